This design comes from an exercise in tuning for small area on the open sky130 flow, not from production work. RTL that was checked went through simulation tests only; none was proved equivalent to the original. Order is by start time. A run may have started before the one above it ended, and the first run may already hold edits. Some runs may be left out. An edit can pass the tests and still lose a function that they never use. Function not checked in run 2: the RTL went through the layout flow alone. Power and IR drop assume default switching activity.

`flow/run.sh`:
```
#!/bin/bash
# synth_recipe.tcl (not shown) runs the flow's synth.tcl, then flattens the netlist and writes it again
# the make line also repeats each setting of config.mk as NAME=value (left out here)
make -C /OpenROAD-flow-scripts/flow DESIGN_CONFIG=/design/flow/config.mk WORK_HOME=/design/flow/orfs CLKGATE_MAP_FILE= SYNTH_SCRIPT=/design/flow/synth_recipe.tcl finish
```
`flow/config.mk`:
```
export PLATFORM = sky130hd
export DESIGN_NAME = tv80s
export DESIGN_NICKNAME = tv80s
export VERILOG_FILES = /design/flow/design.v
export SDC_FILE = /design/flow/constraint.sdc
export NUM_CORES = 4
export LEC_CHECK = 0
export CAP_MARGIN = 20
export CORE_MARGIN = 2
export CORE_UTILIZATION = 40
export SLEW_MARGIN = 20
```
`flow/constraint.sdc`:
```
create_clock -name core_clock -period 11.0 [get_ports {clk}]
set_input_delay 2.2000 -clock core_clock [delete_from_list [all_inputs] [get_ports {clk}]]
set_output_delay 2.2000 -clock core_clock [all_outputs]
set_load 0.01 [all_outputs]
```
`flow/design.v`:
```
module tv80_reg ( 
  DOBH, DOAL, DOCL, DOBL, DOCH, DOAH, 
  AddrC, AddrA, AddrB, DIH, DIL, clk, CEN, WEH, WEL
  );
    input  [2:0] AddrC;
    output [7:0] DOBH;
    input  [2:0] AddrA;
    input  [2:0] AddrB;
    input  [7:0] DIH;
    output [7:0] DOAL;
    output [7:0] DOCL;
    input  [7:0] DIL;
    output [7:0] DOBL;
    output [7:0] DOCH;
    output [7:0] DOAH;
    input  clk, CEN, WEH, WEL;
  reg [7:0] RegsH [0:7];
  reg [7:0] RegsL [0:7];
  always @(posedge clk)
    begin
      if (CEN)
        begin
          if (WEH) RegsH[AddrA] <= DIH;
          if (WEL) RegsL[AddrA] <= DIL;
        end
    end
  assign DOAH = RegsH[AddrA];
  assign DOAL = RegsL[AddrA];
  assign DOBH = RegsH[AddrB];
  assign DOBL = RegsL[AddrB];
  assign DOCH = RegsH[AddrC];
  assign DOCL = RegsL[AddrC];
  wire [7:0] B = RegsH[0];
  wire [7:0] BP = RegsH[4];
  wire [7:0] C = RegsL[0];
  wire [7:0] CP = RegsL[4];
  wire [7:0] D = RegsH[1];
  wire [7:0] DP = RegsH[5];
  wire [7:0] E = RegsL[1];
  wire [7:0] EP = RegsL[5];
  wire [7:0] H = RegsH[2];
  wire [7:0] HP = RegsH[6];
  wire [7:0] L = RegsL[2];
  wire [7:0] LP = RegsL[6];
  wire [15:0] IX = { RegsH[3], RegsL[3] };
  wire [15:0] IY = { RegsH[7], RegsL[7] };
endmodule
module tv80_alu ( 
  Q, F_Out, 
  Arith16, Z16, ALU_Op, IR, ISet, BusA, BusB, F_In
  );
  parameter		Mode   = 0;
  parameter		Flag_C = 0;
  parameter		Flag_N = 1;
  parameter		Flag_P = 2;
  parameter		Flag_X = 3;
  parameter		Flag_H = 4;
  parameter		Flag_Y = 5;
  parameter		Flag_Z = 6;
  parameter		Flag_S = 7;
  input 		Arith16;
  input 		Z16;
  input [3:0]           ALU_Op ;
  input [5:0]           IR;
  input [1:0]           ISet;
  input [7:0]           BusA;
  input [7:0]           BusB;
  input [7:0]           F_In;
  output [7:0]          Q;
  output [7:0]          F_Out;
  reg [7:0]             Q;
  reg [7:0]             F_Out;
  function [4:0] AddSub4;
    input [3:0] A;
    input [3:0] B;
    input Sub;
    input Carry_In;
    begin
      AddSub4 = { 1'b0, A } + { 1'b0, (Sub)?~B:B } + {4'h0,Carry_In};
    end
  endfunction  
  function [3:0] AddSub3;
    input [2:0] A;
    input [2:0] B;
    input Sub;
    input Carry_In;
    begin
      AddSub3 = { 1'b0, A } + { 1'b0, (Sub)?~B:B } + {3'h0,Carry_In};
    end
  endfunction  
  function [1:0] AddSub1;
    input A;
    input B;
    input Sub;
    input Carry_In;
    begin
      AddSub1 = { 1'b0, A } + { 1'b0, (Sub)?~B:B } + {1'h0,Carry_In};
    end
  endfunction  
  reg UseCarry;
  reg Carry7_v;
  reg OverFlow_v;
  reg HalfCarry_v;
  reg Carry_v;
  reg [7:0] Q_v;
  reg [7:0] BitMask;
  always @( ALU_Op or BusA or BusB or F_In or IR)
    begin
      case (IR[5:3])
        3'b000 : BitMask = 8'b00000001;
        3'b001 : BitMask = 8'b00000010;
        3'b010 : BitMask = 8'b00000100; 
        3'b011 : BitMask = 8'b00001000; 
        3'b100 : BitMask = 8'b00010000; 
        3'b101 : BitMask = 8'b00100000; 
        3'b110 : BitMask = 8'b01000000; 
        default: BitMask = 8'b10000000; 
      endcase  
      UseCarry = ~ ALU_Op[2] && ALU_Op[0];
      { HalfCarry_v, Q_v[3:0] } = AddSub4(BusA[3:0], BusB[3:0], ALU_Op[1], ALU_Op[1] ^ (UseCarry && F_In[Flag_C]) );
      { Carry7_v, Q_v[6:4]  } = AddSub3(BusA[6:4], BusB[6:4], ALU_Op[1], HalfCarry_v);
      { Carry_v, Q_v[7] } = AddSub1(BusA[7], BusB[7], ALU_Op[1], Carry7_v);
      OverFlow_v = Carry_v ^ Carry7_v;
    end  
  reg [7:0] Q_t;
  reg [8:0] DAA_Q;
  always @ ( ALU_Op or Arith16 or BitMask or BusA or BusB
	    or Carry_v or F_In or HalfCarry_v or IR or ISet
	    or OverFlow_v or Q_v or Z16)
    begin
      Q_t = 8'hxx;
      DAA_Q = {9{1'bx}};
      F_Out = F_In;
      case (ALU_Op)
	4'b0000, 4'b0001,  4'b0010, 4'b0011, 4'b0100, 4'b0101, 4'b0110, 4'b0111 :
          begin
	    F_Out[Flag_N] = 1'b0;
	    F_Out[Flag_C] = 1'b0;
	    case (ALU_Op[2:0])
	      3'b000, 3'b001 :  
                begin
		  Q_t = Q_v;
		  F_Out[Flag_C] = Carry_v;
		  F_Out[Flag_H] = HalfCarry_v;
		  F_Out[Flag_P] = OverFlow_v;
                end
	      3'b010, 3'b011, 3'b111 :  
                begin
		  Q_t = Q_v;
		  F_Out[Flag_N] = 1'b1;
		  F_Out[Flag_C] = ~ Carry_v;
		  F_Out[Flag_H] = ~ HalfCarry_v;
		  F_Out[Flag_P] = OverFlow_v;
                end
	      3'b100 :  
                begin
		  Q_t[7:0] = BusA & BusB;
		  F_Out[Flag_H] = 1'b1;
                end
	      3'b101 :  
                begin
		  Q_t[7:0] = BusA ^ BusB;
		  F_Out[Flag_H] = 1'b0;
                end
	      default :  
                begin
		  Q_t[7:0] = BusA | BusB;
		  F_Out[Flag_H] = 1'b0;
                end
	    endcase  
	    if (ALU_Op[2:0] == 3'b111 ) 
              begin  
		F_Out[Flag_X] = BusB[3];
		F_Out[Flag_Y] = BusB[5];
	      end 
            else 
              begin
		F_Out[Flag_X] = Q_t[3];
		F_Out[Flag_Y] = Q_t[5];
	      end
	    if (Q_t[7:0] == 8'b00000000 ) 
              begin
		F_Out[Flag_Z] = 1'b1;
		if (Z16 == 1'b1 ) 
                  begin
		    F_Out[Flag_Z] = F_In[Flag_Z];	 
		  end
	      end 
            else 
              begin
		F_Out[Flag_Z] = 1'b0;
	      end  
	    F_Out[Flag_S] = Q_t[7];
	    case (ALU_Op[2:0])
	      3'b000, 3'b001, 3'b010, 3'b011, 3'b111 :  
                ;
	      default :
	        F_Out[Flag_P] = ~(^Q_t);                    
	    endcase  
	    if (Arith16 == 1'b1 ) 
              begin
		F_Out[Flag_S] = F_In[Flag_S];
		F_Out[Flag_Z] = F_In[Flag_Z];
		F_Out[Flag_P] = F_In[Flag_P];
	      end
          end  
	4'b1100 :
          begin
	    F_Out[Flag_H] = F_In[Flag_H];
	    F_Out[Flag_C] = F_In[Flag_C];
	    DAA_Q[7:0] = BusA;
	    DAA_Q[8] = 1'b0;
	    if (F_In[Flag_N] == 1'b0 ) 
              begin
		if (DAA_Q[3:0] > 9 || F_In[Flag_H] == 1'b1 ) 
                  begin
		    if ((DAA_Q[3:0] > 9) ) 
                      begin
			F_Out[Flag_H] = 1'b1;
		      end 
                    else 
                      begin
			F_Out[Flag_H] = 1'b0;
		      end
		    DAA_Q = DAA_Q + 6;
		  end  
		if (DAA_Q[8:4] > 9 || F_In[Flag_C] == 1'b1 ) 
                  begin
		    DAA_Q = DAA_Q + 96;  
		  end
	      end 
            else 
              begin
		if (DAA_Q[3:0] > 9 || F_In[Flag_H] == 1'b1 ) 
                  begin
		    if (DAA_Q[3:0] > 5 ) 
                      begin
			F_Out[Flag_H] = 1'b0;
		      end
		    DAA_Q[7:0] = DAA_Q[7:0] - 6;
		  end
		if (BusA > 153 || F_In[Flag_C] == 1'b1 ) 
                  begin
		    DAA_Q = DAA_Q - 352;  
		  end
	      end  
	    F_Out[Flag_X] = DAA_Q[3];
	    F_Out[Flag_Y] = DAA_Q[5];
	    F_Out[Flag_C] = F_In[Flag_C] || DAA_Q[8];
	    Q_t = DAA_Q[7:0];
	    if (DAA_Q[7:0] == 8'b00000000 ) 
              begin
		F_Out[Flag_Z] = 1'b1;
	      end 
            else 
              begin
		F_Out[Flag_Z] = 1'b0;
	      end
	    F_Out[Flag_S] = DAA_Q[7];
	    F_Out[Flag_P] = ~ (^DAA_Q);
          end  
	4'b1101, 4'b1110 :
          begin
	    Q_t[7:4] = BusA[7:4];
	    if (ALU_Op[0] == 1'b1 ) 
              begin
		Q_t[3:0] = BusB[7:4];
	      end 
            else 
              begin
		Q_t[3:0] = BusB[3:0];
	      end
	    F_Out[Flag_H] = 1'b0;
	    F_Out[Flag_N] = 1'b0;
	    F_Out[Flag_X] = Q_t[3];
	    F_Out[Flag_Y] = Q_t[5];
	    if (Q_t[7:0] == 8'b00000000 ) 
              begin
		F_Out[Flag_Z] = 1'b1;
	      end 
            else 
              begin
		F_Out[Flag_Z] = 1'b0;
	      end
	    F_Out[Flag_S] = Q_t[7];
            F_Out[Flag_P] = ~(^Q_t);
          end  
	4'b1001 :
          begin
	    Q_t[7:0] = BusB & BitMask;
	    F_Out[Flag_S] = Q_t[7];
	    if (Q_t[7:0] == 8'b00000000 ) 
              begin
		F_Out[Flag_Z] = 1'b1;
		F_Out[Flag_P] = 1'b1;
	      end 
            else 
              begin
		F_Out[Flag_Z] = 1'b0;
		F_Out[Flag_P] = 1'b0;
	      end
	    F_Out[Flag_H] = 1'b1;
	    F_Out[Flag_N] = 1'b0;
	    F_Out[Flag_X] = 1'b0;
	    F_Out[Flag_Y] = 1'b0;
	    if (IR[2:0] != 3'b110 ) 
              begin
		F_Out[Flag_X] = BusB[3];
		F_Out[Flag_Y] = BusB[5];
	      end
          end  
	4'b1010 :
	  Q_t[7:0] = BusB | BitMask;
	4'b1011 :
	  Q_t[7:0] = BusB & ~ BitMask;
	4'b1000 :
          begin
	    case (IR[5:3])
	      3'b000 :  
                begin
		  Q_t[7:1] = BusA[6:0];
		  Q_t[0] = BusA[7];
		  F_Out[Flag_C] = BusA[7];
                end
	      3'b010 :  
                begin
		  Q_t[7:1] = BusA[6:0];
		  Q_t[0] = F_In[Flag_C];
		  F_Out[Flag_C] = BusA[7];
                end
	      3'b001 :  
                begin
		  Q_t[6:0] = BusA[7:1];
		  Q_t[7] = BusA[0];
		  F_Out[Flag_C] = BusA[0];
                end
	      3'b011 :  
                begin                        
		  Q_t[6:0] = BusA[7:1];
		  Q_t[7] = F_In[Flag_C];
		  F_Out[Flag_C] = BusA[0];
                end
	      3'b100 :  
                begin
		  Q_t[7:1] = BusA[6:0];
		  Q_t[0] = 1'b0;
		  F_Out[Flag_C] = BusA[7];
                end
	      3'b110 :  
                begin
		  if (Mode == 3 ) 
                    begin
		      Q_t[7:4] = BusA[3:0];
		      Q_t[3:0] = BusA[7:4];
		      F_Out[Flag_C] = 1'b0;                            
		    end 
                  else 
                    begin
		      Q_t[7:1] = BusA[6:0];
		      Q_t[0] = 1'b1;
		      F_Out[Flag_C] = BusA[7];
		    end  
                end  
	      3'b101 :  
                begin
		  Q_t[6:0] = BusA[7:1];
		  Q_t[7] = BusA[7];
		  F_Out[Flag_C] = BusA[0];
                end
	      default :  
                begin
		  Q_t[6:0] = BusA[7:1];
		  Q_t[7] = 1'b0;
		  F_Out[Flag_C] = BusA[0];
                end
	    endcase  
	    F_Out[Flag_H] = 1'b0;
	    F_Out[Flag_N] = 1'b0;
	    F_Out[Flag_X] = Q_t[3];
	    F_Out[Flag_Y] = Q_t[5];
	    F_Out[Flag_S] = Q_t[7];
	    if (Q_t[7:0] == 8'b00000000 ) 
              begin
		F_Out[Flag_Z] = 1'b1;
	      end 
            else 
              begin
		F_Out[Flag_Z] = 1'b0;
	      end
            F_Out[Flag_P] = ~(^Q_t);
	    if (ISet == 2'b00 ) 
              begin
		F_Out[Flag_P] = F_In[Flag_P];
		F_Out[Flag_S] = F_In[Flag_S];
		F_Out[Flag_Z] = F_In[Flag_Z];
	      end
          end  
	default :
	  ;
      endcase  
      Q = Q_t;
    end  
endmodule  
module tv80_mcode 
  ( 
  MCycles, TStates, Prefix, Inc_PC, Inc_WZ, IncDec_16, Read_To_Reg, 
  Read_To_Acc, Set_BusA_To, Set_BusB_To, ALU_Op, Save_ALU, PreserveC, 
  Arith16, Set_Addr_To, IORQ, Jump, JumpE, JumpXY, Call, RstP, LDZ, 
  LDW, LDSPHL, Special_LD, ExchangeDH, ExchangeRp, ExchangeAF, 
  ExchangeRS, I_DJNZ, I_CPL, I_CCF, I_SCF, I_RETN, I_BT, I_BC, I_BTR, 
  I_RLD, I_RRD, I_INRC, SetDI, SetEI, IMode, Halt, NoRead, Write, 
  IR, ISet, MCycle, F, NMICycle, IntCycle
  );
  parameter             Mode   = 0;
  parameter             Flag_C = 0;
  parameter             Flag_N = 1;
  parameter             Flag_P = 2;
  parameter             Flag_X = 3;
  parameter             Flag_H = 4;
  parameter             Flag_Y = 5;
  parameter             Flag_Z = 6;
  parameter             Flag_S = 7;
  input [7:0]           IR;
  input [1:0]           ISet                    ;
  input [6:0]           MCycle                  ;
  input [7:0]           F                       ;
  input                 NMICycle                ;
  input                 IntCycle                ;
  output [2:0]          MCycles                 ;
  output [2:0]          TStates                 ;
  output [1:0]          Prefix                  ;  
  output                Inc_PC                  ;
  output                Inc_WZ                  ;
  output [3:0]          IncDec_16               ;  
  output                Read_To_Reg             ;
  output                Read_To_Acc             ;
  output [3:0]          Set_BusA_To     ;  
  output [3:0]          Set_BusB_To     ;  
  output [3:0]          ALU_Op                  ;
  output                Save_ALU                ;
  output                PreserveC               ;
  output                Arith16                 ;
  output [2:0]          Set_Addr_To             ;  
  output                IORQ                    ;
  output                Jump                    ;
  output                JumpE                   ;
  output                JumpXY                  ;
  output                Call                    ;
  output                RstP                    ;
  output                LDZ                     ;
  output                LDW                     ;
  output                LDSPHL                  ;
  output [2:0]          Special_LD              ;  
  output                ExchangeDH              ;
  output                ExchangeRp              ;
  output                ExchangeAF              ;
  output                ExchangeRS              ;
  output                I_DJNZ                  ;
  output                I_CPL                   ;
  output                I_CCF                   ;
  output                I_SCF                   ;
  output                I_RETN                  ;
  output                I_BT                    ;
  output                I_BC                    ;
  output                I_BTR                   ;
  output                I_RLD                   ;
  output                I_RRD                   ;
  output                I_INRC                  ;
  output                SetDI                   ;
  output                SetEI                   ;
  output [1:0]          IMode                   ;
  output                Halt                    ;
  output                NoRead                  ;
  output                Write   ;                
  reg [2:0]             MCycles                 ;
  reg [2:0]             TStates                 ;
  reg [1:0]             Prefix                  ;  
  reg                   Inc_PC                  ;
  reg                   Inc_WZ                  ;
  reg [3:0]             IncDec_16               ;  
  reg                   Read_To_Reg             ;
  reg                   Read_To_Acc             ;
  reg [3:0]             Set_BusA_To     ;  
  reg [3:0]             Set_BusB_To     ;  
  reg [3:0]             ALU_Op                  ;
  reg                   Save_ALU                ;
  reg                   PreserveC               ;
  reg                   Arith16                 ;
  reg [2:0]             Set_Addr_To             ;  
  reg                   IORQ                    ;
  reg                   Jump                    ;
  reg                   JumpE                   ;
  reg                   JumpXY                  ;
  reg                   Call                    ;
  reg                   RstP                    ;
  reg                   LDZ                     ;
  reg                   LDW                     ;
  reg                   LDSPHL                  ;
  reg [2:0]             Special_LD              ;  
  reg                   ExchangeDH              ;
  reg                   ExchangeRp              ;
  reg                   ExchangeAF              ;
  reg                   ExchangeRS              ;
  reg                   I_DJNZ                  ;
  reg                   I_CPL                   ;
  reg                   I_CCF                   ;
  reg                   I_SCF                   ;
  reg                   I_RETN                  ;
  reg                   I_BT                    ;
  reg                   I_BC                    ;
  reg                   I_BTR                   ;
  reg                   I_RLD                   ;
  reg                   I_RRD                   ;
  reg                   I_INRC                  ;
  reg                   SetDI                   ;
  reg                   SetEI                   ;
  reg [1:0]             IMode                   ;
  reg                   Halt                    ;
  reg                   NoRead                  ;
  reg                   Write   ;                
  parameter             aNone   = 3'b111;
  parameter             aBC     = 3'b000;
  parameter             aDE     = 3'b001;
  parameter             aXY     = 3'b010;
  parameter             aIOA    = 3'b100;
  parameter             aSP     = 3'b101;
  parameter             aZI     = 3'b110;
  function is_cc_true;
    input [7:0] FF;
    input [2:0] cc;
    begin
      if (Mode == 3 ) 
        begin
          case (cc)
            3'b000  : is_cc_true = FF[7] == 1'b0;  
            3'b001  : is_cc_true = FF[7] == 1'b1;  
            3'b010  : is_cc_true = FF[4] == 1'b0;  
            3'b011  : is_cc_true = FF[4] == 1'b1;  
            3'b100  : is_cc_true = 0;
            3'b101  : is_cc_true = 0;
            3'b110  : is_cc_true = 0;
            3'b111  : is_cc_true = 0;
          endcase
        end 
      else 
        begin
          case (cc)
            3'b000  : is_cc_true = FF[6] == 1'b0;  
            3'b001  : is_cc_true = FF[6] == 1'b1;  
            3'b010  : is_cc_true = FF[0] == 1'b0;  
            3'b011  : is_cc_true = FF[0] == 1'b1;  
            3'b100  : is_cc_true = FF[2] == 1'b0;  
            3'b101  : is_cc_true = FF[2] == 1'b1;  
            3'b110  : is_cc_true = FF[7] == 1'b0;  
            3'b111  : is_cc_true = FF[7] == 1'b1;  
          endcase
        end
    end
  endfunction  
  reg [2:0] DDD;
  reg [2:0] SSS;
  reg [1:0] DPAIR;
  always @ ( F or IR or ISet or IntCycle or MCycle
            or NMICycle)
    begin
      DDD = IR[5:3];
      SSS = IR[2:0];
      DPAIR = IR[5:4];
      MCycles = 3'b001;
      if (MCycle[0] ) 
        begin
          TStates = 3'b100;
        end 
      else 
        begin
          TStates = 3'b011;
        end
      Prefix = 2'b00;
      Inc_PC = 1'b0;
      Inc_WZ = 1'b0;
      IncDec_16 = 4'b0000;
      Read_To_Acc = 1'b0;
      Read_To_Reg = 1'b0;
      Set_BusB_To = 4'b0000;
      Set_BusA_To = 4'b0000;
      ALU_Op = { 1'b0, IR[5:3] };
      Save_ALU = 1'b0;
      PreserveC = 1'b0;
      Arith16 = 1'b0;
      IORQ = 1'b0;
      Set_Addr_To = aNone;
      Jump = 1'b0;
      JumpE = 1'b0;
      JumpXY = 1'b0;
      Call = 1'b0;
      RstP = 1'b0;
      LDZ = 1'b0;
      LDW = 1'b0;
      LDSPHL = 1'b0;
      Special_LD = 3'b000;
      ExchangeDH = 1'b0;
      ExchangeRp = 1'b0;
      ExchangeAF = 1'b0;
      ExchangeRS = 1'b0;
      I_DJNZ = 1'b0;
      I_CPL = 1'b0;
      I_CCF = 1'b0;
      I_SCF = 1'b0;
      I_RETN = 1'b0;
      I_BT = 1'b0;
      I_BC = 1'b0;
      I_BTR = 1'b0;
      I_RLD = 1'b0;
      I_RRD = 1'b0;
      I_INRC = 1'b0;
      SetDI = 1'b0;
      SetEI = 1'b0;
      IMode = 2'b11;
      Halt = 1'b0;
      NoRead = 1'b0;
      Write = 1'b0;
      case (ISet)
        2'b00  :
          begin
            casez (IR)
              8'b01zzzzzz :
                begin
                  if (IR[5:0] == 6'b110110)
                    Halt = 1'b1;
                  else if (IR[2:0] == 3'b110)
                    begin
                      MCycles = 3'b010;
                      if (MCycle[0])
                        Set_Addr_To = aXY;
                      if (MCycle[1])
                        begin
                          Set_BusA_To[2:0] = DDD;
                          Read_To_Reg = 1'b1;
                        end
                    end  
                  else if (IR[5:3] == 3'b110)
                    begin
                      MCycles = 3'b010;
                      if (MCycle[0])
                        begin
                          Set_Addr_To = aXY;
                          Set_BusB_To[2:0] = SSS;
                          Set_BusB_To[3] = 1'b0;
                        end
                      if (MCycle[1])
                        Write = 1'b1;
                    end  
                  else
                    begin
                      Set_BusB_To[2:0] = SSS;
                      ExchangeRp = 1'b1;
                      Set_BusA_To[2:0] = DDD;
                      Read_To_Reg = 1'b1;
                    end  
                end  
              8'b00zzz110 :
                begin
                  if (IR[5:3] == 3'b110)
                    begin
                      MCycles = 3'b011;
                      if (MCycle[1])
                        begin
                          Inc_PC = 1'b1;
                          Set_Addr_To = aXY;
                          Set_BusB_To[2:0] = SSS;
                          Set_BusB_To[3] = 1'b0;
                        end
                      if (MCycle[2])
                        Write = 1'b1;
                    end  
                  else
                    begin
                      MCycles = 3'b010;
                      if (MCycle[1])
                        begin
                          Inc_PC = 1'b1;
                          Set_BusA_To[2:0] = DDD;
                          Read_To_Reg = 1'b1;
                        end
                    end
                end
              8'b00001010  :
                begin
                  MCycles = 3'b010;
                  if (MCycle[0])
                    Set_Addr_To = aBC;
                  if (MCycle[1])
                    Read_To_Acc = 1'b1;
                end  
              8'b00011010  :
                begin
                  MCycles = 3'b010;
                  if (MCycle[0])
                    Set_Addr_To = aDE;
                  if (MCycle[1])
                    Read_To_Acc = 1'b1;
                end  
              8'b00111010  :
                begin
                  if (Mode == 3 ) 
                    begin
                      MCycles = 3'b010;
                      if (MCycle[0])
                        Set_Addr_To = aXY;
                      if (MCycle[1])
                        begin
                          Read_To_Acc = 1'b1;
                          IncDec_16 = 4'b1110;
                        end
                    end 
                  else 
                    begin
                      MCycles = 3'b100;
                      if (MCycle[1])
                        begin
                          Inc_PC = 1'b1;
                          LDZ = 1'b1;
                        end
                      if (MCycle[2])
                        begin
                          Set_Addr_To = aZI;
                          Inc_PC = 1'b1;
                        end
                      if (MCycle[3])
                        begin
                          Read_To_Acc = 1'b1;
                        end
                    end  
                end  
              8'b00000010  :
                begin
                  MCycles = 3'b010;
                  if (MCycle[0])
                    begin
                      Set_Addr_To = aBC;
                      Set_BusB_To = 4'b0111;
                    end
                  if (MCycle[1])
                    begin
                      Write = 1'b1;
                    end
                end  
              8'b00010010  :
                begin
                  MCycles = 3'b010;
                  case (1'b1)  
                    MCycle[0] :
                      begin
                        Set_Addr_To = aDE;
                        Set_BusB_To = 4'b0111;
                      end
                    MCycle[1] :
                      Write = 1'b1;
                    default :;
                  endcase  
                end  
              8'b00110010  :
                begin
                  if (Mode == 3 ) 
                    begin
                      MCycles = 3'b010;
                      case (1'b1)  
                        MCycle[0] :
                          begin
                            Set_Addr_To = aXY;
                            Set_BusB_To = 4'b0111;
                          end
                        MCycle[1] :
                          begin
                            Write = 1'b1;
                            IncDec_16 = 4'b1110;
                          end
                        default :;
                      endcase  
                    end 
                  else 
                    begin
                      MCycles = 3'b100;
                      case (1'b1)  
                        MCycle[1] :
                          begin
                            Inc_PC = 1'b1;
                            LDZ = 1'b1;
                          end
                        MCycle[2] :
                          begin
                            Set_Addr_To = aZI;
                            Inc_PC = 1'b1;
                            Set_BusB_To = 4'b0111;
                          end
                        MCycle[3] :
                          begin
                            Write = 1'b1;
                          end
                        default :;
                      endcase
                    end  
                end  
              8'b00000001,8'b00010001,8'b00100001,8'b00110001  :
                begin
                  MCycles = 3'b011;
                  case (1'b1)  
                    MCycle[1] :
                      begin
                        Inc_PC = 1'b1;
                        Read_To_Reg = 1'b1;
                        if (DPAIR == 2'b11 ) 
                          begin
                            Set_BusA_To[3:0] = 4'b1000;
                          end 
                        else 
                          begin
                            Set_BusA_To[2:1] = DPAIR;
                            Set_BusA_To[0] = 1'b1;
                          end
                      end  
                    MCycle[2] :
                      begin
                        Inc_PC = 1'b1;
                        Read_To_Reg = 1'b1;
                        if (DPAIR == 2'b11 ) 
                          begin
                            Set_BusA_To[3:0] = 4'b1001;
                          end 
                        else 
                          begin
                            Set_BusA_To[2:1] = DPAIR;
                            Set_BusA_To[0] = 1'b0;
                          end
                      end  
                    default :;
                  endcase  
                end  
              8'b00101010  :
                begin
                  if (Mode == 3 ) 
                    begin
                      MCycles = 3'b010;
                      case (1'b1)  
                        MCycle[0] :
                          Set_Addr_To = aXY;
                        MCycle[1] :
                          begin
                            Read_To_Acc = 1'b1;
                            IncDec_16 = 4'b0110;
                          end
                        default :;
                      endcase
                    end 
                  else 
                    begin
                      MCycles = 3'b101;
                      case (1'b1)  
                        MCycle[1] :
                          begin
                            Inc_PC = 1'b1;
                            LDZ = 1'b1;
                          end
                        MCycle[2] :
                          begin
                            Set_Addr_To = aZI;
                            Inc_PC = 1'b1;
                            LDW = 1'b1;
                          end
                        MCycle[3] :
                          begin
                            Set_BusA_To[2:0] = 3'b101;  
                            Read_To_Reg = 1'b1;
                            Inc_WZ = 1'b1;
                            Set_Addr_To = aZI;
                          end
                        MCycle[4] :
                          begin
                            Set_BusA_To[2:0] = 3'b100;  
                            Read_To_Reg = 1'b1;
                          end
                        default :;
                      endcase
                    end  
                end  
              8'b00100010  :
                begin
                  if (Mode == 3 ) 
                    begin
                      MCycles = 3'b010;
                      case (1'b1)  
                        MCycle[0] :
                          begin
                            Set_Addr_To = aXY;
                            Set_BusB_To = 4'b0111;
                          end
                        MCycle[1] :
                          begin
                            Write = 1'b1;
                            IncDec_16 = 4'b0110;
                          end
                        default :;
                      endcase
                    end 
                  else 
                    begin
                      MCycles = 3'b101;
                      case (1'b1)  
                        MCycle[1] :
                          begin
                            Inc_PC = 1'b1;
                            LDZ = 1'b1;
                          end
                        MCycle[2] :
                          begin
                            Set_Addr_To = aZI;
                            Inc_PC = 1'b1;
                            LDW = 1'b1;
                            Set_BusB_To = 4'b0101;  
                          end
                        MCycle[3] :
                          begin
                            Inc_WZ = 1'b1;
                            Set_Addr_To = aZI;
                            Write = 1'b1;
                            Set_BusB_To = 4'b0100;  
                          end
                        MCycle[4] :                          
                          Write = 1'b1;
                        default :;
                      endcase
                    end  
                end  
              8'b11111001  :
                begin
                  TStates = 3'b110;
                  LDSPHL = 1'b1;
                end
              8'b11zz0101 :
                begin
                  MCycles = 3'b011;
                  case (1'b1)  
                    MCycle[0] :
                      begin
                        TStates = 3'b101;
                        IncDec_16 = 4'b1111;
                        Set_Addr_To = aSP;
                        if (DPAIR == 2'b11 ) 
                          begin
                            Set_BusB_To = 4'b0111;
                          end 
                        else
                          begin
                            Set_BusB_To[2:1] = DPAIR;
                            Set_BusB_To[0] = 1'b0;
                            Set_BusB_To[3] = 1'b0;
                          end
                      end  
                    MCycle[1] :
                      begin
                        IncDec_16 = 4'b1111;
                        Set_Addr_To = aSP;
                        if (DPAIR == 2'b11 ) 
                          begin
                            Set_BusB_To = 4'b1011;
                          end 
                        else 
                          begin
                            Set_BusB_To[2:1] = DPAIR;
                            Set_BusB_To[0] = 1'b1;
                            Set_BusB_To[3] = 1'b0;
                          end
                        Write = 1'b1;
                      end  
                    MCycle[2] :
                      Write = 1'b1;
                    default :;
                  endcase  
                end  
              8'b11zz0001 :
                begin
                  MCycles = 3'b011;
                  case (1'b1)  
                    MCycle[0] :
                      Set_Addr_To = aSP;
                    MCycle[1] :
                      begin
                        IncDec_16 = 4'b0111;
                        Set_Addr_To = aSP;
                        Read_To_Reg = 1'b1;
                        if (DPAIR == 2'b11 ) 
                          begin
                            Set_BusA_To[3:0] = 4'b1011;
                          end 
                        else 
                          begin
                            Set_BusA_To[2:1] = DPAIR;
                            Set_BusA_To[0] = 1'b1;
                          end
                      end  
                    MCycle[2] :
                      begin
                        IncDec_16 = 4'b0111;
                        Read_To_Reg = 1'b1;
                        if (DPAIR == 2'b11 ) 
                          begin
                            Set_BusA_To[3:0] = 4'b0111;
                          end 
                        else 
                          begin
                            Set_BusA_To[2:1] = DPAIR;
                            Set_BusA_To[0] = 1'b0;
                          end
                      end  
                    default :;
                  endcase  
                end  
              8'b11101011  :
                begin
                  if (Mode != 3 ) 
                    begin
                      ExchangeDH = 1'b1;
                    end
                end
              8'b00001000  :
                begin
                  if (Mode == 3 ) 
                    begin
                      MCycles = 3'b101;
                      case (1'b1)  
                        MCycle[1] :
                          begin
                            Inc_PC = 1'b1;
                            LDZ = 1'b1;
                          end
                        MCycle[2] :
                          begin
                            Set_Addr_To = aZI;
                            Inc_PC = 1'b1;
                            LDW = 1'b1;
                            Set_BusB_To = 4'b1000;
                          end
                        MCycle[3] :
                          begin
                            Inc_WZ = 1'b1;
                            Set_Addr_To = aZI;
                            Write = 1'b1;
                            Set_BusB_To = 4'b1001;
                          end
                        MCycle[4] :
                          Write = 1'b1;
                        default :;
                      endcase
                    end 
                  else if (Mode < 2 ) 
                    begin
                      ExchangeAF = 1'b1;
                    end
                end  
              8'b11011001  :
                begin
                  if (Mode == 3 ) 
                    begin
                      MCycles = 3'b011;
                      case (1'b1)  
                        MCycle[0] :
                          Set_Addr_To = aSP;
                        MCycle[1] :
                          begin
                            IncDec_16 = 4'b0111;
                            Set_Addr_To = aSP;
                            LDZ = 1'b1;
                          end
                        MCycle[2] :
                          begin
                            Jump = 1'b1;
                            IncDec_16 = 4'b0111;
                            I_RETN = 1'b1;
                            SetEI = 1'b1;
                          end
                        default :;
                      endcase
                    end 
                  else if (Mode < 2 ) 
                    begin
                      ExchangeRS = 1'b1;
                    end
                end  
              8'b11100011  :
                begin
                  if (Mode != 3 ) 
                    begin
                      MCycles = 3'b101;
                      case (1'b1)  
                        MCycle[0] :
                          Set_Addr_To = aSP;
                        MCycle[1] :
                          begin
                            Read_To_Reg = 1'b1;
                            Set_BusA_To = 4'b0101;
                            Set_BusB_To = 4'b0101;
                            Set_Addr_To = aSP;
                          end
                        MCycle[2] :
                          begin
                            IncDec_16 = 4'b0111;
                            Set_Addr_To = aSP;
                            TStates = 3'b100;
                            Write = 1'b1;
                          end
                        MCycle[3] :
                          begin
                            Read_To_Reg = 1'b1;
                            Set_BusA_To = 4'b0100;
                            Set_BusB_To = 4'b0100;
                            Set_Addr_To = aSP;
                          end
                        MCycle[4] :
                          begin
                            IncDec_16 = 4'b1111;
                            TStates = 3'b101;
                            Write = 1'b1;
                          end
                        default :;
                      endcase
                    end  
                end  
              8'b10zzzzzz :
                begin
                  if (IR[2:0] == 3'b110)
                    begin
                      MCycles = 3'b010;
                      case (1'b1)  
                        MCycle[0] :
                          Set_Addr_To = aXY;
                        MCycle[1] :
                          begin
                            Read_To_Reg = 1'b1;
                            Save_ALU = 1'b1;
                            Set_BusB_To[2:0] = SSS;
                            Set_BusA_To[2:0] = 3'b111;
                          end
                        default :;
                      endcase  
                    end  
                  else
                    begin
                      Set_BusB_To[2:0] = SSS;
                      Set_BusA_To[2:0] = 3'b111;
                      Read_To_Reg = 1'b1;
                      Save_ALU = 1'b1;
                    end  
                end  
              8'b11zzz110 :
                begin
                  MCycles = 3'b010;
                  if (MCycle[1] ) 
                    begin
                      Inc_PC = 1'b1;
                      Read_To_Reg = 1'b1;
                      Save_ALU = 1'b1;
                      Set_BusB_To[2:0] = SSS;
                      Set_BusA_To[2:0] = 3'b111;
                    end
                end
              8'b00zzz100 :
                begin
                  if (IR[5:3] == 3'b110)
                    begin
                      MCycles = 3'b011;
                      case (1'b1)  
                        MCycle[0] :
                          Set_Addr_To = aXY;
                        MCycle[1] :
                          begin
                            TStates = 3'b100;
                            Set_Addr_To = aXY;
                            Read_To_Reg = 1'b1;
                            Save_ALU = 1'b1;
                            PreserveC = 1'b1;
                            ALU_Op = 4'b0000;
                            Set_BusB_To = 4'b1010;
                            Set_BusA_To[2:0] = DDD;
                          end  
                        MCycle[2] :
                          Write = 1'b1;
                        default :;
                      endcase  
                    end  
                  else
                    begin
                      Set_BusB_To = 4'b1010;
                      Set_BusA_To[2:0] = DDD;
                      Read_To_Reg = 1'b1;
                      Save_ALU = 1'b1;
                      PreserveC = 1'b1;
                      ALU_Op = 4'b0000;
                    end
                end
              8'b00zzz101 :
                begin               
                  if (IR[5:3] == 3'b110)
                    begin
                      MCycles = 3'b011;
                      case (1'b1)  
                        MCycle[0] :
                          Set_Addr_To = aXY;
                        MCycle[1] :
                          begin
                            TStates = 3'b100;
                            Set_Addr_To = aXY;
                            ALU_Op = 4'b0010;
                            Read_To_Reg = 1'b1;
                            Save_ALU = 1'b1;
                            PreserveC = 1'b1;
                            Set_BusB_To = 4'b1010;
                            Set_BusA_To[2:0] = DDD;
                          end  
                        MCycle[2] :
                          Write = 1'b1;
                        default :;
                      endcase  
                    end
                  else
                    begin
                      Set_BusB_To = 4'b1010;
                      Set_BusA_To[2:0] = DDD;
                      Read_To_Reg = 1'b1;
                      Save_ALU = 1'b1;
                      PreserveC = 1'b1;
                      ALU_Op = 4'b0010;
                    end
                end
              8'b00100111  :
                begin
                  Set_BusA_To[2:0] = 3'b111;
                  Read_To_Reg = 1'b1;
                  ALU_Op = 4'b1100;
                  Save_ALU = 1'b1;
                end
              8'b00101111  :
                I_CPL = 1'b1;
              8'b00111111  :
                I_CCF = 1'b1;
              8'b00110111  :
                I_SCF = 1'b1;
              8'b00000000  :
                begin
                  if (NMICycle == 1'b1 ) 
                    begin
                      MCycles = 3'b011;
                      case (1'b1)  
                        MCycle[0] :
                          begin
                            TStates = 3'b101;
                            IncDec_16 = 4'b1111;
                            Set_Addr_To = aSP;
                            Set_BusB_To = 4'b1101;
                          end
                        MCycle[1] :
                          begin
                            TStates = 3'b100;
                            Write = 1'b1;
                            IncDec_16 = 4'b1111;
                            Set_Addr_To = aSP;
                            Set_BusB_To = 4'b1100;
                          end
                        MCycle[2] :
                          begin
                            TStates = 3'b100;
                            Write = 1'b1;
                          end
                        default :;
                      endcase  
                    end 
                  else if (IntCycle == 1'b1 ) 
                    begin
                      MCycles = 3'b101;
                      case (1'b1)  
                        MCycle[0] :
                          begin
                            LDZ = 1'b1;
                            TStates = 3'b101;
                            IncDec_16 = 4'b1111;
                            Set_Addr_To = aSP;
                            Set_BusB_To = 4'b1101;
                          end
                        MCycle[1] :
                          begin
                            TStates = 3'b100;
                            Write = 1'b1;
                            IncDec_16 = 4'b1111;
                            Set_Addr_To = aSP;
                            Set_BusB_To = 4'b1100;
                          end
                        MCycle[2] :
                          begin
                            TStates = 3'b100;
                            Write = 1'b1;
                          end
                        MCycle[3] :
                          begin
                            Inc_PC = 1'b1;
                            LDZ = 1'b1;
                          end
                        MCycle[4] :
                          Jump = 1'b1;
                        default :;
                      endcase
                    end
                end  
              8'b11110011  :
                SetDI = 1'b1;
              8'b11111011  :
                SetEI = 1'b1;
              8'b00zz1001  :
                begin
                  MCycles = 3'b011;
                  case (1'b1)  
                    MCycle[1] :
                      begin
                        NoRead = 1'b1;
                        ALU_Op = 4'b0000;
                        Read_To_Reg = 1'b1;
                        Save_ALU = 1'b1;
                        Set_BusA_To[2:0] = 3'b101;
                        case (IR[5:4])
                          0,1,2  :
                            begin
                              Set_BusB_To[2:1] = IR[5:4];
                              Set_BusB_To[0] = 1'b1;
                            end
                          default :
                            Set_BusB_To = 4'b1000;
                        endcase  
                        TStates = 3'b100;
                        Arith16 = 1'b1;
                      end  
                    MCycle[2] :
                      begin
                        NoRead = 1'b1;
                        Read_To_Reg = 1'b1;
                        Save_ALU = 1'b1;
                        ALU_Op = 4'b0001;
                        Set_BusA_To[2:0] = 3'b100;
                        case (IR[5:4])
                          0,1,2  :
                            Set_BusB_To[2:1] = IR[5:4];
                          default :
                            Set_BusB_To = 4'b1001;
                        endcase
                        Arith16 = 1'b1;
                      end  
                    default :;
                  endcase  
                end  
              8'b00zz0011 :
                begin
                  TStates = 3'b110;
                  IncDec_16[3:2] = 2'b01;
                  IncDec_16[1:0] = DPAIR;
                end
              8'b00zz1011 :
                begin
                  TStates = 3'b110;
                  IncDec_16[3:2] = 2'b11;
                  IncDec_16[1:0] = DPAIR;
                end
              8'b00000111,
                  8'b00010111,
                  8'b00001111,
                  8'b00011111 :
                    begin
                      Set_BusA_To[2:0] = 3'b111;
                      ALU_Op = 4'b1000;
                      Read_To_Reg = 1'b1;
                      Save_ALU = 1'b1;
                    end  
              8'b11000011  :
                begin
                  MCycles = 3'b011;
                  if (MCycle[1])
                    begin
                      Inc_PC = 1'b1;
                      LDZ = 1'b1;
                    end
                  if (MCycle[2])
                    begin
                      Inc_PC = 1'b1;
                      Jump = 1'b1;
                    end
                end  
              8'b11zzz010  :
                begin
                  if (IR[5] == 1'b1 && Mode == 3 ) 
                    begin
                      case (IR[4:3])
                        2'b00  :
                          begin
                            MCycles = 3'b010;
                            case (1'b1)  
                              MCycle[0] :
                                begin
                                  Set_Addr_To = aBC;
                                  Set_BusB_To   = 4'b0111;
                                end
                              MCycle[1] :
                                begin
                                  Write = 1'b1;
                                  IORQ = 1'b1;
                                end
                              default :;
                            endcase  
                          end  
                        2'b01  :
                          begin
                            MCycles = 3'b100;
                            case (1'b1)  
                              MCycle[1] :
                                begin
                                  Inc_PC = 1'b1;
                                  LDZ = 1'b1;
                                end
                              MCycle[2] :
                                begin
                                  Set_Addr_To = aZI;
                                  Inc_PC = 1'b1;
                                  Set_BusB_To = 4'b0111;
                                end
                              MCycle[3] :
                                Write = 1'b1;
                              default :;
                            endcase  
                          end  
                        2'b10  :
                          begin
                            MCycles = 3'b010;
                            case (1'b1)  
                              MCycle[0] :
                                Set_Addr_To = aBC;
                              MCycle[1] :
                                begin
                                  Read_To_Acc = 1'b1;
                                  IORQ = 1'b1;
                                end
                              default :;
                            endcase  
                          end  
                        2'b11  :
                          begin
                            MCycles = 3'b100;
                            case (1'b1)  
                              MCycle[1] :
                                begin
                                  Inc_PC = 1'b1;
                                  LDZ = 1'b1;
                                end
                              MCycle[2] :
                                begin
                                  Set_Addr_To = aZI;
                                  Inc_PC = 1'b1;
                                end
                              MCycle[3] :
                                Read_To_Acc = 1'b1;
                              default :;
                            endcase  
                          end
                      endcase
                    end 
                  else 
                    begin
                      MCycles = 3'b011;
                      case (1'b1)  
                        MCycle[1] :
                          begin
                            Inc_PC = 1'b1;
                            LDZ = 1'b1;
                          end
                        MCycle[2] :
                          begin
                            Inc_PC = 1'b1;
                            if (is_cc_true(F, IR[5:3]) ) 
                              begin
                                Jump = 1'b1;
                              end
                          end
                        default :;
                      endcase
                    end  
                end  
              8'b00011000  :
                begin
                  if (Mode != 2 ) 
                    begin
                      MCycles = 3'b011;
                      case (1'b1)  
                        MCycle[1] :
                          Inc_PC = 1'b1;
                        MCycle[2] :
                          begin
                            NoRead = 1'b1;
                            JumpE = 1'b1;
                            TStates = 3'b101;
                          end
                        default :;
                      endcase
                    end  
                end  
              8'b001zz000  :
                begin
                  if (Mode != 2 ) 
                    begin
                      MCycles = 3'd3;
                      case (1'b1)  
                        MCycle[1] :
                          begin
                            Inc_PC = 1'b1;
                            case (IR[4:3])
                              0 : MCycles = (F[Flag_Z]) ? 3'd2 : 3'd3;
                              1 : MCycles = (!F[Flag_Z]) ? 3'd2 : 3'd3;
                              2 : MCycles = (F[Flag_C]) ? 3'd2 : 3'd3;
                              3 : MCycles = (!F[Flag_C]) ? 3'd2 : 3'd3;
                            endcase
                          end
                        MCycle[2] :
                          begin
                            NoRead = 1'b1;
                            JumpE = 1'b1;
                            TStates = 3'd5;
                          end
                        default :;
                      endcase
                    end  
                end  
              8'b11101001  :
                JumpXY = 1'b1;
              8'b00010000  :
                begin
                  if (Mode == 3 ) 
                    begin
                      I_DJNZ = 1'b1;
                    end 
                  else if (Mode < 2 ) 
                    begin
                      MCycles = 3'b011;
                      case (1'b1)  
                        MCycle[0] :
                          begin
                            TStates = 3'b101;
                            I_DJNZ = 1'b1;
                            Set_BusB_To = 4'b1010;
                            Set_BusA_To[2:0] = 3'b000;
                            Read_To_Reg = 1'b1;
                            Save_ALU = 1'b1;
                            ALU_Op = 4'b0010;
                          end
                        MCycle[1] :
                          begin
                            I_DJNZ = 1'b1;
                            Inc_PC = 1'b1;
                          end
                        MCycle[2] :
                          begin
                            NoRead = 1'b1;
                            JumpE = 1'b1;
                            TStates = 3'b101;
                          end
                        default :;
                      endcase
                    end  
                end  
              8'b11001101  :
                begin
                  MCycles = 3'b101;
                  case (1'b1)  
                    MCycle[1] :
                      begin
                        Inc_PC = 1'b1;
                        LDZ = 1'b1;
                      end
                    MCycle[2] :
                      begin
                        IncDec_16 = 4'b1111;
                        Inc_PC = 1'b1;
                        TStates = 3'b100;
                        Set_Addr_To = aSP;
                        LDW = 1'b1;
                        Set_BusB_To = 4'b1101;
                      end
                    MCycle[3] :
                      begin
                        Write = 1'b1;
                        IncDec_16 = 4'b1111;
                        Set_Addr_To = aSP;
                        Set_BusB_To = 4'b1100;
                      end
                    MCycle[4] :
                      begin
                        Write = 1'b1;
                        Call = 1'b1;
                      end
                    default :;
                  endcase  
                end  
              8'b11zzz100  :
                begin
                  if (IR[5] == 1'b0 || Mode != 3 ) 
                    begin
                      MCycles = 3'b101;
                      case (1'b1)  
                        MCycle[1] :
                          begin
                            Inc_PC = 1'b1;
                            LDZ = 1'b1;
                          end
                        MCycle[2] :
                          begin
                            Inc_PC = 1'b1;
                            LDW = 1'b1;
                            if (is_cc_true(F, IR[5:3]) ) 
                              begin
                                IncDec_16 = 4'b1111;
                                Set_Addr_To = aSP;
                                TStates = 3'b100;
                                Set_BusB_To = 4'b1101;
                              end 
                            else 
                              begin
                                MCycles = 3'b011;
                              end  
                          end  
                        MCycle[3] :
                          begin
                            Write = 1'b1;
                            IncDec_16 = 4'b1111;
                            Set_Addr_To = aSP;
                            Set_BusB_To = 4'b1100;
                          end
                        MCycle[4] :
                          begin
                            Write = 1'b1;
                            Call = 1'b1;
                          end
                        default :;
                      endcase
                    end  
                end  
              8'b11001001  :
                begin
                  MCycles = 3'b011;
                  case (1'b1)  
                    MCycle[0] :
                      begin
                        Set_Addr_To = aSP;
                      end
                    MCycle[1] :
                      begin
                        IncDec_16 = 4'b0111;
                        Set_Addr_To = aSP;
                        LDZ = 1'b1;
                      end
                    MCycle[2] :
                      begin
                        Jump = 1'b1;
                        IncDec_16 = 4'b0111;
                      end
                    default :;
                  endcase  
                end  
              8'b11000000,8'b11001000,8'b11010000,8'b11011000,8'b11100000,8'b11101000,8'b11110000,8'b11111000  :
                begin                  
                  if (IR[5] == 1'b1 && Mode == 3 ) 
                    begin
                      case (IR[4:3])
                        2'b00  :
                          begin
                            MCycles = 3'b011;
                            case (1'b1)  
                              MCycle[1] :
                                begin
                                  Inc_PC = 1'b1;
                                  Set_Addr_To = aIOA;
                                  Set_BusB_To   = 4'b0111;
                                end
                              MCycle[2] :
                                Write = 1'b1;
                              default :;
                            endcase  
                          end  
                        2'b01  :
                          begin
                            MCycles = 3'b011;
                            case (1'b1)  
                              MCycle[1] :
                                begin
                                  ALU_Op = 4'b0000;
                                  Inc_PC = 1'b1;
                                  Read_To_Reg = 1'b1;
                                  Save_ALU = 1'b1;
                                  Set_BusA_To = 4'b1000;
                                  Set_BusB_To = 4'b0110;
                                end
                              MCycle[2] :
                                begin
                                  NoRead = 1'b1;
                                  Read_To_Reg = 1'b1;
                                  Save_ALU = 1'b1;
                                  ALU_Op = 4'b0001;
                                  Set_BusA_To = 4'b1001;
                                  Set_BusB_To = 4'b1110;         
                                end
                              default :;
                            endcase  
                          end  
                        2'b10  :
                          begin
                            MCycles = 3'b011;
                            case (1'b1)  
                              MCycle[1] :
                                begin
                                  Inc_PC = 1'b1;
                                  Set_Addr_To = aIOA;
                                end
                              MCycle[2] :
                                Read_To_Acc = 1'b1;
                              default :;
                            endcase  
                          end  
                        2'b11  :
                          begin
                            MCycles = 3'b101;
                            case (1'b1)  
                              MCycle[1] :
                                begin
                                  Inc_PC = 1'b1;
                                  LDZ = 1'b1;
                                end
                              MCycle[2] :
                                begin
                                  Set_Addr_To = aZI;
                                  Inc_PC = 1'b1;
                                  LDW = 1'b1;
                                end
                              MCycle[3] :
                                begin
                                  Set_BusA_To[2:0] = 3'b101;  
                                  Read_To_Reg = 1'b1;
                                  Inc_WZ = 1'b1;
                                  Set_Addr_To = aZI;
                                end
                              MCycle[4] :
                                begin
                                  Set_BusA_To[2:0] = 3'b100;  
                                  Read_To_Reg = 1'b1;
                                end
                              default :;
                            endcase  
                          end  
                      endcase  
                    end 
                  else 
                    begin
                      MCycles = 3'b011;
                      case (1'b1)  
                        MCycle[0] :
                          begin
                            if (is_cc_true(F, IR[5:3]) )                              
                              begin
                                Set_Addr_To = aSP;
                              end 
                            else 
                              begin
                                MCycles = 3'b001;
                              end
                            TStates = 3'b101;
                          end  
                        MCycle[1] :
                          begin
                            IncDec_16 = 4'b0111;
                            Set_Addr_To = aSP;
                            LDZ = 1'b1;
                          end
                        MCycle[2] :
                          begin
                            Jump = 1'b1;
                            IncDec_16 = 4'b0111;
                          end
                        default :;
                      endcase
                    end  
                end  
              8'b11000111,8'b11001111,8'b11010111,8'b11011111,8'b11100111,8'b11101111,8'b11110111,8'b11111111  :
                begin
                  MCycles = 3'b011;
                  case (1'b1)  
                    MCycle[0] :
                      begin
                        TStates = 3'b101;
                        IncDec_16 = 4'b1111;
                        Set_Addr_To = aSP;
                        Set_BusB_To = 4'b1101;
                      end
                    MCycle[1] :
                      begin
                        Write = 1'b1;
                        IncDec_16 = 4'b1111;
                        Set_Addr_To = aSP;
                        Set_BusB_To = 4'b1100;
                      end
                    MCycle[2] :
                      begin
                        Write = 1'b1;
                        RstP = 1'b1;
                      end
                    default :;
                  endcase  
                end  
              8'b11011011  :
                begin
                  if (Mode != 3 ) 
                    begin
                      MCycles = 3'b011;
                      case (1'b1)  
                        MCycle[1] :
                          begin
                            Inc_PC = 1'b1;
                            Set_Addr_To = aIOA;
                          end
                        MCycle[2] :
                          begin
                            Read_To_Acc = 1'b1;
                            IORQ = 1'b1;
                          end
                        default :;
                      endcase
                    end  
                end  
              8'b11010011  :
                begin
                  if (Mode != 3 ) 
                    begin
                      MCycles = 3'b011;
                      case (1'b1)  
                        MCycle[1] :
                          begin
                            Inc_PC = 1'b1;
                            Set_Addr_To = aIOA;
                            Set_BusB_To = 4'b0111;
                          end
                        MCycle[2] :
                          begin
                            Write = 1'b1;
                            IORQ = 1'b1;
                          end
                        default :;
                      endcase
                    end  
                end  
              8'b11001011  :
                begin
                  if (Mode != 2 ) 
                    begin
                      Prefix = 2'b01;
                    end
                end              
              8'b11101101  :
                begin
                  if (Mode < 2 ) 
                    begin
                      Prefix = 2'b10;
                    end
                end
              8'b11011101,8'b11111101  :
                begin
                  if (Mode < 2 ) 
                    begin
                      Prefix = 2'b11;
                    end
                end
            endcase  
          end  
        2'b01  :
          begin
            Set_BusA_To[2:0] = IR[2:0];
            Set_BusB_To[2:0] = IR[2:0];
            casez (IR)
              8'b00000000,8'b00000001,8'b00000010,8'b00000011,8'b00000100,8'b00000101,8'b00000111,
              8'b00010000,8'b00010001,8'b00010010,8'b00010011,8'b00010100,8'b00010101,8'b00010111,
              8'b00001000,8'b00001001,8'b00001010,8'b00001011,8'b00001100,8'b00001101,8'b00001111,
              8'b00011000,8'b00011001,8'b00011010,8'b00011011,8'b00011100,8'b00011101,8'b00011111,
              8'b00100000,8'b00100001,8'b00100010,8'b00100011,8'b00100100,8'b00100101,8'b00100111,
              8'b00101000,8'b00101001,8'b00101010,8'b00101011,8'b00101100,8'b00101101,8'b00101111,
              8'b00110000,8'b00110001,8'b00110010,8'b00110011,8'b00110100,8'b00110101,8'b00110111,
              8'b00111000,8'b00111001,8'b00111010,8'b00111011,8'b00111100,8'b00111101,8'b00111111 :
                begin
                  if (MCycle[0] ) begin
                    ALU_Op = 4'b1000;
                    Read_To_Reg = 1'b1;
                    Save_ALU = 1'b1;
                  end
                end  
              8'b00zzz110  :
                begin
                  MCycles = 3'b011;
                  case (1'b1)  
                    MCycle[0], MCycle[6] :
                      Set_Addr_To = aXY;
                    MCycle[1] :
                      begin
                        ALU_Op = 4'b1000;
                        Read_To_Reg = 1'b1;
                        Save_ALU = 1'b1;
                        Set_Addr_To = aXY;
                        TStates = 3'b100;
                      end
                    MCycle[2] :
                      Write = 1'b1;
                    default :;
                  endcase  
                end  
              8'b01000000,8'b01000001,8'b01000010,8'b01000011,8'b01000100,8'b01000101,8'b01000111,
                  8'b01001000,8'b01001001,8'b01001010,8'b01001011,8'b01001100,8'b01001101,8'b01001111,
                  8'b01010000,8'b01010001,8'b01010010,8'b01010011,8'b01010100,8'b01010101,8'b01010111,
                  8'b01011000,8'b01011001,8'b01011010,8'b01011011,8'b01011100,8'b01011101,8'b01011111,
                  8'b01100000,8'b01100001,8'b01100010,8'b01100011,8'b01100100,8'b01100101,8'b01100111,
                  8'b01101000,8'b01101001,8'b01101010,8'b01101011,8'b01101100,8'b01101101,8'b01101111,
                  8'b01110000,8'b01110001,8'b01110010,8'b01110011,8'b01110100,8'b01110101,8'b01110111,
                  8'b01111000,8'b01111001,8'b01111010,8'b01111011,8'b01111100,8'b01111101,8'b01111111 :
                    begin
                      if (MCycle[0] )
                        begin
                          Set_BusB_To[2:0] = IR[2:0];
                          ALU_Op = 4'b1001;
                        end
                    end  
              8'b01000110,8'b01001110,8'b01010110,8'b01011110,8'b01100110,8'b01101110,8'b01110110,8'b01111110  :
                begin
                  MCycles = 3'b010;
                  case (1'b1)  
                    MCycle[0], MCycle[6] :
                      Set_Addr_To = aXY;
                    MCycle[1] :
                      begin
                        ALU_Op = 4'b1001;
                        TStates = 3'b100;
                      end
                    default :;
                  endcase  
                end  
              8'b11000000,8'b11000001,8'b11000010,8'b11000011,8'b11000100,8'b11000101,8'b11000111,
                  8'b11001000,8'b11001001,8'b11001010,8'b11001011,8'b11001100,8'b11001101,8'b11001111,
                  8'b11010000,8'b11010001,8'b11010010,8'b11010011,8'b11010100,8'b11010101,8'b11010111,
                  8'b11011000,8'b11011001,8'b11011010,8'b11011011,8'b11011100,8'b11011101,8'b11011111,
                  8'b11100000,8'b11100001,8'b11100010,8'b11100011,8'b11100100,8'b11100101,8'b11100111,
                  8'b11101000,8'b11101001,8'b11101010,8'b11101011,8'b11101100,8'b11101101,8'b11101111,
                  8'b11110000,8'b11110001,8'b11110010,8'b11110011,8'b11110100,8'b11110101,8'b11110111,
                  8'b11111000,8'b11111001,8'b11111010,8'b11111011,8'b11111100,8'b11111101,8'b11111111 :
                    begin
                      if (MCycle[0] ) 
                        begin
                          ALU_Op = 4'b1010;
                          Read_To_Reg = 1'b1;
                          Save_ALU = 1'b1;
                        end
                    end  
              8'b11000110,8'b11001110,8'b11010110,8'b11011110,8'b11100110,8'b11101110,8'b11110110,8'b11111110  :
                begin
                  MCycles = 3'b011;
                  case (1'b1)  
                    MCycle[0], MCycle[6] :
                      Set_Addr_To = aXY;
                    MCycle[1] :
                      begin
                        ALU_Op = 4'b1010;
                        Read_To_Reg = 1'b1;
                        Save_ALU = 1'b1;
                        Set_Addr_To = aXY;
                        TStates = 3'b100;
                      end
                    MCycle[2] :
                      Write = 1'b1;
                    default :;
                  endcase  
                end  
              8'b10000000,8'b10000001,8'b10000010,8'b10000011,8'b10000100,8'b10000101,8'b10000111,
                  8'b10001000,8'b10001001,8'b10001010,8'b10001011,8'b10001100,8'b10001101,8'b10001111,
                  8'b10010000,8'b10010001,8'b10010010,8'b10010011,8'b10010100,8'b10010101,8'b10010111,
                  8'b10011000,8'b10011001,8'b10011010,8'b10011011,8'b10011100,8'b10011101,8'b10011111,
                  8'b10100000,8'b10100001,8'b10100010,8'b10100011,8'b10100100,8'b10100101,8'b10100111,
                  8'b10101000,8'b10101001,8'b10101010,8'b10101011,8'b10101100,8'b10101101,8'b10101111,
                  8'b10110000,8'b10110001,8'b10110010,8'b10110011,8'b10110100,8'b10110101,8'b10110111,
                  8'b10111000,8'b10111001,8'b10111010,8'b10111011,8'b10111100,8'b10111101,8'b10111111 :
                    begin
                      if (MCycle[0] ) 
                        begin
                          ALU_Op = 4'b1011;
                          Read_To_Reg = 1'b1;
                          Save_ALU = 1'b1;
                        end
                    end  
              8'b10000110,8'b10001110,8'b10010110,8'b10011110,8'b10100110,8'b10101110,8'b10110110,8'b10111110  :
                begin
                  MCycles = 3'b011;
                  case (1'b1)  
                    MCycle[0], MCycle[6] :
                      Set_Addr_To = aXY;
                    MCycle[1] :
                      begin
                        ALU_Op = 4'b1011;
                        Read_To_Reg = 1'b1;
                        Save_ALU = 1'b1;
                        Set_Addr_To = aXY;
                        TStates = 3'b100;
                      end
                    MCycle[2] :
                      Write = 1'b1;
                    default :;
                  endcase  
                end  
            endcase  
          end  
        default :
          begin : default_ed_block
            casez (IR)
              8'b01010111  :
                begin
                  Special_LD = 3'b100;
                  TStates = 3'b101;
                end
              8'b01011111  :
                begin
                  Special_LD = 3'b101;
                  TStates = 3'b101;
                end
              8'b01000111  :
                begin
                  Special_LD = 3'b110;
                  TStates = 3'b101;
                end
              8'b01001111  :
                begin
                  Special_LD = 3'b111;
                  TStates = 3'b101;
                end
              8'b01001011,8'b01011011,8'b01101011,8'b01111011  :
                begin
                  MCycles = 3'b101;
                  case (1'b1)  
                    MCycle[1] :
                      begin
                        Inc_PC = 1'b1;
                        LDZ = 1'b1;
                      end
                    MCycle[2] :
                      begin
                        Set_Addr_To = aZI;
                        Inc_PC = 1'b1;
                        LDW = 1'b1;
                      end
                    MCycle[3] :
                      begin
                        Read_To_Reg = 1'b1;
                        if (IR[5:4] == 2'b11 ) 
                          begin
                            Set_BusA_To = 4'b1000;
                          end 
                        else 
                          begin
                            Set_BusA_To[2:1] = IR[5:4];
                            Set_BusA_To[0] = 1'b1;
                          end
                        Inc_WZ = 1'b1;
                        Set_Addr_To = aZI;
                      end  
                    MCycle[4] :
                      begin
                        Read_To_Reg = 1'b1;
                        if (IR[5:4] == 2'b11 ) 
                          begin
                            Set_BusA_To = 4'b1001;
                          end 
                        else 
                          begin
                            Set_BusA_To[2:1] = IR[5:4];
                            Set_BusA_To[0] = 1'b0;
                          end
                      end  
                    default :;
                  endcase  
                end  
              8'b01000011,8'b01010011,8'b01100011,8'b01110011  :
                begin
                  MCycles = 3'b101;
                  case (1'b1)  
                    MCycle[1] :
                      begin
                        Inc_PC = 1'b1;
                        LDZ = 1'b1;
                      end
                    MCycle[2] :
                      begin
                        Set_Addr_To = aZI;
                        Inc_PC = 1'b1;
                        LDW = 1'b1;
                        if (IR[5:4] == 2'b11 ) 
                          begin
                            Set_BusB_To = 4'b1000;
                          end 
                        else 
                          begin
                            Set_BusB_To[2:1] = IR[5:4];
                            Set_BusB_To[0] = 1'b1;
                            Set_BusB_To[3] = 1'b0;
                          end
                      end  
                    MCycle[3] :
                      begin
                        Inc_WZ = 1'b1;
                        Set_Addr_To = aZI;
                        Write = 1'b1;
                        if (IR[5:4] == 2'b11 ) 
                          begin
                            Set_BusB_To = 4'b1001;
                          end 
                        else 
                          begin
                            Set_BusB_To[2:1] = IR[5:4];
                            Set_BusB_To[0] = 1'b0;
                            Set_BusB_To[3] = 1'b0;
                          end
                      end  
                    MCycle[4] :
                      begin
                        Write = 1'b1;
                      end
                    default :;
                  endcase  
                end  
              8'b10100000 , 8'b10101000 , 8'b10110000 , 8'b10111000  :
                begin
                  MCycles = 3'b100;
                  case (1'b1)  
                    MCycle[0] :
                      begin
                        Set_Addr_To = aXY;
                        IncDec_16 = 4'b1100;  
                      end
                    MCycle[1] :
                      begin
                        Set_BusB_To = 4'b0110;
                        Set_BusA_To[2:0] = 3'b111;
                        ALU_Op = 4'b0000;
                        Set_Addr_To = aDE;
                        if (IR[3] == 1'b0 ) 
                          begin
                            IncDec_16 = 4'b0110;  
                          end 
                        else 
                          begin
                            IncDec_16 = 4'b1110;
                          end
                      end  
                    MCycle[2] :
                      begin
                        I_BT = 1'b1;
                        TStates = 3'b101;
                        Write = 1'b1;
                        if (IR[3] == 1'b0 ) 
                          begin
                            IncDec_16 = 4'b0101;  
                          end 
                        else 
                          begin
                            IncDec_16 = 4'b1101;
                          end
                      end  
                    MCycle[3] :
                      begin
                        NoRead = 1'b1;
                        TStates = 3'b101;
                      end
                    default :;
                  endcase  
                end  
              8'b10100001 , 8'b10101001 , 8'b10110001 , 8'b10111001  :
                begin
                  MCycles = 3'b100;
                  case (1'b1)  
                    MCycle[0] :
                      begin
                        Set_Addr_To = aXY;
                        IncDec_16 = 4'b1100;  
                      end
                    MCycle[1] :
                      begin
                        Set_BusB_To = 4'b0110;
                        Set_BusA_To[2:0] = 3'b111;
                        ALU_Op = 4'b0111;
                        Save_ALU = 1'b1;
                        PreserveC = 1'b1;
                        if (IR[3] == 1'b0 ) 
                          begin
                            IncDec_16 = 4'b0110;
                          end 
                        else 
                          begin
                            IncDec_16 = 4'b1110;
                          end
                      end  
                    MCycle[2] :
                      begin
                        NoRead = 1'b1;
                        I_BC = 1'b1;
                        TStates = 3'b101;
                      end
                    MCycle[3] :
                      begin
                        NoRead = 1'b1;
                        TStates = 3'b101;
                      end
                    default :;
                  endcase  
                end  
              8'b01000100,8'b01001100,8'b01010100,8'b01011100,8'b01100100,8'b01101100,8'b01110100,8'b01111100  :
                begin
                  ALU_Op = 4'b0010;
                  Set_BusB_To = 4'b0111;
                  Set_BusA_To = 4'b1010;
                  Read_To_Acc = 1'b1;
                  Save_ALU = 1'b1;
                end
              8'b01000110,8'b01001110,8'b01100110,8'b01101110  :
                begin
                  IMode = 2'b00;
                end
              8'b01010110,8'b01110110  :
                IMode = 2'b01;
              8'b01011110,8'b01110111  :
                IMode = 2'b10;
              8'b01001010,8'b01011010,8'b01101010,8'b01111010  :
                begin
                  MCycles = 3'b011;
                  case (1'b1)  
                    MCycle[1] :
                      begin
                        NoRead = 1'b1;
                        ALU_Op = 4'b0001;
                        Read_To_Reg = 1'b1;
                        Save_ALU = 1'b1;
                        Set_BusA_To[2:0] = 3'b101;
                        case (IR[5:4])
                          0,1,2  :
                            begin
                              Set_BusB_To[2:1] = IR[5:4];
                              Set_BusB_To[0] = 1'b1;
                            end
                          default :
                            Set_BusB_To = 4'b1000;
                        endcase
                        TStates = 3'b100;
                      end  
                    MCycle[2] :
                      begin
                        NoRead = 1'b1;
                        Read_To_Reg = 1'b1;
                        Save_ALU = 1'b1;
                        ALU_Op = 4'b0001;
                        Set_BusA_To[2:0] = 3'b100;
                        case (IR[5:4])
                          0,1,2  :
                            begin
                              Set_BusB_To[2:1] = IR[5:4];
                              Set_BusB_To[0] = 1'b0;
                            end
                          default :
                            Set_BusB_To = 4'b1001;
                        endcase  
                      end  
                    default :;
                  endcase  
                end  
              8'b01000010,8'b01010010,8'b01100010,8'b01110010  :
                begin
                  MCycles = 3'b011;
                  case (1'b1)  
                    MCycle[1] :
                      begin
                        NoRead = 1'b1;
                        ALU_Op = 4'b0011;
                        Read_To_Reg = 1'b1;
                        Save_ALU = 1'b1;
                        Set_BusA_To[2:0] = 3'b101;
                        case (IR[5:4])
                          0,1,2  :
                            begin
                              Set_BusB_To[2:1] = IR[5:4];
                              Set_BusB_To[0] = 1'b1;
                            end
                          default :
                            Set_BusB_To = 4'b1000;
                        endcase
                        TStates = 3'b100;
                      end  
                    MCycle[2] :
                      begin
                        NoRead = 1'b1;
                        ALU_Op = 4'b0011;
                        Read_To_Reg = 1'b1;
                        Save_ALU = 1'b1;
                        Set_BusA_To[2:0] = 3'b100;
                        case (IR[5:4])
                          0,1,2  :
                            Set_BusB_To[2:1] = IR[5:4];
                          default :
                            Set_BusB_To = 4'b1001;
                        endcase
                      end  
                    default :;
                  endcase  
                end  
              8'b01101111  :
                begin
                  MCycles = 3'b100;
                  case (1'b1)  
                    MCycle[1] :
                      begin
                        NoRead = 1'b1;
                        Set_Addr_To = aXY;
                      end
                    MCycle[2] :
                      begin
                        Read_To_Reg = 1'b1;
                        Set_BusB_To[2:0] = 3'b110;
                        Set_BusA_To[2:0] = 3'b111;
                        ALU_Op = 4'b1101;
                        TStates = 3'b100;
                        Set_Addr_To = aXY;
                        Save_ALU = 1'b1;
                      end
                    MCycle[3] :
                      begin
                        I_RLD = 1'b1;
                        Write = 1'b1;
                      end
                    default :;
                  endcase  
                end  
              8'b01100111  :
                begin
                  MCycles = 3'b100;
                  case (1'b1)  
                    MCycle[1] :
                      Set_Addr_To = aXY;
                    MCycle[2] :
                      begin
                        Read_To_Reg = 1'b1;
                        Set_BusB_To[2:0] = 3'b110;
                        Set_BusA_To[2:0] = 3'b111;
                        ALU_Op = 4'b1110;
                        TStates = 3'b100;
                        Set_Addr_To = aXY;
                        Save_ALU = 1'b1;
                      end
                    MCycle[3] :
                      begin
                        I_RRD = 1'b1;
                        Write = 1'b1;
                      end
                    default :;
                  endcase  
                end  
              8'b01000101,8'b01001101,8'b01010101,8'b01011101,8'b01100101,8'b01101101,8'b01110101,8'b01111101  :
                begin
                  MCycles = 3'b011;
                  case (1'b1)  
                    MCycle[0] :
                      Set_Addr_To = aSP;
                    MCycle[1] :
                      begin
                        IncDec_16 = 4'b0111;
                        Set_Addr_To = aSP;
                        LDZ = 1'b1;
                      end
                    MCycle[2] :
                      begin
                        Jump = 1'b1;
                        IncDec_16 = 4'b0111;
                        I_RETN = 1'b1;
                      end
                    default :;
                  endcase  
                end  
              8'b01000000,8'b01001000,8'b01010000,8'b01011000,8'b01100000,8'b01101000,8'b01110000,8'b01111000  :
                begin
                  MCycles = 3'b010;
                  case (1'b1)  
                    MCycle[0] :
                      Set_Addr_To = aBC;
                    MCycle[1] :
                      begin
                        IORQ = 1'b1;
                        if (IR[5:3] != 3'b110 ) 
                          begin
                            Read_To_Reg = 1'b1;
                            Set_BusA_To[2:0] = IR[5:3];
                          end
                        I_INRC = 1'b1;
                      end
                    default :;
                  endcase  
                end  
              8'b01000001,8'b01001001,8'b01010001,8'b01011001,8'b01100001,8'b01101001,8'b01110001,8'b01111001  :
                begin
                  MCycles = 3'b010;
                  case (1'b1)  
                    MCycle[0] :
                      begin
                        Set_Addr_To = aBC;
                        Set_BusB_To[2:0]        = IR[5:3];
                        if (IR[5:3] == 3'b110 ) 
                          begin
                            Set_BusB_To[3] = 1'b1;
                          end
                      end
                    MCycle[1] :
                      begin
                        Write = 1'b1;
                        IORQ = 1'b1;
                      end
                    default :;
                  endcase  
                end  
              8'b10100010 , 8'b10101010 , 8'b10110010 , 8'b10111010  :
                begin
                  MCycles = 3'b100;
                  case (1'b1)  
                    MCycle[0] :
                      begin
                        Set_Addr_To = aBC;
                        Set_BusB_To = 4'b1010;
                        Set_BusA_To = 4'b0000;
                        Read_To_Reg = 1'b1;
                        Save_ALU = 1'b1;
                        ALU_Op = 4'b0010;
                      end
                    MCycle[1] :
                      begin
                        IORQ = 1'b1;
                        Set_BusB_To = 4'b0110;
                        Set_Addr_To = aXY;
                      end
                    MCycle[2] :
                      begin
                        if (IR[3] == 1'b0 ) 
                          begin
			    IncDec_16 = 4'b0110;
                          end 
                        else 
                          begin
			    IncDec_16 = 4'b1110;
                          end
                        TStates = 3'b100;
                        Write = 1'b1;
                        I_BTR = 1'b1;
                      end  
                    MCycle[3] :
                      begin
                        NoRead = 1'b1;
                        TStates = 3'b101;
                      end
                    default :;
                  endcase  
                end  
              8'b10100011 , 8'b10101011 , 8'b10110011 , 8'b10111011  :
                begin
                  MCycles = 3'b100;
                  case (1'b1)  
                    MCycle[0] :
                      begin
                        TStates = 3'b101;
                        Set_Addr_To = aXY;
                        Set_BusB_To = 4'b1010;
                        Set_BusA_To = 4'b0000;
                        Read_To_Reg = 1'b1;
                        Save_ALU = 1'b1;
                        ALU_Op = 4'b0010;
                      end
                    MCycle[1] :
                      begin
                        Set_BusB_To = 4'b0110;
                        Set_Addr_To = aBC;
                        if (IR[3] == 1'b0 ) 
                          begin
                            IncDec_16 = 4'b0110;
                          end 
                        else 
                          begin
                            IncDec_16 = 4'b1110;
                          end
                      end
                    MCycle[2] :
                      begin
                        if (IR[3] == 1'b0 ) 
                          begin
                            IncDec_16 = 4'b0010;
                          end 
                        else 
                          begin
                            IncDec_16 = 4'b1010;
                          end
                        IORQ = 1'b1;
                        Write = 1'b1;
                        I_BTR = 1'b1;
                      end  
                    MCycle[3] :
                      begin
                        NoRead = 1'b1;
                        TStates = 3'b101;
                      end
                    default :;
                  endcase  
                end  
              default : ;
            endcase  
          end  
      endcase  
      if (Mode == 1 ) 
        begin
          if (MCycle[0] ) 
            begin
            end 
          else 
            begin
              TStates = 3'b011;
            end
        end
      if (Mode == 3 ) 
        begin
          if (MCycle[0] ) 
            begin
            end 
          else 
            begin
              TStates = 3'b100;
            end
        end
      if (Mode < 2 ) 
        begin
          if (MCycle[5] ) 
            begin
              Inc_PC = 1'b1;
              if (Mode == 1 ) 
                begin
                  Set_Addr_To = aXY;
                  TStates = 3'b100;
                  Set_BusB_To[2:0] = SSS;
                  Set_BusB_To[3] = 1'b0;
                end
              if (IR == 8'b00110110 || IR == 8'b11001011 ) 
                begin
                  Set_Addr_To = aNone;
                end
            end
          if (MCycle[6] ) 
            begin
              if (Mode == 0 ) 
                begin
                  TStates = 3'b101;
                end
              if (ISet != 2'b01 ) 
                begin
                  Set_Addr_To = aXY;
                end
              Set_BusB_To[2:0] = SSS;
              Set_BusB_To[3] = 1'b0;
              if (IR == 8'b00110110 || ISet == 2'b01 ) 
                begin
                  Inc_PC = 1'b1;
                end 
              else 
                begin
                  NoRead = 1'b1;
                end
            end
        end  
    end  
endmodule  
module tv80_core ( 
  m1_n, iorq, no_read, write, rfsh_n, halt_n, busak_n, A, data_out, mc,
  ts, intcycle_n, IntE, stop,
  reset_n, clk, cen, wait_n, int_n, nmi_n, busrq_n, dinst, data_in
  );
  parameter Mode = 1;    
  parameter IOWait = 1;  
  parameter Flag_C = 0;
  parameter Flag_N = 1;
  parameter Flag_P = 2;
  parameter Flag_X = 3;
  parameter Flag_H = 4;
  parameter Flag_Y = 5;
  parameter Flag_Z = 6;
  parameter Flag_S = 7;
  input     reset_n;            
  input     clk;                
  input     cen;                
  input     wait_n;             
  input     int_n;              
  input     nmi_n;              
  input     busrq_n;            
  output    m1_n;               
  output    iorq;               
  output    no_read;            
  output    write;              
  output    rfsh_n;             
  output    halt_n;             
  output    busak_n;            
  output [15:0] A; 
  input [7:0]   dinst;  
  input [7:0]   data_in;
  output [7:0]  data_out;
  output [6:0]  mc;     
  output [6:0]  ts;     
  output        intcycle_n;     
  output        IntE;           
  output        stop;           
  reg    m1_n;          
  reg    iorq; 
  reg    halt_n;                
  reg    busak_n;               
  reg [15:0] A; 
  reg [7:0]  data_out;
  reg [6:0]  mc;        
  reg [6:0]  ts;        
  reg   intcycle_n;     
  reg   IntE;           
  reg   stop;           
  parameter     aNone    = 3'b111;
  parameter     aBC      = 3'b000;
  parameter     aDE      = 3'b001;
  parameter     aXY      = 3'b010;
  parameter     aIOA     = 3'b100;
  parameter     aSP      = 3'b101;
  parameter     aZI      = 3'b110;
  reg [7:0]     ACC, F;
  reg [7:0]     Ap, Fp;
  reg [7:0]     I;
  reg [15:0]    SP, PC;
  reg [7:0]     RegDIH;
  reg [7:0]     RegDIL;
  wire [15:0]   RegBusA;
  wire [15:0]   RegBusB;
  wire [15:0]   RegBusC;
  reg [2:0]     RegAddrA_r;
  reg [2:0]     RegAddrA;
  reg [2:0]     RegAddrB_r;
  reg [2:0]     RegAddrB;
  reg [2:0]     RegAddrC;
  reg           RegWEH;
  reg           RegWEL;
  reg           Alternate;
  reg [15:0]    TmpAddr;         
  reg [7:0]     IR;              
  reg [1:0]     ISet;            
  reg [15:0]    RegBusA_r;
  reg [15:0]    ID16;
  reg [7:0]     Save_Mux;
  reg [6:0]     tstate;
  reg [6:0]     mcycle;
  reg           last_mcycle, last_tstate;
  reg           IntE_FF1;
  reg           IntE_FF2;
  reg           Halt_FF;
  reg           BusReq_s;
  reg           BusAck;
  reg           ClkEn;
  reg           NMI_s;
  reg           INT_s;
  reg [1:0]     IStatus;
  reg [7:0]     data_in_reg;
  reg           T_Res;
  reg [1:0]     XY_State;
  reg [2:0]     Pre_XY_F_M;
  reg           NextIs_XY_Fetch;
  reg           XY_Ind;
  reg           No_BTR;
  reg           BTR_r;
  reg           Auto_Wait;
  reg           Auto_Wait_t1;
  reg           Auto_Wait_t2;
  reg           IncDecZ;
  reg [7:0]     BusB;
  reg [7:0]     BusA;
  wire [7:0]    ALU_Q;
  wire [7:0]    F_Out;
  reg [4:0]     Read_To_Reg_r;
  reg           Arith16_r;
  reg           Z16_r;
  reg [3:0]     ALU_Op_r;
  reg           Save_ALU_r;
  reg           PreserveC_r;
  reg [2:0]     mcycles;
  wire [2:0]    mcycles_d;
  wire [2:0]    tstates;
  reg           IntCycle;
  reg           NMICycle;
  wire          Inc_PC;
  wire          Inc_WZ;
  wire [3:0]    IncDec_16;
  wire [1:0]    Prefix;
  wire          Read_To_Acc;
  wire          Read_To_Reg;
  wire [3:0]     Set_BusB_To;
  wire [3:0]     Set_BusA_To;
  wire [3:0]     ALU_Op;
  wire           Save_ALU;
  wire           PreserveC;
  wire           Arith16;
  wire [2:0]     Set_Addr_To;
  wire           Jump;
  wire           JumpE;
  wire           JumpXY;
  wire           Call;
  wire           RstP;
  wire           LDZ;
  wire           LDW;
  wire           LDSPHL;
  wire           iorq_i;
  wire [2:0]     Special_LD;
  wire           ExchangeDH;
  wire           ExchangeRp;
  wire           ExchangeAF;
  wire           ExchangeRS;
  wire           I_DJNZ;
  wire           I_CPL;
  wire           I_CCF;
  wire           I_SCF;
  wire           I_RETN;
  wire           I_BT;
  wire           I_BC;
  wire           I_BTR;
  wire           I_RLD;
  wire           I_RRD;
  wire           I_INRC;
  wire           SetDI;
  wire           SetEI;
  wire [1:0]     IMode;
  wire           Halt;
  reg [15:0]     PC16;
  reg [15:0]     PC16_B;
  reg [15:0]     SP16, SP16_A, SP16_B;
  reg [15:0]     ID16_B;
  reg            Oldnmi_n;
  tv80_mcode #(Mode, Flag_C, Flag_N, Flag_P, Flag_X, Flag_H, Flag_Y, Flag_Z, Flag_S) i_mcode
    (
     .IR                   (IR),
     .ISet                 (ISet),
     .MCycle               (mcycle),
     .F                    (F),
     .NMICycle             (NMICycle),
     .IntCycle             (IntCycle),
     .MCycles              (mcycles_d),
     .TStates              (tstates),
     .Prefix               (Prefix),
     .Inc_PC               (Inc_PC),
     .Inc_WZ               (Inc_WZ),
     .IncDec_16            (IncDec_16),
     .Read_To_Acc          (Read_To_Acc),
     .Read_To_Reg          (Read_To_Reg),
     .Set_BusB_To          (Set_BusB_To),
     .Set_BusA_To          (Set_BusA_To),
     .ALU_Op               (ALU_Op),
     .Save_ALU             (Save_ALU),
     .PreserveC            (PreserveC),
     .Arith16              (Arith16),
     .Set_Addr_To          (Set_Addr_To),
     .IORQ                 (iorq_i),
     .Jump                 (Jump),
     .JumpE                (JumpE),
     .JumpXY               (JumpXY),
     .Call                 (Call),
     .RstP                 (RstP),
     .LDZ                  (LDZ),
     .LDW                  (LDW),
     .LDSPHL               (LDSPHL),
     .Special_LD           (Special_LD),
     .ExchangeDH           (ExchangeDH),
     .ExchangeRp           (ExchangeRp),
     .ExchangeAF           (ExchangeAF),
     .ExchangeRS           (ExchangeRS),
     .I_DJNZ               (I_DJNZ),
     .I_CPL                (I_CPL),
     .I_CCF                (I_CCF),
     .I_SCF                (I_SCF),
     .I_RETN               (I_RETN),
     .I_BT                 (I_BT),
     .I_BC                 (I_BC),
     .I_BTR                (I_BTR),
     .I_RLD                (I_RLD),
     .I_RRD                (I_RRD),
     .I_INRC               (I_INRC),
     .SetDI                (SetDI),
     .SetEI                (SetEI),
     .IMode                (IMode),
     .Halt                 (Halt),
     .NoRead               (no_read),
     .Write                (write)
     );
  tv80_alu #(Mode, Flag_C, Flag_N, Flag_P, Flag_X, Flag_H, Flag_Y, Flag_Z, Flag_S) i_alu
    (
     .Arith16              (Arith16_r),
     .Z16                  (Z16_r),
     .ALU_Op               (ALU_Op_r),
     .IR                   (IR[5:0]),
     .ISet                 (ISet),
     .BusA                 (BusA),
     .BusB                 (BusB),
     .F_In                 (F),
     .Q                    (ALU_Q),
     .F_Out                (F_Out)
     );
  function [6:0] number_to_bitvec;
    input [2:0] num;
    begin
      case (num)
        1 : number_to_bitvec = 7'b0000001;
        2 : number_to_bitvec = 7'b0000010;
        3 : number_to_bitvec = 7'b0000100;
        4 : number_to_bitvec = 7'b0001000;
        5 : number_to_bitvec = 7'b0010000;
        6 : number_to_bitvec = 7'b0100000;
        7 : number_to_bitvec = 7'b1000000;
        default : number_to_bitvec = 7'bx;
      endcase  
    end
  endfunction  
  function [2:0] mcyc_to_number;
    input [6:0] mcyc;
    begin
      casez (mcyc)
        7'b1zzzzzz : mcyc_to_number = 3'h7;
        7'b01zzzzz : mcyc_to_number = 3'h6;
        7'b001zzzz : mcyc_to_number = 3'h5;
        7'b0001zzz : mcyc_to_number = 3'h4;
        7'b00001zz : mcyc_to_number = 3'h3;
        7'b000001z : mcyc_to_number = 3'h2;
        7'b0000001 : mcyc_to_number = 3'h1;
        default : mcyc_to_number = 3'h1;
      endcase
    end
  endfunction
  always @( mcycle or mcycles or tstate or tstates)
    begin
      case (mcycles)
        1 : last_mcycle = mcycle[0];
        2 : last_mcycle = mcycle[1];
        3 : last_mcycle = mcycle[2];
        4 : last_mcycle = mcycle[3];
        5 : last_mcycle = mcycle[4];
        6 : last_mcycle = mcycle[5];
        7 : last_mcycle = mcycle[6];
        default : last_mcycle = 1'bx;
      endcase  
      case (tstates)
        0 : last_tstate = tstate[0];
        1 : last_tstate = tstate[1];
        2 : last_tstate = tstate[2];
        3 : last_tstate = tstate[3];
        4 : last_tstate = tstate[4];
        5 : last_tstate = tstate[5];
        6 : last_tstate = tstate[6];
        default : last_tstate = 1'bx;
      endcase
    end  
  always @( ALU_Q or BusAck or BusB or data_in_reg
	   or ExchangeRp or IR or Save_ALU_r or Set_Addr_To or XY_Ind
	   or XY_State or cen or last_tstate or mcycle)
    begin
      ClkEn = cen && ~ BusAck;
      if (last_tstate)
        T_Res = 1'b1;
      else T_Res = 1'b0;
      if (XY_State != 2'b00 && XY_Ind == 1'b0 &&
          ((Set_Addr_To == aXY) ||
           (mcycle[0] && IR == 8'b11001011) ||
           (mcycle[0] && IR == 8'b00110110)))
        NextIs_XY_Fetch = 1'b1;
      else 
        NextIs_XY_Fetch = 1'b0;
      if (ExchangeRp)
        Save_Mux = BusB;
      else if (!Save_ALU_r)
        Save_Mux = data_in_reg;
      else
        Save_Mux = ALU_Q;
    end  
  always @ (posedge clk)  
    begin
      if (reset_n == 1'b0 ) 
        begin
          PC <= 0;   
          A <= 0;
          TmpAddr <= 0;
          IR <= 8'b00000000;
          ISet <= 2'b00;
          XY_State <= 2'b00;
          IStatus <= 2'b00;
          mcycles <= 3'b000;
          data_out <= 8'b00000000;
          ACC <= 8'hFF;
          F <= 8'hFF;
          Ap <= 8'hFF;
          Fp <= 8'hFF;
          I <= 0;
          SP <= 16'hFFFF;
          Alternate <= 1'b0;
          Read_To_Reg_r <= 5'b00000;
          Arith16_r <= 1'b0;
          BTR_r <= 1'b0;
          Z16_r <= 1'b0;
          ALU_Op_r <= 4'b0000;
          Save_ALU_r <= 1'b0;
          PreserveC_r <= 1'b0;
          XY_Ind <= 1'b0;
        end 
      else 
        begin
          if (ClkEn == 1'b1 ) 
            begin
              ALU_Op_r <= 4'b0000;
              Save_ALU_r <= 1'b0;
              Read_To_Reg_r <= 5'b00000;
              mcycles <= mcycles_d;
              if (IMode != 2'b11 ) 
                begin
                  IStatus <= IMode;
                end
              Arith16_r <= Arith16;
              PreserveC_r <= PreserveC;
              if (ISet == 2'b10 && ALU_Op[2] == 1'b0 && ALU_Op[0] == 1'b1 && mcycle[2] ) 
                begin
                  Z16_r <= 1'b1;
                end 
              else 
                begin
                  Z16_r <= 1'b0;
                end
              if (mcycle[0] && (tstate[1] | tstate[2] | tstate[3] )) 
                begin
                  if (tstate[2] && wait_n == 1'b1 ) 
                    begin
                      if (Jump == 1'b0 && Call == 1'b0 && NMICycle == 1'b0 && IntCycle == 1'b0 && ~ (Halt_FF == 1'b1 || Halt == 1'b1) ) 
                        begin
                          PC <= PC16;
                        end
                      if (IntCycle == 1'b1 && IStatus == 2'b01 ) 
                        begin
                          IR <= 8'b11111111;
                        end 
                      else if (Halt_FF == 1'b1 || (IntCycle == 1'b1 && IStatus == 2'b10) || NMICycle == 1'b1 ) 
                        begin
                          IR <= 8'b00000000;
			  TmpAddr[7:0] <= dinst;  
                        end 
                      else 
                        begin
                          IR <= dinst;
                        end
                      ISet <= 2'b00;
                      if (Prefix != 2'b00 ) 
                        begin
                          if (Prefix == 2'b11 ) 
                            begin
                              if (IR[5] == 1'b1 ) 
                                begin
                                  XY_State <= 2'b10;
                                end 
                              else 
                                begin
                                  XY_State <= 2'b01;
                                end
                            end 
                          else 
                            begin
                              if (Prefix == 2'b10 ) 
                                begin
                                  XY_State <= 2'b00;
                                  XY_Ind <= 1'b0;
                                end
                              ISet <= Prefix;
                            end
                        end 
                      else 
                        begin
                          XY_State <= 2'b00;
                          XY_Ind <= 1'b0;
                        end
                    end  
                end 
              else 
                begin
                  if (mcycle[5] ) 
                    begin
                      XY_Ind <= 1'b1;
                      if (Prefix == 2'b01 ) 
                        begin
                          ISet <= 2'b01;
                        end
                    end
                  if (T_Res == 1'b1 ) 
                    begin
                      BTR_r <= (I_BT || I_BC || I_BTR) && ~ No_BTR;
                      if (Jump == 1'b1 ) 
                        begin
                          A[15:8] <= data_in_reg;
                          A[7:0] <= TmpAddr[7:0];
                          PC[15:8] <= data_in_reg;
                          PC[7:0] <= TmpAddr[7:0];
                        end 
                      else if (JumpXY == 1'b1 ) 
                        begin
                          A <= RegBusC;
                          PC <= RegBusC;
                        end else if (Call == 1'b1 || RstP == 1'b1 ) 
                          begin
                            A <= TmpAddr;
                            PC <= TmpAddr;
                          end 
                        else if (last_mcycle && NMICycle == 1'b1 ) 
                          begin
                            A <= 16'b0000000001100110;
                            PC <= 16'b0000000001100110;
                          end 
                        else if (mcycle[2] && IntCycle == 1'b1 && IStatus == 2'b10 ) 
                          begin
                            A[15:8] <= I;
                            A[7:0] <= TmpAddr[7:0];
                            PC[15:8] <= I;
                            PC[7:0] <= TmpAddr[7:0];
                          end 
                        else 
                          begin
                            case (Set_Addr_To)
                              aXY :
                                begin
                                  if (XY_State == 2'b00 ) 
                                    begin
                                      A <= RegBusC;
                                    end 
                                  else 
                                    begin
                                      if (NextIs_XY_Fetch == 1'b1 )
                                        begin
                                          A <= PC;
                                        end 
                                      else 
                                        begin
                                          A <= TmpAddr;
                                        end
                                    end  
                                end  
                              aIOA :
                                begin
                                  if (Mode == 3 ) 
                                    begin
                                      A[15:8] <= 8'hFF;
                                    end 
                                  else if (Mode == 2 ) 
                                    begin
                                      A[15:8] <= data_in_reg;
                                    end 
                                  else 
                                    begin
                                      A[15:8] <= ACC;
                                    end
                                  A[7:0] <= data_in_reg;
                                end  
                              aSP :
                                begin
                                  A <= SP;
                                end
                              aBC :
                                begin
                                  if (Mode == 3 && iorq_i == 1'b1 ) 
                                    begin
                                      A[15:8] <= 8'hFF;
                                      A[7:0] <= RegBusC[7:0];
                                    end 
                                  else 
                                    begin
                                      A <= RegBusC;
                                    end
                                end  
                              aDE :
                                begin
                                  A <= RegBusC;
                                end
                              aZI :
                                begin                                  
                                  if (Inc_WZ == 1'b1 ) 
                                    begin
                                      A <= TmpAddr + 1;
                                    end 
                                  else 
                                    begin
                                      A[15:8] <= data_in_reg;
                                      A[7:0] <= TmpAddr[7:0];
                                    end
                                end  
                              default   :
                                begin                                    
                                  A <= PC;
                                end
                            endcase  
                          end  
                      Save_ALU_r <= Save_ALU;
                      ALU_Op_r <= ALU_Op;
                      if (I_CPL == 1'b1 ) 
                        begin
                          ACC <= ~ ACC;
                          F[Flag_Y] <= ~ ACC[5];
                          F[Flag_H] <= 1'b1;
                          F[Flag_X] <= ~ ACC[3];
                          F[Flag_N] <= 1'b1;
                        end
                      if (I_CCF == 1'b1 ) 
                        begin
                          F[Flag_C] <= ~ F[Flag_C];
                          F[Flag_Y] <= ACC[5];
                          F[Flag_H] <= F[Flag_C];
                          F[Flag_X] <= ACC[3];
                          F[Flag_N] <= 1'b0;
                        end
                      if (I_SCF == 1'b1 ) 
                        begin
                          F[Flag_C] <= 1'b1;
                          F[Flag_Y] <= ACC[5];
                          F[Flag_H] <= 1'b0;
                          F[Flag_X] <= ACC[3];
                          F[Flag_N] <= 1'b0;
                        end
                    end  
                  if (tstate[2] && wait_n == 1'b1 ) 
                    begin
                      if (ISet == 2'b01 && mcycle[6] ) 
                        begin
                          IR <= dinst;
                        end
                      if (JumpE == 1'b1 ) 
                        begin
                          PC <= PC16;
                        end 
                      else if (Inc_PC == 1'b1 ) 
                        begin
                          PC <= PC16;
                        end
                      if (BTR_r == 1'b1 ) 
                        begin
                          PC <= PC16;
                        end
                      if (RstP == 1'b1 ) 
                        begin
                          TmpAddr <= { 10'h0, IR[5:3], 3'h0 };
                        end
                    end
                  if (tstate[3] && mcycle[5] ) 
                    begin
                      TmpAddr <= SP16;
                    end
                  if ((tstate[2] && wait_n == 1'b1) || (tstate[4] && mcycle[0]) ) 
                    begin
                      if (IncDec_16[2:0] == 3'b111 ) 
                        begin
                          SP <= SP16;
                        end
                    end
                  if (LDSPHL == 1'b1 ) 
                    begin
                      SP <= RegBusC;
                    end
                  if (ExchangeAF == 1'b1 ) 
                    begin
                      Ap <= ACC;
                      ACC <= Ap;
                      Fp <= F;
                      F <= Fp;
                    end
                  if (ExchangeRS == 1'b1 ) 
                    begin
                      Alternate <= ~ Alternate;
                    end
                end  
              if (tstate[3] ) 
                begin
                  if (LDZ == 1'b1 ) 
                    begin
                      TmpAddr[7:0] <= data_in_reg;
                    end
                  if (LDW == 1'b1 ) 
                    begin
                      TmpAddr[15:8] <= data_in_reg;
                    end
                  if (Special_LD[2] == 1'b1 ) 
                    begin
                      case (Special_LD[1:0])
                        2'b00 :
                          begin
                            ACC <= I;
                            F[Flag_P] <= IntE_FF2;
			    F[Flag_Z] <= (I == 0);
			    F[Flag_S] <= I[7];
			    F[Flag_H] <= 0;
			    F[Flag_N] <= 0; 
                          end
                        2'b01 :
                          begin
                            ACC <= 0;
                            F[Flag_P] <= IntE_FF2;
			    F[Flag_Z] <= (I == 0);
			    F[Flag_S] <= I[7];
			    F[Flag_H] <= 0;
			    F[Flag_N] <= 0; 
                          end
                        2'b10 :
                          I <= ACC;
                        default : ;
                      endcase
                    end
                end  
              if ((I_DJNZ == 1'b0 && Save_ALU_r == 1'b1) || ALU_Op_r == 4'b1001 ) 
                begin
                  if (Mode == 3 ) 
                    begin
                      F[6] <= F_Out[6];
                      F[5] <= F_Out[5];
                      F[7] <= F_Out[7];
                      if (PreserveC_r == 1'b0 ) 
                        begin
                          F[4] <= F_Out[4];
                        end
                    end 
                  else 
                    begin
                      F[7:1] <= F_Out[7:1];
                      if (PreserveC_r == 1'b0 ) 
                        begin
                          F[Flag_C] <= F_Out[0];
                        end
                    end
                end  
              if (T_Res == 1'b1 && I_INRC == 1'b1 ) 
                begin
                  F[Flag_H] <= 1'b0;
                  F[Flag_N] <= 1'b0;
                  if (data_in_reg[7:0] == 8'b00000000 )
                    begin
                      F[Flag_Z] <= 1'b1;
                    end 
                  else 
                    begin
                      F[Flag_Z] <= 1'b0;
                    end
                  F[Flag_S] <= data_in_reg[7];
                  F[Flag_P] <= ~ (^data_in_reg[7:0]);
                end  
              if (tstate[1] && Auto_Wait_t1 == 1'b0 ) 
                begin
                  data_out <= BusB;
                  if (I_RLD == 1'b1 ) 
                    begin
                      data_out[3:0] <= BusA[3:0];
                      data_out[7:4] <= BusB[3:0];
                    end
                  if (I_RRD == 1'b1 ) 
                    begin
                      data_out[3:0] <= BusB[7:4];
                      data_out[7:4] <= BusA[3:0];
                    end
                end
              if (T_Res == 1'b1 ) 
                begin
                  Read_To_Reg_r[3:0] <= Set_BusA_To;
                  Read_To_Reg_r[4] <= Read_To_Reg;
                  if (Read_To_Acc == 1'b1 ) 
                    begin
                      Read_To_Reg_r[3:0] <= 4'b0111;
                      Read_To_Reg_r[4] <= 1'b1;
                    end
                end
              if (tstate[1] && I_BT == 1'b1 ) 
                begin
                  F[Flag_X] <= ALU_Q[3];
                  F[Flag_Y] <= ALU_Q[1];
                  F[Flag_H] <= 1'b0;
                  F[Flag_N] <= 1'b0;
                end
              if (I_BC == 1'b1 || I_BT == 1'b1 ) 
                begin
                  F[Flag_P] <= IncDecZ;
                end
              if ((tstate[1] && Save_ALU_r == 1'b0 && Auto_Wait_t1 == 1'b0) ||
                  (Save_ALU_r == 1'b1 && ALU_Op_r != 4'b0111) ) 
                begin
                  case (Read_To_Reg_r)
                    5'b10111 :
                      ACC <= Save_Mux;
                    5'b10110 :
                      data_out <= Save_Mux;
                    5'b11000 :
                      SP[7:0] <= Save_Mux;
                    5'b11001 :
                      SP[15:8] <= Save_Mux;
                    5'b11011 :
                      F <= Save_Mux;
                    default : ;
                  endcase
                end  
            end  
        end  
    end
  always @ (posedge clk)
    begin
      if (ClkEn == 1'b1 ) 
        begin
          RegAddrA_r <= { Alternate, Set_BusA_To[2:1] };
          if (XY_Ind == 1'b0 && XY_State != 2'b00 && Set_BusA_To[2:1] == 2'b10 ) 
            begin
              RegAddrA_r <= { XY_State[1],  2'b11 };
            end
          RegAddrB_r <= { Alternate, Set_BusB_To[2:1] };
          if (XY_Ind == 1'b0 && XY_State != 2'b00 && Set_BusB_To[2:1] == 2'b10 ) 
            begin
              RegAddrB_r <= { XY_State[1],  2'b11 };
            end
          RegAddrC <= { Alternate,  Set_Addr_To[1:0] };
          if ((JumpXY == 1'b1 || LDSPHL == 1'b1) ) 
            begin
              RegAddrC <= { Alternate, 2'b10 };
            end
          if (((JumpXY == 1'b1 || LDSPHL == 1'b1) && XY_State != 2'b00) || (mcycle[5]) ) 
            begin
              RegAddrC <= { XY_State[1],  2'b11 };
            end
          if (I_DJNZ == 1'b1 && Save_ALU_r == 1'b1 && Mode < 2 ) 
            begin
              IncDecZ <= F_Out[Flag_Z];
            end
          if ((tstate[2] || (tstate[3] && mcycle[0])) && IncDec_16[2:0] == 3'b100 ) 
            begin
              if (ID16 == 0 ) 
                begin
                  IncDecZ <= 1'b0;
                end 
              else 
                begin
                  IncDecZ <= 1'b1;
                end
            end
          RegBusA_r <= RegBusA;
        end
    end  
  always @( Alternate or ExchangeDH or IncDec_16
	   or RegAddrA_r or RegAddrB_r or XY_State or mcycle or tstate)
    begin
      if ((tstate[2] || (tstate[3] && mcycle[0] && IncDec_16[2] == 1'b1)) && XY_State == 2'b00)
        RegAddrA = { Alternate, IncDec_16[1:0] };
      else if ((tstate[2] || (tstate[3] && mcycle[0] && IncDec_16[2] == 1'b1)) && IncDec_16[1:0] == 2'b10)
        RegAddrA = { XY_State[1], 2'b11 };
      else if (ExchangeDH == 1'b1 && tstate[3])
        RegAddrA = { Alternate, 2'b10 };
      else if (ExchangeDH == 1'b1 && tstate[4])
        RegAddrA = { Alternate, 2'b01 };
      else
        RegAddrA = RegAddrA_r;
      if (ExchangeDH == 1'b1 && tstate[3])
        RegAddrB = { Alternate, 2'b01 };
      else
        RegAddrB = RegAddrB_r;
    end  
  always @( ALU_Op_r or Auto_Wait_t1 or ExchangeDH
	   or IncDec_16 or Read_To_Reg_r or Save_ALU_r or mcycle
	   or tstate or wait_n)
    begin
      RegWEH = 1'b0;
      RegWEL = 1'b0;
      if ((tstate[1] && ~Save_ALU_r && ~Auto_Wait_t1) ||
          (Save_ALU_r && (ALU_Op_r != 4'b0111)) ) 
        begin
          case (Read_To_Reg_r)
            5'b10000 , 5'b10001 , 5'b10010 , 5'b10011 , 5'b10100 , 5'b10101 :
              begin
                RegWEH = ~ Read_To_Reg_r[0];
                RegWEL = Read_To_Reg_r[0];
              end  
            default : ;
          endcase  
        end  
      if (ExchangeDH && (tstate[3] || tstate[4]) ) 
        begin
          RegWEH = 1'b1;
          RegWEL = 1'b1;
        end
      if (IncDec_16[2] && ((tstate[2] && wait_n && ~mcycle[0]) || (tstate[3] && mcycle[0])) ) 
        begin
          case (IncDec_16[1:0])
            2'b00 , 2'b01 , 2'b10 :
              begin
                RegWEH = 1'b1;
                RegWEL = 1'b1;
              end  
            default : ;
          endcase
        end
    end  
  always @( ExchangeDH or ID16 or IncDec_16 or RegBusA_r
	   or RegBusB or Save_Mux or mcycle or tstate)
    begin
      RegDIH = Save_Mux;
      RegDIL = Save_Mux;
      if (ExchangeDH == 1'b1 && tstate[3] ) 
        begin
          RegDIH = RegBusB[15:8];
          RegDIL = RegBusB[7:0];
        end
      else if (ExchangeDH == 1'b1 && tstate[4] ) 
        begin
          RegDIH = RegBusA_r[15:8];
          RegDIL = RegBusA_r[7:0];
        end
      else if (IncDec_16[2] == 1'b1 && ((tstate[2] && ~mcycle[0]) || (tstate[3] && mcycle[0])) ) 
        begin
          RegDIH = ID16[15:8];
          RegDIL = ID16[7:0];
        end
    end
  tv80_reg i_reg
    (
     .clk                  (clk),
     .CEN                  (ClkEn),
     .WEH                  (RegWEH),
     .WEL                  (RegWEL),
     .AddrA                (RegAddrA),
     .AddrB                (RegAddrB),
     .AddrC                (RegAddrC),
     .DIH                  (RegDIH),
     .DIL                  (RegDIL),
     .DOAH                 (RegBusA[15:8]),
     .DOAL                 (RegBusA[7:0]),
     .DOBH                 (RegBusB[15:8]),
     .DOBL                 (RegBusB[7:0]),
     .DOCH                 (RegBusC[15:8]),
     .DOCL                 (RegBusC[7:0])
     );
  always @ (posedge clk)
    begin
      if (ClkEn == 1'b1 ) 
        begin
          case (Set_BusB_To)
            4'b0111 :
              BusB <= ACC;
            4'b0000 , 4'b0001 , 4'b0010 , 4'b0011 , 4'b0100 , 4'b0101 :
              begin
                if (Set_BusB_To[0] == 1'b1 ) 
                  begin
                    BusB <= RegBusB[7:0];
                  end 
                else 
                  begin
                    BusB <= RegBusB[15:8];
                  end
              end
            4'b0110 :
              BusB <= data_in_reg;
            4'b1000 :
              BusB <= SP[7:0];
            4'b1001 :
              BusB <= SP[15:8];
            4'b1010 :
              BusB <= 8'b00000001;
            4'b1011 :
              BusB <= F;
            4'b1100 :
              BusB <= PC[7:0];
            4'b1101 :
              BusB <= PC[15:8];
            4'b1110 :
              BusB <= 8'b00000000;
            default :
              BusB <= 8'h0;
          endcase
          case (Set_BusA_To)
            4'b0111 :
              BusA <= ACC;
            4'b0000 , 4'b0001 , 4'b0010 , 4'b0011 , 4'b0100 , 4'b0101 :
              begin
                if (Set_BusA_To[0] == 1'b1 )
                  begin
                    BusA <= RegBusA[7:0];
                  end 
                else 
                  begin
                    BusA <= RegBusA[15:8];
                  end
              end
            4'b0110 :
              BusA <= data_in_reg;
            4'b1000 :
              BusA <= SP[7:0];
            4'b1001 :
              BusA <= SP[15:8];
            4'b1010 :
              BusA <= 8'b00000000;
            default :
              BusA <= 8'h0;
          endcase
        end
    end
  assign rfsh_n = 1'b1;
  always @( BusAck or Halt_FF or I_DJNZ or IntCycle
	   or IntE_FF1 or data_in or iorq_i or mcycle or tstate)
    begin
      mc = mcycle;
      ts = tstate;
      data_in_reg = data_in;
      halt_n = ~ Halt_FF;
      busak_n = ~ BusAck;
      intcycle_n = ~ IntCycle;
      IntE = IntE_FF1;
      iorq = iorq_i;
      stop = I_DJNZ;
    end
  always @ (posedge clk)  
    begin : sync_inputs
      if (~reset_n) 
        begin
          BusReq_s <= 1'b0;
          INT_s <= 1'b0;
          NMI_s <= 1'b0;
          Oldnmi_n <= 1'b0;
        end 
      else
        begin
          if (cen == 1'b1 ) 
            begin
              BusReq_s <= ~ busrq_n;
              INT_s <= ~ int_n;
              if (NMICycle == 1'b1 ) 
                begin
                  NMI_s <= 1'b0;
                end 
              else if (nmi_n == 1'b0 && Oldnmi_n == 1'b1 ) 
                begin
                  NMI_s <= 1'b1;
                end
              Oldnmi_n <= nmi_n;
            end
        end
    end
  always @ (posedge clk)  
    begin
      if (reset_n == 1'b0 ) 
        begin
          mcycle <= 7'b0000001;
          tstate <= 7'b0000001;
          Pre_XY_F_M <= 3'b000;
          Halt_FF <= 1'b0;
          BusAck <= 1'b0;
          NMICycle <= 1'b0;
          IntCycle <= 1'b0;
          IntE_FF1 <= 1'b0;
          IntE_FF2 <= 1'b0;
          No_BTR <= 1'b0;
          Auto_Wait_t1 <= 1'b0;
          Auto_Wait_t2 <= 1'b0;
          m1_n <= 1'b1;
        end 
      else
        begin
          if (cen == 1'b1 ) 
            begin
              if (T_Res == 1'b1 ) 
                begin
                  Auto_Wait_t1 <= 1'b0;
                end 
              else 
                begin
		  Auto_Wait_t1 <= Auto_Wait || (iorq_i & ~Auto_Wait_t2);
                end
              Auto_Wait_t2 <= Auto_Wait_t1 & !T_Res;
              No_BTR <= (I_BT && (~ IR[4] || ~ F[Flag_P])) ||
                        (I_BC && (~ IR[4] || F[Flag_Z] || ~ F[Flag_P])) ||
                        (I_BTR && (~ IR[4] || F[Flag_Z]));
              if (tstate[2] ) 
                begin
                  if (SetEI == 1'b1 ) 
                    begin
                      if (!NMICycle)
                        IntE_FF1 <= 1'b1;
                      IntE_FF2 <= 1'b1;
                    end
                  if (I_RETN == 1'b1 ) 
                    begin
                      IntE_FF1 <= IntE_FF2;
                    end
                end
              if (tstate[3] ) 
                begin
                  if (SetDI == 1'b1 ) 
                    begin
                      IntE_FF1 <= 1'b0;
                      IntE_FF2 <= 1'b0;
                    end
                end
              if (IntCycle == 1'b1 || NMICycle == 1'b1 ) 
                begin
                  Halt_FF <= 1'b0;
                end
              if (mcycle[0] && tstate[2] && wait_n == 1'b1 ) 
                begin
                  m1_n <= 1'b1;
                end
              if (BusReq_s == 1'b1 && BusAck == 1'b1 ) 
                begin
                end 
              else 
                begin
                  BusAck <= 1'b0;
                  if (tstate[2] && wait_n == 1'b0 ) 
                    begin
                    end 
                  else if (T_Res == 1'b1 ) 
                    begin
                      if (Halt == 1'b1 ) 
                        begin
                          Halt_FF <= 1'b1;
                        end
                      if (BusReq_s == 1'b1 ) 
                        begin
                          BusAck <= 1'b1;
                        end 
                      else 
                        begin
                          tstate <= 7'b0000010;
                          if (NextIs_XY_Fetch == 1'b1 ) 
                            begin
                              mcycle <= 7'b0100000;
                              Pre_XY_F_M <= mcyc_to_number(mcycle);
                              if (IR == 8'b00110110 && Mode == 0 ) 
                                begin
                                  Pre_XY_F_M <= 3'b010;
                                end
                            end 
                          else if ((mcycle[6]) || (mcycle[5] && Mode == 1 && ISet != 2'b01) ) 
                            begin
                              mcycle <= number_to_bitvec(Pre_XY_F_M + 1);
                            end 
                          else if ((last_mcycle) ||
                                   No_BTR == 1'b1 ||
                                   (mcycle[1] && I_DJNZ == 1'b1 && IncDecZ == 1'b1) ) 
                            begin
                              m1_n <= 1'b0;
                              mcycle <= 7'b0000001;
                              IntCycle <= 1'b0;
                              NMICycle <= 1'b0;
                              if (NMI_s == 1'b1 && Prefix == 2'b00 ) 
                                begin
                                  NMICycle <= 1'b1;
                                  IntE_FF1 <= 1'b0;
                                end 
                              else if ((IntE_FF1 == 1'b1 && INT_s == 1'b1) && Prefix == 2'b00 && SetEI == 1'b0 ) 
                                begin
                                  IntCycle <= 1'b1;
                                  IntE_FF1 <= 1'b0;
                                  IntE_FF2 <= 1'b0;
                                end
                            end 
                          else 
                            begin
                              mcycle <= { mcycle[5:0], mcycle[6] };
                            end
                        end
                    end 
                  else 
                    begin    
                      if ( ~(Auto_Wait == 1'b1 && Auto_Wait_t2 == 1'b0) &&
                           ~(IOWait == 1 && iorq_i == 1'b1 && Auto_Wait_t1 == 1'b0) ) 
                        begin
                          tstate <= { tstate[5:0], tstate[6] };
                        end
                    end
                end
              if (tstate[0]) 
                begin
                  m1_n <= 1'b0;
                end
            end
        end
    end
  always @( BTR_r or data_in_reg or IncDec_16 or JumpE or PC
	   or RegBusA or RegBusC or SP or tstate)
    begin
      if (JumpE == 1'b1 ) 
        begin
          PC16_B = { {8{data_in_reg[7]}}, data_in_reg };
        end 
      else if (BTR_r == 1'b1 ) 
        begin
          PC16_B = -2;
        end
      else
        begin
          PC16_B = 1;
        end
      if (tstate[3])
        begin
          SP16_A = RegBusC;
          SP16_B = { {8{data_in_reg[7]}}, data_in_reg };
        end
      else
        begin
          SP16_A = SP;
          if (IncDec_16[3] == 1'b1)
            SP16_B = -1;
          else
            SP16_B = 1;
        end
      if (IncDec_16[3])  
        ID16_B = -1;
      else
        ID16_B = 1;
      ID16 = RegBusA + ID16_B;
      PC16 = PC + PC16_B;
      SP16 = SP16_A + SP16_B;
    end  
  always @( IntCycle or NMICycle or mcycle)
    begin
      Auto_Wait = 1'b0;
      if (IntCycle == 1'b1 || NMICycle == 1'b1 ) 
        begin
          if (mcycle[0] ) 
            begin
              Auto_Wait = 1'b1;
            end
        end
    end  
endmodule  
module tv80s ( 
  m1_n, mreq_n, iorq_n, rd_n, wr_n, rfsh_n, halt_n, busak_n, A, data_out,
  reset_n, clk, wait_n, int_n, nmi_n, busrq_n, data_in
  );
  parameter Mode = 0;     
  parameter T2Write = 1;  
  parameter IOWait  = 1;  
  input         reset_n; 
  input         clk; 
  input         wait_n; 
  input         int_n; 
  input         nmi_n; 
  input         busrq_n; 
  output        m1_n; 
  output        mreq_n; 
  output        iorq_n; 
  output        rd_n; 
  output        wr_n; 
  output        rfsh_n; 
  output        halt_n; 
  output        busak_n; 
  output [15:0] A;
  input [7:0]   data_in;
  output [7:0]  data_out;
  reg           mreq_n; 
  reg           iorq_n; 
  reg           rd_n; 
  reg           wr_n; 
  wire          cen;
  wire          intcycle_n;
  wire          no_read;
  wire          write;
  wire          iorq;
  reg [7:0]     data_in_reg;
  wire [6:0]    mcycle;
  wire [6:0]    tstate;
  assign    cen = 1;
  tv80_core #(Mode, IOWait) i_tv80_core
    (
     .cen (cen),
     .m1_n (m1_n),
     .iorq (iorq),
     .no_read (no_read),
     .write (write),
     .rfsh_n (rfsh_n),
     .halt_n (halt_n),
     .wait_n (wait_n),
     .int_n (int_n),
     .nmi_n (nmi_n),
     .reset_n (reset_n),
     .busrq_n (busrq_n),
     .busak_n (busak_n),
     .clk (clk),
     .IntE (),
     .stop (),
     .A (A),
     .dinst (data_in),
     .data_in (data_in_reg),
     .data_out (data_out),
     .mc (mcycle),
     .ts (tstate),
     .intcycle_n (intcycle_n)
     );  
  always @(posedge clk)  
    begin
      if (!reset_n)
        begin
          rd_n   <= 1'b1;
          wr_n   <= 1'b1;
          iorq_n <= 1'b1;
          mreq_n <= 1'b1;
          data_in_reg <= 0;
        end
      else
        begin
          rd_n <= 1'b1;
          wr_n <= 1'b1;
          iorq_n <= 1'b1;
          mreq_n <= 1'b1;
          if (mcycle[0])
            begin
              if (tstate[1] || (tstate[2] && wait_n == 1'b0))
                begin
                  rd_n <= ~ intcycle_n;
                  mreq_n <= ~ intcycle_n;
                  iorq_n <= intcycle_n;
                end
            end  
          else
            begin
              if ((tstate[1] || (tstate[2] && wait_n == 1'b0)) && no_read == 1'b0 && write == 1'b0)
                begin
                  rd_n <= 1'b0;
                  iorq_n <= ~ iorq;
                  mreq_n <= iorq;
                end
              if (T2Write == 0)
                begin                          
                  if (tstate[2] && write == 1'b1)
                    begin
                      wr_n <= 1'b0;
                      iorq_n <= ~ iorq;
                      mreq_n <= iorq;
                    end
                end
              else
                begin
                  if ((tstate[1] || (tstate[2] && wait_n == 1'b0)) && write == 1'b1)
                    begin
                      wr_n <= 1'b0;
                      iorq_n <= ~ iorq;
                      mreq_n <= iorq;
                  end
                end  
            end  
          if (tstate[2] && wait_n == 1'b1 && !write && !no_read)
            data_in_reg <= data_in;
        end  
    end  
endmodule  
```
==> out/qor.tcl, run 1 <==
set qor(run_status) {timing/DRC/antenna clean}
set qor(drt_first_pass_iters) 9
set qor(core.rowCount) 105
set qor(timing.critical_path.arrival_ps) 9840
set qor(design.final.nets) 4424
set qor(postLayoutSetupSlackWorst_ps) 1481
set qor(slew_at_the_pin_with_the_worst_max_slew_slack_ps) 1293
set qor(setup_tns_final_ps) 0
set qor(criticalPathCategory) {register to register}
set qor(critical_path.max_fanout) 46
set qor(final_hold_violation_count) 0
set qor(gp_congestion) 1.072
set qor(async_flop_share) 0
set qor(rr_worst_depth) 23
set qor(synth_compound_gate_area_share) 0.2918
set qor(clock_network_latency_to_the_later_pin_of_the_worst_skew_pair_ps) 640
set qor(synth-adder-area-share) 0.04292
set qor(final-setup-viol-count) 0
set qor(fp.dieH_um) 293.0
set qor(critPathCaptureType) {register}
set qor(cts_root_buf) {sky130_fd_sc_hd__clkbuf_16}
set qor(grt_antenna_before_repair) 20
set qor(cts_resized) 0
set qor(numPortBuffers) 44
set qor(netlist_instances) 4414
set qor(start_util) 0.4056
set qor(post_layout_nonfiller_instances) 5416
set qor(whs_path_depth) 2
set qor(grt_start_max_net_pins) 68
set qor(place.detailed.hpwl_um) 144500
set qor(dp.cells) 5324
set qor(fillCellCount) 8448
set qor(sink_of_the_worst_hold_path) {i_tv80_core.Fp[5]}
set qor(timing.reg2reg.setup_slack_ps) 1480
set qor(placed_cell_area_sq_mm) 0.03516
set qor(core_sq_mm) 0.08237
set qor(vias) 38580
set qor(ys_dominant_reg_cell) {sky130_fd_sc_hd__dfxtp_1}
set qor(rr_endpoint) {i_tv80_core.i_reg.RegsH[7][7]}
set qor(synth_seq_cells) 358
set qor(reg_top3) {i_tv80_core.i_reg.RegsH: 64 flops, i_tv80_core.i_reg.RegsL: 64 flops}
set qor(synth-xor-area-share) 0.02697
set qor(post_cts.repair.setup_buffers) 0
set qor(die_width_um) 293.0
set qor(cp-start-kind) {register}
set qor(fraction_of_the_yosys_area_taken_by_sequential_cells) 0.2655
set qor(path_common_cell) {sky130_fd_sc_hd__nand2_1}
set qor(cts.sink_count) 358
set qor(drt-total-wl_um) 192000
set qor(combined_area_of_all_synthesized_cells_sq_mm) 0.03341
set qor(synth_enable_flop_cells) 170
set qor(cp_num_buf_inv) 3
set qor(timing.critical_path.max_delay_family) {simple AND/OR/NAND/NOR gates}
set qor(critPathRequiredTime_ps) 11320
set qor(tritoncts) {yes}
set qor(gr-usage-all-layers) 0.4326
set qor(wl_per_cell_um) 35.45
set qor(clk_transition_reported_paths_ps) 70
set qor(cellPowerDensity_mw_per_mm2) 179.8
set qor(r2r_start) {i_tv80_core.IR[0]}
set qor(holdCritPathClass) {register to register}
set qor(synth_area_per_cell_sq_um) 7.568
set qor(min_period_ps) 9519
set qor(max_clock_freq_mhz) 105.1
set qor(max_cap_violations) 0
set qor(yosysWarnings) 5
set qor(cp_slowest_cell) {sky130_fd_sc_hd__dfxtp_2}
set qor(synth_nets) 4537
set qor(ioPinCount) 46
set qor(die_area_sq_mm) 0.08585
set qor(post-route-drc-count) 0
set qor(clk_path_buf_depth) 3
set qor(first_iter_violations) 5419
set qor(number_of_global_route_vias_before_repair) 35140
set qor(finalMaxSlewViolations) 0
set qor(vdd_ir_drop_max_v) 0.0001669
set qor(hold_path.startpoint) {i_tv80_core.Fp[5]}
set qor(cts_buffers) 44
set qor(via_per_inst) 7.122
set qor(critPathMaxStageDelay_ps) 980
set qor(muxShareOfSynthArea) 0.08648
set qor(fin_worst_skew_ps) 46.96
set qor(htree_num_levels) 2
set qor(final_area_sq_mm) 0.03665
set qor(first_pass_grt_wire_length_um) 268800
set qor(layout-drive-gt1-share) 0.1003
set qor(ys_types) 113
set qor(synth_simple_gate_area_share) 0.2283
set qor(cellLeakagePower_nw) 13.54
set qor(areaGrowthSynthToFinish_pct) 9.708
set qor(timing.slew.headroom) 0.1337
set qor(path_cells) {buf_4, or4_1, o21ai_1, nor4_1, nand4_1, inv_1, nor2_1, a21o_1, nand2_1, buf_4, or2_0, o221ai_1, nor3_1, ha_1, nand2_1, nand2_1, a21o_1, o31ai_1, o31ai_2, a31oi_1, o21ai_0, a21oi_1, o31ai_1}
set qor(detail-route-antenna-nets) 0
set qor(synth_top_family_by_area) {compound AO/OA/AOI/OAI gates}
set qor(grt_overflow) 0
set qor(grt_setup_unrepaired) {false}
set qor(ctsHoldBuffers) 0
set qor(dpl_worst_slack_ps) 1734
set qor(period_share) 0.8653
==> worst max-delay path by stage <==
stage,from,depth (start not counted),to
3_5_place_dp,i_tv80_core.IR[0],23,i_tv80_core.i_reg.RegsH[6][7]
4_1_cts,i_tv80_core.IR[0],23,i_tv80_core.i_reg.RegsH[7][7]
3_3_place_gp,i_tv80_core.IR[4],24,i_tv80_core.i_reg.RegsH[6][7]
5_1_grt,i_tv80_core.IR[6],26,i_tv80_core.i_reg.RegsH[0][7]
6_report,i_tv80_core.IR[0],23,i_tv80_core.i_reg.RegsH[7][7]
2_1_floorplan,i_tv80_core.IR[6],26,i_tv80_core.i_reg.RegsH[0][7]
==> worst register-to-register path, stage by stage, from the launching register on <==
cell	delay (ps)
sky130_fd_sc_hd__dfxtp_2	980
sky130_fd_sc_hd__buf_4	470
sky130_fd_sc_hd__or4_1	420
sky130_fd_sc_hd__o21ai_1	260
sky130_fd_sc_hd__nor4_1	750
sky130_fd_sc_hd__nand4_1	640
sky130_fd_sc_hd__inv_1	590
sky130_fd_sc_hd__nor2_1	150
sky130_fd_sc_hd__a21o_1	220
sky130_fd_sc_hd__nand2_1	650
sky130_fd_sc_hd__buf_4	310
sky130_fd_sc_hd__or2_0	530
sky130_fd_sc_hd__o221ai_1	200
sky130_fd_sc_hd__nor3_1	560
sky130_fd_sc_hd__ha_1	290
sky130_fd_sc_hd__nand2_1	60
sky130_fd_sc_hd__nand2_1	110
sky130_fd_sc_hd__a21o_1	100
sky130_fd_sc_hd__o31ai_1	90
sky130_fd_sc_hd__o31ai_2	450
sky130_fd_sc_hd__a31oi_1	250
sky130_fd_sc_hd__o21ai_0	320
sky130_fd_sc_hd__a21oi_1	120
sky130_fd_sc_hd__o31ai_1	700
==> kinds of logic after synthesis <==
kind of cell               count (synthesis)
buffers and inverters                    488
AOI/OAI and AO/OA                       1503
xor gates and xnor gates                 102
muxes                                    226
and+or+nand+nor                         1626
DFF                                      358
adders and majority gates                110
other                                      1
==> area by class of cell <==
type,instances,area [sq um],area share
clock inverters,29,299.0,0.008159
diodes,10,25.02,0.0006828
flip-flops and latches,358,8886,0.2425
repair buffers,218,1748,0.04769
multi-input cells,3568,22770,0.6214
well taps,1070,1339,0.03653
inverters,111,419.2,0.01144
clock buffers,52,1161,0.03168
==> stage by stage <==
stage,hold slack (ps),total power [W],utilization
2_1_floorplan,432.0,0.003832,-
3_3_place_gp,445.3,0.004965,0.4266
3_5_place_dp,448.6,0.004971,0.4268
6_report,461.2,0.006590,0.4449
4_1_cts,462.7,0.006467,0.4445
5_1_grt,490.4,0.006848,0.4447
==> cells in the mapped netlist (14+ instances only) <==
library cell / count / area [sq um]
sky130_fd_sc_hd__a211o_1: 14 / 122.6
sky130_fd_sc_hd__nand2_1: 547 / 2053
sky130_fd_sc_hd__o22ai_1: 79 / 494.2
sky130_fd_sc_hd__o31ai_1: 21 / 157.7
sky130_fd_sc_hd__nand3b_1: 15 / 112.6
sky130_fd_sc_hd__o211ai_1: 73 / 548.0
sky130_fd_sc_hd__and2_1: 33 / 206.5
sky130_fd_sc_hd__a211oi_1: 92 / 690.7
sky130_fd_sc_hd__nor2b_1: 55 / 344.1
sky130_fd_sc_hd__a22oi_1: 66 / 495.5
sky130_fd_sc_hd__xor2_1: 27 / 236.5
sky130_fd_sc_hd__or2_2: 21 / 131.4
sky130_fd_sc_hd__dfxtp_1: 188 / 3764
sky130_fd_sc_hd__inv_1: 99 / 371.6
sky130_fd_sc_hd__a31oi_1: 53 / 331.6
sky130_fd_sc_hd__o221ai_1: 59 / 516.8
sky130_fd_sc_hd__a21o_1: 23 / 172.7
sky130_fd_sc_hd__mux4_2: 46 / 1036
sky130_fd_sc_hd__xnor2_1: 74 / 648.1
sky130_fd_sc_hd__buf_1: 26 / 97.59
sky130_fd_sc_hd__a21oi_1: 406 / 2032
sky130_fd_sc_hd__nor3_1: 92 / 460.4
sky130_fd_sc_hd__o21bai_1: 20 / 150.1
sky130_fd_sc_hd__o2111ai_1: 17 / 148.9
sky130_fd_sc_hd__nor2_1: 456 / 1712
sky130_fd_sc_hd__a32oi_1: 18 / 157.7
sky130_fd_sc_hd__a21boi_0: 21 / 157.7
sky130_fd_sc_hd__edfxtp_1: 170 / 5105
sky130_fd_sc_hd__mux2i_1: 148 / 1481
sky130_fd_sc_hd__and3_1: 46 / 287.8
sky130_fd_sc_hd__o21ai_0: 338 / 1692
sky130_fd_sc_hd__clkbuf_1: 312 / 1171
sky130_fd_sc_hd__buf_2: 25 / 125.1
sky130_fd_sc_hd__nand2b_1: 41 / 256.5
sky130_fd_sc_hd__a2111oi_0: 20 / 175.2
sky130_fd_sc_hd__nor4_1: 25 / 156.4
sky130_fd_sc_hd__or3_1: 22 / 137.6
sky130_fd_sc_hd__nand3_1: 135 / 675.7
sky130_fd_sc_hd__ha_1: 101 / 1264
sky130_fd_sc_hd__a221oi_1: 37 / 324.1
sky130_fd_sc_hd__mux2_2: 31 / 349.1
sky130_fd_sc_hd__nand4_1: 44 / 275.3
==> layout by cell type (no fill, tap or decap), types with 41 or more instances in the layout <==
cell	instances
sky130_fd_sc_hd__a21oi_1	401
sky130_fd_sc_hd__edfxtp_1	170
sky130_fd_sc_hd__o221ai_1	59
sky130_fd_sc_hd__and3_1	46
sky130_fd_sc_hd__xnor2_1	74
sky130_fd_sc_hd__clkdlybuf4s50_1	43
sky130_fd_sc_hd__a31oi_1	53
sky130_fd_sc_hd__a211oi_1	92
sky130_fd_sc_hd__nand2_1	547
sky130_fd_sc_hd__o21ai_0	337
sky130_fd_sc_hd__mux4_2	46
sky130_fd_sc_hd__ha_1	101
sky130_fd_sc_hd__clkbuf_16	44
sky130_fd_sc_hd__nand2b_1	41
sky130_fd_sc_hd__mux2i_1	144
sky130_fd_sc_hd__o211ai_1	73
sky130_fd_sc_hd__nor3_1	87
sky130_fd_sc_hd__nor2_1	450
sky130_fd_sc_hd__dfxtp_1	178
sky130_fd_sc_hd__nor2b_1	55
sky130_fd_sc_hd__buf_4	174
sky130_fd_sc_hd__o22ai_1	78
sky130_fd_sc_hd__a22oi_1	66
sky130_fd_sc_hd__nand3_1	135
sky130_fd_sc_hd__inv_1	99
sky130_fd_sc_hd__nand4_1	44
==> per-layer routing <==
layer  wire length [um]  up-vias  GRT usage  share of wire
li1                   -    16310          -              -
met1              73130    18600     0.5524           0.38
met2              78740     2924     0.6250           0.41
met3              24080      726     0.1312           0.13
met4              15910       24     0.2939          0.083
met5                154        -          0        0.00080
==> where the power goes <==
part	internal [W]	switching (W)	total [W]
Clock	0.000819	0.000684	0.00150
Combinational	0.00120	0.00206	0.00327
Sequential	0.00156	0.000256	0.00182
==> run 2, diff against run 1 <==
--- a/flow/design.v
+++ b/flow/design.v
@@ -2663,3 +2663,3 @@
   reg [1:0]     ISet;            
-  reg [15:0]    RegBusA_r;
+  reg [1:0]     DHswap;          
   reg [15:0]    ID16;
@@ -2750,3 +2750,2 @@
   reg [15:0]     SP16, SP16_A, SP16_B;
-  reg [15:0]     ID16_B;
   reg            Oldnmi_n;
@@ -3357,3 +3356,4 @@
             end
-          RegBusA_r <= RegBusA;
+          if (ExchangeDH == 1'b1 && tstate[4])
+            DHswap[Alternate] <= ~DHswap[Alternate];
         end
@@ -3396,7 +3396,2 @@
         end  
-      if (ExchangeDH && (tstate[3] || tstate[4]) ) 
-        begin
-          RegWEH = 1'b1;
-          RegWEL = 1'b1;
-        end
       if (IncDec_16[2] && ((tstate[2] && wait_n && ~mcycle[0]) || (tstate[3] && mcycle[0])) ) 
@@ -3413,4 +3408,3 @@
     end  
-  always @( ExchangeDH or ID16 or IncDec_16 or RegBusA_r
-	   or RegBusB or Save_Mux or mcycle or tstate)
+  always @(*) 
     begin
@@ -3418,13 +3412,3 @@
       RegDIL = Save_Mux;
-      if (ExchangeDH == 1'b1 && tstate[3] ) 
-        begin
-          RegDIH = RegBusB[15:8];
-          RegDIL = RegBusB[7:0];
-        end
-      else if (ExchangeDH == 1'b1 && tstate[4] ) 
-        begin
-          RegDIH = RegBusA_r[15:8];
-          RegDIL = RegBusA_r[7:0];
-        end
-      else if (IncDec_16[2] == 1'b1 && ((tstate[2] && ~mcycle[0]) || (tstate[3] && mcycle[0])) ) 
+      if (IncDec_16[2] == 1'b1 && ((tstate[2] && ~mcycle[0]) || (tstate[3] && mcycle[0])) ) 
         begin
@@ -3434,2 +3418,8 @@
     end
+  function [2:0] ren_dh;
+    input [2:0] a;
+    begin
+      ren_dh = (a[1] ^ a[0]) && DHswap[a[2]] ? { a[2], ~a[1:0] } : a;
+    end
+  endfunction
   tv80_reg i_reg
@@ -3440,5 +3430,5 @@
      .WEL                  (RegWEL),
-     .AddrA                (RegAddrA),
-     .AddrB                (RegAddrB),
-     .AddrC                (RegAddrC),
+     .AddrA                (ren_dh(RegAddrA)),
+     .AddrB                (ren_dh(RegAddrB)),
+     .AddrC                (ren_dh(RegAddrC)),
      .DIH                  (RegDIH),
@@ -3697,4 +3687,3 @@
     end
-  always @( BTR_r or data_in_reg or IncDec_16 or JumpE or PC
-	   or RegBusA or RegBusC or SP or tstate)
+  always @(*)
     begin
@@ -3712,3 +3701,3 @@
         end
-      if (tstate[3])
+      if (tstate[3] && !mcycle[0])
         begin
@@ -3719,15 +3708,8 @@
         begin
-          SP16_A = SP;
-          if (IncDec_16[3] == 1'b1)
-            SP16_B = -1;
-          else
-            SP16_B = 1;
+          SP16_A = (IncDec_16[1:0] == 2'b11) ? SP : RegBusA;
+          SP16_B = IncDec_16[3] ? 16'hFFFF : 16'h0001;
         end
-      if (IncDec_16[3])  
-        ID16_B = -1;
-      else
-        ID16_B = 1;
-      ID16 = RegBusA + ID16_B;
       PC16 = PC + PC16_B;
       SP16 = SP16_A + SP16_B;
+      ID16 = SP16;
     end  
==> flow/flow/run.sh (new file) <==
#!/bin/bash
# Standard ORFS flow, except that after the standard synthesis the
# combinational logic is re-mapped by ABC for area (flip-flops, their names
# and cell types are left exactly as the standard synthesis made them).
set -euo pipefail
R=orfs/results/sky130hd/tv80s/base
LIB=$FLOW_HOME/platforms/sky130hd/lib/sky130_fd_sc_hd__tt_025C_1v80.lib
YOSYS=$(command -v yosys || echo $FLOW_HOME/../tools/install/yosys/bin/yosys)

bash standard.sh synth > std_synth.log 2>&1
cp $R/1_2_yosys.v std_1_2_yosys.v

DUARGS=$(sed 's/^/-dont_use /' flow/dontuse.txt | tr '\n' ' ')
cat > reabc.ys <<EOT
read_liberty -ignore_miss_func -overwrite -setattr liberty_cell $LIB
read_verilog std_1_2_yosys.v
hierarchy -top $FLOW_TOP
setattr -mod -set keep_hierarchy 1 sky130_fd_sc_hd__dfxtp_1 sky130_fd_sc_hd__edfxtp_1 sky130_fd_sc_hd__dfrtp_1 sky130_fd_sc_hd__conb_1
flatten
opt_clean -purge
abc -liberty $LIB $DUARGS -script flow/reabc.abc
opt_clean -purge
hilomap -singleton -hicell sky130_fd_sc_hd__conb_1 HI -locell sky130_fd_sc_hd__conb_1 LO
insbuf -buf sky130_fd_sc_hd__buf_4 A X
opt_clean -purge
rename -hide {w:*\$func\$*}
tee -o reabc_stat.txt stat -liberty $LIB
select $FLOW_TOP
write_verilog -noattr -nohex -nodec -selected reabc_1_2_yosys.v
EOT
$YOSYS -s reabc.ys > reabc_yosys.log 2>&1

ffs() { grep -E '^ *sky130_fd_sc_hd__(e?dfxtp|dfrtp)_[0-9]+ ' "$1" | sort; }
if ! cmp -s <(ffs std_1_2_yosys.v) <(ffs reabc_1_2_yosys.v); then
  echo "re-mapped netlist changed the flip-flops" >&2
  exit 1
fi

cp reabc_1_2_yosys.v $R/1_2_yosys.v
touch $R/1_2_yosys.v
rm -f $R/1_synth.odb $R/1_synth.sdc
bash standard.sh finish > std_finish.log 2>&1
==> flow/flow/dontuse.txt (new file) <==
sky130_fd_sc_hd__probe_p_8
sky130_fd_sc_hd__probec_p_8
sky130_fd_sc_hd__lpflow_bleeder_1
sky130_fd_sc_hd__lpflow_clkbufkapwr_1
sky130_fd_sc_hd__lpflow_clkbufkapwr_16
sky130_fd_sc_hd__lpflow_clkbufkapwr_2
sky130_fd_sc_hd__lpflow_clkbufkapwr_4
sky130_fd_sc_hd__lpflow_clkbufkapwr_8
sky130_fd_sc_hd__lpflow_clkinvkapwr_1
sky130_fd_sc_hd__lpflow_clkinvkapwr_16
sky130_fd_sc_hd__lpflow_clkinvkapwr_2
sky130_fd_sc_hd__lpflow_clkinvkapwr_4
sky130_fd_sc_hd__lpflow_clkinvkapwr_8
sky130_fd_sc_hd__lpflow_decapkapwr_12
sky130_fd_sc_hd__lpflow_decapkapwr_3
sky130_fd_sc_hd__lpflow_decapkapwr_4
sky130_fd_sc_hd__lpflow_decapkapwr_6
sky130_fd_sc_hd__lpflow_decapkapwr_8
sky130_fd_sc_hd__lpflow_inputiso0n_1
sky130_fd_sc_hd__lpflow_inputiso0p_1
sky130_fd_sc_hd__lpflow_inputiso1n_1
sky130_fd_sc_hd__lpflow_inputiso1p_1
sky130_fd_sc_hd__lpflow_inputisolatch_1
sky130_fd_sc_hd__lpflow_isobufsrc_1
sky130_fd_sc_hd__lpflow_isobufsrc_16
sky130_fd_sc_hd__lpflow_isobufsrc_2
sky130_fd_sc_hd__lpflow_isobufsrc_4
sky130_fd_sc_hd__lpflow_isobufsrc_8
sky130_fd_sc_hd__lpflow_isobufsrckapwr_16
sky130_fd_sc_hd__lpflow_lsbuf_lh_hl_isowell_tap_1
sky130_fd_sc_hd__lpflow_lsbuf_lh_hl_isowell_tap_2
sky130_fd_sc_hd__lpflow_lsbuf_lh_hl_isowell_tap_4
sky130_fd_sc_hd__lpflow_lsbuf_lh_isowell_4
sky130_fd_sc_hd__lpflow_lsbuf_lh_isowell_tap_1
sky130_fd_sc_hd__lpflow_lsbuf_lh_isowell_tap_2
sky130_fd_sc_hd__lpflow_lsbuf_lh_isowell_tap_4
sky130_fd_sc_hd__fill_1
sky130_fd_sc_hd__fill_2
sky130_fd_sc_hd__fill_4
sky130_fd_sc_hd__fill_8
==> flow/flow/reabc.abc (new file) <==
strash
dch -f
amap
topo
stime -c
buffer -c
upsize -c -D 8000
dnsize -c -D 8000
==> flow/standard.sh (new file) <==
#!/bin/bash
# synth_recipe.tcl (not shown) runs the flow's synth.tcl, then flattens the netlist and writes it again
# the make line also repeats each setting of config.mk as NAME=value (left out here)
make -C /OpenROAD-flow-scripts/flow DESIGN_CONFIG=/design/flow/config.mk WORK_HOME=/design/flow/orfs CLKGATE_MAP_FILE= SYNTH_SCRIPT=/design/flow/synth_recipe.tcl "${@:-finish}"
--- a/flow/config.mk
+++ b/flow/config.mk
@@ -9,3 +9,6 @@
 export CORE_MARGIN = 2
-export CORE_UTILIZATION = 40
+export CORE_UTILIZATION = 65
+export CTS_BUF_LIST = sky130_fd_sc_hd__clkbuf_8
+export CTS_CLUSTER_SIZE = 30
+export PLACE_DENSITY = 0.75
 export SLEW_MARGIN = 20
removed: flow/run.sh
==> run 2 against run 1 <==
  * The flow now stops in 5_1_grt
  * Area after synthesis shrank 15%
  * Synthesized cell count shrank 6.0%
==> out/qor.tcl, run 2 <==
set qor(gp_congestion) 1.679 ;# was 1.072
set qor(run_status) {did not finish} ;# was timing/DRC/antenna clean
set qor(combined_area_of_all_synthesized_cells_sq_mm) 0.02855 ;# was 0.03341 sq mm
set qor(cts_buffers) 58 ;# was 44
set qor(cts_root_buf) {sky130_fd_sc_hd__clkbuf_8} ;# was sky130_fd_sc_hd__clkbuf_16
set qor(ctsHoldBuffers) 0 ;# unchanged
set qor(tool.error) {[ERROR GRT-0116] Global routing finished with congestion. Check the congestion regions in the DRC Viewer.}
set qor(clk_path_buf_depth) 3 ;# unchanged
set qor(core.rowCount) 76 ;# was 105
set qor(ioPinCount) 46 ;# unchanged
set qor(htree_num_levels) 2 ;# unchanged
set qor(place.detailed.hpwl_um) 108300 ;# was 144,500 um
set qor(fp.dieH_um) 213.6 ;# was 293.0 um
set qor(synth_nets) 4163 ;# was 4,537
set qor(netlist_instances) 4149 ;# was 4,414
set qor(cts_resized) 0 ;# unchanged
set qor(numPortBuffers) 44 ;# unchanged
set qor(synth_area_per_cell_sq_um) 6.881 ;# was 7.568 sq um
set qor(yosysWarnings) 5 ;# unchanged
set qor(start_util) 0.6613 ;# was 0.4056
set qor(stop_stage) {5_1_grt}
set qor(grt_start_max_net_pins) 77
set qor(die_width_um) 213.6 ;# was 293.0 um
set qor(post_cts.repair.setup_buffers) 0 ;# unchanged
==> run 2: stage by stage <==
step | worst slack, ps | cells | util | instance area, sq um | total power (W)
3_3_place_gp | 1081 | 4689 | 0.6907 | 29820 | 0.008321
2_1_floorplan | 2062 | 4149 | - | 28550 | 0.006054
3_5_place_dp | 717.7 | 4689 | 0.6907 | 29820 | 0.008469
4_1_cts | 709.6 | 4797 | 0.7183 | 31010 | 0.009686
==> run 2: worst max path at each step <==
stage,slack [ps],to,depth (start not counted)
floorplan,2060,i_tv80_core.IncDecZ,48
global placement,1080,i_tv80_core.i_reg.RegsH[6][7],50
detailed placement,720,i_tv80_core.i_reg.RegsH[7][7],48
CTS,710,i_tv80_core.i_reg.RegsH[1][7],48
==> run 2: power groups by stage <==
stage / Clock (W) / Combinational [W] / Sequential, W
3_3_place_gp: 0 / 0.00630 / 0.00203
4_1_cts: 0.00121 / 0.00647 / 0.00201
2_1_floorplan: 0 / 0.00414 / 0.00191
3_5_place_dp: 0 / 0.00644 / 0.00203
==> run 3, diff against run 2 <==
--- a/flow/design.v
+++ b/flow/design.v
@@ -2663,7 +2663,10 @@
   reg [1:0]     ISet;            
-  reg [1:0]     DHswap;          
+  reg           DHswap0;         
+  reg           DHswap1;         
   reg [15:0]    ID16;
   reg [7:0]     Save_Mux;
-  reg [6:0]     tstate;
-  reg [6:0]     mcycle;
+  reg [2:0]     ts_n;
+  reg [2:0]     mc_n;
+  wire [6:0]    tstate = 7'b0000001 << ts_n;
+  wire [6:0]    mcycle = 7'b0000001 << mc_n;
   reg           last_mcycle, last_tstate;
@@ -2900,3 +2903,2 @@
           A <= 0;
-          TmpAddr <= 0;
           IR <= 8'b00000000;
@@ -2906,3 +2908,2 @@
           mcycles <= 3'b000;
-          data_out <= 8'b00000000;
           ACC <= 8'hFF;
@@ -3356,4 +3357,6 @@
             end
-          if (ExchangeDH == 1'b1 && tstate[4])
-            DHswap[Alternate] <= ~DHswap[Alternate];
+          if (ExchangeDH == 1'b1 && tstate[4] && Alternate == 1'b0)
+            DHswap0 <= ~DHswap0;
+          if (ExchangeDH == 1'b1 && tstate[4] && Alternate == 1'b1)
+            DHswap1 <= ~DHswap1;
         end
@@ -3421,3 +3424,3 @@
     begin
-      ren_dh = (a[1] ^ a[0]) && DHswap[a[2]] ? { a[2], ~a[1:0] } : a;
+      ren_dh = (a[1] ^ a[0]) && (a[2] ? DHswap1 : DHswap0) ? { a[2], ~a[1:0] } : a;
     end
@@ -3551,4 +3554,4 @@
         begin
-          mcycle <= 7'b0000001;
-          tstate <= 7'b0000001;
+          mc_n <= 3'd0;
+          ts_n <= 3'd0;
           Pre_XY_F_M <= 3'b000;
@@ -3631,7 +3634,7 @@
                         begin
-                          tstate <= 7'b0000010;
+                          ts_n <= 3'd1;
                           if (NextIs_XY_Fetch == 1'b1 ) 
                             begin
-                              mcycle <= 7'b0100000;
-                              Pre_XY_F_M <= mcyc_to_number(mcycle);
+                              mc_n <= 3'd5;
+                              Pre_XY_F_M <= mc_n + 3'd1;
                               if (IR == 8'b00110110 && Mode == 0 ) 
@@ -3643,3 +3646,3 @@
                             begin
-                              mcycle <= number_to_bitvec(Pre_XY_F_M + 1);
+                              mc_n <= Pre_XY_F_M;
                             end 
@@ -3650,3 +3653,3 @@
                               m1_n <= 1'b0;
-                              mcycle <= 7'b0000001;
+                              mc_n <= 3'd0;
                               IntCycle <= 1'b0;
@@ -3667,3 +3670,3 @@
                             begin
-                              mcycle <= { mcycle[5:0], mcycle[6] };
+                              mc_n <= (mc_n == 3'd6) ? 3'd0 : mc_n + 3'd1;
                             end
@@ -3676,3 +3679,3 @@
                         begin
-                          tstate <= { tstate[5:0], tstate[6] };
+                          ts_n <= (ts_n == 3'd6) ? 3'd0 : ts_n + 3'd1;
                         end
@@ -3798,3 +3801,2 @@
           mreq_n <= 1'b1;
-          data_in_reg <= 0;
         end
--- a/flow/flow/run.sh
+++ b/flow/flow/run.sh
@@ -20,3 +20,3 @@
 opt_clean -purge
-abc -liberty $LIB $DUARGS -script flow/reabc.abc
+abc -liberty $LIB $DUARGS -script flow/reabc.abc $FLOW_TOP
 opt_clean -purge
==> flow/flow/reabc.abc (replaced) <==
strash
dc2
&get -n
&deepsyn -T 180
&put
dc2
&get -n
&deepsyn -T 180
&put
dch -f
amap
topo
stime -c
buffer -c
upsize -c -D 8000
dnsize -c -D 8000
--- a/flow/config.mk
+++ b/flow/config.mk
@@ -9,6 +9,6 @@
 export CORE_MARGIN = 2
-export CORE_UTILIZATION = 65
+export CORE_UTILIZATION = 40
 export CTS_BUF_LIST = sky130_fd_sc_hd__clkbuf_8
-export CTS_CLUSTER_SIZE = 30
-export PLACE_DENSITY = 0.75
+export CTS_CLUSTER_DIAMETER = 100
+export CTS_CLUSTER_SIZE = 10
 export SLEW_MARGIN = 20
==> run 3 against run 2 <==
  * The run now finishes clean
  * Area after synthesis fell by 18%
  * Synthesized cell count down 23%
==> out/qor.tcl, run 3 <==
set qor(run_status) {timing/DRC/antenna clean} ;# was did not finish
set qor(final_area_sq_mm) 0.02572
set qor(vias) 29530
set qor(synth_nets) 3204 ;# was 4,163
set qor(holdCritPathClass) {register to register}
set qor(critical_path.max_fanout) 9
set qor(max_clock_freq_mhz) 98.58
set qor(numPortBuffers) 44 ;# unchanged
set qor(placed_cell_area_sq_mm) 0.02497 ;# was 0.02982 sq mm
set qor(post-route-drc-count) 0
set qor(final_hold_violation_count) 0
set qor(design.final.nets) 3280
set qor(finalMaxSlewViolations) 0
set qor(timing.critical_path.arrival_ps) 10580
set qor(first_pass_grt_wire_length_um) 203900
set qor(grt_setup_unrepaired) {false}
set qor(critPathRequiredTime_ps) 11440
set qor(clk_transition_reported_paths_ps) 80
set qor(netlist_instances) 3190 ;# was 4,149
set qor(final_cell_mix) {sky130_fd_sc_hd__nor2_1, sky130_fd_sc_hd__inv_1, sky130_fd_sc_hd__o22ai_1, sky130_fd_sc_hd__o21ai_0, sky130_fd_sc_hd__nand2_1}
set qor(final-setup-viol-count) 0
set qor(htree_num_levels) 2 ;# unchanged
set qor(start_util) 0.4044 ;# was 0.6613
set qor(via_per_inst) 7.275
set qor(final_common_cell) {sky130_fd_sc_hd__nor2_1}
set qor(layout-drive-gt1-share) 0.06606
set qor(first_iter_violations) 5885
set qor(cts_root_buf) {sky130_fd_sc_hd__clkbuf_8} ;# unchanged
set qor(drt_first_pass_iters) 14
set qor(clk_path_buf_depth) 3 ;# unchanged
set qor(ioPinCount) 46 ;# unchanged
set qor(yosysWarnings) 5 ;# unchanged
set qor(wl_per_cell_um) 35.90
set qor(slew_at_the_pin_with_the_worst_max_slew_slack_ps) 1351
set qor(critPathCaptureType) {register}
set qor(detail-route-antenna-nets) 0
set qor(cellPowerDensity_mw_per_mm2) 252.7
set qor(cp-start-kind) {register}
set qor(timing.critical_path.max_delay_family) {simple AND/OR/NAND/NOR gates}
set qor(timing.slew.headroom) 0.09003
set qor(fillCellCount) 5917
set qor(cp_num_buf_inv) 7
set qor(path_common_cell) {sky130_fd_sc_hd__nor2_1}
set qor(reg_top3) {i_tv80_core.i_reg.RegsH: 64 flops, i_tv80_core.i_reg.RegsL: 64 flops}
set qor(number_of_global_route_vias_before_repair) 27390
set qor(gp_congestion) 1.103 ;# was 1.679
set qor(core_sq_mm) 0.05759
set qor(min_period_ps) 10140
set qor(finalCoreUtilization) 0.4466
set qor(grt_antenna_before_repair) 3
set qor(vdd_ir_drop_max_v) 0.0002218
set qor(areaGrowthSynthToFinish_pct) 10.42
set qor(place.detailed.hpwl_um) 112000 ;# was 108,300 um
set qor(fin_worst_skew_ps) 44.53
set qor(drt-total-wl_um) 145700
set qor(cts_buffers) 40 ;# was 58
set qor(critPathMaxStageDelay_ps) 600
set qor(core.rowCount) 88 ;# was 76
set qor(cp_slowest_cell) {sky130_fd_sc_hd__or4_1}
set qor(fp.dieH_um) 245.3 ;# was 213.6 um
set qor(synth_area_per_cell_sq_um) 7.301 ;# was 6.881 sq um
set qor(die_area_sq_mm) 0.06017
set qor(tritoncts) {yes}
set qor(combined_area_of_all_synthesized_cells_sq_mm) 0.02329 ;# was 0.02855 sq mm
set qor(grt_start_max_net_pins) 43
set qor(cts.sink_count) 336
set qor(die_width_um) 245.3 ;# was 213.6 um
set qor(max_cap_violations) 0
set qor(gr-usage-all-layers) 0.4720
set qor(grt_overflow) 0
set qor(cellLeakagePower_nw) 9.334
set qor(post_cts.repair.setup_buffers) 0 ;# unchanged
set qor(clock_network_latency_to_the_later_pin_of_the_worst_skew_pair_ps) 680
set qor(fin_worst_hold_slack_ps) 462.3
set qor(criticalPathCategory) {register to register}
set qor(setup_tns_final_ps) 0
set qor(period_share) 0.9222
## run 3: final timing paths
path,end,from,slack [ps],depth (start not counted)
worst max-delay path,i_tv80_core.i_reg.RegsH[2][6],i_tv80_core.mc_n[1],860,55
worst min register to register,i_tv80_core.A[7],i_tv80_core.A[7],460,2
worst max register to register,i_tv80_core.i_reg.RegsH[2][6],i_tv80_core.mc_n[1],860,55
worst min-delay path,i_tv80_core.A[7],i_tv80_core.A[7],460,2
## run 3: cell type report
class                      count  area [sq um]  area share
clock inverter                21         127.6    0.004963
clock buffer                  40         550.5     0.02141
multi-input combinational   2371         12860      0.5001
tap                          765         957.2     0.03722
sequential                   336          8611      0.3348
antenna                        9         22.52   0.0008757
inverter                     375          1411     0.05488
timing repair buffer         142          1176     0.04573
## run 3: worst reg2reg max path, delay by kind of cell, from the launching register on
family / cells / cell delay, ps
compound gates: 15 / 3340
simple gates: 33 / 4970
buf+inv: 7 / 1160
flops: 1 / 480
## run 3: power by group
part | internal [W] | switching, W
Combinational | 0.00104 | 0.00286
Sequential | 0.00150 | 0.000202
Clock | 0.000362 | 0.000521
Total | 0.00291 | 0.00359
## run 3: stage by stage
| step | power [W] | worst slack (ps) | cells |
|---|---|---|---|
| global placement | 0.005338 | 1237 | 3989 |
| global route | 0.006659 | 73.67 | 4050 |
| floorplan | 0.003745 | 2529 | 3190 |
| detailed placement | 0.005328 | 794.0 | 3989 |
| finish | 0.006499 | 856.3 | 4059 |
| CTS | 0.006195 | 742.3 | 4050 |
## run 3: repair_timing
action	4_1_cts	5_1_grt
hold buffers	0	0
setup endpoints to repair	0	29
endpoints found under the hold margin	0	0
resized for setup	0	7
## run 3: per-layer routing
layer | vias up | track usage | part of all wire
met1 | 13860 | 0.6119 | 0.37
met2 | 2980 | 0.6606 | 0.40
li1 | 11990 | - | -
met5 | - | 0 | 0.00036
met3 | 698 | 0.1839 | 0.16
met4 | 4 | 0.2767 | 0.074
==> run 4, diff against run 3 <==
--- a/flow/flow/run.sh
+++ b/flow/flow/run.sh
@@ -4,2 +4,4 @@
 # and cell types are left exactly as the standard synthesis made them).
+# Three ABC runs with different random seeds go in parallel; the smallest
+# netlist is laid out.
 set -euo pipefail
@@ -13,3 +15,5 @@
 DUARGS=$(sed 's/^/-dont_use /' flow/dontuse.txt | tr '\n' ' ')
-cat > reabc.ys <<EOT
+for S in 1 2 3; do
+  sed "s/@SEED@/$S/g" flow/reabc.abc.in > reabc_$S.abc
+  cat > reabc_$S.ys <<EOT
 read_liberty -ignore_miss_func -overwrite -setattr liberty_cell $LIB
@@ -20,3 +24,3 @@
 opt_clean -purge
-abc -liberty $LIB $DUARGS -script flow/reabc.abc $FLOW_TOP
+abc -liberty $LIB $DUARGS -script reabc_$S.abc $FLOW_TOP
 opt_clean -purge
@@ -26,15 +30,23 @@
 rename -hide {w:*\$func\$*}
-tee -o reabc_stat.txt stat -liberty $LIB
+tee -o reabc_stat_$S.txt stat -liberty $LIB
 select $FLOW_TOP
-write_verilog -noattr -nohex -nodec -selected reabc_1_2_yosys.v
+write_verilog -noattr -nohex -nodec -selected reabc_$S.v
 EOT
-$YOSYS -s reabc.ys > reabc_yosys.log 2>&1
+  $YOSYS -s reabc_$S.ys > reabc_yosys_$S.log 2>&1 &
+done
+wait
 
 ffs() { grep -E '^ *sky130_fd_sc_hd__(e?dfxtp|dfrtp)_[0-9]+ ' "$1" | sort; }
-if ! cmp -s <(ffs std_1_2_yosys.v) <(ffs reabc_1_2_yosys.v); then
-  echo "re-mapped netlist changed the flip-flops" >&2
-  exit 1
-fi
+BEST=""; BESTA=""
+for S in 1 2 3; do
+  [[ -s reabc_$S.v ]] || continue
+  cmp -s <(ffs std_1_2_yosys.v) <(ffs reabc_$S.v) || continue
+  A=$(grep "Chip area for module '.$FLOW_TOP'" reabc_stat_$S.txt | awk '{print $NF}')
+  echo "seed $S area $A" >> reabc_choice.log
+  if [[ -z "$BESTA" ]] || awk "BEGIN{exit !($A < $BESTA)}"; then BEST=$S; BESTA=$A; fi
+done
+[[ -n "$BEST" ]] || { echo "no usable re-mapped netlist" >&2; exit 1; }
+echo "chosen seed $BEST area $BESTA" >> reabc_choice.log
 
-cp reabc_1_2_yosys.v $R/1_2_yosys.v
+cp reabc_$BEST.v $R/1_2_yosys.v
 touch $R/1_2_yosys.v
==> flow/flow/reabc.abc.in (new file) <==
strash
dc2
&get -n
&deepsyn -T 180 -S @SEED@
&put
dc2
&get -n
&deepsyn -T 180 -S @SEED@
&put
dch -f
amap
topo
stime -c
buffer -c
upsize -c -D 8000
dnsize -c -D 8000
--- a/flow/config.mk
+++ b/flow/config.mk
@@ -13,2 +13,4 @@
 export CTS_CLUSTER_SIZE = 10
+export PLACE_DENSITY = 0.5
+export SETUP_SLACK_MARGIN = 0.25
 export SLEW_MARGIN = 20
removed: flow/flow/reabc.abc
==> run 4 against run 3 <==
  * Still clean on timing, DRC and antenna
  * Critical path depth shrank 1
  * Count of clock-buffer cells in the layout grew 1
  * Via count grew 0.89%
==> out/qor.tcl, run 4 <==
set qor(synth_nets) 3216 ;# was 3,204
set qor(synth_area_per_cell_sq_um) 7.310 ;# was 7.301 sq um
set qor(power.switching_fraction) 0.5165 ;# was 0.5521
set qor(cts_buffers) 40 ;# unchanged
set qor(grt_start_max_net_pins) 43 ;# unchanged
set qor(path_common_cell) {sky130_fd_sc_hd__nor2_1} ;# unchanged
set qor(yosysWarnings) 5 ;# unchanged
set qor(core.rowCount) 88 ;# unchanged
set qor(first_iter_violations) 5403 ;# was 5,885
set qor(numPortBuffers) 44 ;# unchanged
set qor(die_width_um) 245.9 ;# was 245.3 um
set qor(design.final.nets) 3297 ;# was 3,280
set qor(holdCritPathClass) {register to register} ;# unchanged
set qor(final-setup-viol-count) 0 ;# unchanged
set qor(cp_num_buf_inv) 9 ;# was 7
set qor(cp-start-kind) {register} ;# unchanged
set qor(ioPinCount) 46 ;# unchanged
set qor(grt_overflow) 0 ;# unchanged
set qor(vdd_ir_drop_max_v) 0.0001600 ;# was 0.0002218 V
set qor(die_area_sq_mm) 0.06047 ;# was 0.06017 sq mm
set qor(timing.critical_path.max_delay_family) {simple AND/OR/NAND/NOR gates} ;# unchanged
set qor(netlist_instances) 3202 ;# was 3,190
set qor(min_period_ps) 9760 ;# was 10,140 ps
set qor(final_area_sq_mm) 0.02597 ;# was 0.02572 sq mm
set qor(wl_per_cell_um) 35.72 ;# was 35.90 um
set qor(grt_antenna_before_repair) 7 ;# was 3
set qor(power.internal_w) 0.002599 ;# was 0.002911 W
set qor(cellLeakagePower_nw) 9.396 ;# was 9.334 nW
set qor(grt_setup_unrepaired) {false} ;# unchanged
set qor(drt_first_pass_iters) 10 ;# was 14
set qor(timing.slew.headroom) 0.09268 ;# was 0.09003
set qor(post-route-drc-count) 0 ;# unchanged
set qor(gr-usage-all-layers) 0.4698 ;# was 0.4720
set qor(first_pass_grt_wire_length_um) 203700 ;# was 203,900 um
set qor(clk_transition_reported_paths_ps) 100 ;# was 80 ps
set qor(fillCellCount) 5894 ;# was 5,917
set qor(critPathCaptureType) {register} ;# unchanged
set qor(fp.dieH_um) 245.9 ;# was 245.3 um
set qor(combined_area_of_all_synthesized_cells_sq_mm) 0.02341 ;# was 0.02329 sq mm
set qor(vias) 29790 ;# was 29,530
set qor(start_util) 0.4049 ;# was 0.4044
set qor(placed_cell_area_sq_mm) 0.02515 ;# was 0.02497 sq mm
set qor(finalMaxSlewViolations) 0 ;# unchanged
set qor(finalCoreUtilization) 0.4493 ;# was 0.4466
set qor(final_cell_mix) {sky130_fd_sc_hd__nor2_1, sky130_fd_sc_hd__inv_1, sky130_fd_sc_hd__o21ai_0, sky130_fd_sc_hd__o22ai_1, sky130_fd_sc_hd__edfxtp_1} ;# was sky130_fd_sc_hd__nor2_1, sky130_fd_sc_hd__inv_1, sky130_fd_sc_hd__o22ai_1, sky130_fd_sc_hd__o21ai_0, sky130_fd_sc_hd__nand2_1
set qor(cts.sink_count) 336 ;# unchanged
set qor(core_sq_mm) 0.05781 ;# was 0.05759 sq mm
set qor(detail-route-antenna-nets) 0 ;# unchanged
set qor(pwr-share-seq) 0.307 ;# was 0.262
set qor(cellPowerDensity_mw_per_mm2) 206.9 ;# was 252.7 mW/mm^2
set qor(layout-drive-gt1-share) 0.07611 ;# was 0.06606
set qor(number_of_global_route_vias_before_repair) 27700 ;# was 27,390
set qor(max_cap_violations) 0 ;# unchanged
set qor(critPathRequiredTime_ps) 11450 ;# was 11,440 ps
set qor(clock_network_latency_to_the_later_pin_of_the_worst_skew_pair_ps) 690 ;# was 680 ps
set qor(power.share.combinational) 0.530 ;# was 0.602
set qor(clkPwrFrac) 0.163 ;# was 0.136
set qor(fin_worst_skew_ps) 52.22 ;# was 44.53 ps
set qor(cts_root_buf) {sky130_fd_sc_hd__clkbuf_8} ;# unchanged
set qor(timing.critical_path.arrival_ps) 10210 ;# was 10,580 ps
set qor(setup_tns_final_ps) 0 ;# unchanged
set qor(htree_num_levels) 2 ;# unchanged
set qor(period_share) 0.8873 ;# was 0.9222
set qor(final_hold_violation_count) 0 ;# unchanged
set qor(areaGrowthSynthToFinish_pct) 10.96 ;# was 10.42%
set qor(max_clock_freq_mhz) 102.5 ;# was 98.58 MHz
set qor(final_common_cell) {sky130_fd_sc_hd__nor2_1} ;# unchanged
set qor(gp_congestion) 1.088 ;# was 1.103
set qor(via_per_inst) 7.300 ;# was 7.275
set qor(cp_slowest_cell) {sky130_fd_sc_hd__dfxtp_2} ;# was sky130_fd_sc_hd__or4_1
set qor(slew_at_the_pin_with_the_worst_max_slew_slack_ps) 1343 ;# was 1351 ps
set qor(critPathMaxStageDelay_ps) 470 ;# was 600 ps
set qor(power.net_switching_w) 0.002776 ;# was 0.003588 W
set qor(run_status) {timing/DRC/antenna clean} ;# unchanged
set qor(clk_path_buf_depth) 3 ;# unchanged
set qor(drt-total-wl_um) 145800 ;# was 145,700 um
set qor(reg_top3) {i_tv80_core.i_reg.RegsH: 64 flops, i_tv80_core.i_reg.RegsL: 64 flops} ;# unchanged
set qor(critical_path.max_fanout) 17 ;# was 9
set qor(tritoncts) {yes} ;# unchanged
set qor(criticalPathCategory) {register to register} ;# unchanged
set qor(place.detailed.hpwl_um) 111800 ;# was 112,000 um
-- run 4: final timing paths --
check	start	slack (ps)	end	depth (start not counted)
max	i_tv80_core.IR[7]	1240	i_tv80_core.i_reg.RegsH[1][7]	54
min	i_tv80_core.A[1]	470	i_tv80_core.A[1]	2
max reg2reg	i_tv80_core.IR[7]	1240	i_tv80_core.i_reg.RegsH[1][7]	54
min reg2reg	i_tv80_core.A[1]	470	i_tv80_core.A[1]	2
-- run 4: area by class of cell --
cell class                      instances  area [sq um]  area share
Multi-Input combinational cell       2396         13090      0.5041
Clock buffer                           41         564.3     0.02173
Inverter                              356          1336     0.05145
Antenna cell                            5         12.51   0.0004817
Sequential cell                       336          8612      0.3316
Tap cell                              765         957.2     0.03685
Clock inverter                         29         142.6    0.005492
Timing Repair Buffer                  153          1255     0.04832
-- run 4: power by group through the flow --
| stage | sequential (W) | clock (W) | combinational, W |
|---|---|---|---|
| after floorplan | 0.00156 | 0 | 0.00160 |
| after global placement | 0.00166 | 0 | 0.00263 |
| after detailed placement | 0.00166 | 0 | 0.00265 |
| after CTS | 0.00163 | 0.000869 | 0.00267 |
| after global routing | 0.00164 | 0.000911 | 0.00295 |
| final | 0.00165 | 0.000876 | 0.00285 |
-- run 4: what timing repair did --
| action | in CTS | in global routing |
|---|---|---|
| gates resized for setup | 0 | 19 |
| hold buffers | 0 | 0 |
| endpoints found under the setup margin | 0 | 58 |
| hold endpoints to repair | 0 | 0 |
| buffers inserted | 0 | 0 |
-- run 4: worst register-to-register path, delay by kind of cell (launching register included) --
family	cells	cell delay, ps
and+or+nand+nor	24	4260
DFF	1	470
AOI/OAI and AO/OA	21	3470
buffers and inverters	9	1310
-- run 4: metal layers --
layer	GRT usage	vias to the layer above	wire, um
met4	0.3381	2	13570
met5	0	-	13
li1	-	12110	-
met3	0.1385	807	19710
met2	0.6936	2821	60060
met1	0.5827	14050	52410
-- run 4: stage by stage --
| stage | cells | setup slack [ps] | power [W] | hold WS, ps |
|---|---|---|---|---|
| after floorplan | 3202 | 2453 | 0.003157 | 424.1 |
| after global placement | 4005 | 1095 | 0.004281 | 448.5 |
| after detailed placement | 4005 | 704.8 | 0.004307 | 461.0 |
| after CTS | 4075 | 661.3 | 0.005161 | 474.3 |
| after global routing | 4077 | 273.9 | 0.005502 | 496.7 |
| final | 4081 | 1240 | 0.005375 | 473.6 |
==> run 5, diff against run 4 <==
==> flow/flow/run.sh (replaced) <==
#!/bin/bash
# Standard ORFS flow, except that after the standard synthesis the
# combinational logic is re-mapped by ABC for area (flip-flops, their names
# and cell types are left exactly as the standard synthesis made them).
set -euo pipefail
R=orfs/results/sky130hd/tv80s/base
LIB=$FLOW_HOME/platforms/sky130hd/lib/sky130_fd_sc_hd__tt_025C_1v80.lib
YOSYS=$(command -v yosys || echo $FLOW_HOME/../tools/install/yosys/bin/yosys)

bash standard.sh synth > std_synth.log 2>&1
cp $R/1_2_yosys.v std_1_2_yosys.v

DUARGS=$(sed 's/^/-dont_use /' flow/dontuse.txt | tr '\n' ' ')
cat > reabc.ys <<EOT
read_liberty -ignore_miss_func -overwrite -setattr liberty_cell $LIB
read_verilog std_1_2_yosys.v
hierarchy -top $FLOW_TOP
setattr -mod -set keep_hierarchy 1 sky130_fd_sc_hd__dfxtp_1 sky130_fd_sc_hd__edfxtp_1 sky130_fd_sc_hd__dfrtp_1 sky130_fd_sc_hd__conb_1
flatten
opt_clean -purge
abc -liberty $LIB $DUARGS -script flow/reabc.abc $FLOW_TOP
opt_clean -purge
hilomap -singleton -hicell sky130_fd_sc_hd__conb_1 HI -locell sky130_fd_sc_hd__conb_1 LO
insbuf -buf sky130_fd_sc_hd__buf_4 A X
opt_clean -purge
rename -hide {w:*\$func\$*}
tee -o reabc_stat.txt stat -liberty $LIB
select $FLOW_TOP
write_verilog -noattr -nohex -nodec -selected reabc_1_2_yosys.v
EOT
$YOSYS -s reabc.ys > reabc_yosys.log 2>&1

ffs() { grep -E '^ *sky130_fd_sc_hd__(e?dfxtp|dfrtp)_[0-9]+ ' "$1" | sort; }
if ! cmp -s <(ffs std_1_2_yosys.v) <(ffs reabc_1_2_yosys.v); then
  echo "re-mapped netlist changed the flip-flops" >&2
  exit 1
fi

cp reabc_1_2_yosys.v $R/1_2_yosys.v
touch $R/1_2_yosys.v
rm -f $R/1_synth.odb $R/1_synth.sdc
bash standard.sh finish > std_finish.log 2>&1
==> flow/flow/reabc.abc (new file) <==
strash
dc2
&get -n
&deepsyn -T 180
&put
dc2
&get -n
&deepsyn -T 180
&put
dc2
&get -n
&deepsyn -T 180
&put
dch -f
amap
topo
stime -c
buffer -c
upsize -c -D 8000
dnsize -c -D 8000
--- a/flow/config.mk
+++ b/flow/config.mk
@@ -12,5 +12,3 @@
 export CTS_CLUSTER_DIAMETER = 100
-export CTS_CLUSTER_SIZE = 10
-export PLACE_DENSITY = 0.5
-export SETUP_SLACK_MARGIN = 0.25
+export CTS_CLUSTER_SIZE = 12
 export SLEW_MARGIN = 20
removed: flow/flow/reabc.abc.in
==> run 5 against run 4 <==
  * Still clean
  * Maximum frequency fell by 2.4%
  * Hold slack improved by 1.0 ps
  * Sequential share of layout area rose by 0.27 points
  * Area after synthesis fell by 0.69%
  * Critical path depth fell by 1
  * Count of clock-buffer cells in the layout fell by 3
  * First-iteration DRC count rose by 3.8%
  * Clock skew rose by 16 ps
  * Via count fell by 2.4%
  * Setup slack got worse by 240 ps
  * Total power rose by 18%
  * Cell area fell by 0.86%
  * Largest cell class unchanged
  * Highest routed layer unchanged
==> out/qor.tcl, run 5 <==
set qor(post-route-drc-count) 0 ;# unchanged
set qor(design.final.nets) 3275 ;# was 3,297
set qor(path_common_cell) {sky130_fd_sc_hd__nor2_1} ;# unchanged
set qor(number_of_global_route_vias_before_repair) 26570 ;# was 27,700
set qor(fin_worst_skew_ps) 68.31 ;# was 52.22 ps
set qor(cts_buffers) 35 ;# was 40
set qor(critPathRequiredTime_ps) 11380 ;# was 11,450 ps
set qor(cp-start-kind) {register} ;# unchanged
set qor(cts_resized) 0 ;# unchanged
set qor(vias) 29070 ;# was 29,790
set qor(tritoncts) {yes} ;# unchanged
set qor(cp_num_buf_inv) 4 ;# was 9
set qor(critPathCaptureType) {register} ;# unchanged
set qor(postLayoutSetupSlackWorst_ps) 998.4 ;# was 1240 ps
set qor(grt_setup_unrepaired) {false} ;# unchanged
set qor(drt_first_pass_iters) 8 ;# was 10
set qor(critical_path.max_fanout) 17 ;# unchanged
set qor(final_hold_violation_count) 0 ;# unchanged
set qor(placed_cell_area_sq_mm) 0.02501 ;# was 0.02515 sq mm
set qor(die_area_sq_mm) 0.06006 ;# was 0.06047 sq mm
set qor(cp_slowest_cell) {sky130_fd_sc_hd__a221oi_1} ;# was sky130_fd_sc_hd__dfxtp_2
set qor(fillCellCount) 5958 ;# was 5,894
set qor(yosysWarnings) 5 ;# unchanged
set qor(reg_top3) {i_tv80_core.i_reg.RegsH: 64 flops, i_tv80_core.i_reg.RegsL: 64 flops} ;# unchanged
set qor(cellLeakagePower_nw) 9.381 ;# was 9.396 nW
set qor(core_sq_mm) 0.05759 ;# was 0.05781 sq mm
set qor(final_cell_mix) {sky130_fd_sc_hd__nor2_1, sky130_fd_sc_hd__inv_1, sky130_fd_sc_hd__o22ai_1, sky130_fd_sc_hd__o21ai_0, sky130_fd_sc_hd__edfxtp_1} ;# was sky130_fd_sc_hd__nor2_1, sky130_fd_sc_hd__inv_1, sky130_fd_sc_hd__o21ai_0, sky130_fd_sc_hd__o22ai_1, sky130_fd_sc_hd__edfxtp_1
set qor(netlist_instances) 3182 ;# was 3,202
set qor(timing.critical_path.arrival_ps) 10390 ;# was 10,210 ps
set qor(grt_start_max_net_pins) 35 ;# was 43
set qor(slew_at_the_pin_with_the_worst_max_slew_slack_ps) 1335 ;# was 1343 ps
set qor(max_clock_freq_mhz) 99.98 ;# was 102.5 MHz
set qor(criticalPathCategory) {register to register} ;# unchanged
set qor(final_area_sq_mm) 0.02575 ;# was 0.02597 sq mm
set qor(via_per_inst) 7.168 ;# was 7.300
set qor(start_util) 0.4037 ;# was 0.4049
set qor(finalMaxSlewViolations) 0 ;# unchanged
set qor(core.rowCount) 88 ;# unchanged
set qor(timing.slew.headroom) 0.1032 ;# was 0.09268
set qor(wl_per_cell_um) 35.21 ;# was 35.72 um
set qor(combined_area_of_all_synthesized_cells_sq_mm) 0.02324 ;# was 0.02341 sq mm
set qor(holdCritPathClass) {register to register} ;# unchanged
set qor(place.detailed.hpwl_um) 110200 ;# was 111,800 um
set qor(grt_antenna_before_repair) 7 ;# unchanged
set qor(gr-usage-all-layers) 0.4619 ;# was 0.4698
set qor(clk_path_buf_depth) 3 ;# unchanged
set qor(detail-route-antenna-nets) 0 ;# unchanged
set qor(ioPinCount) 46 ;# unchanged
set qor(grt_overflow) 0 ;# unchanged
set qor(areaGrowthSynthToFinish_pct) 10.78 ;# was 10.96%
set qor(die_width_um) 245.1 ;# was 245.9 um
set qor(critPathMaxStageDelay_ps) 470 ;# about the same
set qor(vdd_ir_drop_max_v) 0.0001118 ;# was 0.0001600 V
set qor(first_pass_grt_wire_length_um) 199800 ;# was 203,700 um
set qor(post_cts.repair.setup_buffers) 0 ;# unchanged
set qor(clk_transition_reported_paths_ps) 90 ;# was 100 ps
set qor(ctsHoldBuffers) 0 ;# unchanged
set qor(final_common_cell) {sky130_fd_sc_hd__nor2_1} ;# unchanged
set qor(fp.dieH_um) 245.1 ;# was 245.9 um
set qor(setup_tns_final_ps) 0 ;# unchanged
set qor(min_period_ps) 10000 ;# was 9760 ps
set qor(synth_area_per_cell_sq_um) 7.305 ;# was 7.310 sq um
set qor(final-setup-viol-count) 0 ;# unchanged
set qor(numPortBuffers) 44 ;# unchanged
set qor(cts.sink_count) 336 ;# unchanged
set qor(drt-total-wl_um) 142800 ;# was 145,800 um
set qor(layout-drive-gt1-share) 0.06965 ;# was 0.07611
set qor(cts_root_buf) {sky130_fd_sc_hd__clkbuf_8} ;# unchanged
set qor(period_share) 0.9092 ;# was 0.8873
set qor(htree_num_levels) 2 ;# unchanged
set qor(max_cap_violations) 0 ;# unchanged
set qor(dpl_worst_slack_ps) 1249 ;# was 704.8 ps
set qor(timing.critical_path.max_delay_family) {compound AO/OA/AOI/OAI gates} ;# was simple AND/OR/NAND/NOR gates
set qor(run_status) {timing/DRC/antenna clean} ;# unchanged
set qor(synth_nets) 3196 ;# was 3,216
set qor(first_iter_violations) 5610 ;# was 5,403
set qor(clock_network_latency_to_the_later_pin_of_the_worst_skew_pair_ps) 670 ;# was 690 ps
set qor(gp_congestion) 1.096 ;# was 1.088
set qor(cellPowerDensity_mw_per_mm2) 246.9 ;# was 206.9 mW/mm^2
[run 5: metal layers]
layer | share of wire | global-route usage | vias to the layer above
li1 | - | - | 11900
met1 | 0.38 | 0.6124 | 13870
met2 | 0.39 | 0.6460 | 2695
met3 | 0.16 | 0.1688 | 603
met4 | 0.070 | 0.2543 | 10
met5 | 0.00073 | 0 | -
[run 5: worst paths after layout]
path                     startpoint                       endpoint  slack, ps  cells past startpoint
hold reg to reg    i_tv80_core.A[3]               i_tv80_core.A[3]        470                      2
setup reg to reg  i_tv80_core.IR[4]  i_tv80_core.i_reg.RegsH[2][7]       1000                     53
setup / recovery  i_tv80_core.IR[4]  i_tv80_core.i_reg.RegsH[2][7]       1000                     53
hold / removal     i_tv80_core.A[3]               i_tv80_core.A[3]        470                      2
[run 5: cell type report]
class                           instances  area, sq um  share of cell area
Multi-Input combinational cell       2359        12810              0.4977
Sequential cell                       336         8608              0.3343
Inverter                              375         1408             0.05466
Timing Repair Buffer                  154         1266             0.04917
Tap cell                              765        957.2             0.03717
Clock buffer                           38        523.0             0.02031
Clock inverter                         26        165.2            0.006414
Antenna cell                            3        7.507           0.0002915
[run 5: stage by stage]
step,util,instances,power [W],hold WS (ps)
floorplan,-,3182,0.003698,426.3
detailed placement,0.4343,3989,0.005207,457.0
CTS,0.4462,4053,0.006072,477.7
finish,0.4472,4056,0.006358,474.6
global route,0.4470,4053,0.006536,512.2
global placement,0.4341,3989,0.005207,436.9
[run 5: worst register-to-register path: cells and delay by family (launching register included)]
family / cells / cell delay, ps
AO/OA/AOI/OAI: 17 / 4580
AND/OR/NAND/NOR: 32 / 4000
buffers and inverters: 4 / 790
flip-flops: 1 / 340
[run 5: where the power goes]
group / switching (W) / leakage (nW) / internal (W)
combinational: 0.00276 / 5.99 / 0.00105
sequential: 0.000182 / 2.96 / 0.00149
clock: 0.000514 / 0.426 / 0.000371
total: 0.00345 / 9.38 / 0.00290
==> run 6, diff against run 5 <==
--- a/flow/flow/reabc.abc
+++ b/flow/flow/reabc.abc
@@ -13,4 +13,10 @@
 &put
-dch -f
-amap
+dc2
+&get -n
+&deepsyn -T 180
+&put
+&get -n
+&dch -f
+&nf -R 1000
+&put
 topo
--- a/flow/config.mk
+++ b/flow/config.mk
@@ -12,3 +12,3 @@
 export CTS_CLUSTER_DIAMETER = 100
-export CTS_CLUSTER_SIZE = 12
+export CTS_CLUSTER_SIZE = 10
 export SLEW_MARGIN = 20
==> run 6 against run 5 <==
  * Largest cell class unchanged
  * Critical path type unchanged
  * Via count shrank 3.8%
  * Utilization shrank 0.22 points
  * Critical endpoint is now i_tv80_core.i_reg.RegsH[2][5]
  * Synthesized cell count shrank 8.7%
==> out/qor.tcl, run 6 <==
set qor(cts_resized) 0 ;# unchanged
set qor(grt_overflow) 0 ;# unchanged
set qor(start_util) 0.4025 ;# was 0.4037
set qor(number_of_global_route_vias_before_repair) 25880 ;# was 26,570
set qor(synth_nets) 2920 ;# was 3,196
set qor(fin_worst_hold_slack_ps) 449.6 ;# was 474.6 ps
set qor(cts.sink_count) 336 ;# unchanged
set qor(final_cell_mix) {sky130_fd_sc_hd__nor2_1, sky130_fd_sc_hd__nand2_1, sky130_fd_sc_hd__o21ai_0, sky130_fd_sc_hd__a21oi_1, sky130_fd_sc_hd__edfxtp_1} ;# was sky130_fd_sc_hd__nor2_1, sky130_fd_sc_hd__inv_1, sky130_fd_sc_hd__o22ai_1, sky130_fd_sc_hd__o21ai_0, sky130_fd_sc_hd__edfxtp_1
set qor(pwr-share-seq) 0.257 ;# was 0.263
set qor(cts_root_buf) {sky130_fd_sc_hd__clkbuf_8} ;# unchanged
set qor(wl_per_cell_um) 37.02 ;# was 35.21 um
set qor(post_cts.repair.setup_buffers) 0 ;# unchanged
set qor(final_hold_violation_count) 0 ;# unchanged
set qor(design.final.nets) 2994 ;# was 3,275
set qor(core.rowCount) 88 ;# unchanged
set qor(gr-usage-all-layers) 0.4555 ;# was 0.4619
set qor(ctsHoldBuffers) 0 ;# unchanged
set qor(areaGrowthSynthToFinish_pct) 10.55 ;# was 10.78%
set qor(rr_worst_depth) 39 ;# was 53
set qor(grt_antenna_before_repair) 11 ;# was 7
set qor(netlist_instances) 2906 ;# was 3,182
set qor(timing.reg2reg.setup_slack_ps) 790 ;# was 1000 ps
set qor(vias) 27960 ;# was 29,070
set qor(first_pass_grt_wire_length_um) 196700 ;# was 199,800 um
set qor(setup_tns_final_ps) 0 ;# unchanged
set qor(cp_slowest_cell) {sky130_fd_sc_hd__nor2b_1} ;# was sky130_fd_sc_hd__a221oi_1
set qor(cellLeakagePower_nw) 8.854 ;# was 9.381 nW
set qor(numPortBuffers) 44 ;# unchanged
set qor(sink_of_the_worst_hold_path) {i_tv80_core.A[11]} ;# was i_tv80_core.A[3]
set qor(clk_path_buf_depth) 3 ;# unchanged
set qor(timing.critical_path.max_delay_family) {simple AND/OR/NAND/NOR gates} ;# was compound AO/OA/AOI/OAI gates
set qor(power.net_switching_w) 0.003767 ;# was 0.003454 W
set qor(critPathMaxStageDelay_ps) 770 ;# was 470 ps
set qor(slew_at_the_pin_with_the_worst_max_slew_slack_ps) 1321 ;# was 1335 ps
set qor(htree_num_levels) 2 ;# unchanged
set qor(critPathCaptureType) {register} ;# unchanged
set qor(final_common_cell) {sky130_fd_sc_hd__nor2_1} ;# unchanged
set qor(power.switching_fraction) 0.5408 ;# was 0.5433
set qor(die_width_um) 244.5 ;# was 245.1 um
set qor(reg_top3) {i_tv80_core.i_reg.RegsH: 64 flops, i_tv80_core.i_reg.RegsL: 64 flops} ;# unchanged
set qor(clock_network_latency_to_the_later_pin_of_the_worst_skew_pair_ps) 670 ;# about the same
set qor(synth_area_per_cell_sq_um) 7.960 ;# was 7.305 sq um
set qor(hold_path.startpoint) {i_tv80_core.A[11]} ;# was i_tv80_core.A[3]
set qor(combined_area_of_all_synthesized_cells_sq_mm) 0.02313 ;# was 0.02324 sq mm
set qor(timing.slew.headroom) 0.1161 ;# was 0.1032
set qor(whs_path_depth) 2 ;# unchanged
set qor(yosysWarnings) 5 ;# unchanged
set qor(final-setup-viol-count) 0 ;# unchanged
set qor(cp-start-kind) {register} ;# unchanged
set qor(gp_congestion) 1.083 ;# was 1.096
set qor(vdd_ir_drop_max_v) 0.0006453 ;# was 0.0001118 V
set qor(run_status) {timing/DRC/antenna clean} ;# unchanged
set qor(criticalPathCategory) {register to register} ;# unchanged
set qor(drt_first_pass_iters) 19 ;# was 8
set qor(power.share.combinational) 0.618 ;# was 0.598
set qor(core_sq_mm) 0.05748 ;# was 0.05759 sq mm
set qor(fp.dieH_um) 244.5 ;# was 245.1 um
set qor(via_per_inst) 7.404 ;# was 7.168
set qor(clk_transition_reported_paths_ps) 80 ;# was 90 ps
set qor(max_cap_violations) 0 ;# unchanged
set qor(layout-drive-gt1-share) 0.07677 ;# was 0.06965
set qor(rr_endpoint) {i_tv80_core.i_reg.RegsH[2][5]} ;# was i_tv80_core.i_reg.RegsH[2][7]
set qor(clkPwrFrac) 0.125 ;# was 0.139
set qor(fillCellCount) 5865 ;# was 5,958
set qor(cp_num_buf_inv) 2 ;# was 4
set qor(die_area_sq_mm) 0.05977 ;# was 0.06006 sq mm
set qor(grt_start_max_net_pins) 35 ;# unchanged
set qor(path_common_cell) {sky130_fd_sc_hd__maj3_2} ;# was sky130_fd_sc_hd__nor2_1
set qor(critical_path.max_fanout) 26 ;# was 17
set qor(final_area_sq_mm) 0.02557 ;# was 0.02575 sq mm
set qor(holdCritPathClass) {register to register} ;# unchanged
set qor(cellPowerDensity_mw_per_mm2) 272.4 ;# was 246.9 mW/mm^2
set qor(grt_setup_unrepaired) {false} ;# unchanged
set qor(min_period_ps) 10210 ;# was 10,000 ps
set qor(cts_buffers) 40 ;# was 35
set qor(tritoncts) {yes} ;# unchanged
set qor(finalMaxSlewViolations) 0 ;# unchanged
set qor(place.detailed.hpwl_um) 105700 ;# was 110,200 um
set qor(power.internal_w) 0.003198 ;# was 0.002904 W
set qor(drt-total-wl_um) 139800 ;# was 142,800 um
set qor(detail-route-antenna-nets) 0 ;# unchanged
set qor(max_clock_freq_mhz) 97.96 ;# was 99.98 MHz
set qor(fin_worst_skew_ps) 43.75 ;# was 68.31 ps
set qor(placed_cell_area_sq_mm) 0.02487 ;# was 0.02501 sq mm
set qor(r2r_start) {i_tv80_core.mc_n[2]} ;# was i_tv80_core.IR[4]
set qor(ioPinCount) 46 ;# unchanged
set qor(critPathRequiredTime_ps) 11370 ;# was 11,380 ps
set qor(period_share) 0.9280 ;# was 0.9092
set qor(timing.critical_path.arrival_ps) 10580 ;# was 10,390 ps
set qor(first_iter_violations) 4970 ;# was 5,610
set qor(post-route-drc-count) 0 ;# unchanged
==> run 6: cell type report <==
class	instances	area (sq um)	area share
diodes	2	5.005	0.0001957
multi-input cells	2391	13810	0.5399
clock inverters	31	132.6	0.005186
inverters	47	176.4	0.006899
well taps	765	957.2	0.03743
flip-flops and latches	336	8608	0.3366
clock buffers	40	550.5	0.02153
repair buffers	164	1336	0.05225
==> run 6: power by group through the flow <==
stage               clock network, W  logic (W)  registers [W]
finish                      0.000872    0.00431        0.00179
global route                0.000904    0.00447        0.00179
CTS                         0.000868    0.00407        0.00177
detailed placement                 0    0.00405        0.00179
global placement                   0    0.00405        0.00179
floorplan                          0    0.00242        0.00174
==> run 6: layer usage <==
metal	GRT usage	routed length, um	part of all wire
met2	0.6480	56280	0.40
met1	0.6007	53500	0.38
met3	0.1674	21000	0.15
met5	0	98	0.00070
met4	0.2364	8912	0.064
==> run 6: worst max path at each step <==
stage | endpoint | slack, ps | cells after the start | start
finish | i_tv80_core.i_reg.RegsH[2][5] | 790 | 39 | i_tv80_core.mc_n[2]
global route | i_tv80_core.i_reg.RegsH[2][5] | 360 | 39 | i_tv80_core.IR[4]
CTS | i_tv80_core.i_reg.RegsH[1][5] | 1080 | 40 | i_tv80_core.mc_n[2]
detailed placement | i_tv80_core.i_reg.RegsH[4][5] | 1100 | 39 | i_tv80_core.mc_n[2]
global placement | i_tv80_core.i_reg.RegsH[0][5] | 1320 | 40 | i_tv80_core.mc_n[2]
floorplan | i_tv80_core.TmpAddr[15] | 2230 | 41 | i_tv80_core.IR[3]
==> run 6: worst reg2reg max path: cells and delay by family, from the launching register on <==
family	cells	cell delay [ps]
AOI/OAI and AO/OA	12	2290
xor gates and xnor gates	2	530
adders and majority gates	8	2740
buffers and inverters	2	430
DFF	1	310
and+or+nand+nor	15	3650
==> run 6: stage by stage <==
step | setup slack, ps | total power [W] | utilization | instances
after global routing | 360.1 | 0.007160 | 0.4449 | 3775
after CTS | 1082 | 0.006704 | 0.4446 | 3774
after floorplan | 2233 | 0.004160 | - | 2906
final | 791.8 | 0.006965 | 0.4449 | 3776
after detailed placement | 1102 | 0.005845 | 0.4327 | 3703
after global placement | 1321 | 0.005841 | 0.4325 | 3702
==> run 7, diff against run 6 <==
==> flow/run.sh (new file) <==
#!/bin/bash
# synth_recipe.tcl (not shown) runs the flow's synth.tcl, then flattens the netlist and writes it again
# the make line also repeats each setting of config.mk as NAME=value (left out here)
make -C /OpenROAD-flow-scripts/flow DESIGN_CONFIG=/design/flow/config.mk WORK_HOME=/design/flow/orfs CLKGATE_MAP_FILE= SYNTH_SCRIPT=/design/flow/synth_recipe.tcl finish
removed: flow/flow/run.sh
removed: flow/flow/dontuse.txt
removed: flow/flow/reabc.abc
removed: flow/standard.sh
==> run 7 against run 6 <==
  * Still clean on timing, DRC and antenna
  * Synthesized cell count rose by 41%
  * Clock power increased by 6.7%
  * Register-to-register slack better by 300 ps
  * Critical path depth is 11 lower
  * Global-route usage shrank 1.7 points
  * Utilization is 0.91 points lower
  * Clock skew is 51 ps higher
  * Sequential power is 15% higher
==> out/qor.tcl, run 7 <==
set qor(synth_top_family_by_area) {compound AO/OA/AOI/OAI gates}
set qor(start_util) 0.4031 ;# was 0.4025
set qor(critPathMaxStageDelay_ps) 800 ;# was 770 ps
set qor(final-setup-viol-count) 0 ;# unchanged
set qor(final_hold_violation_count) 0 ;# unchanged
set qor(slew_at_the_pin_with_the_worst_max_slew_slack_ps) 1316 ;# was 1321 ps
set qor(cts_resized) 0 ;# unchanged
set qor(cts_buffers) 42 ;# was 40
set qor(holdCritPathClass) {register to register} ;# unchanged
set qor(whs_path_depth) 2 ;# unchanged
set qor(design.final.nets) 4139 ;# was 2,994
set qor(critPathRequiredTime_ps) 11340 ;# was 11,370 ps
set qor(vdd_ir_drop_max_v) 0.0001946 ;# was 0.0006453 V
set qor(synthTopCellsByCount) {sky130_fd_sc_hd__nor2_1, sky130_fd_sc_hd__nand2_1, sky130_fd_sc_hd__a21oi_1, sky130_fd_sc_hd__o21ai_0, sky130_fd_sc_hd__clkbuf_1}
set qor(synth_area_per_cell_sq_um) 7.912 ;# was 7.960 sq um
set qor(cts_root_buf) {sky130_fd_sc_hd__clkbuf_8} ;# unchanged
set qor(criticalPathCategory) {register to register} ;# unchanged
set qor(core_sq_mm) 0.08042 ;# was 0.05748 sq mm
set qor(post-route-drc-count) 0 ;# unchanged
set qor(setup_tns_final_ps) 0 ;# unchanged
set qor(cts.sink_count) 336 ;# unchanged
set qor(htree_num_levels) 2 ;# unchanged
set qor(cp.depth) 28 ;# was 39
set qor(synth.most_common_cell) {sky130_fd_sc_hd__nor2_1}
set qor(wl_per_cell_um) 36.81 ;# was 37.02 um
set qor(cp_num_buf_inv) 2 ;# unchanged
set qor(placed_cell_area_sq_mm) 0.03422 ;# was 0.02487 sq mm
set qor(ioPinCount) 46 ;# unchanged
set qor(via_per_inst) 7.342 ;# was 7.404
set qor(final_common_cell) {sky130_fd_sc_hd__nor2_1} ;# unchanged
set qor(drt_first_pass_iters) 10 ;# was 19
set qor(areaGrowthSynthToFinish_pct) 8.117 ;# was 10.55%
set qor(multiInputGateArea_sq_mm) 0.02206 ;# was 0.01381 sq mm
set qor(gr-usage-all-layers) 0.4382 ;# was 0.4555
set qor(final_cell_mix) {sky130_fd_sc_hd__nor2_1, sky130_fd_sc_hd__nand2_1, sky130_fd_sc_hd__a21oi_1, sky130_fd_sc_hd__o21ai_0} ;# was sky130_fd_sc_hd__nor2_1, sky130_fd_sc_hd__nand2_1, sky130_fd_sc_hd__o21ai_0, sky130_fd_sc_hd__a21oi_1, sky130_fd_sc_hd__edfxtp_1
set qor(cp_slowest_cell) {sky130_fd_sc_hd__o21ai_0} ;# was sky130_fd_sc_hd__nor2b_1
set qor(cp-start-kind) {register} ;# unchanged
set qor(fillCellCount) 8288 ;# was 5,865
set qor(max_clock_freq_mhz) 101.0 ;# was 97.96 MHz
set qor(fp.dieH_um) 288.7 ;# was 244.5 um
set qor(fin_worst_skew_ps) 94.63 ;# was 43.75 ps
set qor(critical_path.max_fanout) 19 ;# was 26
set qor(timing.slew.headroom) 0.1143 ;# was 0.1161
set qor(gp_congestion) 1.134 ;# was 1.083
set qor(grt_overflow) 0 ;# unchanged
set qor(post_cts.repair.setup_buffers) 0 ;# unchanged
set qor(max_cap_violations) 0 ;# unchanged
set qor(post-synth-top-area-cell) {sky130_fd_sc_hd__edfxtp_1}
set qor(clk_path_buf_depth) 3 ;# unchanged
set qor(timing.critical_path.max_delay_family) {compound AO/OA/AOI/OAI gates} ;# was simple AND/OR/NAND/NOR gates
set qor(critPathCaptureType) {register} ;# unchanged
set qor(tritoncts) {yes} ;# unchanged
set qor(drt-total-wl_um) 188700 ;# was 139,800 um
set qor(grt_antenna_before_repair) 15 ;# was 11
set qor(synth_seq_cells) 336
set qor(synth_simple_gate_area_share) 0.2201
set qor(ff_latch_area_sq_mm) 0.008622 ;# was 0.008608 sq mm
set qor(grt_busiest_layer) {met2} ;# unchanged
set qor(synth-adder-area-share) 0.04022
set qor(min_period_ps) 9906 ;# was 10,210 ps
set qor(grtUsageMet2) 0.6006 ;# was 0.6480
set qor(core.rowCount) 104 ;# was 88
set qor(vias) 37640 ;# was 27,960
set qor(cellLeakagePower_nw) 12.89 ;# was 8.854 nW
set qor(fin_worst_hold_slack_ps) 457.4 ;# was 449.6 ps
set qor(synth_enable_flop_cells) 188
set qor(numPortBuffers) 44 ;# unchanged
set qor(met1_use_gr) 0.5980 ;# was 0.6007
set qor(ctsHoldBuffers) 0 ;# unchanged
set qor(synth_top_cell_area_share) 0.1742
set qor(layout-drive-gt1-share) 0.1040 ;# was 0.07677
set qor(path_common_cell) {sky130_fd_sc_hd__o21ai_0} ;# was sky130_fd_sc_hd__maj3_2
set qor(run_status) {timing/DRC/antenna clean} ;# unchanged
set qor(die_area_sq_mm) 0.08333 ;# was 0.05977 sq mm
set qor(grt_setup_unrepaired) {false} ;# unchanged
set qor(ys_types) 118
set qor(ys_dominant_reg_cell) {sky130_fd_sc_hd__edfxtp_1}
set qor(combined_area_of_all_synthesized_cells_sq_mm) 0.03241 ;# was 0.02313 sq mm
set qor(timing.critical_path.arrival_ps) 10250 ;# was 10,580 ps
set qor(grt_start_max_net_pins) 47 ;# was 35
set qor(async_flop_share) 0
set qor(muxShareOfSynthArea) 0.1079
set qor(netlist_instances) 4097 ;# was 2,906
set qor(synth_nets) 4211 ;# was 2,920
set qor(synth_compound_gate_area_share) 0.2832
set qor(gr-usage-met3) 0.1750 ;# was 0.1674
set qor(rr_worst_depth) 28 ;# was 39
set qor(cellPowerDensity_mw_per_mm2) 289.5 ;# was 272.4 mW/mm^2
set qor(finalMaxSlewViolations) 0 ;# unchanged
set qor(clock_network_latency_to_the_later_pin_of_the_worst_skew_pair_ps) 700 ;# was 670 ps
set qor(detail-route-antenna-nets) 0 ;# unchanged
set qor(first_pass_grt_wire_length_um) 262400 ;# was 196,700 um
set qor(final_area_sq_mm) 0.03505 ;# was 0.02557 sq mm
set qor(fraction_of_the_yosys_area_taken_by_sequential_cells) 0.2656
set qor(yosysWarnings) 5 ;# unchanged
set qor(clk_transition_reported_paths_ps) 90 ;# was 80 ps
set qor(first_iter_violations) 6665 ;# was 4,970
set qor(place.detailed.hpwl_um) 143500 ;# was 105,700 um
set qor(synth-xor-area-share) 0.02324
set qor(number_of_global_route_vias_before_repair) 33890 ;# was 25,880
set qor(period_share) 0.9005 ;# was 0.9280
set qor(reg_top3) {i_tv80_core.i_reg.RegsH: 64 flops, i_tv80_core.i_reg.RegsL: 64 flops} ;# unchanged
set qor(post_synth_main_area_contributors) {sky130_fd_sc_hd__edfxtp_1, sky130_fd_sc_hd__dfxtp_1, sky130_fd_sc_hd__mux2i_1}
set qor(die_width_um) 288.7 ;# was 244.5 um
run 7: layout make-up:
cell class / instances / share of cell area
Multi-Input combinational cell: 3308 / 0.6294
Sequential cell: 336 / 0.2460
Timing Repair Buffer: 233 / 0.05327
Tap cell: 1060 / 0.03784
Clock buffer: 42 / 0.01649
Inverter: 104 / 0.01114
Clock inverter: 34 / 0.005105
Antenna cell: 10 / 0.0007140
run 7: worst paths after layout:
path                                                       to               from  slack (ps)
worst max-delay path            i_tv80_core.i_reg.RegsH[4][4]  i_tv80_core.IR[6]        1090
worst min-delay path                         i_tv80_core.A[1]   i_tv80_core.A[1]         460
worst max register to register  i_tv80_core.i_reg.RegsH[4][4]  i_tv80_core.IR[6]        1090
worst min register to register               i_tv80_core.A[1]   i_tv80_core.A[1]         460
run 7: logic make-up (layout without fill, tap and decap cells):
logic type,Yosys count,in the layout
compound gates,1398,1398
xor+xnor,86,86
fa+ha+maj,100,100
buf+inv,453,413
flops,336,336
mux,259,259
other cells,1,11
simple gates,1464,1464
run 7: metrics by stage:
stage / utilization / setup WS, ps / total power, W / std cells
final: 0.4358 / 1094 / 0.01014 / 5127
after global routing: 0.4355 / 493.5 / 0.01054 / 5118
after CTS: 0.4350 / 1521 / 0.009770 / 5116
after detailed placement: 0.4256 / 1478 / 0.008823 / 5040
after global placement: 0.4255 / 1538 / 0.008826 / 5040
after floorplan: - / 3431 / 0.006257 / 4097
run 7: routing by layer:
metal  part of all wire  routed length, um  vias to the layer above
met1               0.39              74490                    18120
met4              0.061              11500                       16
met5            0.00059                112                        -
li1                   -                  -                    15430
met2               0.39              73260                     3326
met3               0.16              29380                      746
run 7: report_power, final:
part           leakage, nW  switching (W)  total (W)  internal, W
clock                0.478       0.000561   0.000930     0.000369
combinational         9.45        0.00474    0.00717      0.00243
sequential            2.97       0.000395    0.00205      0.00165
total                 12.9        0.00570     0.0101      0.00445
run 7: worst reg2reg max path, delay by kind of cell, from the launching register on:
family          cells  cell delay, ps
buf+inv             2             440
flops               1             630
xor+xnor            1             180
simple gates        5            1670
compound gates     16            5450
mux                 2             460
fa+ha+maj           2             800

[afterwards: timing with drivers on the ports]
How much do the figures lean on ideal ports? The routed layouts below were timed once more, with nothing changed but the port constraints. Step 1 (the two cells are an assumption about what drives the block):
set clk [get_ports {clk}]
set_driving_cell -lib_cell sky130_fd_sc_hd__clkbuf_16 $clk
set_driving_cell -lib_cell sky130_fd_sc_hd__buf_2 [delete_from_list [all_inputs] $clk]
Step 2 also shifts input and output timing later by t, the mid clock arrival at the registers, as if the neighbouring blocks saw the same clock. a / b / c = no drivers / after step 1 / after step 2; a / b = the first two.
| run | shift t [ns] | setup slack, ns | worst setup path after step 2 | clock arrival spread, ns | worst slew at a driven data input, ns |
|---|---|---|---|---|---|
| run 1 | 0.685 | 1.481 / 1.481 / 1.481 | register to register | 0.047 / 0.047 | 0.05 |
| run 3 | 0.721 | 0.856 / 0.856 / 0.856 | register to register | 0.045 / 0.046 | 0.06 |
| run 4 | 0.723 | 1.240 / 1.240 / 1.240 | register to register | 0.052 / 0.052 | 0.08 |
| run 5 | 0.696 | 0.998 / 0.998 / 0.998 | register to register | 0.068 / 0.068 | 0.14 |
| run 6 | 0.708 | 0.792 / 0.792 / 0.792 | register to register | 0.045 / 0.045 | 0.06 |
| run 7 | 0.719 | 1.094 / 1.094 / 1.094 | register to register | 0.094 / 0.095 | 0.07 |
After both steps every run listed still meets setup and hold.
